This is an optimization exercise on Yosys and OpenROAD, whose aim is small area, not a production implementation. Where RTL was checked, it was by simulation tests only, not by an equivalence proof against the original. Runs are listed by start time; runs that overlapped did not see each other's results, and the first one shown may already differ from the original design. The series may have gaps, and a smaller design here may also do less where the tests do not look. Function not checked in runs 2 to 6 and 15: the RTL went through the layout flow alone. The flow treats the clock pin as an ideal source, which a real chip does not have. Power is estimated from default activity; no workload was simulated.

===== design/flow/config.mk =====
export PLATFORM = sky130hd
export DESIGN_NAME = mem_ram
export DESIGN_NICKNAME = mem_ram
export VERILOG_FILES = /design/flow/design.v
export SDC_FILE = /design/flow/constraint.sdc
export NUM_CORES = 4
export LEC_CHECK = 0
export CAP_MARGIN = 20
export CORE_MARGIN = 2
export CORE_UTILIZATION = 40
export SLEW_MARGIN = 20

===== design/flow/constraint.sdc =====
create_clock -name core_clock -period 10.0 [get_ports {clk}]
set_input_delay 2.0000 -clock core_clock [delete_from_list [all_inputs] [get_ports {clk}]]
set_output_delay 2.0000 -clock core_clock [all_outputs]
set_load 0.01 [all_outputs]

===== design/flow/design.v =====
module mult(input [3:0] a, input [3:0] b, output reg [8:0] c
    );
always@(*)
c= a*b;
endmodule
module ad(input [8:0] a1, input [8:0] b1, output reg [9:0] c1
    );
always@(*)
c1= a1+b1;
endmodule
module ad2(input [8:0] a2, input [9:0] b2, output reg [10:0] c2
    );
always@(*)
c2= a2+b2;
endmodule
module ad3(input [8:0] a3, input [10:0] b3, output reg [11:0] c3
    );
always@(*)
c3= a3+b3;
endmodule
`timescale 1ns / 1ps
module mem_ram (input clk, wren, 
                input [3:0] d11,input [3:0] d12,input [3:0] d13,input [3:0] d14,input [3:0] d15,input [3:0] d16,input [3:0] d17,input [3:0]d18,
					 input [3:0] d21,input [3:0] d22,input [3:0] d23,input [3:0] d24,input [3:0] d25,input [3:0] d26,input [3:0] d27,input [3:0]d28,
					 input [3:0] d31,input [3:0] d32,input [3:0] d33,input [3:0] d34,input [3:0] d35,input [3:0] d36,input [3:0] d37,input [3:0]d38,
					 input [3:0] d41,input [3:0] d42,input [3:0] d43,input [3:0] d44,input [3:0] d45,input [3:0] d46,input [3:0] d47,input [3:0]d48,
					 input [3:0] r1,input [3:0] r2,
					 input [3:0] r3,input [3:0] r4,
					 output [11:0] w_sum11,
					 output [11:0] w_sum12,
					 output [11:0] w_sum13,
					 output [11:0] w_sum14,
					 output [11:0] w_sum15,
					 output [11:0] w_sum16,
					 output [11:0] w_sum17,
					 output [11:0] w_sum18
					 );
  reg [31:0] mem [3:0];  
  wire [8:0] p11, p21,p31,p41;
  wire [8:0] p12, p22,p32,p42;
  wire [8:0] p13, p23,p33,p43;
  wire [8:0] p14, p24,p34,p44;
  wire [8:0] p15, p25,p35,p45;
  wire [8:0] p16, p26,p36,p46;
  wire [8:0] p17, p27,p37,p47;
  wire [8:0] p18, p28,p38,p48;
wire [9:0] s11,s12,s13,s14,s15,s16,s17,s18;
wire [10:0] s21,s22,s23,s24,s25,s26,s27,s28;
wire [11:0] s31,s32,s33,s34,s35,s36,s37,s38;
  always @(posedge clk) 
      begin
            if (wren) begin
                mem[0][31-:4]<=d11;
					 mem[0][27-:4] <=d12;
					 mem[0][23-:4]<=d13;
					 mem[0][19-:4]<=d14;
					 mem[0][15-:4]<=d15;
					 mem[0][11-:4]<=d16;
					 mem[0][7-:4]<=d17;
					 mem[0][3-:4]<=d18;
					 mem[1][31-:4]<=d21;
					 mem[1][27-:4] <=d22;
					 mem[1][23-:4]<=d23;
					 mem[1][19-:4]<=d24;
					 mem[1][15-:4]<=d25;
					 mem[1][11-:4]<=d26;
					 mem[1][7-:4]<=d27;
					 mem[1][3-:4]<=d28;
					 mem[2][31-:4]<=d31;
					 mem[2][27-:4] <=d32;
					 mem[2][23-:4]<=d33;
					 mem[2][19-:4]<=d34;
					 mem[2][15-:4]<=d35;
					 mem[2][11-:4]<=d36;
					 mem[2][7-:4]<=d37;
					 mem[2][3-:4]<=d38;
					 mem[3][31-:4]<=d41;
					 mem[3][27-:4] <=d42;
					 mem[3][23-:4]<=d43;
					 mem[3][19-:4]<=d44;
					 mem[3][15-:4]<=d45;
					 mem[3][11-:4]<=d46;
					 mem[3][7-:4]<=d47;
					 mem[3][3-:4]<=d48;
            end
		end		 
generate
   mult m11(.a(r1),
				.b(mem[0][31-:4]),
				.c(p11) 
				);
	mult m21(
	         .a(r2),
				.b(mem[1][31-:4]),
				.c(p21)
	         );		
   mult m31(
	         .a(r3),
				.b(mem[2][31-:4]),
				.c(p31)
	         );		
   mult m41(
	         .a(r4),
				.b(mem[3][31-:4]), 
				.c(p41)
	         );	
  ad add11 ( 
            .a1(p11),
				.b1(p21),
				.c1(s11)
           );  
  ad2 add21 (
            .b2(s11),
				.a2(p31),
				.c2(s21)
          );
  ad3 add31 (
             .b3(s21),
				 .a3(p41),
				 .c3(s31)
				 );
    mult m12(.a(r1),
				.b(mem[0][27-:4]),
				.c(p12)
				);
	mult m22(
	         .a(r2),
				.b(mem[1][27-:4]),
				.c(p22)
	         );		
   mult m32(
	         .a(r3),
				.b(mem[2][27-:4]),
				.c(p32)
	         );		
   mult m42(
	         .a(r4),
				.b(mem[3][27-:4]), 
				.c(p42)
	         );	
  ad add12 ( 
            .a1(p12),
				.b1(p22),
				.c1(s12)
           );  
  ad2 add22 (
            .b2(s12),
				.a2(p32),
				.c2(s22)
          );
  ad3 add32 (
             .b3(s22),
				 .a3(p42),
				 .c3(s32)
				 );
   mult m13(.a(r1),
				.b(mem[0][23-:4]),
				.c(p13)
				);
	mult m23(
	         .a(r2),
				.b(mem[1][23-:4]),
				.c(p23)
	         );		
   mult m33(
	         .a(r3),
				.b(mem[2][23-:4]),
				.c(p33)
	         );		
   mult m43(
	         .a(r4),
				.b(mem[3][23-:4]), 
				.c(p43)
	         );	
  ad add13 ( 
            .a1(p13),
				.b1(p23),
				.c1(s13)
           );  
  ad2 add23 (
            .b2(s13),
				.a2(p33),
				.c2(s23)
          );
  ad3 add33 (
             .b3(s23),
				 .a3(p43),
				 .c3(s33)
				 );
  mult m14(.a(r1),
				.b(mem[0][19-:4]),
				.c(p14)
				);
	mult m24(
	         .a(r2),
				.b(mem[1][19-:4]),
				.c(p24)
	         );		
   mult m34(
	         .a(r3),
				.b(mem[2][19-:4]),
				.c(p34)
	         );		
   mult m44(
	         .a(r4),
				.b(mem[3][19-:4]), 
				.c(p44)
	         );	
  ad add14 ( 
            .a1(p14),
				.b1(p24),
				.c1(s14)
           );  
  ad2 add24 (
            .b2(s14),
				.a2(p34),
				.c2(s24)
          );
  ad3 add34 (
             .b3(s24),
				 .a3(p44),
				 .c3(s34)
				 );
  mult m15(.a(r1),
				.b(mem[0][15-:4]),
				.c(p15)
				);
	mult m25(
	         .a(r2),
				.b(mem[1][15-:4]),
				.c(p25)
	         );		
   mult m35(
	         .a(r3),
				.b(mem[2][15-:4]),
				.c(p35)
	         );		
   mult m45(
	         .a(r4),
				.b(mem[3][15-:4]), 
				.c(p45)
	         );	
  ad add15 ( 
            .a1(p15),
				.b1(p25),
				.c1(s15)
           );  
  ad2 add25 (
            .b2(s15),
				.a2(p35),
				.c2(s25)
          );
  ad3 add35 (
             .b3(s25),
				 .a3(p45),
				 .c3(s35)
				 );
   mult m16(.a(r1),
				.b(mem[0][11-:4]),
				.c(p16)
				);
	mult m26(
	         .a(r2),
				.b(mem[1][11-:4]),
				.c(p26)
	         );		
   mult m36(
	         .a(r3),
				.b(mem[2][11-:4]),
				.c(p36)
	         );		
   mult m46(
	         .a(r4),
				.b(mem[3][11-:4]), 
				.c(p46)
	         );	
  ad add16 ( 
            .a1(p16),
				.b1(p26),
				.c1(s16)
           );  
  ad2 add26 (
            .b2(s16),
				.a2(p36),
				.c2(s26)
          );
  ad3 add36 (
             .b3(s26),
				 .a3(p46),
				 .c3(s36)
				 );
   mult m17(.a(r1),
				.b(mem[0][7-:4]),
				.c(p17)
				);
	mult m27(
	         .a(r2),
				.b(mem[1][7-:4]),
				.c(p27)
	         );		
   mult m37(
	         .a(r3),
				.b(mem[2][7-:4]),
				.c(p37)
	         );		
   mult m47(
	         .a(r4),
				.b(mem[3][7-:4]), 
				.c(p47)
	         );	
  ad add17 ( 
            .a1(p17),
				.b1(p27),
				.c1(s17)
           );  
  ad2 add27 (
            .b2(s17),
				.a2(p37),
				.c2(s27)
          );
  ad3 add37 (
             .b3(s27),
				 .a3(p47),
				 .c3(s37)
				 );
  mult m18(.a(r1),
				.b(mem[0][3-:4]),
				.c(p18)
				);
	mult m28(
	         .a(r2),
				.b(mem[1][3-:4]),
				.c(p28)
	         );		
   mult m38(
	         .a(r3),
				.b(mem[2][3-:4]),
				.c(p38)
	         );		
   mult m48(
	         .a(r4),
				.b(mem[3][3-:4]), 
				.c(p48)
	         );	
  ad add18 ( 
            .a1(p18),
				.b1(p28),
				.c1(s18)
           );  
  ad2 add28 (
            .b2(s18),
				.a2(p38),
				.c2(s28)
          );
  ad3 add38 (
             .b3(s28),
				 .a3(p48),
				 .c3(s38)
				 );
assign w_sum11 =s31;
assign w_sum12 =s32;
assign w_sum13 =s33;
assign w_sum14 =s34;
assign w_sum15 =s35;
assign w_sum16 =s36;
assign w_sum17 =s37;
assign w_sum18 =s38;
endgenerate
endmodule

===== design/flow/run.sh =====
#!/bin/bash
# synth_recipe.tcl (not shown) runs the flow's synth.tcl, then flattens the netlist and writes it again
# the make line also repeats each setting of config.mk as NAME=value (left out here)
make -C /OpenROAD-flow-scripts/flow DESIGN_CONFIG=/design/flow/config.mk WORK_HOME=/design/flow/orfs CLKGATE_MAP_FILE= SYNTH_SCRIPT=/design/flow/synth_recipe.tcl finish

==> summary.txt, run 1 <==
worst hold-check path type in2reg; H-tree level count 4; via count around 15k; fin util 0.477; Worst setup EP type primary output; post-synthesis adder-cell area fraction 0.517; Global Route Usage Sum 0.197; post-CTS resize count 0; Synth top cells by count inv_1 (575), fa_1 (384), and2_1 (348); Slew Limit Fails 0; Synth-to-Final Area Change 17.8%; Critical Path Start Type primary input; CTS tree done; Synth area leaders fa_1 (35%), edfxtp_1 (18%), ha_1 (16%); Slew headroom 0.421; Critical Path AT between 7000 and 8000 ps; Final Cycle Share 0.965; most common cell in the synthesized netlist inv_1; RSZ-0062 raised after global routing no; syn avg cell area 10.0 um^2; total grt overflow 0; Yosys top cell area share 0.352; Synth Area in Simple Gates 0.143; worst slew pin tran 868 ps; Cell Area, Placed 25100 um^2; fmax 104 MHz; Top reg by flops mem; layout cells sized above 1 0.0299; number of synthesized flops with an enable pin 128; die area 56500 um^2; top-level I/O count 242; clock slew at reported path FFs 70 ps; final setup fails 0; nets@finish 3214; Max Cap Viol 0; DRT Pass-1 Iters 5; top flop regs mem: 128 flops; Post-Synthesis Cells 2174; Routed WL per cell roughly 17 um; max FFs per register between 100 and 150; post-CTS setup buffers 0; clock buffer count from CTS 17; global-route wire length before repair 85600 um; TNS Setup 0 ps; Post-synth ARST share 0; maximum number of pins on one net before global-route repair 78; PortBufs 233; Compound-Gate Fraction of Synth Area 0.0384; HPWL after DPL 40300 um; routability congestion estimate 0.804; post-synthesis register bit count approximately 130; count of cell types in the netlist 41; Final ANT Viol Nets 0; Root Buffer clkbuf_16; Fin. Hold Viols 0; hold-fix buffers at CTS 0; ys flop type edfxtp_1; initial DRC count 604; CTS sink cnt 128; Cell Area, Synth around 22000 um^2; # DRC 0; status no timing/DRC/antenna violations; Design Area, Final 25700 um^2; area leader, netlist fa_1; Starting Density 0.405; vias in the first global route 16.6k; Post-Synth XOR/XNOR Area 0.0136; Die Y-Extent 238 um; Core Rows 85; synth warn 7; main combinational cell family by area after synthesis adder cells; via/cell ratio 4.82; core footprint around 54000 um^2; critical path type in2out; worst hold slack 2050 ps; DIE WIDTH 238 um; Antenna Cells 0; mux share of post-synthesis cell area 0.00275; Seq/Total Area, Yosys 0.176; initial antenna violation count 3; CP required approximately 8000 ps; drt total wl 52000 um; crit-path max FO 32; deepest clock path buffer count 2; min Tclk post-route 9650 ps
## path summary, 6_finish.rpt
kind | start | to | slack, ps | cells past startpoint
hold / removal | d24[1] | mem[1][17] | 2050 | 1
setup / recovery | r3[3] | w_sum15[8] | 350 | 18
## cell usage in the layout, fill, tap and decap left out, types with 4 or more instances in the layout
| cell | instances |
|---|---|
| a211oi_1 | 7 |
| inv_1 | 575 |
| and2_1 | 348 |
| xor2_1 | 14 |
| buf_4 | 8 |
| clkdlybuf4s50_1 | 224 |
| a21oi_2 | 5 |
| o21a_1 | 12 |
| and4b_1 | 4 |
| a211oi_2 | 6 |
| nor3_1 | 7 |
| bufinv_16 | 6 |
| buf_12 | 11 |
| nor2b_1 | 7 |
| a21o_1 | 13 |
| o21ai_0 | 16 |
| buf_2 | 8 |
| mux2i_1 | 6 |
| o21ai_1 | 6 |
| nand2_1 | 183 |
| conb_1 | 8 |
| clkinv_4 | 4 |
| o21bai_1 | 6 |
| nor2_1 | 16 |
| edfxtp_1 | 128 |
| nand3_1 | 8 |
| ha_1 | 288 |
| a21oi_1 | 35 |
| clkbuf_16 | 17 |
| xnor2_1 | 20 |
| fa_1 | 384 |
## layer usage
layer  part of all wire  GRT usage
met2               0.49      0.334
met4              0.022     0.0646
met3              0.041     0.0305
met5            0.00038          0
met1               0.44      0.259
## final cells by class
| cell class | count | area [um^2] |
|---|---|---|
| timing repair buffer | 252 | 2570 |
| tap | 696 | 871 |
| clock inverter | 14 | 239 |
| multi-input combinational | 1422 | 15600 |
| inverter | 575 | 2160 |
| clock buffer | 17 | 425 |
| sequential | 128 | 3840 |
| fill | 5068 | 28200 |
## cells by family (layout without fill, tap and decap cells)
group / after synthesis / after routing
XOR/XNOR: 34 / 34
AND/OR/NAND/NOR: 578 / 578
multiplexers: 6 / 6
AO/OA/AOI/OAI: 124 / 124
buffers and inverters: 631 / 858
other: 1 / 8
flip-flops: 128 / 128
adder cells (fa/ha/maj): 672 / 672
## worst max-delay path, cell delays in order
cell and delay [ps]:
clkdlybuf4s50_1 450, buf_12 200, and2_1 180, fa_1 530, inv_1 50, fa_1 460, fa_1 510, inv_1 60
fa_1 530, inv_1 50, fa_1 380, fa_1 510, inv_1 40, ha_1 340, a211oi_1 340, o21ai_0 190
a22oi_1 220, clkdlybuf4s50_1 570
## metrics by stage
step	std cells	worst slack, ps
final	3104	352
after global routing	3104	91.1
after CTS	3104	361
after detailed placement	3073	380
after global placement	3073	433
after floorplan	2181	1530
Power of run 1 is not shown: the default activity estimate is doubtful for this run.
==> inputs of run 2 (changes only) <==
==> design/flow/design.v (replaced) <==
module mem_ram (input clk, wren,
  input [3:0] d11, d12, d13, d14, d15, d16, d17, d18,
  input [3:0] d21, d22, d23, d24, d25, d26, d27, d28,
  input [3:0] d31, d32, d33, d34, d35, d36, d37, d38,
  input [3:0] d41, d42, d43, d44, d45, d46, d47, d48,
  input [3:0] r1, r2, r3, r4,
  output [11:0] w_sum11, w_sum12, w_sum13, w_sum14,
  output [11:0] w_sum15, w_sum16, w_sum17, w_sum18);
  reg [31:0] mem [3:0];  
  always @(posedge clk)
    if (wren) begin
      mem[0] <= {d11, d12, d13, d14, d15, d16, d17, d18};
      mem[1] <= {d21, d22, d23, d24, d25, d26, d27, d28};
      mem[2] <= {d31, d32, d33, d34, d35, d36, d37, d38};
      mem[3] <= {d41, d42, d43, d44, d45, d46, d47, d48};
    end
  wire [3:0] e1_a = r1 & ~r2;
  wire [3:0] e2_a = ~r1 & r2;
  wire [3:0] e3_a = r1 & r2;
  wire [3:0] e1_b = r3 & ~r4;
  wire [3:0] e2_b = ~r3 & r4;
  wire [3:0] e3_b = r3 & r4;
  wire [11:0] y [0:7];
  genvar c;
  generate
    for (c = 0; c < 8; c = c + 1) begin : g_col
      mem_col u_col (.w1(mem[0][31-4*c -: 4]), .w2(mem[1][31-4*c -: 4]),
                     .w3(mem[2][31-4*c -: 4]), .w4(mem[3][31-4*c -: 4]),
                     .e1_a(e1_a), .e2_a(e2_a), .e3_a(e3_a),
                     .e1_b(e1_b), .e2_b(e2_b), .e3_b(e3_b), .y(y[c]));
    end
  endgenerate
  assign w_sum11 = y[0];
  assign w_sum12 = y[1];
  assign w_sum13 = y[2];
  assign w_sum14 = y[3];
  assign w_sum15 = y[4];
  assign w_sum16 = y[5];
  assign w_sum17 = y[6];
  assign w_sum18 = y[7];
endmodule
module mem_col (input [3:0] w1, w2, w3, w4,
                input [3:0] e1_a, e2_a, e3_a, e1_b, e2_b, e3_b,
                output [11:0] y);
  wire s1, c2;
  mem_ha u3 (.a(w1[0]), .b(w2[0]), .s(s1), .co(c2));
  wire s4, c5;
  mem_fa u6 (.a(w1[1]), .b(w2[1]), .c(c2), .s(s4), .co(c5));
  wire s7, c8;
  mem_fa u9 (.a(w1[2]), .b(w2[2]), .c(c5), .s(s7), .co(c8));
  wire s10, c11;
  mem_fa u12 (.a(w1[3]), .b(w2[3]), .c(c8), .s(s10), .co(c11));
  wire s13, c14;
  mem_ha u15 (.a(w3[0]), .b(w4[0]), .s(s13), .co(c14));
  wire s16, c17;
  mem_fa u18 (.a(w3[1]), .b(w4[1]), .c(c14), .s(s16), .co(c17));
  wire s19, c20;
  mem_fa u21 (.a(w3[2]), .b(w4[2]), .c(c17), .s(s19), .co(c20));
  wire s22, c23;
  mem_fa u24 (.a(w3[3]), .b(w4[3]), .c(c20), .s(s22), .co(c23));
  wire p25;
  mem_selinv u26 (.e1(e1_a[0]), .e2(e2_a[0]), .e3(e3_a[0]), .w1(w1[0]), .w2(w2[0]), .s(s1), .x(p25));
  wire p27;
  mem_selinv u28 (.e1(e1_a[0]), .e2(e2_a[0]), .e3(e3_a[0]), .w1(w1[1]), .w2(w2[1]), .s(s4), .x(p27));
  wire p29;
  mem_selinv u30 (.e1(e1_a[0]), .e2(e2_a[0]), .e3(e3_a[0]), .w1(w1[2]), .w2(w2[2]), .s(s7), .x(p29));
  wire p31;
  mem_selinv u32 (.e1(e1_a[0]), .e2(e2_a[0]), .e3(e3_a[0]), .w1(w1[3]), .w2(w2[3]), .s(s10), .x(p31));
  wire p33;
  assign p33 = ~(e3_a[0] & c11);
  wire p34;
  mem_selinv u35 (.e1(e1_b[0]), .e2(e2_b[0]), .e3(e3_b[0]), .w1(w3[0]), .w2(w4[0]), .s(s13), .x(p34));
  wire p36;
  mem_selinv u37 (.e1(e1_b[0]), .e2(e2_b[0]), .e3(e3_b[0]), .w1(w3[1]), .w2(w4[1]), .s(s16), .x(p36));
  wire p38;
  mem_selinv u39 (.e1(e1_b[0]), .e2(e2_b[0]), .e3(e3_b[0]), .w1(w3[2]), .w2(w4[2]), .s(s19), .x(p38));
  wire p40;
  mem_selinv u41 (.e1(e1_b[0]), .e2(e2_b[0]), .e3(e3_b[0]), .w1(w3[3]), .w2(w4[3]), .s(s22), .x(p40));
  wire p42;
  assign p42 = ~(e3_b[0] & c23);
  wire p43;
  mem_selinv u44 (.e1(e1_a[1]), .e2(e2_a[1]), .e3(e3_a[1]), .w1(w1[0]), .w2(w2[0]), .s(s1), .x(p43));
  wire p45;
  mem_selinv u46 (.e1(e1_a[1]), .e2(e2_a[1]), .e3(e3_a[1]), .w1(w1[1]), .w2(w2[1]), .s(s4), .x(p45));
  wire p47;
  mem_selinv u48 (.e1(e1_a[1]), .e2(e2_a[1]), .e3(e3_a[1]), .w1(w1[2]), .w2(w2[2]), .s(s7), .x(p47));
  wire p49;
  mem_selinv u50 (.e1(e1_a[1]), .e2(e2_a[1]), .e3(e3_a[1]), .w1(w1[3]), .w2(w2[3]), .s(s10), .x(p49));
  wire p51;
  assign p51 = ~(e3_a[1] & c11);
  wire p52;
  mem_selinv u53 (.e1(e1_b[1]), .e2(e2_b[1]), .e3(e3_b[1]), .w1(w3[0]), .w2(w4[0]), .s(s13), .x(p52));
  wire p54;
  mem_selinv u55 (.e1(e1_b[1]), .e2(e2_b[1]), .e3(e3_b[1]), .w1(w3[1]), .w2(w4[1]), .s(s16), .x(p54));
  wire p56;
  mem_selinv u57 (.e1(e1_b[1]), .e2(e2_b[1]), .e3(e3_b[1]), .w1(w3[2]), .w2(w4[2]), .s(s19), .x(p56));
  wire p58;
  mem_selinv u59 (.e1(e1_b[1]), .e2(e2_b[1]), .e3(e3_b[1]), .w1(w3[3]), .w2(w4[3]), .s(s22), .x(p58));
  wire p60;
  assign p60 = ~(e3_b[1] & c23);
  wire p61;
  mem_selinv u62 (.e1(e1_a[2]), .e2(e2_a[2]), .e3(e3_a[2]), .w1(w1[0]), .w2(w2[0]), .s(s1), .x(p61));
  wire p63;
  mem_selinv u64 (.e1(e1_a[2]), .e2(e2_a[2]), .e3(e3_a[2]), .w1(w1[1]), .w2(w2[1]), .s(s4), .x(p63));
  wire p65;
  mem_selinv u66 (.e1(e1_a[2]), .e2(e2_a[2]), .e3(e3_a[2]), .w1(w1[2]), .w2(w2[2]), .s(s7), .x(p65));
  wire p67;
  mem_selinv u68 (.e1(e1_a[2]), .e2(e2_a[2]), .e3(e3_a[2]), .w1(w1[3]), .w2(w2[3]), .s(s10), .x(p67));
  wire p69;
  assign p69 = ~(e3_a[2] & c11);
  wire p70;
  mem_selinv u71 (.e1(e1_b[2]), .e2(e2_b[2]), .e3(e3_b[2]), .w1(w3[0]), .w2(w4[0]), .s(s13), .x(p70));
  wire p72;
  mem_selinv u73 (.e1(e1_b[2]), .e2(e2_b[2]), .e3(e3_b[2]), .w1(w3[1]), .w2(w4[1]), .s(s16), .x(p72));
  wire p74;
  mem_selinv u75 (.e1(e1_b[2]), .e2(e2_b[2]), .e3(e3_b[2]), .w1(w3[2]), .w2(w4[2]), .s(s19), .x(p74));
  wire p76;
  mem_selinv u77 (.e1(e1_b[2]), .e2(e2_b[2]), .e3(e3_b[2]), .w1(w3[3]), .w2(w4[3]), .s(s22), .x(p76));
  wire p78;
  assign p78 = ~(e3_b[2] & c23);
  wire p79;
  mem_selinv u80 (.e1(e1_a[3]), .e2(e2_a[3]), .e3(e3_a[3]), .w1(w1[0]), .w2(w2[0]), .s(s1), .x(p79));
  wire p81;
  mem_selinv u82 (.e1(e1_a[3]), .e2(e2_a[3]), .e3(e3_a[3]), .w1(w1[1]), .w2(w2[1]), .s(s4), .x(p81));
  wire p83;
  mem_selinv u84 (.e1(e1_a[3]), .e2(e2_a[3]), .e3(e3_a[3]), .w1(w1[2]), .w2(w2[2]), .s(s7), .x(p83));
  wire p85;
  mem_selinv u86 (.e1(e1_a[3]), .e2(e2_a[3]), .e3(e3_a[3]), .w1(w1[3]), .w2(w2[3]), .s(s10), .x(p85));
  wire p87;
  assign p87 = ~(e3_a[3] & c11);
  wire p88;
  mem_selinv u89 (.e1(e1_b[3]), .e2(e2_b[3]), .e3(e3_b[3]), .w1(w3[0]), .w2(w4[0]), .s(s13), .x(p88));
  wire p90;
  mem_selinv u91 (.e1(e1_b[3]), .e2(e2_b[3]), .e3(e3_b[3]), .w1(w3[1]), .w2(w4[1]), .s(s16), .x(p90));
  wire p92;
  mem_selinv u93 (.e1(e1_b[3]), .e2(e2_b[3]), .e3(e3_b[3]), .w1(w3[2]), .w2(w4[2]), .s(s19), .x(p92));
  wire p94;
  mem_selinv u95 (.e1(e1_b[3]), .e2(e2_b[3]), .e3(e3_b[3]), .w1(w3[3]), .w2(w4[3]), .s(s22), .x(p94));
  wire p96;
  assign p96 = ~(e3_b[3] & c23);
  wire s97, c98;
  mem_fa u99 (.a(p25), .b(p34), .c(1'b1), .s(s97), .co(c98));
  wire s100, c101;
  mem_fa u102 (.a(p27), .b(p36), .c(p43), .s(s100), .co(c101));
  wire s103, c104;
  mem_fa u105 (.a(p52), .b(c98), .c(s100), .s(s103), .co(c104));
  wire s106, c107;
  mem_fa u108 (.a(p29), .b(p38), .c(1'b1), .s(s106), .co(c107));
  wire s109, c110;
  mem_fa u111 (.a(p45), .b(p54), .c(p61), .s(s109), .co(c110));
  wire s112, c113;
  mem_fa u114 (.a(p70), .b(c101), .c(s106), .s(s112), .co(c113));
  wire s115, c116;
  mem_fa u117 (.a(s109), .b(c104), .c(s112), .s(s115), .co(c116));
  wire s118, c119;
  mem_fa u120 (.a(p31), .b(p40), .c(1'b1), .s(s118), .co(c119));
  wire s121, c122;
  mem_fa u123 (.a(p47), .b(p56), .c(p63), .s(s121), .co(c122));
  wire s124, c125;
  mem_fa u126 (.a(p72), .b(p79), .c(p88), .s(s124), .co(c125));
  wire s127, c128;
  mem_fa u129 (.a(c107), .b(c110), .c(s118), .s(s127), .co(c128));
  wire s130, c131;
  mem_fa u132 (.a(s121), .b(s124), .c(c113), .s(s130), .co(c131));
  wire s133, c134;
  mem_fa u135 (.a(s127), .b(c116), .c(s130), .s(s133), .co(c134));
  wire s136, c137;
  mem_fa u138 (.a(p33), .b(p42), .c(1'b1), .s(s136), .co(c137));
  wire s139, c140;
  mem_fa u141 (.a(p49), .b(p58), .c(p65), .s(s139), .co(c140));
  wire s142, c143;
  mem_fa u144 (.a(p74), .b(p81), .c(p90), .s(s142), .co(c143));
  wire s145, c146;
  mem_fa u147 (.a(c119), .b(c122), .c(c125), .s(s145), .co(c146));
  wire s148, c149;
  mem_fa u150 (.a(s136), .b(s139), .c(s142), .s(s148), .co(c149));
  wire s151, c152;
  mem_fa u153 (.a(c128), .b(s145), .c(s148), .s(s151), .co(c152));
  wire s154, c155;
  mem_fa u156 (.a(c131), .b(s151), .c(c134), .s(s154), .co(c155));
  wire s157, c158;
  mem_fa u159 (.a(p51), .b(p60), .c(p67), .s(s157), .co(c158));
  wire s160, c161;
  mem_fa u162 (.a(p76), .b(p83), .c(p92), .s(s160), .co(c161));
  wire s163, c164;
  mem_fa u165 (.a(c137), .b(c140), .c(c143), .s(s163), .co(c164));
  wire s166, c167;
  mem_fa u168 (.a(s157), .b(s160), .c(c146), .s(s166), .co(c167));
  wire s169, c170;
  mem_fa u171 (.a(c149), .b(s163), .c(c152), .s(s169), .co(c170));
  wire s172, c173;
  mem_fa u174 (.a(s166), .b(s169), .c(c155), .s(s172), .co(c173));
  wire s175, c176;
  mem_fa u177 (.a(p69), .b(p78), .c(1'b1), .s(s175), .co(c176));
  wire s178, c179;
  mem_fa u180 (.a(p85), .b(p94), .c(c158), .s(s178), .co(c179));
  wire s181, c182;
  mem_fa u183 (.a(c161), .b(s175), .c(c164), .s(s181), .co(c182));
  wire s184, c185;
  mem_fa u186 (.a(s178), .b(c167), .c(s181), .s(s184), .co(c185));
  wire s187, c188;
  mem_fa u189 (.a(c170), .b(s184), .c(c173), .s(s187), .co(c188));
  wire s190, c191;
  mem_fa u192 (.a(p87), .b(p96), .c(c176), .s(s190), .co(c191));
  wire s193, c194;
  mem_fa u195 (.a(c179), .b(s190), .c(c182), .s(s193), .co(c194));
  wire s196, c197;
  mem_fa u198 (.a(c185), .b(s193), .c(c188), .s(s196), .co(c197));
  wire s199, c200;
  mem_fa u201 (.a(c191), .b(c194), .c(c197), .s(s199), .co(c200));
  assign y[0] = ~s97;
  assign y[1] = ~s103;
  assign y[2] = ~s115;
  assign y[3] = ~s133;
  assign y[4] = ~s154;
  assign y[5] = ~s172;
  assign y[6] = ~s187;
  assign y[7] = ~s196;
  assign y[8] = ~s199;
  assign y[9] = ~c200;
  assign y[11:10] = 2'b00;
endmodule
module mem_fa (input a, b, c, output s, co);
  assign s = a ^ b ^ c;
  assign co = (a & b) | (a & c) | (b & c);
endmodule
module mem_ha (input a, b, output s, co);
  assign s = a ^ b;
  assign co = a & b;
endmodule
module mem_fa1 (input a, b, output s, co);
  assign s = ~(a ^ b);
  assign co = a | b;
endmodule
module mem_selinv (input e1, e2, e3, w1, w2, s, output x);
  assign x = ~((e1 & w1) | (e2 & w2) | (e3 & s));
endmodule
module mem_seltrue (input e1, e2, e3, w1, w2, s, output x);
  assign x = (e1 & w1) | (e2 & w2) | (e3 & s);
endmodule
--- a/design/flow/config.mk
+++ b/design/flow/config.mk
@@ -9,3 +9,5 @@
 export CORE_MARGIN = 2
 export CORE_UTILIZATION = 40
 export SLEW_MARGIN = 20
+export SYNTH_HIERARCHICAL = 1
+export SYNTH_MINIMUM_KEEP_SIZE = 0
==> run 2 against run 1 <==
Compared with the run above:
- routed wire length shrank 11%
- via count shrank 25%
- core utilization grew 4.9 points
- synthesized area shrank 35%
- sequential share of layout area grew 6.1 points
- setup slack lost 180 ps
- synthesized cell count shrank 57%
- first-iteration DRC count grew to 4.9 times the previous value
- count of clock-buffer cells in the layout grew 1
- critical endpoint is now w_sum16[8]
==> summary.txt, run 2 <==
layout cells sized above 1 0.0849; number of synthesized flops with an enable pin 128; final std cells w/o fill 1719; global-route wire length before repair 68900 um; worst vdd ir ~0.49 mV; CTS tree done; maximum number of pins on one net before global-route repair 78; register share of total power 0.122; CTS sink cnt about 130; total grt overflow 0; HPWL after DPL 32900 um; deepest clock path buffer count 2; Core Rows 68; pwr dens about 320 nW/um^2; commonest non-fill, non-tap cells in the layout fa_1 (326), a222oi_1 (256), clkdlybuf4s50_1 (224), edfxtp_1 (128), inv_1 (80); H-tree level count 4; clock share of power 0.121; Seq/Total Area, Yosys 0.273; routability congestion estimate 0.890; core footprint 34600 um^2; worst hold slack about 2100 ps; crit-path max FO 20; Cell Area, Synth 14100 um^2; RSZ-0062 raised after global routing no; Final ANT Viol Nets 0; final setup fails 0; PortBufs roughly 230; DIE WIDTH around 190 um; vias in the first global route between 10k and 15k; post-synthesis register bit count 128; initial DRC count about 3k; fmax 102 MHz; sw frac 0.409; Worst setup EP type primary output; area leader, netlist fa_1; Final Cycle Share 0.983; Slew Limit Fails 0; ys flop type edfxtp_1; Slew headroom 0.463; Die Y-Extent between 150 and 200 um; Top reg by flops mem; Net Switching 2380 uW; via count 11.2k; Pint around 3500 uW; most common cell in the synthesized netlist fa_1; Fin. Hold Viols 0; clock slew at reported path FFs 60 ps; count of cell types in the netlist 10; critical path type in2out; top-level I/O count around 240; Root Buffer clkbuf_16; Global Route Usage Sum 0.256; Post-Synthesis Cells just over 900; Synth top cells by count fa_1 (328), a222oi_1 (256), edfxtp_1 (128); worst slew pin tran 806 ps; DP Cell Count 1683; Lkg Pwr 0.00627 uW; max FFs per register between 100 and 150; CP required 8000 ps; syn avg cell area 15.2 um^2; WP buf/inv 4; Max Cap Viol 0; Critical Path AT 7830 ps; Worst path slowest cell clkdlybuf4s50_1; synth warn 9; # DRC 0; CP delay by family, top adder cells; Yosys top cell area share 0.466; crit-path cells clkdlybuf4s50_1 > and2b_2 > buf_12 > a222oi_1 > fa_1 > fa_1 > fa_1 > fa_1 > fa_1 > fa_1 > fa_1 > fa_1 > fa_1 > inv_1 > clkdlybuf4s50_1; Synth-to-Final Area Change 29.4%; Routed WL per cell 26.8 um; DRT Pass-1 Iters 15; Post-synth ARST share 0; commonest non-fill, non-tap cell in the layout fa_1; Critical Path Start Type primary input; nets@finish ~1.7k; status no timing/DRC/antenna violations; via/cell ratio 6.53; initial antenna violation count 5; Gate power share 0.757; slowest cell delay on critical path approximately 530 ps; min Tclk post-route 9830 ps; CP dominant cell by count fa_1; Starting Density 0.407; drt total wl ~46000 um; die area 36800 um^2; worst hold-check path type in2reg; clock buffer count from CTS 17; TNS Setup 0 ps; Synth area leaders fa_1 (47%), edfxtp_1 (27%), a222oi_1 (18%); top flop regs mem: 128 flops; Power, Total approximately 5800 uW
## run 2: changes by cell type after synthesis, sizes merged, moves of 16 or more
cell,delta
ha,-272
o21ai,-23
fa,-56
a222oi,+256
nor2,-16
nand2,-120
and2b,+16
inv,-495
and2,-340
xnor2,-20
a21oi,-40
clkbuf,-48
## run 2: power groups by stage
stage	clock network, uW	registers (uW)	logic (uW)
floorplan	0	700	2250
global placement	0	719	4480
detailed placement	0	721	4490
CTS	721	711	4520
global route	736	721	4920
finish	704	713	4420
## run 2: cell families (layout without fill, tap and decap cells)
group                      count (synthesis)  in the layout  share of synthesized area
buffers and inverters                     96            388                     0.0298
AOI/OAI and AO/OA                        256            256                      0.182
DFF                                      128            128                      0.273
other                                     16             60                    0.00426
adders and majority gates                344            344                      0.480
and+or+nand+nor                           88             88                     0.0312
## run 2: repair_timing
action / in CTS / in global routing
gates resized for setup: 0 / 3
hold endpoints to repair: 0 / 0
setup buffers: 0 / 0
hold buffers: 0 / 0
setup endpoints to repair: 0 / 6
## run 2: area by class of cell
type,instances,area [um^2]
Multi-Input combinational cell,744,9990
Timing Repair Buffer,276,2890
Antenna cell,4,10.0
Inverter,80,300
Clock inverter,14,214
Tap cell,455,569
Fill cell,2916,16400
Sequential cell,128,3840
Clock buffer,18,429
## run 2: per-stage QoR
step	util	area (um^2)	setup slack [ps]
2_1_floorplan	-	14200	1430
3_3_place_gp	0.508	17600	135
3_5_place_dp	0.508	17600	125
4_1_cts	0.526	18200	104
5_1_grt	0.527	18200	1.62
6_report	0.527	18200	173
## run 2: final timing paths
check,end,depth (start not counted),slack (ps),from
hold / removal,mem[2][27],1,2100,wren
setup / recovery,w_sum16[8],15,170,r4[0]
## run 2: per-module statistics from Yosys, one instance, submodules excluded
module	copies in the design	area, um^2	flops+latches	cells
mem_fa	328	20.0	0	1
mem_col	8	90.1	0	22
mem_ha	16	12.5	0	1
mem_ram	1	4040	128	152
mem_selinv	256	10.0	0	1
## run 2: layer usage
metal  vias to the layer above  track usage  share of wire
met3                       144       0.0667           0.13
met1                      5640        0.313           0.33
met5                         -            0        0.00028
met2                       977        0.425           0.49
met4                         2        0.123          0.042
li1                       4463            -              -
==> inputs of run 3 (changes only) <==
==> design/flow/flow/run.sh (new file) <==
#!/bin/bash
# Standard ORFS layout; only the port buffers are the smallest buffer instead of ORFS's pick.
set -euo pipefail
bash standard.sh BUFFER_PORTS_ARGS="-buffer_cell sky130_fd_sc_hd__buf_1" finish > standard.log 2>&1
==> design/flow/standard.sh (new file) <==
#!/bin/bash
# synth_recipe.tcl (not shown) runs the flow's synth.tcl, then flattens the netlist and writes it again
# the make line also repeats each setting of config.mk as NAME=value (left out here)
make -C /OpenROAD-flow-scripts/flow DESIGN_CONFIG=/design/flow/config.mk WORK_HOME=/design/flow/orfs CLKGATE_MAP_FILE= SYNTH_SCRIPT=/design/flow/synth_recipe.tcl "${@:-finish}"
--- a/design/flow/config.mk
+++ b/design/flow/config.mk
@@ -8,6 +8,7 @@
 export CAP_MARGIN = 20
 export CORE_MARGIN = 2
 export CORE_UTILIZATION = 40
+export CTS_BUF_LIST = sky130_fd_sc_hd__clkbuf_4 sky130_fd_sc_hd__clkbuf_8
 export SLEW_MARGIN = 20
 export SYNTH_HIERARCHICAL = 1
 export SYNTH_MINIMUM_KEEP_SIZE = 0
removed: design/flow/run.sh
==> run 3 against run 2 <==
Compared with the run above:
- synthesized cell count unchanged
- fmax up 5.3%
- highest routed layer is now met4
- non-clock buffer count down 28
- synthesized area unchanged
- clock power down 39%
- global-route usage down 0.65 points
- flip-flop and latch count unchanged
- via count down 0.52%
==> summary.txt, run 3 <==
status no timing/DRC/antenna violations; worst vdd ir 0.486 mV; core footprint roughly 35000 um^2; clock buffer count from CTS 17; Hold EP mem[1][7]; Critical Path Start Type primary input; final std cells w/o fill 1688; via count 11.2k; Layout fillers 3169; Fin. Hold Viols 0; CTS sink cnt between 100 and 150; post-synthesis register bit count around 130; layout cells sized above 1 0.0649; Synth-to-Final Area Change 14.2%; PortBufs 225; syn avg cell area between 15 and 20 um^2; commonest non-fill, non-tap cells in the layout fa_1 (328), a222oi_1 (256), buf_1 (224), edfxtp_1 (128), inv_1 (80); synth warn 9; # DRC 0; DP Cell Count 1655; fmax 107 MHz; initial antenna violation count 1; Post-synth ARST share 0; top flop regs mem: 128 flops; ys flop type edfxtp_1; Root Buffer clkbuf_8; drt total wl 45100 um; die area 36800 um^2; TNS Setup 0 ps; nets@finish 1709; worst hold slack 1650 ps; Die Y-Extent between 150 and 200 um; CP required 8000 ps; global-route wire length before repair approximately 67000 um; top-level I/O count 242; post-CTS setup buffers 0; Top reg by flops mem; Final Cycle Share 0.933; Post-Synthesis Cells 928; Worst setup EP type primary output; CTS tree done; routability congestion estimate 0.884; most common cell in the synthesized netlist fa_1; final setup fails 0; post-CTS resize count 0; max FFs per register ~130; H-tree level count 4; hold-fix buffers at CTS 0; Final ANT Viol Nets 0; Global Route Usage Sum 0.250; via/cell ratio 6.62; pwr dens 284 nW/um^2; Slew Limit Fails 0; commonest non-fill, non-tap cell in the layout fa_1; number of synthesized flops with an enable pin 128; Core Rows 68; clock slew at reported path FFs 100 ps; Synth top cells by count fa_1 (328), a222oi_1 (256), edfxtp_1 (128); worst slew pin tran approximately 1100 ps; worst hold-check path type in2reg; Critical Path AT 7330 ps; Lkg Pwr between 0.005 and 0.006 uW; deepest clock path buffer count 2; worst hold path cell count 1; Synth area leaders fa_1 (47%), edfxtp_1 (27%), a222oi_1 (18%); HPWL after DPL 31400 um; crit-path max FO 22; RSZ-0062 raised after global routing no; maximum number of pins on one net before global-route repair 69; Seq/Total Area, Yosys 0.273; Yosys top cell area share 0.466; Starting Density 0.407; min Tclk post-route 9330 ps; area leader, netlist fa_1; Routed WL per cell 26.7 um; HP Start d27[3]; Max Cap Viol 0; count of cell types in the netlist 10; Slew headroom 0.290; Design Area, Final 16100 um^2; DIE WIDTH 192 um; critical path type in2out; initial DRC count 3028; vias in the first global route 11.6k; Cell Area, Placed 15700 um^2; DRT Pass-1 Iters 17; total grt overflow 0; Cell Area, Synth 14100 um^2
-- run 3: cell families (layout without fill, tap and decap cells) --
kind of cell             after synthesis  in the layout  synth area share
AO/OA/AOI/OAI                        256            256             0.182
buffers and inverters                 96            360            0.0298
other                                 16             57           0.00426
flip-flops                           128            128             0.273
adder cells (fa/ha/maj)              344            344             0.480
AND/OR/NAND/NOR                       88             88            0.0312
-- run 3: final cells by class --
cell class	instances	area, um^2	share of cell area
inverters	80	300	0.0187
clock buffers	18	241	0.0150
diodes	1	2.50	0.000156
repair buffers	248	1050	0.0650
flip-flops and latches	128	3840	0.239
multi-input cells	744	9980	0.620
well taps	455	569	0.0354
clock inverters	14	106	0.00661
-- run 3: per-layer routing --
layer  vias up  GRT usage  wire, um
met4         0      0.105      1670
met3       143     0.0709      6170
met2       992      0.415     22000
met1      5634      0.306     15300
met5         -          0         0
li1       4399          -         -
-- run 3: Yosys stat by module, one instance, submodules excluded --
| module | times used | area [um^2] |
|---|---|---|
| mem_col | 8 | 90.1 |
| mem_fa | 328 | 20.0 |
| mem_ha | 16 | 12.5 |
| mem_ram | 1 | 4040 |
| mem_selinv | 256 | 10.0 |
-- run 3: how the worst max path moves through the flow --
stage,start,endpoint,slack [ps]
2_1_floorplan,r4[0],w_sum11[8],1430
3_3_place_gp,r2[0],w_sum11[8],730
3_5_place_dp,r2[0],w_sum11[8],670
4_1_cts,r2[0],w_sum11[8],660
5_1_grt,r2[0],w_sum13[8],500
6_report,r2[0],w_sum11[8],670
-- run 3: through the flow --
stage | setup slack, ps | total power [uW] | util
5_1_grt | 496 | 5110 | 0.465
2_1_floorplan | 1430 | 2950 | -
4_1_cts | 658 | 4710 | 0.465
3_5_place_dp | 667 | 4250 | 0.455
3_3_place_gp | 732 | 4220 | 0.455
6_report | 666 | 4570 | 0.465
-- run 3: where the power goes --
part,internal (uW),switching (uW)
registers,641,73.6
logic,1390,2040
clock network,176,252
-- run 3: worst max-delay path, cell delays in order --
cell,delay (ps)
buf_1,90
and2b_2,420
buf_4,280
a222oi_1,530
fa_1,500
fa_1,460
fa_1,400
fa_1,410
fa_1,400
fa_1,390
fa_1,390
fa_1,390
fa_1,440
inv_1,60
buf_1,140
==> inputs of run 4 (changes only) <==
--- a/design/flow/config.mk
+++ b/design/flow/config.mk
@@ -9,6 +9,7 @@
 export CORE_MARGIN = 2
 export CORE_UTILIZATION = 40
 export CTS_BUF_LIST = sky130_fd_sc_hd__clkbuf_4 sky130_fd_sc_hd__clkbuf_8
+export GPL_TIMING_DRIVEN = 0
 export SLEW_MARGIN = 20
 export SYNTH_HIERARCHICAL = 1
 export SYNTH_MINIMUM_KEEP_SIZE = 0
==> run 4 against run 3 <==
Compared with the run above:
- hold slack lost 4.4 ps
- critical path type unchanged
- non-clock buffer count fell by 3
- highest routed layer unchanged
- final cell count shrank 0.24%
- still clean
- synthesized cell count unchanged
- cell area rose by 0.51%
- setup slack got worse by 220 ps
- die area unchanged
- global-route usage is 0.067 points lower
==> summary.txt, run 4 <==
worst slew pin tran 1210 ps; Worst path slowest cell and2_2; layout cells sized above 1 0.0618; RSZ-0062 raised after global routing no; pwr dens 285 nW/um^2; via/cell ratio 6.59; Yosys top cell area share 0.466; DIE WIDTH approximately 190 um; crit-path cells buf_1 > and2_2 > a222oi_1 > fa_1 > fa_1 > fa_1 > fa_1 > fa_1 > fa_1 > fa_1 > fa_1 > fa_1 > inv_1 > buf_1; setup slack after layout 451 ps; Die Y-Extent 192 um; main combinational cell family by area after synthesis adder cells; Starting Density 0.407; Routed WL per cell 26.5 um; Synth top cells by count fa_1 (328), a222oi_1 (256), edfxtp_1 (128); Lkg Pwr around 0.0054 uW; Max Cap Viol 0; post-synthesis register bit count 128; CTS tree done; initial DRC count 3267; Critical Path Start Type primary input; HPWL after DPL 29200 um; Root Buffer clkbuf_8; clock buffer count from CTS 17; Cell Area, Synth 14100 um^2; Synth-to-Final Area Change 14.7%; commonest non-fill, non-tap cell in the layout fa_1; Critical Path AT 7550 ps; synth warn 9; commonest non-fill, non-tap cells in the layout fa_1 (328), a222oi_1 (256), buf_1 (224), edfxtp_1 (128), inv_1 (80); core footprint 34600 um^2; global-route wire length before repair 66900 um; via count about 11k; count of cell types in the netlist 10; deepest clock path buffer count 2; Slew headroom 0.190; post-CTS setup buffers 0; clock slew at reported path FFs around 90 ps; fin util 0.467; PortBufs 225; pre-CTS WS 462 ps; drt total wl 44700 um; critical path type in2out; number of synthesized flops with an enable pin 128; area leader, netlist fa_1; post-synthesis adder-cell area fraction 0.480; # DRC 0; Synth area leaders fa_1 (47%), edfxtp_1 (27%), a222oi_1 (18%); CP required 8000 ps; total grt overflow 0; min Tclk post-route between 9000 and 10000 ps; Post-Synth XOR/XNOR Area 0; Global Route Usage Sum 0.249; Post-Synthesis Cells slightly above 900; worst vdd ir 0.340 mV; DRT Pass-1 Iters 15; nets@finish roughly 1.7k; final setup fails 0; TNS Setup 0 ps; routability congestion estimate about 0.86; Fin. Hold Viols 0; Layout fillers 3193; initial antenna violation count 0; Final ANT Viol Nets 0; Worst setup EP type primary output; Seq/Total Area, Yosys 0.273; mux share of post-synthesis cell area 0; Synth Area in Simple Gates 0.0313; Slew Limit Fails 0; slowest cell delay on critical path 960 ps; CP dominant cell by count fa_1; post-CTS resize count 0; max FFs per register 128; worst hold-check path type in2reg; Compound-Gate Fraction of Synth Area 0.182; top-level I/O count 242; CTS sink cnt 128; Top reg by flops mem; crit-path max FO 40; die area roughly 37000 um^2; Antenna Cells 0; syn avg cell area 15.2 um^2; top flop regs mem: 128 flops; maximum number of pins on one net before global-route repair 41; Post-synth ARST share 0; H-tree level count 4; hold-fix buffers at CTS 0; most common cell in the synthesized netlist fa_1; fmax 105 MHz; vias in the first global route 11.7k; Final Cycle Share 0.955; ys flop type edfxtp_1; Core Rows 68; status no timing/DRC/antenna violations
run 4: cell counts after synthesis:
Identical to the previous run, type by type.
run 4: kinds of logic after synthesis:
kind of cell,Yosys count
AOI/OAI and AO/OA,256
adders and majority gates,344
buffers and inverters,96
DFF,128
other,16
and+or+nand+nor,88
run 4: final timing paths:
path | slack (ps) | to | cells after the start | from
setup / recovery | 450 | w_sum13[8] | 14 | r4[0]
hold / removal | 1650 | mem[0][8] | 1 | d16[0]
run 4: worst max-delay path, delay by kind of cell:
kind | cells | cell delay (ps)
buf+inv | 3 | 320
compound gates | 1 | 280
fa+ha+maj | 9 | 3970
simple gates | 1 | 960
run 4: final cells by class:
type / instances / area, um^2 / area share
Buffer: 16 / 120 / 0.00743
Clock buffer: 18 / 241 / 0.0149
Clock inverter: 14 / 190 / 0.0118
Inverter: 80 / 300 / 0.0186
Multi-Input combinational cell: 744 / 9980 / 0.617
Sequential cell: 128 / 3840 / 0.238
Tap cell: 455 / 569 / 0.0352
Timing Repair Buffer: 229 / 926 / 0.0573
run 4: stage by stage:
step	cells	hold slack [ps]	area, um^2	total power (uW)
global route	1684	1620	16200	5130
floorplan	968	2100	14200	2950
global placement	1648	2170	15700	4150
finish	1684	1650	16200	4610
detailed placement	1652	2170	15700	4190
CTS	1684	1610	16200	4720
run 4: power breakdown:
group	internal [uW]	switching, uW
clock	273	241
sequential	641	69.1
combinational	1370	2020
total	2280	2330
run 4: Yosys stat by module, one instance, submodules excluded:
module	cells	area [um^2]	copies in the design
mem_col	22	90.1	8
mem_fa	1	20.0	328
mem_ha	1	12.5	16
mem_ram	152	4040	1
mem_selinv	1	10.0	256
run 4: layer usage:
metal,GRT usage,wire [um]
met4,0.119,1660
met2,0.406,21700
met5,0,0
met1,0.314,15200
met3,0.0601,6190
==> inputs of run 5 (changes only) <==
--- a/design/flow/design.v
+++ b/design/flow/design.v
@@ -139,85 +139,90 @@
   wire p96;
   assign p96 = ~(e3_b[3] & c23);
   wire s97, c98;
-  mem_fa u99 (.a(p25), .b(p34), .c(1'b1), .s(s97), .co(c98));
-  wire s100, c101;
-  mem_fa u102 (.a(p27), .b(p36), .c(p43), .s(s100), .co(c101));
-  wire s103, c104;
-  mem_fa u105 (.a(p52), .b(c98), .c(s100), .s(s103), .co(c104));
-  wire s106, c107;
-  mem_fa u108 (.a(p29), .b(p38), .c(1'b1), .s(s106), .co(c107));
-  wire s109, c110;
-  mem_fa u111 (.a(p45), .b(p54), .c(p61), .s(s109), .co(c110));
-  wire s112, c113;
-  mem_fa u114 (.a(p70), .b(c101), .c(s106), .s(s112), .co(c113));
-  wire s115, c116;
-  mem_fa u117 (.a(s109), .b(c104), .c(s112), .s(s115), .co(c116));
-  wire s118, c119;
-  mem_fa u120 (.a(p31), .b(p40), .c(1'b1), .s(s118), .co(c119));
-  wire s121, c122;
-  mem_fa u123 (.a(p47), .b(p56), .c(p63), .s(s121), .co(c122));
-  wire s124, c125;
-  mem_fa u126 (.a(p72), .b(p79), .c(p88), .s(s124), .co(c125));
-  wire s127, c128;
-  mem_fa u129 (.a(c107), .b(c110), .c(s118), .s(s127), .co(c128));
-  wire s130, c131;
-  mem_fa u132 (.a(s121), .b(s124), .c(c113), .s(s130), .co(c131));
-  wire s133, c134;
-  mem_fa u135 (.a(s127), .b(c116), .c(s130), .s(s133), .co(c134));
-  wire s136, c137;
-  mem_fa u138 (.a(p33), .b(p42), .c(1'b1), .s(s136), .co(c137));
+  mem_xor u99 (.a(p25), .b(p34), .y(s97));
+  mem_or u100 (.a(p25), .b(p34), .y(c98));
+  wire s101, c102;
+  mem_fa u103 (.a(p27), .b(p36), .c(p43), .s(s101), .co(c102));
+  wire s104, c105;
+  mem_fa u106 (.a(p52), .b(c98), .c(s101), .s(s104), .co(c105));
+  wire s107, c108;
+  mem_fa u109 (.a(p29), .b(p38), .c(p45), .s(s107), .co(c108));
+  wire s110, c111;
+  mem_fa u112 (.a(p54), .b(p61), .c(p70), .s(s110), .co(c111));
+  wire s113, c114;
+  mem_fa u115 (.a(c102), .b(s107), .c(s110), .s(s113), .co(c114));
+  wire s116, c117;
+  mem_xor u118 (.a(c105), .b(s113), .y(s116));
+  mem_or u119 (.a(c105), .b(s113), .y(c117));
+  wire s120, c121;
+  mem_fa u122 (.a(p31), .b(p40), .c(p47), .s(s120), .co(c121));
+  wire s123, c124;
+  mem_fa u125 (.a(p56), .b(p63), .c(p72), .s(s123), .co(c124));
+  wire s126, c127;
+  mem_fa u128 (.a(p79), .b(p88), .c(c108), .s(s126), .co(c127));
+  wire s129, c130;
+  mem_fa u131 (.a(c111), .b(s120), .c(s123), .s(s129), .co(c130));
+  wire s132, c133;
+  mem_fa u134 (.a(c114), .b(s126), .c(s129), .s(s132), .co(c133));
+  wire s135, c136;
+  mem_xor u137 (.a(c117), .b(s132), .y(s135));
+  mem_or u138 (.a(c117), .b(s132), .y(c136));
   wire s139, c140;
-  mem_fa u141 (.a(p49), .b(p58), .c(p65), .s(s139), .co(c140));
+  mem_fa u141 (.a(p33), .b(p42), .c(p49), .s(s139), .co(c140));
   wire s142, c143;
-  mem_fa u144 (.a(p74), .b(p81), .c(p90), .s(s142), .co(c143));
+  mem_fa u144 (.a(p58), .b(p65), .c(p74), .s(s142), .co(c143));
   wire s145, c146;
-  mem_fa u147 (.a(c119), .b(c122), .c(c125), .s(s145), .co(c146));
+  mem_fa u147 (.a(p81), .b(p90), .c(c121), .s(s145), .co(c146));
   wire s148, c149;
-  mem_fa u150 (.a(s136), .b(s139), .c(s142), .s(s148), .co(c149));
+  mem_fa u150 (.a(c124), .b(s139), .c(s142), .s(s148), .co(c149));
   wire s151, c152;
-  mem_fa u153 (.a(c128), .b(s145), .c(s148), .s(s151), .co(c152));
+  mem_fa u153 (.a(c127), .b(c130), .c(s145), .s(s151), .co(c152));
   wire s154, c155;
-  mem_fa u156 (.a(c131), .b(s151), .c(c134), .s(s154), .co(c155));
+  mem_fa u156 (.a(s148), .b(c133), .c(s151), .s(s154), .co(c155));
   wire s157, c158;
-  mem_fa u159 (.a(p51), .b(p60), .c(p67), .s(s157), .co(c158));
-  wire s160, c161;
-  mem_fa u162 (.a(p76), .b(p83), .c(p92), .s(s160), .co(c161));
-  wire s163, c164;
-  mem_fa u165 (.a(c137), .b(c140), .c(c143), .s(s163), .co(c164));
-  wire s166, c167;
-  mem_fa u168 (.a(s157), .b(s160), .c(c146), .s(s166), .co(c167));
-  wire s169, c170;
-  mem_fa u171 (.a(c149), .b(s163), .c(c152), .s(s169), .co(c170));
-  wire s172, c173;
-  mem_fa u174 (.a(s166), .b(s169), .c(c155), .s(s172), .co(c173));
-  wire s175, c176;
-  mem_fa u177 (.a(p69), .b(p78), .c(1'b1), .s(s175), .co(c176));
-  wire s178, c179;
-  mem_fa u180 (.a(p85), .b(p94), .c(c158), .s(s178), .co(c179));
-  wire s181, c182;
-  mem_fa u183 (.a(c161), .b(s175), .c(c164), .s(s181), .co(c182));
-  wire s184, c185;
-  mem_fa u186 (.a(s178), .b(c167), .c(s181), .s(s184), .co(c185));
-  wire s187, c188;
-  mem_fa u189 (.a(c170), .b(s184), .c(c173), .s(s187), .co(c188));
-  wire s190, c191;
-  mem_fa u192 (.a(p87), .b(p96), .c(c176), .s(s190), .co(c191));
-  wire s193, c194;
-  mem_fa u195 (.a(c179), .b(s190), .c(c182), .s(s193), .co(c194));
-  wire s196, c197;
-  mem_fa u198 (.a(c185), .b(s193), .c(c188), .s(s196), .co(c197));
-  wire s199, c200;
-  mem_fa u201 (.a(c191), .b(c194), .c(c197), .s(s199), .co(c200));
-  assign y[0] = ~s97;
-  assign y[1] = ~s103;
-  assign y[2] = ~s115;
-  assign y[3] = ~s133;
-  assign y[4] = ~s154;
-  assign y[5] = ~s172;
-  assign y[6] = ~s187;
-  assign y[7] = ~s196;
-  assign y[8] = ~s199;
-  assign y[9] = ~c200;
+  mem_xor u159 (.a(c136), .b(s154), .y(s157));
+  mem_or u160 (.a(c136), .b(s154), .y(c158));
+  wire s161, c162;
+  mem_fa u163 (.a(p51), .b(p60), .c(p67), .s(s161), .co(c162));
+  wire s164, c165;
+  mem_fa u166 (.a(p76), .b(p83), .c(p92), .s(s164), .co(c165));
+  wire s167, c168;
+  mem_fa u169 (.a(c140), .b(c143), .c(s161), .s(s167), .co(c168));
+  wire s170, c171;
+  mem_fa u172 (.a(s164), .b(c146), .c(c149), .s(s170), .co(c171));
+  wire s173, c174;
+  mem_fa u175 (.a(s167), .b(c152), .c(s170), .s(s173), .co(c174));
+  wire s176, c177;
+  mem_fa u178 (.a(c155), .b(s173), .c(c158), .s(s176), .co(c177));
+  wire s179, c180;
+  mem_fa u181 (.a(p69), .b(p78), .c(p85), .s(s179), .co(c180));
+  wire s182, c183;
+  mem_fa u184 (.a(p94), .b(c162), .c(c165), .s(s182), .co(c183));
+  wire s185, c186;
+  mem_fa u187 (.a(s179), .b(c168), .c(s182), .s(s185), .co(c186));
+  wire s188, c189;
+  mem_fa u190 (.a(c171), .b(s185), .c(c174), .s(s188), .co(c189));
+  wire s191, c192;
+  mem_xor u193 (.a(s188), .b(c177), .y(s191));
+  mem_or u194 (.a(s188), .b(c177), .y(c192));
+  wire s195, c196;
+  mem_fa u197 (.a(p87), .b(p96), .c(c180), .s(s195), .co(c196));
+  wire s198, c199;
+  mem_fa u200 (.a(c183), .b(s195), .c(c186), .s(s198), .co(c199));
+  wire s201, c202;
+  mem_fa u203 (.a(s198), .b(c189), .c(c192), .s(s201), .co(c202));
+  wire s204, c205;
+  mem_fa u206 (.a(c196), .b(c199), .c(c202), .s(s204), .co(c205));
+  assign y[0] = s97;
+  assign y[1] = ~s104;
+  assign y[2] = s116;
+  assign y[3] = s135;
+  assign y[4] = s157;
+  assign y[5] = ~s176;
+  assign y[6] = s191;
+  assign y[7] = ~s201;
+  assign y[8] = ~s204;
+  assign y[9] = ~c205;
   assign y[11:10] = 2'b00;
 endmodule
 module mem_fa (input a, b, c, output s, co);
@@ -228,9 +233,14 @@
   assign s = a ^ b;
   assign co = a & b;
 endmodule
-module mem_fa1 (input a, b, output s, co);
-  assign s = ~(a ^ b);
-  assign co = a | b;
+module mem_xnor (input a, b, output y);
+  assign y = ~(a ^ b);
+endmodule
+module mem_xor (input a, b, output y);
+  assign y = a ^ b;
+endmodule
+module mem_or (input a, b, output y);
+  assign y = a | b;
 endmodule
 module mem_selinv (input e1, e2, e3, w1, w2, s, output x);
   assign x = ~((e1 & w1) | (e2 & w2) | (e3 & s));
==> design/flow/config.mk (replaced) <==
export PLATFORM = sky130hd
export DESIGN_NAME = mem_ram
export DESIGN_NICKNAME = mem_ram
export VERILOG_FILES = /design/flow/design.v
export SDC_FILE = /design/flow/constraint.sdc
export NUM_CORES = 4
export LEC_CHECK = 0
export CAP_MARGIN = 0
export CORE_MARGIN = 2
export CORE_UTILIZATION = 40
export CTS_BUF_LIST = sky130_fd_sc_hd__clkbuf_4 sky130_fd_sc_hd__clkbuf_8
export CTS_CLUSTER_DIAMETER = 100
export CTS_CLUSTER_SIZE = 30
export GPL_TIMING_DRIVEN = 0
export SLEW_MARGIN = 0
export SYNTH_HIERARCHICAL = 1
export SYNTH_MINIMUM_KEEP_SIZE = 0
==> run 5 against run 4 <==
Compared with the run above:
- clock power fell by 19%
- final cell count barely moved
- core utilization fell by 0.80 points
- critical endpoint is now w_sum15[8]
- largest power group unchanged
- hold slack improved by 15 ps
- sequential power barely moved
- critical path type unchanged
- non-clock buffer count rose by 39
- highest routed layer unchanged
- fmax rose by 1.2%
- sequential share of layout area rose by 0.47 points
==> summary.txt, run 5 <==
ys flop type edfxtp_1; via count 11.0k; Slew Limit Fails 0; HPWL after DPL roughly 28000 um; worst vdd ir 0.279 mV; Synth-to-Final Area Change 13.1%; die area 36500 um^2; syn avg cell area 14.6 um^2; hold-fix buffers at CTS 0; nets@finish 1665; clock buffer count from CTS 17; Cell Area, Synth 14000 um^2; Routed WL per cell 26.4 um; Core Rows 68; deepest clock path buffer count 2; max FFs per register between 100 and 150; post-CTS setup buffers 0; top flop regs mem: 128 flops; CTS sink cnt 128; CP dominant cell by count fa_1; fmax 106 MHz; Die Y-Extent 191 um; DRT Pass-1 Iters 14; crit-path cells buf_1 > and2_2 > a222oi_1 > fa_1 > fa_1 > fa_1 > fa_1 > or2_1 > fa_1 > or2_1 > fa_1 > fa_1 > inv_1 > buf_1; Final ANT Viol Nets 0; CTS tree done; layout cells sized above 1 0.0936; CP delay by family, top adder cells; Critical Path AT between 7000 and 8000 ps; Seq/Total Area, Yosys 0.274; Synth top cells by count fa_1 (288), a222oi_1 (256), edfxtp_1 (128); total grt overflow 0; worst hold-check path type in2reg; Antenna Cells 0; Global Route Usage Sum 0.246; commonest non-fill, non-tap cells in the layout fa_1 (288), a222oi_1 (256), buf_1 (224), edfxtp_1 (128), nand2_1 (64); Top reg by flops mem; top-level I/O count 242; TNS Setup 0 ps; most common cell in the synthesized netlist fa_1; CP required 8000 ps; RSZ-0062 raised after global routing no; worst slew pin tran 1230 ps; drt total wl 44400 um; Worst path slowest cell and2_2; via/cell ratio 6.53; Layout fillers 3188; Post-Synthesis Cells 960; Yosys top cell area share 0.411; status no timing/DRC/antenna violations; Worst setup EP type primary output; core footprint 34500 um^2; Root Buffer clkbuf_8; Final Cycle Share 0.944; vias in the first global route 11.6k; Critical Path Start Type primary input; # DRC 0; Fin. Hold Viols 0; DIE WIDTH 191 um; number of synthesized flops with an enable pin around 130; post-CTS resize count 0; register area 3840 um^2; min Tclk post-route 9440 ps; crit-path max FO 40; commonest non-fill, non-tap cell in the layout fa_1; final setup fails 0; pwr dens just over 300 nW/um^2; initial antenna violation count 0; initial DRC count 3112; maximum number of pins on one net before global-route repair 41; synth warn 9; Max Cap Viol 0; Synth area leaders fa_1 (41%), edfxtp_1 (27%), a222oi_1 (18%); Post-synth ARST share 0; count of cell types in the netlist 12; Slew headroom 0.182; slowest cell delay on critical path 1000 ps; WP buf/inv 3; area leader, netlist fa_1; combined area of the multi-input logic cells 9630 um^2; H-tree level count 4; post-synthesis register bit count ~130; Starting Density 0.406; routability congestion estimate 0.816; Lkg Pwr ~0.005 uW; worst hold slack about 1700 ps; critical path type in2out; global-route wire length before repair 66200 um; clock slew at reported path FFs 90 ps; PortBufs 225
run 5: changes by cell type after synthesis:
| cell | previous run | this run |
|---|---|---|
| conb_1 | 16 | 8 |
| fa_1 | 328 | 288 |
| buf_4 | 16 | 56 |
| or2_1 | 0 | 40 |
| xor2_1 | 0 | 40 |
| inv_1 | 80 | 40 |
run 5: cell families (layout without fill, tap and decap cells):
| group | after synthesis | in the layout | synth area share |
|---|---|---|---|
| xor gates and xnor gates | 40 | 40 | 0.0250 |
| other | 8 | 16 | 0.00214 |
| and+or+nand+nor | 128 | 128 | 0.0493 |
| adders and majority gates | 304 | 304 | 0.426 |
| DFF | 128 | 128 | 0.274 |
| buffers and inverters | 96 | 356 | 0.0407 |
| AOI/OAI and AO/OA | 256 | 256 | 0.183 |
run 5: final timing paths:
| kind | from | to | slack [ps] | depth (start not counted) |
|---|---|---|---|---|
| hold / removal | d18[1] | mem[0][1] | 1660 | 1 |
| setup / recovery | r4[0] | w_sum15[8] | 560 | 14 |
run 5: final cells by class:
cell class | count | area share
multi-input cells | 744 | 0.607
clock inverters | 14 | 0.00600
repair buffers | 228 | 0.0571
well taps | 455 | 0.0359
inverters | 40 | 0.00947
plain buffers | 56 | 0.0265
flip-flops and latches | 128 | 0.242
clock buffers | 18 | 0.0152
run 5: through the flow:
stage	instances	util	instance area (um^2)	worst slack, ps	power, uW
floorplan	968	-	14000	1570	3440
CTS	1683	0.459	15900	614	5000
detailed placement	1651	0.449	15500	627	4560
global placement	1648	0.447	15500	683	4520
global route	1683	0.459	15900	434	5440
finish	1683	0.459	15900	560	4930
run 5: Yosys stat by module, one instance, submodules excluded:
module      cell area, um^2  copies in the design
mem_col                 105                     8
mem_or                 6.26                    40
mem_ha                 12.5                    16
mem_fa                 20.0                   288
mem_xor                8.76                    40
mem_ram                4040                     1
mem_selinv             10.0                   256
run 5: layer usage:
layer  up-vias  global-route usage  part of all wire
li1       4467                   -                 -
met1      5466               0.312              0.35
met2       955               0.401              0.49
met3       107              0.0562              0.13
met4         0               0.113             0.032
met5         -                   0                 0
run 5: report_power, final:
part / leakage (uW) / total, uW / switching (uW) / internal [uW]
Combinational: 0.00361 / 3800 / 2020 / 1780
Clock: 0.000169 / 415 / 243 / 172
Sequential: 0.00125 / 710 / 68.9 / 641
==> inputs of run 6 (changes only) <==
==> design/flow/config.mk (replaced) <==
export PLATFORM = sky130hd
export DESIGN_NAME = mem_ram
export DESIGN_NICKNAME = mem_ram
export VERILOG_FILES = /design/flow/design.v
export SDC_FILE = /design/flow/constraint.sdc
export NUM_CORES = 4
export LEC_CHECK = 0
export CAP_MARGIN = 20
export CORE_MARGIN = 2
export CORE_UTILIZATION = 40
export CTS_BUF_LIST = sky130_fd_sc_hd__clkbuf_4 sky130_fd_sc_hd__clkbuf_8
export CTS_CLUSTER_DIAMETER = 100
export CTS_CLUSTER_SIZE = 30
export GPL_TIMING_DRIVEN = 0
export SLEW_MARGIN = 20
export SYNTH_HIERARCHICAL = 1
export SYNTH_MINIMUM_KEEP_SIZE = 0
==> run 6 against run 5 <==
Compared with the run above:
- still clean on timing, DRC and antenna
- non-clock buffer count increased by 1
- fmax increased by 0.66%
- largest power group unchanged
- first-iteration DRC count decreased by 1.3%
- total power increased by 0.87%
- synthesized area unchanged
- setup slack improved by 62 ps
==> summary.txt, run 6 <==
min Tclk post-route 9380 ps; ys flop type edfxtp_1; H-tree level count 4; Post-Synthesis Cells 960; hold-fix buffers at CTS 0; Yosys top cell area share 0.411; Core Rows 68; top-level I/O count 242; Synth-to-Final Area Change 13.6%; commonest non-fill, non-tap cells in the layout fa_1 (288), a222oi_1 (256), buf_1 (224), edfxtp_1 (128), nand2_1 (64); maximum number of pins on one net before global-route repair 41; number of synthesized flops with an enable pin between 100 and 150; syn avg cell area roughly 15 um^2; final std cells w/o fill between 1.5k and 2k; fin util 0.461; Starting Density 0.406; CP required 8000 ps; drt total wl 44400 um; Final Cycle Share 0.938; Fin. Hold Viols 0; setup slack after layout a little over 600 ps; Worst setup EP type primary output; clock buffer count from CTS 17; DIE WIDTH 191 um; HPWL after DPL between 20000 and 30000 um; vias in the first global route ~12k; Global Route Usage Sum 0.245; CTS sink cnt 128; layout cells sized above 1 0.0944; # DRC 0; Post-synth ARST share 0; Synth top cells by count fa_1 (288), a222oi_1 (256), edfxtp_1 (128); Critical Path Start Type primary input; Seq/Total Area, Yosys 0.274; worst slew pin tran 1190 ps; worst hold-check path type in2reg; post-CTS setup buffers 0; pwr dens about 310 nW/um^2; PortBufs 225; Synth Area in Simple Gates 0.0493; commonest non-fill, non-tap cell in the layout fa_1; count of cell types in the netlist 12; Slew Limit Fails 0; clock slew at reported path FFs approximately 90 ps; deepest clock path buffer count 2; DP Cell Count 1652; Root Buffer clkbuf_8; initial DRC count 3070; area leader, netlist fa_1; final setup fails 0; Lkg Pwr 0.00506 uW; Cell Area, Synth roughly 14000 um^2; Post-Synth XOR/XNOR Area 0.0250; Synth area leaders fa_1 (41%), edfxtp_1 (27%), a222oi_1 (18%); Top reg by flops mem; total grt overflow 0; Compound-Gate Fraction of Synth Area 0.183; core footprint 34500 um^2; initial antenna violation count 0; critical path type in2out; die area 36500 um^2; via/cell ratio 6.58; Antenna Cells 0; status no timing/DRC/antenna violations; top flop regs mem: 128 flops; post-synthesis adder-cell area fraction 0.426; synth warn 9; post-CTS resize count 0; crit-path max FO 40; global-route wire length before repair 66000 um; DRT Pass-1 Iters 15; most common cell in the synthesized netlist fa_1; nets@finish 1666; Die Y-Extent approximately 190 um; via count roughly 11k; worst vdd ir 0.367 mV; post-synthesis register bit count 128; Layout fillers 3173; Slew headroom 0.204; CTS tree done; main combinational cell family by area after synthesis adder cells; mux share of post-synthesis cell area 0; fmax 107 MHz; Design Area, Final about 16000 um^2; max FFs per register 128; Critical Path AT 7380 ps; pre-CTS WS 644 ps; RSZ-0062 raised after global routing no; Final ANT Viol Nets 0; TNS Setup 0 ps; routability congestion estimate roughly 0.8; Cell Area, Placed 15500 um^2; Max Cap Viol 0; Routed WL per cell between 20 and 30 um
==> run 6: cell counts after synthesis <==
Identical to the previous run, type by type.
==> run 6: critical path, cell delays in order <==
cell	delay, ps
buf_1	130
and2_2	970
a222oi_1	280
fa_1	580
fa_1	450
fa_1	540
fa_1	460
or2_1	260
fa_1	390
or2_1	250
fa_1	390
fa_1	450
inv_1	70
buf_1	140
==> run 6: kinds of logic after synthesis <==
kind of cell	after synthesis
adder cells (fa/ha/maj)	304
AND/OR/NAND/NOR	128
XOR/XNOR	40
AO/OA/AOI/OAI	256
buffers and inverters	96
flip-flops	128
other	8
==> run 6: through the flow <==
step	power [uW]	hold WS, ps
global placement	4520	2170
CTS	5040	1620
finish	4970	1660
floorplan	3440	2100
detailed placement	4550	2170
global route	5480	1620
==> run 6: modules after synthesis (local to each module, per instance) <==
| module | cell area [um^2] | times used |
|---|---|---|
| mem_fa | 20.0 | 288 |
| mem_col | 105 | 8 |
| mem_selinv | 10.0 | 256 |
| mem_or | 6.26 | 40 |
| mem_xor | 8.76 | 40 |
| mem_ram | 4040 | 1 |
| mem_ha | 12.5 | 16 |
==> run 6: layout make-up <==
cell class / count / area, um^2 / area share
Multi-Input combinational cell: 744 / 9630 / 0.605
Sequential cell: 128 / 3840 / 0.241
Timing Repair Buffer: 229 / 926 / 0.0582
Tap cell: 455 / 569 / 0.0358
Buffer: 56 / 420 / 0.0264
Clock buffer: 17 / 234 / 0.0147
Inverter: 40 / 150 / 0.00943
Clock inverter: 15 / 145 / 0.00912
==> run 6: report_power, final <==
part	switching (uW)	internal [uW]	leakage (uW)
Clock	243	218	0.000185
Combinational	2020	1780	0.00362
Sequential	69.6	641	0.00125
Total	2330	2640	0.00506
==> run 6: routing by layer <==
layer	global-route usage	wire length, um
met1	0.312	16300
met3	0.0499	5250
met2	0.407	21400
met5	0	0
met4	0.107	1420
==> run 6: path summary, 6_finish.rpt <==
path	slack (ps)	start	end	depth (start not counted)
hold / removal	1660	d21[0]	mem[1][28]	1
setup / recovery	620	r4[0]	w_sum12[8]	14
==> inputs of run 7 (changes only) <==
--- a/design/flow/design.v
+++ b/design/flow/design.v
@@ -20,7 +20,7 @@
   wire [3:0] e1_b = r3 & ~r4;
   wire [3:0] e2_b = ~r3 & r4;
   wire [3:0] e3_b = r3 & r4;
-  wire [11:0] y [0:7];
+  wire [9:0] y [0:7];
   genvar c;
   generate
     for (c = 0; c < 8; c = c + 1) begin : g_col
@@ -30,18 +30,18 @@
                      .e1_b(e1_b), .e2_b(e2_b), .e3_b(e3_b), .y(y[c]));
     end
   endgenerate
-  assign w_sum11 = y[0];
-  assign w_sum12 = y[1];
-  assign w_sum13 = y[2];
-  assign w_sum14 = y[3];
-  assign w_sum15 = y[4];
-  assign w_sum16 = y[5];
-  assign w_sum17 = y[6];
-  assign w_sum18 = y[7];
+  assign w_sum11 = {2'b00, y[0]};
+  assign w_sum12 = {2'b00, y[1]};
+  assign w_sum13 = {2'b00, y[2]};
+  assign w_sum14 = {2'b00, y[3]};
+  assign w_sum15 = {2'b00, y[4]};
+  assign w_sum16 = {2'b00, y[5]};
+  assign w_sum17 = {2'b00, y[6]};
+  assign w_sum18 = {2'b00, y[7]};
 endmodule
 module mem_col (input [3:0] w1, w2, w3, w4,
                 input [3:0] e1_a, e2_a, e3_a, e1_b, e2_b, e3_b,
-                output [11:0] y);
+                output [9:0] y);
   wire s1, c2;
   mem_ha u3 (.a(w1[0]), .b(w2[0]), .s(s1), .co(c2));
   wire s4, c5;
@@ -139,91 +139,90 @@
   wire p96;
   assign p96 = ~(e3_b[3] & c23);
   wire s97, c98;
-  mem_xor u99 (.a(p25), .b(p34), .y(s97));
-  mem_or u100 (.a(p25), .b(p34), .y(c98));
-  wire s101, c102;
-  mem_fa u103 (.a(p27), .b(p36), .c(p43), .s(s101), .co(c102));
-  wire s104, c105;
-  mem_fa u106 (.a(p52), .b(c98), .c(s101), .s(s104), .co(c105));
-  wire s107, c108;
-  mem_fa u109 (.a(p29), .b(p38), .c(p45), .s(s107), .co(c108));
-  wire s110, c111;
-  mem_fa u112 (.a(p54), .b(p61), .c(p70), .s(s110), .co(c111));
-  wire s113, c114;
-  mem_fa u115 (.a(c102), .b(s107), .c(s110), .s(s113), .co(c114));
-  wire s116, c117;
-  mem_xor u118 (.a(c105), .b(s113), .y(s116));
-  mem_or u119 (.a(c105), .b(s113), .y(c117));
-  wire s120, c121;
-  mem_fa u122 (.a(p31), .b(p40), .c(p47), .s(s120), .co(c121));
-  wire s123, c124;
-  mem_fa u125 (.a(p56), .b(p63), .c(p72), .s(s123), .co(c124));
-  wire s126, c127;
-  mem_fa u128 (.a(p79), .b(p88), .c(c108), .s(s126), .co(c127));
-  wire s129, c130;
-  mem_fa u131 (.a(c111), .b(s120), .c(s123), .s(s129), .co(c130));
-  wire s132, c133;
-  mem_fa u134 (.a(c114), .b(s126), .c(s129), .s(s132), .co(c133));
-  wire s135, c136;
-  mem_xor u137 (.a(c117), .b(s132), .y(s135));
-  mem_or u138 (.a(c117), .b(s132), .y(c136));
+  assign s97 = p25 ^ p34;
+  mem_or u99 (.a(p25), .b(p34), .y(c98));
+  wire s100, c101;
+  mem_fa u102 (.a(p27), .b(p36), .c(p43), .s(s100), .co(c101));
+  wire s103, c104;
+  mem_fa u105 (.a(p52), .b(c98), .c(s100), .s(s103), .co(c104));
+  wire s106, c107;
+  mem_fa u108 (.a(p29), .b(p38), .c(p45), .s(s106), .co(c107));
+  wire s109, c110;
+  mem_fa u111 (.a(p54), .b(p61), .c(p70), .s(s109), .co(c110));
+  wire s112, c113;
+  mem_fa u114 (.a(c101), .b(s106), .c(s109), .s(s112), .co(c113));
+  wire s115, c116;
+  assign s115 = c104 ^ s112;
+  mem_or u117 (.a(c104), .b(s112), .y(c116));
+  wire s118, c119;
+  mem_fa u120 (.a(p31), .b(p40), .c(p47), .s(s118), .co(c119));
+  wire s121, c122;
+  mem_fa u123 (.a(p56), .b(p63), .c(p72), .s(s121), .co(c122));
+  wire s124, c125;
+  mem_fa u126 (.a(p79), .b(p88), .c(c107), .s(s124), .co(c125));
+  wire s127, c128;
+  mem_fa u129 (.a(c110), .b(s118), .c(s121), .s(s127), .co(c128));
+  wire s130, c131;
+  mem_fa u132 (.a(c113), .b(s124), .c(s127), .s(s130), .co(c131));
+  wire s133, c134;
+  assign s133 = c116 ^ s130;
+  mem_or u135 (.a(c116), .b(s130), .y(c134));
+  wire s136, c137;
+  mem_fa u138 (.a(p33), .b(p42), .c(p49), .s(s136), .co(c137));
   wire s139, c140;
-  mem_fa u141 (.a(p33), .b(p42), .c(p49), .s(s139), .co(c140));
+  mem_fa u141 (.a(p58), .b(p65), .c(p74), .s(s139), .co(c140));
   wire s142, c143;
-  mem_fa u144 (.a(p58), .b(p65), .c(p74), .s(s142), .co(c143));
+  mem_fa u144 (.a(p81), .b(p90), .c(c119), .s(s142), .co(c143));
   wire s145, c146;
-  mem_fa u147 (.a(p81), .b(p90), .c(c121), .s(s145), .co(c146));
+  mem_fa u147 (.a(c122), .b(s136), .c(s139), .s(s145), .co(c146));
   wire s148, c149;
-  mem_fa u150 (.a(c124), .b(s139), .c(s142), .s(s148), .co(c149));
+  mem_fa u150 (.a(c125), .b(c128), .c(s142), .s(s148), .co(c149));
   wire s151, c152;
-  mem_fa u153 (.a(c127), .b(c130), .c(s145), .s(s151), .co(c152));
+  mem_fa u153 (.a(s145), .b(c131), .c(s148), .s(s151), .co(c152));
   wire s154, c155;
-  mem_fa u156 (.a(s148), .b(c133), .c(s151), .s(s154), .co(c155));
+  assign s154 = c134 ^ s151;
+  mem_or u156 (.a(c134), .b(s151), .y(c155));
   wire s157, c158;
-  mem_xor u159 (.a(c136), .b(s154), .y(s157));
-  mem_or u160 (.a(c136), .b(s154), .y(c158));
-  wire s161, c162;
-  mem_fa u163 (.a(p51), .b(p60), .c(p67), .s(s161), .co(c162));
-  wire s164, c165;
-  mem_fa u166 (.a(p76), .b(p83), .c(p92), .s(s164), .co(c165));
-  wire s167, c168;
-  mem_fa u169 (.a(c140), .b(c143), .c(s161), .s(s167), .co(c168));
-  wire s170, c171;
-  mem_fa u172 (.a(s164), .b(c146), .c(c149), .s(s170), .co(c171));
-  wire s173, c174;
-  mem_fa u175 (.a(s167), .b(c152), .c(s170), .s(s173), .co(c174));
-  wire s176, c177;
-  mem_fa u178 (.a(c155), .b(s173), .c(c158), .s(s176), .co(c177));
-  wire s179, c180;
-  mem_fa u181 (.a(p69), .b(p78), .c(p85), .s(s179), .co(c180));
-  wire s182, c183;
-  mem_fa u184 (.a(p94), .b(c162), .c(c165), .s(s182), .co(c183));
-  wire s185, c186;
-  mem_fa u187 (.a(s179), .b(c168), .c(s182), .s(s185), .co(c186));
-  wire s188, c189;
-  mem_fa u190 (.a(c171), .b(s185), .c(c174), .s(s188), .co(c189));
-  wire s191, c192;
-  mem_xor u193 (.a(s188), .b(c177), .y(s191));
-  mem_or u194 (.a(s188), .b(c177), .y(c192));
-  wire s195, c196;
-  mem_fa u197 (.a(p87), .b(p96), .c(c180), .s(s195), .co(c196));
-  wire s198, c199;
-  mem_fa u200 (.a(c183), .b(s195), .c(c186), .s(s198), .co(c199));
-  wire s201, c202;
-  mem_fa u203 (.a(s198), .b(c189), .c(c192), .s(s201), .co(c202));
-  wire s204, c205;
-  mem_fa u206 (.a(c196), .b(c199), .c(c202), .s(s204), .co(c205));
+  mem_fa u159 (.a(p51), .b(p60), .c(p67), .s(s157), .co(c158));
+  wire s160, c161;
+  mem_fa u162 (.a(p76), .b(p83), .c(p92), .s(s160), .co(c161));
+  wire s163, c164;
+  mem_fa u165 (.a(c137), .b(c140), .c(s157), .s(s163), .co(c164));
+  wire s166, c167;
+  mem_fa u168 (.a(s160), .b(c143), .c(c146), .s(s166), .co(c167));
+  wire s169, c170;
+  mem_fa u171 (.a(s163), .b(c149), .c(s166), .s(s169), .co(c170));
+  wire s172, c173;
+  mem_fa u174 (.a(c152), .b(s169), .c(c155), .s(s172), .co(c173));
+  wire s175, c176;
+  mem_fa u177 (.a(p69), .b(p78), .c(p85), .s(s175), .co(c176));
+  wire s178, c179;
+  mem_fa u180 (.a(p94), .b(c158), .c(c161), .s(s178), .co(c179));
+  wire s181, c182;
+  mem_fa u183 (.a(s175), .b(c164), .c(s178), .s(s181), .co(c182));
+  wire s184, c185;
+  mem_fa u186 (.a(c167), .b(s181), .c(c170), .s(s184), .co(c185));
+  wire s187, c188;
+  assign s187 = s184 ^ c173;
+  mem_or u189 (.a(s184), .b(c173), .y(c188));
+  wire s190, c191;
+  mem_fa u192 (.a(p87), .b(p96), .c(c176), .s(s190), .co(c191));
+  wire s193, c194;
+  mem_fa u195 (.a(c179), .b(s190), .c(c182), .s(s193), .co(c194));
+  wire s196, c197;
+  mem_fa u198 (.a(s193), .b(c185), .c(c188), .s(s196), .co(c197));
+  wire s199, c200;
+  mem_fa u201 (.a(c191), .b(c194), .c(c197), .s(s199), .co(c200));
   assign y[0] = s97;
-  assign y[1] = ~s104;
-  assign y[2] = s116;
-  assign y[3] = s135;
-  assign y[4] = s157;
-  assign y[5] = ~s176;
-  assign y[6] = s191;
-  assign y[7] = ~s201;
-  assign y[8] = ~s204;
-  assign y[9] = ~c205;
-  assign y[11:10] = 2'b00;
+  assign y[1] = ~s103;
+  assign y[2] = s115;
+  assign y[3] = s133;
+  assign y[4] = s154;
+  assign y[5] = ~s172;
+  assign y[6] = s187;
+  assign y[7] = ~s196;
+  assign y[8] = ~s199;
+  assign y[9] = ~c200;
 endmodule
 module mem_fa (input a, b, c, output s, co);
   assign s = a ^ b ^ c;
==> design/flow/flow/run.sh (replaced) <==
#!/bin/bash
# Standard ORFS layout (standard.sh) with these changes: the port buffers are the
# smallest buffer, the buffers that synthesis left are removed at floorplan, and CTS adds
# no dummy load cells.
set -euo pipefail
bash standard.sh BUFFER_PORTS_ARGS="-buffer_cell sky130_fd_sc_hd__buf_1" REMOVE_ABC_BUFFERS=1 \
  CTS_ARGS="-sink_clustering_enable -repair_clock_nets -dont_use_dummy_load -buf_list sky130_fd_sc_hd__clkbuf_8" \
  finish > standard.log 2>&1
==> design/flow/config.mk (replaced) <==
export PLATFORM = sky130hd
export DESIGN_NAME = mem_ram
export DESIGN_NICKNAME = mem_ram
export VERILOG_FILES = /design/flow/design.v
export SDC_FILE = /design/flow/constraint.sdc
export NUM_CORES = 4
export LEC_CHECK = 0
export CAP_MARGIN = 0
export CORE_MARGIN = 2
export CORE_UTILIZATION = 40
export GPL_TIMING_DRIVEN = 0
export SLEW_MARGIN = 0
export SYNTH_HIERARCHICAL = 1
export SYNTH_MINIMUM_KEEP_SIZE = 0
==> run 7 against run 6 <==
Compared with the run above:
- highest routed layer unchanged
- final cell count fell by 4.3%
- non-clock buffer count shrank 57
- die area down 0.18%
- still clean on timing, DRC and antenna
- largest power group unchanged
- critical path type unchanged
- synthesized cell count fell by 0.73%
==> summary.txt, run 7 <==
status no timing/DRC/antenna violations; Starting Density 0.406; worst vdd ir 0.333 mV; crit-path max FO 40; combined area of the multi-input logic cells between 9000 and 10000 um^2; final std cells w/o fill 1612; slowest cell delay on critical path 1000 ps; PortBufs 225; Global Route Usage Sum 0.248; fmax 106 MHz; number of synthesized flops with an enable pin 128; pre-CTS WS between 600 and 700 ps; Fin. Hold Viols 0; maximum number of pins on one net before global-route repair 41; Top reg by flops mem; initial DRC count 2729; syn avg cell area about 15 um^2; Slew Limit Fails 0; top flop regs mem: 128 flops; commonest non-fill, non-tap cells in the layout fa_1 (288), a222oi_1 (256), buf_1 (224), edfxtp_1 (128), nand2_1 (64); worst hold-check path type in2reg; Final ANT Viol Nets 0; Worst setup EP type primary output; Power, Total 4340 uW; Critical Path AT 7430 ps; min Tclk post-route 9430 ps; # DRC 0; CP delay by family, top adder cells; worst hold path cell count 1; final setup fails 0; main combinational cell family by area after synthesis adder cells; setup slack after layout ~570 ps; RSZ-0062 raised after global routing no; area leader, netlist fa_1; crit path launch r4[0]; deepest clock path buffer count 2; hold-fix buffers at CTS 0; max FFs per register 128; Seq/Total Area, Yosys 0.275; Synth Area in Simple Gates 0.0494; clock slew at reported path FFs 90 ps; Final Cycle Share 0.943; Hold EP mem[2][19]; Lkg Pwr roughly 0.0047 uW; core footprint roughly 34000 um^2; register area 3840 um^2; via/cell ratio 6.72; H-tree level count 4; most common cell in the synthesized netlist fa_1; post-CTS setup buffers 0; Slew headroom 0.155; Worst path slowest cell and2_2; post-synthesis adder-cell area fraction 0.427; Layout fillers 3195; HPWL after DPL 28100 um; critical path type in2out; DIE WIDTH 191 um; Core Rows 68; Post-Synthesis Cells 953; Synth top cells by count fa_1 (288), a222oi_1 (256), edfxtp_1 (128); Die Y-Extent 191 um; count of cell types in the netlist 12; Post-synth ARST share 0; DRT Pass-1 Iters 14; TNS Setup 0 ps; CTS tree done; Antenna Cells 0; Synth-to-Final Area Change 9.62%; WP buf/inv 3; post-CTS resize count 0; top-level I/O count 242; post-synthesis register bit count 128; CP required 8000 ps; Synth area leaders fa_1 (41%), edfxtp_1 (27%), a222oi_1 (18%); Post-Synth XOR/XNOR Area 0.0250; Root Buffer clkbuf_8; ys flop type edfxtp_1; drt total wl 44700 um; nets@finish 1609; layout cells sized above 1 0.0389; CTS sink cnt around 130; HP Start d34[3]; CP dominant cell by count fa_1; DP Cell Count about 1.6k; clock buffer count from CTS 17; crit-path cells buf_1 > and2_2 > a222oi_1 > fa_1 > fa_1 > fa_1 > fa_1 > or2_1 > fa_1 > or2_1 > fa_1 > fa_1 > inv_1 > buf_1; Yosys top cell area share 0.412; routability congestion estimate 0.839; worst slew pin tran between 1000 and 1500 ps; initial antenna violation count 0; Routed WL per cell between 20 and 30 um; mux share of post-synthesis cell area 0; Critical Path Start Type primary input; synth warn 9; pwr dens about 280 nW/um^2; via count approximately 11k; Compound-Gate Fraction of Synth Area 0.183; total grt overflow 0; die area 36500 um^2; Max Cap Viol 0; fin util 0.445; vias in the first global route between 10k and 15k; global-route wire length before repair between 60000 and 70000 um; commonest non-fill, non-tap cell in the layout fa_1; Cell Area, Synth 14000 um^2
-- run 7: worst max path at each step --
stage	slack, ps	to	cells past startpoint
after floorplan	1570	w_sum11[8]	12
after global placement	620	w_sum12[8]	14
after detailed placement	620	w_sum12[8]	14
after CTS	610	w_sum12[8]	14
final	570	w_sum12[8]	14
after global routing	440	w_sum12[8]	14
-- run 7: per-layer routing --
metal  routed length, um  up-vias  GRT usage
li1                    -     4340          -
met1               15600     5445      0.312
met2               21600      922      0.411
met3                5870      120     0.0628
met4                1560        0     0.0963
met5                   0        -          0
-- run 7: report_power, final --
part / leakage (uW) / total (uW) / switching [uW] / internal [uW]
clock network: 0.000122 / 351 / 201 / 149
logic: 0.00333 / 3280 / 1920 / 1360
registers: 0.00125 / 709 / 67.5 / 641
total: 0.00471 / 4340 / 2190 / 2150
-- run 7: cell type report --
| type | count | area share |
|---|---|---|
| clock buffers | 17 | 0.0153 |
| inverters | 40 | 0.00979 |
| multi-input cells | 744 | 0.628 |
| flip-flops and latches | 128 | 0.251 |
| well taps | 455 | 0.0371 |
| repair buffers | 228 | 0.0591 |
-- run 7: kinds of logic (layout without fill, tap and decap cells) --
family / after synthesis / after routing
fa+ha+maj: 304 / 304
compound gates: 256 / 256
flops: 128 / 128
simple gates: 128 / 128
buf+inv: 96 / 285
xor+xnor: 40 / 40
other cells: 1 / 16
-- run 7: Yosys stat by module (local to each module, per instance) --
module,cells,area [um^2],flip-flops and latches
mem_ram,169,4170,128
mem_col,23,130,0
mem_fa,1,20.0,0
mem_ha,1,12.5,0
mem_selinv,1,10.0,0
mem_or,1,6.26,0
-- run 7: stage by stage --
stage | hold slack [ps] | cell area (um^2)
finish | 1680 | 15300
global route | 1640 | 15300
CTS | 1630 | 15300
detailed placement | 2170 | 15100
global placement | 2170 | 15000
floorplan | 2100 | 13600
==> inputs of run 8 (changes only) <==
==> design/flow/flow/run.sh (replaced) <==
#!/bin/bash
# Standard ORFS layout (standard.sh) with these changes: the port buffers are the
# smallest buffer; the buffers that synthesis left are removed at floorplan; one tie cell
# drives all constant outputs; CTS adds no dummy load cells.
set -euo pipefail
bash standard.sh BUFFER_PORTS_ARGS="-buffer_cell sky130_fd_sc_hd__buf_1" REMOVE_ABC_BUFFERS=1 \
  SKIP_REPAIR_TIE_FANOUT=1 \
  CTS_ARGS="-sink_clustering_enable -repair_clock_nets -dont_use_dummy_load -buf_list sky130_fd_sc_hd__clkbuf_8" \
  finish > standard.log 2>&1
==> run 8 against run 7 <==
Compared with the run above:
- still clean
- flip-flop and latch count unchanged
- clock power about the same
- die area unchanged
- synthesized cell count unchanged
- synthesized area unchanged
- core utilization down 0.16 points
- combinational power about the same
- count of clock-buffer cells in the layout unchanged
- fmax up 0.74%
- global-route usage down 0.49 points
- cell area down 0.37%
- critical endpoint is now w_sum14[8]
- largest power group unchanged
==> summary.txt, run 8 <==
status no timing/DRC/antenna violations; Final ANT Viol Nets 0; max FFs per register 128; number of synthesized flops with an enable pin approximately 130; via count 10.9k; Die Y-Extent approximately 190 um; Post-Synthesis Cells approximately 950; Worst path slowest cell and2_2; Seq/Total Area, Yosys 0.275; drt total wl 43600 um; Design Area, Final 15300 um^2; clock slew at reported path FFs approximately 80 ps; worst hold-check path type in2reg; HPWL after DPL 28000 um; Critical Path AT 7360 ps; vias in the first global route 11.5k; Worst setup EP type primary output; Cell Area, Placed between 15000 and 20000 um^2; Synth area leaders fa_1 (41%), edfxtp_1 (27%), a222oi_1 (18%); most common cell in the synthesized netlist fa_1; register share of total power 0.164; Top reg by flops mem; worst vdd ir approximately 0.35 mV; Critical Path Start Type primary input; Gate power share 0.755; ys flop type edfxtp_1; initial antenna violation count 0; crit-path cells buf_1 > and2_2 > a222oi_1 > fa_1 > fa_1 > fa_1 > fa_1 > or2_1 > fa_1 > or2_1 > fa_1 > fa_1 > inv_1 > buf_1; combined area of the multi-input logic cells 9570 um^2; initial DRC count 3456; Antenna Cells 0; Global Route Usage Sum 0.243; Routed WL per cell around 27 um; Net Switching 2190 uW; RSZ-0062 raised after global routing no; Starting Density 0.406; Layout fillers 3183; PortBufs 225; routability congestion estimate 0.828; Pint 2140 uW; via/cell ratio 6.82; maximum number of pins on one net before global-route repair 42; hold-fix buffers at CTS 0; TNS Setup 0 ps; Cell Area, Synth 14000 um^2; DIE WIDTH around 190 um; Core Rows 68; Synth-to-Final Area Change 9.21%; min Tclk post-route 9360 ps; Slew headroom 0.166; final setup fails 0; syn avg cell area 14.7 um^2; fmax around 110 MHz; Post-synth ARST share 0; total grt overflow 0; CP required ~8000 ps; top flop regs mem: 128 flops; worst hold slack around 1700 ps; clock share of power 0.081; top-level I/O count around 240; core footprint roughly 34000 um^2; Fin. Hold Viols 0; critical path type in2out; die area between 30000 and 40000 um^2; CP dominant cell by count fa_1; sw frac 0.505; Final Cycle Share 0.936; Max Cap Viol 0; commonest non-fill, non-tap cell in the layout fa_1; worst slew pin tran 1250 ps; synth warn 9; H-tree level count 4; deepest clock path buffer count 2; commonest non-fill, non-tap cells in the layout fa_1 (288), a222oi_1 (256), buf_1 (224), edfxtp_1 (128), nand2_1 (64); Yosys top cell area share 0.412; pwr dens 284 nW/um^2; Synth top cells by count fa_1 (288), a222oi_1 (256), edfxtp_1 (128); slowest cell delay on critical path 970 ps; # DRC 0; Slew Limit Fails 0; DRT Pass-1 Iters 17; area leader, netlist fa_1; crit-path max FO 40; Root Buffer clkbuf_8; CTS sink cnt between 100 and 150; clock buffer count from CTS 17; post-CTS setup buffers 0; post-CTS resize count 0; count of cell types in the netlist 12; layout cells sized above 1 0.0394; post-synthesis register bit count ~130; register area 3840 um^2; nets@finish about 1.6k; CTS tree done; Lkg Pwr 0.00466 uW; global-route wire length before repair roughly 66000 um
run 8: worst paths after layout:
kind | from | endpoint | slack, ps | cells past startpoint
max | r4[1] | w_sum14[8] | 640 | 14
min | d21[1] | mem[1][29] | 1680 | 1
run 8: cells by family (layout without fill, tap and decap cells):
| logic type | count (synthesis) | count (layout) | share of synthesized area |
|---|---|---|---|
| other | 1 | 1 | 0.000268 |
| adders and majority gates | 304 | 304 | 0.427 |
| xor gates and xnor gates | 40 | 40 | 0.0250 |
| buffers and inverters | 96 | 285 | 0.0408 |
| AOI/OAI and AO/OA | 256 | 256 | 0.183 |
| DFF | 128 | 128 | 0.275 |
| and+or+nand+nor | 128 | 128 | 0.0494 |
run 8: final cells by class:
type                    instances  share of cell area
multi-input cells             729               0.627
flip-flops and latches        128               0.252
repair buffers                228              0.0593
well taps                     455              0.0373
clock buffers                  17              0.0153
inverters                      40             0.00983
run 8: metrics by stage:
step | instances | setup WS [ps] | total power [uW] | util
floorplan | 897 | 1570 | 2950 | -
global placement | 1577 | 702 | 4010 | 0.435
detailed placement | 1580 | 679 | 4040 | 0.437
CTS | 1597 | 669 | 4420 | 0.443
global route | 1597 | 484 | 4820 | 0.443
finish | 1597 | 642 | 4330 | 0.443
run 8: power by group through the flow:
stage	logic (uW)	clock network, uW	registers [uW]
floorplan	2250	0	700
global placement	3290	0	721
detailed placement	3320	0	718
CTS	3340	367	707
global route	3720	384	717
finish	3270	350	710
run 8: critical path, delay by kind of cell:
| family | cells | cell delay [ps] |
|---|---|---|
| adders and majority gates | 7 | 3160 |
| and+or+nand+nor | 3 | 1490 |
| buffers and inverters | 3 | 390 |
| AOI/OAI and AO/OA | 1 | 280 |
run 8: routing by layer:
| layer | wire length, um | GRT usage | up-vias |
|---|---|---|---|
| met5 | 0 | 0 | - |
| met4 | 1440 | 0.0951 | 0 |
| li1 | - | - | 4325 |
| met2 | 20800 | 0.395 | 928 |
| met3 | 5660 | 0.0547 | 113 |
| met1 | 15800 | 0.317 | 5529 |
run 8: Yosys stat by module, one instance, submodules excluded:
module	cells	copies in the design	flops+latches	area (um^2)
mem_ram	169	1	128	4170
mem_selinv	1	256	0	10.0
mem_fa	1	288	0	20.0
mem_ha	1	16	0	12.5
mem_col	23	8	0	130
mem_or	1	40	0	6.26
==> inputs of run 9 (changes only) <==
==> design/flow/flow/run.sh (replaced) <==
#!/bin/bash
# Standard ORFS layout (standard.sh) with these changes: the port buffers are the
# smallest buffer; the buffers that synthesis left are removed at floorplan; one tie cell
# drives all constant outputs; CTS adds no dummy load cells and uses clkbuf_4 leaves, of
# which those that drive 9 or more registers are made clkbuf_8 (flow/post_cts.tcl).
set -euo pipefail
here=$(pwd)
bash standard.sh BUFFER_PORTS_ARGS="-buffer_cell sky130_fd_sc_hd__buf_1" REMOVE_ABC_BUFFERS=1 \
  SKIP_REPAIR_TIE_FANOUT=1 \
  CTS_ARGS="-sink_clustering_enable -repair_clock_nets -dont_use_dummy_load -buf_list sky130_fd_sc_hd__clkbuf_4 -root_buf sky130_fd_sc_hd__clkbuf_8" \
  POST_CTS_TCL="$here/flow/post_cts.tcl" \
  finish > standard.log 2>&1
==> design/flow/flow/post_cts.tcl (new file) <==
# After CTS: a leaf clock buffer (clkbuf_4) that drives 9 or more registers becomes a clkbuf_8,
# to keep the slew at the register clock pins low; then the placement is legalized again.
set db [ord::get_db]
set block [ord::get_db_block]
set m8 [$db findMaster sky130_fd_sc_hd__clkbuf_8]
set count 0
foreach inst [$block getInsts] {
  if { [[$inst getMaster] getName] ne "sky130_fd_sc_hd__clkbuf_4" } { continue }
  set net [[$inst findITerm X] getNet]
  if { $net eq "NULL" || [$net getSigType] ne "CLOCK" } { continue }
  set n [expr { [llength [$net getITerms]] - 1 }]
  if { $n >= 9 } {
    $inst swapMaster $m8
    incr count
  }
}
puts "post_cts: $count leaf clock buffers resized to clkbuf_8"
detailed_placement
check_placement -verbose
estimate_parasitics -placement
==> run 9 against run 8 <==
Compared with the run above:
- critical path depth unchanged
- routed wire length decreased by 0.16%
- first-iteration DRC count decreased by 3.0%
- largest power group unchanged
- sequential power about the same
- die area unchanged
- synthesized area unchanged
==> summary.txt, run 9 <==
PortBufs 225; Synth-to-Final Area Change 8.74%; nets@finish 1594; crit-path max FO 40; max FFs per register between 100 and 150; Seq/Total Area, Yosys 0.275; crit path launch r3[1]; layout cells sized above 1 0.0394; commonest non-fill, non-tap cells in the layout fa_1 (288), a222oi_1 (256), buf_1 (224), edfxtp_1 (128), nand2_1 (64); CP delay by family, top adder cells; final setup fails 0; core footprint 34500 um^2; synth warn 9; HP Start d38[1]; CTS sink cnt approximately 130; area leader, netlist fa_1; fmax 107 MHz; Synth top cells by count fa_1 (288), a222oi_1 (256), edfxtp_1 (128); Fin. Hold Viols 0; global-route wire length before repair 65800 um; pwr dens 281 nW/um^2; Layout fillers 3195; DIE WIDTH 191 um; total grt overflow 0; via/cell ratio 6.80; Final Cycle Share 0.937; critical path type in2out; CP required around 8000 ps; worst vdd ir 0.351 mV; count of cell types in the netlist 12; Max Cap Viol 0; Global Route Usage Sum 0.243; initial DRC count 3353; status no timing/DRC/antenna violations; Critical Path AT ~7400 ps; Slew headroom 0.160; TNS Setup 0 ps; Yosys top cell area share 0.412; worst hold slack ~1700 ps; Worst path slowest cell and2_2; via count roughly 11k; vias in the first global route 11.5k; Lkg Pwr approximately 0.0046 uW; number of synthesized flops with an enable pin 128; die area approximately 36000 um^2; Slew Limit Fails 0; min Tclk post-route 9370 ps; Worst setup EP type primary output; Post-Synthesis Cells 953; # DRC 0; Synth area leaders fa_1 (41%), edfxtp_1 (27%), a222oi_1 (18%); crit-path cells buf_1 > and2_2 > a222oi_1 > fa_1 > fa_1 > fa_1 > fa_1 > or2_1 > fa_1 > or2_1 > fa_1 > fa_1 > inv_1 > buf_1; drt total wl 43600 um; Top reg by flops mem; worst hold-check path type in2reg; top flop regs mem: 128 flops; Post-synth ARST share 0; final std cells w/o fill 1598; CP dominant cell by count fa_1; WP buf/inv 3; top-level I/O count around 240; ys flop type edfxtp_1; Die Y-Extent 191 um; Routed WL per cell 27.3 um; DP Cell Count 1580; Core Rows between 60 and 70; Starting Density 0.406; Final ANT Viol Nets 0; initial antenna violation count 1; syn avg cell area 14.7 um^2; routability congestion estimate 0.828; worst slew pin tran roughly 1300 ps; HPWL after DPL approximately 28000 um; slowest cell delay on critical path about 990 ps; most common cell in the synthesized netlist fa_1; RSZ-0062 raised after global routing no; Critical Path Start Type primary input; Cell Area, Synth 14000 um^2; DRT Pass-1 Iters 17; commonest non-fill, non-tap cell in the layout fa_1; clock slew at reported path FFs 120 ps; CTS tree done; post-synthesis register bit count approximately 130; maximum number of pins on one net before global-route repair 42
==> run 9: cell counts after synthesis <==
No cell type changed its count.
==> run 9: cell families after synthesis <==
group,Yosys count,share of synthesized area
flip-flops,128,0.275
AO/OA/AOI/OAI,256,0.183
AND/OR/NAND/NOR,128,0.0494
other,1,0.000268
buffers and inverters,96,0.0408
XOR/XNOR,40,0.0250
adder cells (fa/ha/maj),304,0.427
==> run 9: cell type report <==
| cell class | count | area, um^2 | share of cell area |
|---|---|---|---|
| Multi-Input combinational cell | 729 | 9570 | 0.629 |
| Sequential cell | 128 | 3840 | 0.253 |
| Timing Repair Buffer | 228 | 906 | 0.0596 |
| Tap cell | 455 | 569 | 0.0374 |
| Clock buffer | 17 | 165 | 0.0109 |
| Inverter | 40 | 150 | 0.00987 |
| Antenna cell | 1 | 2.50 | 0.000165 |
==> run 9: path summary, 6_finish.rpt <==
check | to | cells after the start
max | w_sum14[8] | 14
min | mem[2][1] | 1
==> run 9: report_power, final <==
group	switching (uW)	leakage (uW)	total, uW	internal [uW]
clock	194	0.0000938	298	104
sequential	67.9	0.00125	709	641
combinational	1920	0.00329	3270	1350
==> run 9: metal layers <==
metal	up-vias	wire length, um	track usage
met2	926	20700	0.394
met3	115	5840	0.0560
met1	5504	15600	0.315
met4	0	1410	0.0969
li1	4328	-	-
met5	-	0	0
==> run 9: metrics by stage <==
| stage | setup slack (ps) | util | total power (uW) | area, um^2 |
|---|---|---|---|---|
| 2_1_floorplan | 1570 | - | 2950 | 13600 |
| 3_3_place_gp | 702 | 0.435 | 4010 | 15000 |
| 3_5_place_dp | 679 | 0.437 | 4040 | 15000 |
| 5_1_grt | 483 | 0.441 | 4770 | 15200 |
| 6_report | 631 | 0.441 | 4280 | 15200 |
==> run 9: Yosys stat by module (local to each module, per instance) <==
module | cells inside | area [um^2] | flip-flops and latches
mem_col | 23 | 130 | 0
mem_fa | 1 | 20.0 | 0
mem_ha | 1 | 12.5 | 0
mem_or | 1 | 6.26 | 0
mem_ram | 169 | 4170 | 128
mem_selinv | 1 | 10.0 | 0
==> inputs of run 10 (changes only) <==
==> design/flow/flow/run.sh (replaced) <==
#!/bin/bash
# Standard ORFS layout (standard.sh) with these changes: the port buffers are the
# smallest buffer; the buffers that synthesis left are removed at floorplan; one tie cell
# drives all constant outputs; CTS adds no dummy load cells and uses a clkbuf_16 root and clkbuf_4 leaves, of
# which those whose estimated slew at the registers is over 105 ps are made clkbuf_8 (flow/post_cts.tcl).
set -euo pipefail
here=$(pwd)
bash standard.sh BUFFER_PORTS_ARGS="-buffer_cell sky130_fd_sc_hd__buf_1" REMOVE_ABC_BUFFERS=1 \
  SKIP_REPAIR_TIE_FANOUT=1 \
  CTS_ARGS="-sink_clustering_enable -repair_clock_nets -dont_use_dummy_load -buf_list sky130_fd_sc_hd__clkbuf_4 -root_buf sky130_fd_sc_hd__clkbuf_16" \
  POST_CTS_TCL="$here/flow/post_cts.tcl" \
  finish > standard.log 2>&1
==> design/flow/flow/post_cts.tcl (replaced) <==
# After CTS: every leaf clock buffer (clkbuf_4) whose estimated worst slew at the register
# clock pins it drives is over 105 ps becomes a clkbuf_8; then the placement is legalized again.
set db [ord::get_db]
set block [ord::get_db_block]
set m8 [$db findMaster sky130_fd_sc_hd__clkbuf_8]
estimate_parasitics -placement
set count 0
foreach inst [$block getInsts] {
  if { [[$inst getMaster] getName] ne "sky130_fd_sc_hd__clkbuf_4" } { continue }
  set net [[$inst findITerm X] getNet]
  if { $net eq "NULL" || [$net getSigType] ne "CLOCK" } { continue }
  set worst 0
  foreach it [$net getITerms] {
    if { [$it isOutputSignal] } { continue }
    set s [get_property [get_pins "[[$it getInst] getName]/[[$it getMTerm] getName]"] slew_max]
    if { $s > $worst } { set worst $s }
  }
  if { $worst > 0.105 } {
    $inst swapMaster $m8
    incr count
  }
}
puts "post_cts: $count leaf clock buffers resized to clkbuf_8"
detailed_placement
check_placement -verbose
estimate_parasitics -placement
==> run 10 against run 9 <==
Compared with the run above:
- non-clock buffer count unchanged
- setup slack better by 7.9 ps
- cell area up 0.18%
- fmax about the same
- die area unchanged
- synthesized area unchanged
- via count up 0.37%
- highest routed layer unchanged
- core utilization up 0.080 points
- critical endpoint unchanged
- sequential power about the same
- global-route usage about the same
- hold slack better by 82 ps
- total power up 0.67%
==> summary.txt, run 10 <==
status no timing/DRC/antenna violations; RSZ-0062 raised after global routing no; Slew Limit Fails 0; pwr dens 283 nW/um^2; worst hold-check path type in2reg; synth warn 9; CTS tree done; Fin. Hold Viols 0; crit-path cells buf_1 > and2_2 > a222oi_1 > fa_1 > fa_1 > fa_1 > fa_1 > or2_1 > fa_1 > or2_1 > fa_1 > fa_1 > inv_1 > buf_1; top-level I/O count between 200 and 250; HPWL after DPL 28000 um; layout cells sized above 1 0.0394; last element of the critical path w_sum14[8]; Synth-to-Final Area Change 8.94%; clock slew at reported path FFs 100 ps; CTS sink cnt 128; crit path launch r3[1]; Synth area leaders fa_1 (41%), edfxtp_1 (27%), a222oi_1 (18%); Post-Synthesis Cells 953; via count 10.9k; top flop regs mem: 128 flops; crit-path max FO 40; initial DRC count 3293; syn avg cell area between 10 and 15 um^2; critical path type in2out; number of synthesized flops with an enable pin ~130; maximum number of pins on one net before global-route repair 42; Core Rows 68; Slew headroom 0.171; Design Area, Final 15200 um^2; worst hold path cell count 1; global-route wire length before repair 65800 um; Seq/Total Area, Yosys 0.275; Critical Path Start Type primary input; Max Cap Viol 0; Top reg by flops mem; post-synthesis register bit count about 130; slowest cell delay on critical path between 900 and 1000 ps; Starting Density 0.406; final setup fails 0; ys flop type edfxtp_1; DIE WIDTH roughly 190 um; Cell Area, Synth 14000 um^2; HP Start d37[3]; nets@finish 1594; commonest non-fill, non-tap cell in the layout fa_1; area leader, netlist fa_1; Final Cycle Share 0.936; Global Route Usage Sum 0.243; worst vdd ir 0.351 mV; commonest non-fill, non-tap cells in the layout fa_1 (288), a222oi_1 (256), buf_1 (224), edfxtp_1 (128), nand2_1 (64); worst slew pin tran approximately 1200 ps; most common cell in the synthesized netlist fa_1; Synth top cells by count fa_1 (288), a222oi_1 (256), edfxtp_1 (128); CP dominant cell by count fa_1; CP required 8000 ps; Worst setup EP type primary output; Post-synth ARST share 0; PortBufs 225; initial antenna violation count 0; DP Cell Count 1580; Antenna Cells 0; via/cell ratio roughly 6.8; Critical Path AT 7360 ps; final std cells w/o fill 1597; total grt overflow 0; fmax roughly 110 MHz; Routed WL per cell 27.3 um; Cell Area, Placed between 15000 and 20000 um^2; Die Y-Extent 191 um; TNS Setup 0 ps; Lkg Pwr 0.00464 uW; routability congestion estimate about 0.83; Final ANT Viol Nets 0; max FFs per register approximately 130; count of cell types in the netlist 12; die area around 36000 um^2; Worst path slowest cell and2_2; DRT Pass-1 Iters 14; Yosys top cell area share 0.412; drt total wl 43700 um; vias in the first global route 11.5k; # DRC 0; min Tclk post-route 9360 ps; core footprint 34500 um^2
## run 10: cells by family (layout without fill, tap and decap cells)
| kind of cell | after synthesis | count (layout) | share of synthesized area |
|---|---|---|---|
| fa+ha+maj | 304 | 304 | 0.427 |
| compound gates | 256 | 256 | 0.183 |
| flops | 128 | 128 | 0.275 |
| simple gates | 128 | 128 | 0.0494 |
| buf+inv | 96 | 285 | 0.0408 |
| xor+xnor | 40 | 40 | 0.0250 |
| other cells | 1 | 1 | 0.000268 |
## run 10: report_power, final
group	internal, uW	leakage, uW	switching (uW)	total, uW
clock network	127	0.000107	196	323
logic	1350	0.00329	1920	3270
registers	641	0.00125	68.3	709
## run 10: area by class of cell
class	count	area (um^2)
Inverter	40	150
Multi-Input combinational cell	729	9570
Sequential cell	128	3840
Timing Repair Buffer	228	906
Clock buffer	17	195
Tap cell	455	569
Fill cell	3193	19200
## run 10: metrics by stage
stage	hold WS (ps)	utilization	worst slack, ps	power, uW
finish	1750	0.442	638	4310
global placement	2170	0.435	702	4010
floorplan	2100	-	1570	2950
global route	1730	0.442	483	4800
detailed placement	2170	0.437	679	4040
## run 10: how the worst min path moves through the flow
stage / endpoint / slack, ps
detailed placement: mem[0][11] / 2170
global route: mem[0][7] / 1730
global placement: mem[3][11] / 2170
finish: mem[2][7] / 1750
floorplan: mem[0][0] / 2100
## run 10: per-module statistics from Yosys (local to each module, per instance)
module | area (um^2) | flip-flops and latches | cells | times used
mem_fa | 20.0 | 0 | 1 | 288
mem_selinv | 10.0 | 0 | 1 | 256
mem_ram | 4170 | 128 | 169 | 1
mem_or | 6.26 | 0 | 1 | 40
mem_ha | 12.5 | 0 | 1 | 16
mem_col | 130 | 0 | 23 | 8
## run 10: routing by layer
| metal | routed length [um] | vias to the layer above | global-route usage |
|---|---|---|---|
| met5 | 0 | - | 0 |
| met4 | 1360 | 0 | 0.0969 |
| met3 | 5780 | 106 | 0.0560 |
| met2 | 21000 | 958 | 0.394 |
| met1 | 15500 | 5527 | 0.315 |
| li1 | - | 4322 | - |
## run 10: critical path, delay by kind of cell
family / cells / cell delay, ps
AO/OA/AOI/OAI: 1 / 280
AND/OR/NAND/NOR: 3 / 1500
buffers and inverters: 3 / 390
adder cells (fa/ha/maj): 7 / 3160
==> inputs of run 11 (changes only) <==
==> design/flow/flow/run.sh (replaced) <==
#!/bin/bash
# Standard ORFS layout (standard.sh) with these changes: the port buffers are the
# smallest buffer; the buffers that synthesis left are removed at floorplan; one tie cell
# drives all constant outputs; CTS adds no dummy load cells and uses clkbuf_4 leaves, of
# which those whose estimated slew at the registers is over 105 ps are made clkbuf_8 (flow/post_cts.tcl).
set -euo pipefail
here=$(pwd)
bash standard.sh BUFFER_PORTS_ARGS="-buffer_cell sky130_fd_sc_hd__buf_1" REMOVE_ABC_BUFFERS=1 \
  SKIP_REPAIR_TIE_FANOUT=1 \
  CTS_ARGS="-sink_clustering_enable -repair_clock_nets -dont_use_dummy_load -buf_list sky130_fd_sc_hd__clkbuf_4 -root_buf sky130_fd_sc_hd__clkbuf_8" \
  POST_CTS_TCL="$here/flow/post_cts.tcl" \
  finish > standard.log 2>&1
==> run 11 against run 10 <==
Compared with the run above:
- critical path type unchanged
- via count fell by 0.39%
- sequential share of layout area about the same
- still clean
- fmax rose by 0.13%
- largest cell class unchanged
- clock power is 3% lower
- combinational power is essentially flat
- final cell count unchanged
- largest power group unchanged
- global-route usage hardly changed
==> summary.txt, run 11 <==
status no timing/DRC/antenna violations; Lkg Pwr 0.00464 uW; Slew headroom 0.162; Top reg by flops mem; Synth area leaders fa_1 (41%), edfxtp_1 (27%), a222oi_1 (18%); Core Rows 68; Critical Path Stages 14; maximum number of pins on one net before global-route repair 42; via/cell ratio 6.81; Critical Path Start Type primary input; top-level I/O count roughly 240; combined area of the multi-input logic cells 9570 um^2; WP buf/inv 3; Synth top cells by count fa_1 (288), a222oi_1 (256), edfxtp_1 (128); ys flop type edfxtp_1; last element of the critical path w_sum14[8]; Die Y-Extent 191 um; CP dominant cell by count fa_1; CTS tree done; PortBufs 225; area leader, netlist fa_1; CP required 8000 ps; Critical Path AT 7350 ps; Slew Limit Fails 0; Seq/Total Area, Yosys 0.275; register area 3840 um^2; DRT Pass-1 Iters 13; Gate power share 0.762; routability congestion estimate around 0.83; DIE WIDTH roughly 190 um; commonest non-fill, non-tap cell in the layout fa_1; CTS sink cnt 128; core footprint 34500 um^2; CP delay by family, top adder cells; TNS Setup 0 ps; clock slew at reported path FFs 100 ps; max FFs per register 128; syn avg cell area between 10 and 15 um^2; HPWL after DPL 28000 um; Yosys top cell area share 0.412; min Tclk post-route 9350 ps; fmax between 100 and 150 MHz; clock share of power 0.073; fin util 0.442; layout cells sized above 1 0.0394; crit-path cells buf_1 > and2_2 > a222oi_1 > fa_1 > fa_1 > fa_1 > fa_1 > or2_1 > fa_1 > or2_1 > fa_1 > fa_1 > inv_1 > buf_1; Post-Synthesis Cells 953; final setup fails 0; Layout fillers 3192; Global Route Usage Sum 0.243; Final ANT Viol Nets 0; Starting Density 0.406; Post-synth ARST share 0; die area 36500 um^2; count of cell types in the netlist 12; Final Cycle Share 0.935; via count 10.9k; Net Switching 2180 uW; commonest non-fill, non-tap cells in the layout fa_1 (288), a222oi_1 (256), buf_1 (224), edfxtp_1 (128), nand2_1 (64); Worst path slowest cell and2_2; nets@finish 1594; register share of total power 0.165; Worst setup EP type primary output; RSZ-0062 raised after global routing no; Max Cap Viol 0; synth warn 9; critical path type in2out; slowest cell delay on critical path between 900 and 1000 ps; worst slew pin tran 1260 ps; Routed WL per cell 27.3 um; drt total wl 43700 um; top flop regs mem: 128 flops; initial DRC count 3347; Cell Area, Synth about 14000 um^2; worst hold-check path type in2reg; total grt overflow 0; number of synthesized flops with an enable pin 128; Fin. Hold Viols 0; # DRC 0; pwr dens 282 nW/um^2; Antenna Cells 0; sw frac 0.508; most common cell in the synthesized netlist fa_1; crit-path max FO 40; Pint about 2100 uW; global-route wire length before repair 65800 um; post-synthesis register bit count 128; Power, Total 4290 uW; Synth-to-Final Area Change 8.86%; vias in the first global route 11.5k; worst vdd ir 0.351 mV; crit path launch r3[1]; initial antenna violation count 0
[run 11: changes by cell type in the layout (fill, tap and decap cells not counted)]
cell       delta
clkbuf_16     -1
clkbuf_8      +1
[run 11: how the worst min path moves through the flow]
stage                      start          to  depth (start not counted)
after detailed placement  d16[3]  mem[0][11]                          1
after floorplan           d18[0]   mem[0][0]                          0
final                     d37[3]   mem[2][7]                          1
after global placement    d46[3]  mem[3][11]                          1
after global routing      d17[3]   mem[0][7]                          1
[run 11: layout make-up]
type                       instances  share of cell area
multi-input combinational        729               0.629
sequential                       128               0.252
timing repair buffer             228              0.0595
tap                              455              0.0374
clock buffer                      17              0.0121
inverter                          40             0.00986
[run 11: Yosys stat by module, one instance, submodules excluded]
module	cells	times used	flops+latches	area [um^2]
mem_ram	169	1	128	4170
mem_col	23	8	0	130
mem_fa	1	288	0	20.0
mem_ha	1	16	0	12.5
mem_selinv	1	256	0	10.0
mem_or	1	40	0	6.26
[run 11: power by group through the flow]
stage | registers, uW | logic, uW | clock network [uW]
3_5_place_dp | 718 | 3320 | 0
6_report | 709 | 3270 | 313
5_1_grt | 717 | 3720 | 345
2_1_floorplan | 700 | 2250 | 0
3_3_place_gp | 721 | 3290 | 0
[run 11: stage by stage]
step / setup WS [ps] / hold WS [ps] / instance area (um^2) / cells
after global routing: 483 / 1640 / 15200 / 1597
after floorplan: 1570 / 2100 / 13600 / 897
after detailed placement: 679 / 2170 / 15000 / 1580
final: 651 / 1680 / 15200 / 1597
after global placement: 702 / 2170 / 15000 / 1577
[run 11: metal layers]
layer	routed length, um	GRT usage	share of wire	vias up
met1	15500	0.315	0.35	5523
met5	0	0	0	-
met2	20900	0.394	0.48	925
met4	1330	0.0969	0.030	0
li1	-	-	-	4322
met3	5920	0.0560	0.14	100
[run 11: kinds of logic (layout without fill, tap and decap cells)]
logic type      count (synthesis)  in the layout  share of synthesized area
compound gates                256            256                      0.183
other cells                     1              1                   0.000268
flops                         128            128                      0.275
xor+xnor                       40             40                     0.0250
simple gates                  128            128                     0.0494
fa+ha+maj                     304            304                      0.427
buf+inv                        96            285                     0.0408
==> inputs of run 12 (changes only) <==
==> design/flow/flow/run.sh (replaced) <==
#!/bin/bash
# Standard ORFS layout (standard.sh) with these changes: the port buffers are the
# smallest buffer; the buffers that synthesis left are removed at floorplan; one tie cell
# drives all constant outputs; CTS adds no dummy load cells and uses clkbuf_4 leaves, of
# which those whose estimated slew at the registers is over 105 ps are made clkbuf_8 (flow/post_cts.tcl); after global routing, gates off the critical paths are downsized (RECOVER_POWER).
set -euo pipefail
here=$(pwd)
bash standard.sh BUFFER_PORTS_ARGS="-buffer_cell sky130_fd_sc_hd__buf_1" REMOVE_ABC_BUFFERS=1 \
  SKIP_REPAIR_TIE_FANOUT=1 RECOVER_POWER=100 \
  CTS_ARGS="-sink_clustering_enable -repair_clock_nets -dont_use_dummy_load -buf_list sky130_fd_sc_hd__clkbuf_4 -root_buf sky130_fd_sc_hd__clkbuf_8" \
  POST_CTS_TCL="$here/flow/post_cts.tcl" \
  finish > standard.log 2>&1
==> run 12 against run 11 <==
Compared with the run above:
- now fails the layout checks on capacitance limit, slew limit
- cell area is 0.30% lower
- critical endpoint unchanged
- total power hardly changed
- die area stayed put
- largest power group unchanged
- critical path depth stayed put
- largest cell class unchanged
- critical path type unchanged
- routed wire length is 0.26% lower
==> summary.txt, run 12 <==
status failed layout checks; layout check faults capacitance limit, slew limit; Post-synth ARST share 0; worst hold-check path type in2reg; crit-path max FO 40; CP dominant cell by count fa_1; pre-CTS WS 679 ps; via/cell ratio around 6.8; Net Switching 2180 uW; Starting Density 0.406; RSZ-0062 raised after global routing no; Top reg by flops mem; mux share of post-synthesis cell area 0; Post-Synthesis Cells roughly 950; initial antenna violation count 0; Worst path slowest cell and2_2; worst hold path cell count 1; Lkg Pwr ~0.0046 uW; pwr dens 282 nW/um^2; TNS Setup 0 ps; routability congestion estimate 0.828; Routed WL per cell 27.2 um; fmax 107 MHz; PortBufs ~230; final setup fails 0; WP buf/inv 3; # DRC 0; drt total wl 43600 um; Yosys top cell area share 0.412; global-route wire length before repair around 66000 um; Worst setup EP type primary output; Pint 2110 uW; CTS tree done; Global Route Usage Sum 0.243; Critical Path Start Type primary input; CP delay by family, top adder cells; Synth Area in Simple Gates 0.0494; count of cell types in the netlist 12; Synth top cells by count fa_1 (288), a222oi_1 (256), edfxtp_1 (128); die area around 36000 um^2; number of synthesized flops with an enable pin roughly 130; register share of total power 0.166; slowest cell delay on critical path 980 ps; clock slew at reported path FFs 90 ps; critical path type in2out; total grt overflow 0; Final Cycle Share 0.936; area leader, netlist fa_1; main combinational cell family by area after synthesis adder cells; Core Rows 68; ys flop type edfxtp_1; via count 10.8k; sw frac 0.509; Synth area leaders fa_1 (41%), edfxtp_1 (27%), a222oi_1 (18%); HPWL after DPL ~28000 um; worst vdd ir about 0.35 mV; max FFs per register ~130; maximum number of pins on one net before global-route repair 42; Critical Path Stages 14; Synth-to-Final Area Change 8.53%; syn avg cell area 14.7 um^2; Cell Area, Synth 14000 um^2; Fin. Hold Viols 0; CTS sink cnt roughly 130; setup slack after layout roughly 640 ps; HP Start d36[3]; Seq/Total Area, Yosys 0.275; Slew Limit Fails 83; synth warn 9; clock share of power 0.073; min Tclk post-route 9360 ps; Compound-Gate Fraction of Synth Area 0.183; Gate power share 0.761; layout cells sized above 1 0.0359; post-synthesis register bit count 128; Final ANT Viol Nets 0; most common cell in the synthesized netlist fa_1; vias in the first global route 11.5k; Max Cap Viol 2; worst slew pin tran 2260 ps; DRT Pass-1 Iters 15; initial DRC count 3395; commonest non-fill, non-tap cells in the layout fa_1 (288), a222oi_1 (256), buf_1 (224), edfxtp_1 (128), nand2_1 (64); core footprint 34500 um^2; top-level I/O count around 240; Die Y-Extent 191 um; Hold EP mem[2][11]; Slew headroom -0.504; DIE WIDTH 191 um; post-synthesis adder-cell area fraction 0.427; nets@finish 1594; Post-Synth XOR/XNOR Area 0.0250; crit-path cells buf_1 > and2_2 > a222oi_1 > fa_1 > fa_1 > fa_1 > fa_1 > or2_0 > fa_1 > or2_0 > fa_1 > fa_1 > inv_1 > buf_1; top flop regs mem: 128 flops; commonest non-fill, non-tap cell in the layout fa_1; Critical Path AT 7360 ps; CP required around 8000 ps
## run 12: cell count changes in the layout (fill, tap and decap cells not counted)
cell | before | now
or2_0 | 0 | 15
or2_1 | 40 | 25
clkbuf_1 | 0 | 4
buf_12 | 3 | 0
diode_2 | 0 | 2
buf_2 | 1 | 0
## run 12: how the worst max path moves through the flow
stage,from,to
6_report,r3[1],w_sum14[8]
5_1_grt,r4[0],w_sum13[8]
3_5_place_dp,r2[0],w_sum14[8]
3_3_place_gp,r3[1],w_sum14[8]
2_1_floorplan,r4[0],w_sum11[8]
## run 12: kinds of logic (layout without fill, tap and decap cells)
| logic type | Yosys count | in the layout |
|---|---|---|
| fa+ha+maj | 304 | 304 |
| compound gates | 256 | 256 |
| flops | 128 | 128 |
| simple gates | 128 | 128 |
| buf+inv | 96 | 285 |
| xor+xnor | 40 | 40 |
| other cells | 1 | 3 |
## run 12: per-module statistics from Yosys, one instance, submodules excluded
module / cells / area, um^2 / copies in the design / flops+latches
mem_ram: 169 / 4170 / 1 / 128
mem_col: 23 / 130 / 8 / 0
mem_fa: 1 / 20.0 / 288 / 0
mem_ha: 1 / 12.5 / 16 / 0
mem_selinv: 1 / 10.0 / 256 / 0
mem_or: 1 / 6.26 / 40 / 0
## run 12: layer usage
metal | GRT usage | vias up | share of wire
li1 | - | 4329 | -
met1 | 0.315 | 5467 | 0.36
met2 | 0.394 | 912 | 0.48
met3 | 0.0560 | 109 | 0.13
met4 | 0.0969 | 0 | 0.032
met5 | 0 | - | 0
## run 12: area by class of cell
type | instances | area, um^2
Fill cell | 3203 | 19300
Multi-Input combinational cell | 729 | 9570
Sequential cell | 128 | 3840
Timing Repair Buffer | 228 | 856
Tap cell | 455 | 569
Clock buffer | 17 | 184
Inverter | 40 | 150
Antenna cell | 2 | 5.00
## run 12: power groups by stage
stage / combinational, uW / clock, uW / sequential [uW]
finish: 3260 / 313 / 710
detailed placement: 3320 / 0 / 718
global placement: 3290 / 0 / 721
floorplan: 2250 / 0 / 700
global route: 3720 / 345 / 719
## run 12: metrics by stage
stage | instances | hold WS (ps) | util | power [uW] | cell area [um^2]
3_3_place_gp | 1577 | 2170 | 0.435 | 4010 | 15000
6_report | 1599 | 1680 | 0.441 | 4290 | 15200
2_1_floorplan | 897 | 2100 | - | 2950 | 13600
3_5_place_dp | 1580 | 2170 | 0.437 | 4040 | 15000
5_1_grt | 1597 | 1640 | 0.440 | 4780 | 15200
==> inputs of run 13 (changes only) <==
--- a/design/flow/config.mk
+++ b/design/flow/config.mk
@@ -5,10 +5,10 @@
 export SDC_FILE = /design/flow/constraint.sdc
 export NUM_CORES = 4
 export LEC_CHECK = 0
-export CAP_MARGIN = 0
+export CAP_MARGIN = 20
 export CORE_MARGIN = 2
 export CORE_UTILIZATION = 40
 export GPL_TIMING_DRIVEN = 0
-export SLEW_MARGIN = 0
+export SLEW_MARGIN = 20
 export SYNTH_HIERARCHICAL = 1
 export SYNTH_MINIMUM_KEEP_SIZE = 0
==> run 13 against run 12 <==
Compared with the run above:
- still fails the layout checks on capacitance limit, slew limit
- highest routed layer unchanged
- synthesized cell count is the same
- flip-flop and latch count stayed put
- combinational power about the same
- core utilization hardly changed
- final cell count about the same
- non-clock buffer count increased by 1
- first-iteration DRC count fell by 2.9%
- setup slack improved by 44 ps
- global-route usage shrank 0.12 points
- total power about the same
- cell area is essentially flat
==> summary.txt, run 13 <==
Yosys top cell area share 0.412; Critical Path AT 7320 ps; critical path type in2out; via/cell ratio 6.80; Post-Synthesis Cells between 900 and 1k; top-level I/O count 242; worst hold-check path type in2reg; top flop regs mem: 128 flops; Synth-to-Final Area Change 8.53%; via count 10.9k; Lkg Pwr 0.00461 uW; number of synthesized flops with an enable pin 128; min Tclk post-route 9320 ps; layout cells sized above 1 0.0359; Slew Limit Fails 67; clock share of power 0.073; max FFs per register 128; DIE WIDTH roughly 190 um; # DRC 0; Die Y-Extent around 190 um; Synth area leaders fa_1 (41%), edfxtp_1 (27%), a222oi_1 (18%); Slew headroom -0.242; commonest non-fill, non-tap cells in the layout fa_1 (288), a222oi_1 (256), buf_1 (224), edfxtp_1 (128), nand2_1 (64); fin util 0.441; Routed WL per cell 27.3 um; initial DRC count between 3k and 4k; Synth top cells by count fa_1 (288), a222oi_1 (256), edfxtp_1 (128); vias in the first global route 11.5k; maximum number of pins on one net before global-route repair 41; syn avg cell area roughly 15 um^2; Gate power share 0.761; drt total wl 43600 um; Core Rows 68; Starting Density 0.406; Critical Path Start Type primary input; pwr dens 283 nW/um^2; nets@finish 1595; worst vdd ir between 0.3 and 0.4 mV; Cell Area, Synth 14000 um^2; commonest non-fill, non-tap cell in the layout fa_1; layout check faults capacitance limit, slew limit; Pint 2110 uW; Layout fillers around 3.2k; synth warn 9; Post-synth ARST share 0; Antenna Cells 0; Max Cap Viol 2; PortBufs 225; global-route wire length before repair 65900 um; Net Switching 2180 uW; Final ANT Viol Nets 0; ys flop type edfxtp_1; total grt overflow 0; clock slew at reported path FFs 110 ps; Fin. Hold Viols 0; register share of total power 0.166; Final Cycle Share 0.932; worst slew pin tran between 1500 and 2000 ps; CTS tree done; initial antenna violation count 0; worst hold slack 1670 ps; CP required roughly 8000 ps; Power, Total 4290 uW; fmax 107 MHz; die area between 30000 and 40000 um^2; Worst setup EP type primary output; core footprint 34500 um^2; TNS Setup 0 ps; DRT Pass-1 Iters 14; post-synthesis register bit count about 130; final setup fails 0; crit-path max FO 40; Top reg by flops mem; Global Route Usage Sum 0.241; routability congestion estimate between 0.8 and 0.9; HPWL after DPL 28100 um; sw frac 0.509; most common cell in the synthesized netlist fa_1; CTS sink cnt 128; count of cell types in the netlist 12; area leader, netlist fa_1; RSZ-0062 raised after global routing no; status failed layout checks; Seq/Total Area, Yosys 0.275
[run 13: cell counts after synthesis]
No cell type changed its count.
[run 13: path summary, 6_finish.rpt]
path                    from    endpoint  slack, ps  cells after the start
worst min-delay path  d31[1]  mem[2][29]       1670                      1
worst max-delay path   r3[1]  w_sum14[8]        680                     14
[run 13: per-stage QoR]
stage / cells / area, um^2 / setup WS [ps]
finish: 1598 / 15200 / 684
global route: 1598 / 15200 / 469
detailed placement: 1581 / 15100 / 691
global placement: 1577 / 15000 / 702
floorplan: 897 / 13600 / 1570
[run 13: final cells by class]
type / instances / area, um^2 / share of cell area
sequential: 128 / 3840 / 0.253
timing repair buffer: 229 / 860 / 0.0566
tap: 455 / 569 / 0.0375
clock buffer: 17 / 184 / 0.0121
inverter: 40 / 150 / 0.00989
multi-input combinational: 729 / 9570 / 0.631
[run 13: kinds of logic after synthesis]
group                    count (synthesis)  synth area share
adder cells (fa/ha/maj)                304             0.427
AO/OA/AOI/OAI                          256             0.183
AND/OR/NAND/NOR                        128            0.0494
flip-flops                             128             0.275
buffers and inverters                   96            0.0408
XOR/XNOR                                40            0.0250
other                                    1          0.000268
[run 13: power by group through the flow]
stage | Combinational, uW | Clock (uW) | Sequential [uW]
after floorplan | 2250 | 0 | 700
after global placement | 3290 | 0 | 721
after detailed placement | 3320 | 0 | 719
after global routing | 3710 | 345 | 719
final | 3270 | 314 | 711
[run 13: critical path: stages]
cell      delay, ps
buf_1           110
and2_2          960
a222oi_1        280
fa_1            520
fa_1            460
fa_1            530
fa_1            440
or2_0           250
fa_1            410
or2_0           250
fa_1            390
fa_1            450
inv_1            60
buf_1           190
[run 13: layer usage]
layer	vias to the layer above	global-route usage	part of all wire
met5	-	0	0
met4	0	0.0936	0.029
met3	105	0.0534	0.13
met2	895	0.390	0.48
met1	5542	0.318	0.36
li1	4326	-	-
[run 13: modules after synthesis, one instance, submodules excluded]
module,times used,area (um^2),cells inside
mem_col,8,130,23
mem_fa,288,20.0,1
mem_ha,16,12.5,1
mem_or,40,6.26,1
mem_ram,1,4170,169
mem_selinv,256,10.0,1
==> inputs of run 14 (changes only) <==
--- a/design/flow/design.v
+++ b/design/flow/design.v
@@ -7,13 +7,18 @@
   output [11:0] w_sum11, w_sum12, w_sum13, w_sum14,
   output [11:0] w_sum15, w_sum16, w_sum17, w_sum18);
   reg [31:0] mem [3:0];  
-  always @(posedge clk)
-    if (wren) begin
-      mem[0] <= {d11, d12, d13, d14, d15, d16, d17, d18};
-      mem[1] <= {d21, d22, d23, d24, d25, d26, d27, d28};
-      mem[2] <= {d31, d32, d33, d34, d35, d36, d37, d38};
-      mem[3] <= {d41, d42, d43, d44, d45, d46, d47, d48};
-    end
+  wire wren_n = ~wren;
+  wire [31:0] nxt [3:0];
+  mem_hold u_h0 (.en(wren), .en_n(wren_n), .d({d11, d12, d13, d14, d15, d16, d17, d18}), .q(mem[0]), .y(nxt[0]));
+  mem_hold u_h1 (.en(wren), .en_n(wren_n), .d({d21, d22, d23, d24, d25, d26, d27, d28}), .q(mem[1]), .y(nxt[1]));
+  mem_hold u_h2 (.en(wren), .en_n(wren_n), .d({d31, d32, d33, d34, d35, d36, d37, d38}), .q(mem[2]), .y(nxt[2]));
+  mem_hold u_h3 (.en(wren), .en_n(wren_n), .d({d41, d42, d43, d44, d45, d46, d47, d48}), .q(mem[3]), .y(nxt[3]));
+  always @(posedge clk) begin
+    mem[0] <= nxt[0];
+    mem[1] <= nxt[1];
+    mem[2] <= nxt[2];
+    mem[3] <= nxt[3];
+  end
   wire [3:0] e1_a = r1 & ~r2;
   wire [3:0] e2_a = ~r1 & r2;
   wire [3:0] e3_a = r1 & r2;
@@ -224,6 +229,9 @@
   assign y[8] = ~s199;
   assign y[9] = ~c200;
 endmodule
+module mem_hold (input en, en_n, input [31:0] d, q, output [31:0] y);
+  assign y = ({32{en}} & d) | ({32{en_n}} & q);
+endmodule
 module mem_fa (input a, b, c, output s, co);
   assign s = a ^ b ^ c;
   assign co = (a & b) | (a & c) | (b & c);
==> design/flow/flow/run.sh (replaced) <==
#!/bin/bash
# Standard ORFS layout (standard.sh) with these changes: the port buffers are the
# smallest buffer; the buffers that synthesis left are removed at floorplan; one tie cell
# drives all constant outputs; CTS adds no dummy load cells and uses clkbuf_4 leaves, of
# which those whose estimated slew at the registers is over 105 ps are made clkbuf_8 (flow/post_cts.tcl).
set -euo pipefail
here=$(pwd)
bash standard.sh BUFFER_PORTS_ARGS="-buffer_cell sky130_fd_sc_hd__buf_1" REMOVE_ABC_BUFFERS=1 \
  SKIP_REPAIR_TIE_FANOUT=1 \
  CTS_ARGS="-sink_clustering_enable -repair_clock_nets -dont_use_dummy_load -buf_list sky130_fd_sc_hd__clkbuf_4 -root_buf sky130_fd_sc_hd__clkbuf_8" \
  POST_CTS_TCL="$here/flow/post_cts.tcl" \
  finish > standard.log 2>&1
--- a/design/flow/config.mk
+++ b/design/flow/config.mk
@@ -5,10 +5,10 @@
 export SDC_FILE = /design/flow/constraint.sdc
 export NUM_CORES = 4
 export LEC_CHECK = 0
-export CAP_MARGIN = 20
+export CAP_MARGIN = 0
 export CORE_MARGIN = 2
 export CORE_UTILIZATION = 40
 export GPL_TIMING_DRIVEN = 0
-export SLEW_MARGIN = 20
+export SLEW_MARGIN = 0
 export SYNTH_HIERARCHICAL = 1
 export SYNTH_MINIMUM_KEEP_SIZE = 0
==> run 14 against run 13 <==
Compared with the run above:
- now clean on timing, DRC and antenna
- die area increased by 0.87%
- routed wire length increased by 4.2%
- synthesized cell count increased by 16%
- setup slack got worse by 110 ps
- count of clock-buffer cells in the layout unchanged
- global-route usage increased by 0.92 points
- hold slack got worse by 1100 ps
- core utilization decreased by 0.45 points
- cell area decreased by 0.54%
==> summary.txt, run 14 <==
PortBufs roughly 230; clock share of power 0.078; Post-synth ARST share 0; CTS tree done; Final Cycle Share 0.943; count of cell types in the netlist 15; global-route wire length before repair between 60000 and 70000 um; register area 2560 um^2; Routed WL per cell roughly 26 um; DIE WIDTH 192 um; worst hold-check path type reg2reg; RSZ-0062 raised after global routing no; Max Cap Viol 0; number of synthesized flops with an enable pin 0; worst vdd ir 0.345 mV; Slew headroom 0.179; Cell Area, Synth approximately 14000 um^2; top-level I/O count 242; Power, Total 4150 uW; fmax 106 MHz; Layout fillers roughly 3.3k; CP required approximately 8000 ps; Seq/Total Area, Yosys 0.182; nets@finish 1723; Worst setup EP type primary output; commonest non-fill, non-tap cells in the layout fa_1 (288), a222oi_1 (256), buf_1 (224), dfxtp_1 (128), a22o_1 (120); Final ANT Viol Nets 0; Synth area leaders fa_1 (41%), a222oi_1 (18%), dfxtp_1 (18%); core footprint around 35000 um^2; Slew Limit Fails 0; die area 36800 um^2; via/cell ratio 6.76; min Tclk post-route around 9400 ps; Lkg Pwr around 0.0049 uW; initial antenna violation count 1; Critical Path AT 7430 ps; CTS sink cnt between 100 and 150; DRT Pass-1 Iters 15; Critical Path Start Type primary input; syn avg cell area 12.8 um^2; via count 11.7k; most common cell in the synthesized netlist fa_1; clock skew 0 ps; crit-path max FO 40; Fin. Hold Viols 0; Net Switching 2140 uW; Synth-to-Final Area Change 7.00%; maximum number of pins on one net before global-route repair 74; Global Route Usage Sum 0.251; post-synthesis register bit count approximately 130; critical path type in2out; combined area of the multi-input logic cells about 11000 um^2; worst hold slack 594 ps; DP Cell Count 1709; vias in the first global route 12.1k; max FFs per register 128; routability congestion estimate between 0.8 and 0.9; initial DRC count 2964; Top reg by flops mem; Pint 2010 uW; Post-Synthesis Cells roughly 1.1k; commonest non-fill, non-tap cell in the layout fa_1; sw frac 0.515; # DRC 0; clock latency on the worst-skew pair 470 ps; top flop regs mem: 128 flops; register share of total power 0.157; worst slew pin tran about 1200 ps; synth warn 9; Starting Density 0.408; final std cells w/o fill between 1.5k and 2k; final setup fails 0; Yosys top cell area share 0.409; total grt overflow 0; pwr dens 275 nW/um^2; layout cells sized above 1 0.0425; Core Rows 68; clock slew at reported path FFs 80 ps; area leader, netlist fa_1; Synth top cells by count fa_1 (288), a222oi_1 (256), dfxtp_1 (128); ys flop type dfxtp_1; Gate power share 0.765; Die Y-Extent 192 um; status no timing/DRC/antenna violations; HPWL after DPL 29600 um; drt total wl 45500 um
-- run 14: cell count changes after synthesis --
| cell | before | now |
|---|---|---|
| buf_6 | 0 | 24 |
| a22o_1 | 0 | 120 |
| a22o_2 | 0 | 8 |
| dfxtp_1 | 0 | 128 |
| edfxtp_1 | 128 | 0 |
| inv_1 | 40 | 41 |
-- run 14: metrics by stage --
step,TNS [ps],setup slack [ps],utilization,area (um^2)
3_3_place_gp,-391980,-3120,0.428,14800
2_1_floorplan,0,1570,-,13400
6_report,0,570,0.436,15100
5_1_grt,0,378,0.436,15100
3_5_place_dp,0,623,0.430,14900
-- run 14: worst paths after layout --
| kind | from | end | slack (ps) | depth (start not counted) |
|---|---|---|---|---|
| setup reg to reg | mem[0][30] | mem[0][30] | 9250 | 1 |
| hold reg to reg | mem[2][0] | mem[2][0] | 590 | 1 |
| hold / removal | mem[2][0] | mem[2][0] | 590 | 1 |
| setup / recovery | r3[0] | w_sum12[8] | 570 | 14 |
-- run 14: logic make-up after synthesis --
| group | after synthesis | share of synthesized area |
|---|---|---|
| other | 1 | 0.000266 |
| adder cells (fa/ha/maj) | 304 | 0.423 |
| buffers and inverters | 121 | 0.0599 |
| XOR/XNOR | 40 | 0.0248 |
| AND/OR/NAND/NOR | 128 | 0.0489 |
| flip-flops | 128 | 0.182 |
| AO/OA/AOI/OAI | 384 | 0.262 |
-- run 14: layer usage --
metal / track usage / up-vias / wire length, um
met4: 0.0820 / 0 / 1150
met2: 0.396 / 882 / 21200
met3: 0.0596 / 82 / 5470
li1: - / 4853 / -
met5: 0 / - / 0
met1: 0.339 / 5862 / 17700
-- run 14: critical path: stages --
cell and delay, ps:
buf_1 140, and2_2 970, a222oi_1 300, fa_1 560, fa_1 430, fa_1 530, fa_1 440, or2_1 270
fa_1 400, or2_1 280, fa_1 390, fa_1 430, inv_1 110, buf_1 160
-- run 14: cell type report --
class | instances | area share
multi-input cells | 857 | 0.709
flip-flops and latches | 128 | 0.170
repair buffers | 228 | 0.0605
well taps | 455 | 0.0377
clock buffers | 17 | 0.0126
inverters | 41 | 0.0104
diodes | 1 | 0.000166
-- run 14: Yosys stat by module (local to each module, per instance) --
module,flops+latches,times used,area (um^2),cells
mem_col,0,8,130,23
mem_ha,0,16,12.5,1
mem_or,0,40,6.26,1
mem_selinv,0,256,10.0,1
mem_fa,0,288,20.0,1
mem_hold,0,4,350,38
mem_ram,128,1,2890,170
-- run 14: power by group through the flow --
| stage | logic (uW) | registers, uW | clock network (uW) |
|---|---|---|---|
| detailed placement | 3210 | 660 | 0 |
| global route | 3590 | 661 | 352 |
| floorplan | 2180 | 634 | 0 |
| global placement | 3190 | 655 | 0 |
| finish | 3170 | 650 | 324 |
==> inputs of run 15 (changes only) <==
--- a/design/flow/design.v
+++ b/design/flow/design.v
@@ -9,22 +9,33 @@
   reg [31:0] mem [3:0];  
   wire wren_n = ~wren;
   wire [31:0] nxt [3:0];
-  mem_hold u_h0 (.en(wren), .en_n(wren_n), .d({d11, d12, d13, d14, d15, d16, d17, d18}), .q(mem[0]), .y(nxt[0]));
-  mem_hold u_h1 (.en(wren), .en_n(wren_n), .d({d21, d22, d23, d24, d25, d26, d27, d28}), .q(mem[1]), .y(nxt[1]));
-  mem_hold u_h2 (.en(wren), .en_n(wren_n), .d({d31, d32, d33, d34, d35, d36, d37, d38}), .q(mem[2]), .y(nxt[2]));
-  mem_hold u_h3 (.en(wren), .en_n(wren_n), .d({d41, d42, d43, d44, d45, d46, d47, d48}), .q(mem[3]), .y(nxt[3]));
+  wire [31:0] din [3:0];
+  assign din[0] = {d11, d12, d13, d14, d15, d16, d17, d18};
+  assign din[1] = {d21, d22, d23, d24, d25, d26, d27, d28};
+  assign din[2] = {d31, d32, d33, d34, d35, d36, d37, d38};
+  assign din[3] = {d41, d42, d43, d44, d45, d46, d47, d48};
+  genvar hr, hb;
+  generate
+    for (hr = 0; hr < 4; hr = hr + 1) begin : g_hrow
+      for (hb = 0; hb < 32; hb = hb + 1) begin : g_hbit
+        mem_hold u_h (.en(wren), .en_n(wren_n), .d(din[hr][hb]), .q(mem[hr][hb]), .y(nxt[hr][hb]));
+      end
+    end
+  endgenerate
   always @(posedge clk) begin
     mem[0] <= nxt[0];
     mem[1] <= nxt[1];
     mem[2] <= nxt[2];
     mem[3] <= nxt[3];
   end
-  wire [3:0] e1_a = r1 & ~r2;
-  wire [3:0] e2_a = ~r1 & r2;
-  wire [3:0] e3_a = r1 & r2;
-  wire [3:0] e1_b = r3 & ~r4;
-  wire [3:0] e2_b = ~r3 & r4;
-  wire [3:0] e3_b = r3 & r4;
+  wire [3:0] e1_a, e2_a, e3_a, e1_b, e2_b, e3_b;
+  genvar dj;
+  generate
+    for (dj = 0; dj < 4; dj = dj + 1) begin : g_dec
+      mem_dec u_da (.a(r1[dj]), .b(r2[dj]), .e1(e1_a[dj]), .e2(e2_a[dj]), .e3(e3_a[dj]));
+      mem_dec u_db (.a(r3[dj]), .b(r4[dj]), .e1(e1_b[dj]), .e2(e2_b[dj]), .e3(e3_b[dj]));
+    end
+  endgenerate
   wire [9:0] y [0:7];
   genvar c;
   generate
@@ -229,8 +240,13 @@
   assign y[8] = ~s199;
   assign y[9] = ~c200;
 endmodule
-module mem_hold (input en, en_n, input [31:0] d, q, output [31:0] y);
-  assign y = ({32{en}} & d) | ({32{en_n}} & q);
+module mem_hold (input en, en_n, d, q, output y);
+  assign y = (en & d) | (en_n & q);
+endmodule
+module mem_dec (input a, b, output e1, e2, e3);
+  assign e1 = a & ~b;
+  assign e2 = ~a & b;
+  assign e3 = a & b;
 endmodule
 module mem_fa (input a, b, c, output s, co);
   assign s = a ^ b ^ c;
==> run 15 against run 14 <==
Compared with the run above:
- cell area rose by 0.82%
- clock power is 3% lower
- critical endpoint is now w_sum16[8]
- count of clock-buffer cells in the layout is the same
- critical path type unchanged
- synthesized area shrank 2.1%
- global-route usage rose by 0.15 points
==> summary.txt, run 15 <==
Slew headroom 0.181; Slew Limit Fails 0; WP buf/inv 3; crit-path max FO 40; count of cell types in the netlist 14; Lkg Pwr 0.00492 uW; fin util 0.444; Layout fillers around 3.3k; initial DRC count 2914; Synth area leaders fa_1 (42%), a222oi_1 (19%), dfxtp_1 (19%); Antenna Cells 0; Cell Area, Synth 13800 um^2; Starting Density 0.403; crit-path cells buf_1 > and2_2 > a222oi_1 > fa_1 > fa_1 > fa_1 > fa_1 > or2_1 > fa_1 > or2_1 > fa_1 > fa_1 > inv_1 > buf_1; routability congestion estimate 0.846; CP dominant cell by count fa_1; CP delay by family, top adder cells; fmax 106 MHz; DIE WIDTH 190 um; Worst R2R Setup Slack 9260 ps; Routed WL per cell about 26 um; global-route wire length before repair 69300 um; Fin. Hold Viols 0; worst vdd ir 0.319 mV; min Tclk post-route 9460 ps; final setup fails 0; HPWL after DPL 30000 um; Critical Path Start Type primary input; max FFs per register 128; Global Route Usage Sum 0.252; R2R cell count 1; syn avg cell area ~13 um^2; DRT Pass-1 Iters 15; Final ANT Viol Nets 0; critical path type in2out; top-level I/O count ~240; Worst setup EP type primary output; Cell Area, Placed 15000 um^2; Hold EP mem[2][28]; worst slew pin tran 1230 ps; worst flop-to-flop path startpoint mem[2][13]; slowest cell delay on critical path roughly 1000 ps; post-synthesis register bit count 128; Core Rows 68; top flop regs mem: 128 flops; commonest non-fill, non-tap cells in the layout fa_1 (288), a222oi_1 (256), buf_1 (224), a22o_1 (128), dfxtp_1 (128); worst hold path cell count 1; most common cell in the synthesized netlist fa_1; drt total wl 44900 um; number of synthesized flops with an enable pin 0; ys flop type dfxtp_1; PortBufs 225; maximum number of pins on one net before global-route repair 88; Yosys top cell area share 0.417; clock latency on the worst-skew pair 450 ps; RR Endpoint mem[2][13]; Post-Synthesis Cells 1082; area leader, netlist fa_1; vias in the first global route 12.1k; Synth-to-Final Area Change 10.2%; total grt overflow 0; via count 11.8k; CP required 8000 ps; CTS tree done; clock slew at reported path FFs approximately 80 ps; RSZ-0062 raised after global routing no; Seq/Total Area, Yosys 0.186; TNS Setup 0 ps; CTS sink cnt 128; # DRC 0; HP Start mem[2][28]; Worst path slowest cell and2_2; commonest non-fill, non-tap cell in the layout fa_1; pwr dens 273 nW/um^2; Post-synth ARST share 0; Die Y-Extent between 150 and 200 um; Max Cap Viol 0; clock skew 0 ps; initial antenna violation count 2; synth warn 9; layout cells sized above 1 0.0392; die area 36000 um^2; status no timing/DRC/antenna violations; Top reg by flops mem; Final Cycle Share 0.946; worst hold-check path type reg2reg; nets@finish between 1.5k and 2k; core footprint between 30000 and 40000 um^2; via/cell ratio 6.80; Power, Total between 4000 and 5000 uW; Critical Path Stages 14; Synth top cells by count fa_1 (288), a222oi_1 (256), a22o_1 (128), dfxtp_1 (128), nand2_1 (64); Critical Path AT about 7500 ps; Design Area, Final 15200 um^2
run 15: final cells by class:
class / instances / area [um^2] / share of cell area
well taps: 455 / 569 / 0.0374
multi-input cells: 857 / 10700 / 0.705
inverters: 41 / 156 / 0.0103
flip-flops and latches: 128 / 2560 / 0.168
clock buffers: 17 / 184 / 0.0121
repair buffers: 232 / 1020 / 0.0667
run 15: how the worst max path moves through the flow:
stage	startpoint	endpoint	slack, ps
2_1_floorplan	r1[0]	w_sum11[8]	910
3_3_place_gp	wren	mem[1][22]	-3140
3_5_place_dp	r4[0]	w_sum16[8]	590
5_1_grt	r4[0]	w_sum16[8]	370
6_report	r4[0]	w_sum16[8]	540
run 15: per-layer routing:
metal,up-vias,track usage,part of all wire
li1,4861,-,-
met3,85,0.0504,0.14
met2,955,0.405,0.47
met5,-,0,0.00022
met1,5866,0.346,0.37
met4,2,0.0766,0.021
run 15: report_power, final:
group          internal [uW]  leakage [uW]  switching [uW]
registers                558       0.00108            93.9
logic                   1340       0.00374            1850
clock network            117      0.000102             199
run 15: cell families (layout without fill, tap and decap cells):
logic type / count (synthesis) / in the layout / synth area share
AO/OA/AOI/OAI: 384 / 384 / 0.267
AND/OR/NAND/NOR: 128 / 128 / 0.0486
adder cells (fa/ha/maj): 304 / 304 / 0.432
other: 1 / 1 / 0.000272
buffers and inverters: 97 / 290 / 0.0416
XOR/XNOR: 40 / 40 / 0.0254
flip-flops: 128 / 128 / 0.186
run 15: metrics by stage:
stage	cells	setup WS, ps	hold slack [ps]
6_report	1730	538	598
2_1_floorplan	1026	908	529
3_3_place_gp	1706	-3140	554
3_5_place_dp	1713	591	571
5_1_grt	1730	367	607
run 15: per-module statistics from Yosys (local to each module, per instance):
module      cells inside  flip-flops and latches  area (um^2)
mem_ram              146                     128         2690
mem_hold               1                       0         8.76
mem_or                 1                       0         6.26
mem_fa                 1                       0         20.0
mem_ha                 1                       0         12.5
mem_selinv             1                       0         10.0
mem_dec                3                       0         22.5
mem_col               23                       0          130

==> what the ideal ports hide <==
The results above use ideal ports. As a check the final layouts listed here were re-extracted and re-timed, cells and wires unchanged. Step 1, drivers: a clkbuf_16 drives clk and a buf_2 each remaining input, both assumed. Step 2 times the ports against the registers' clock, not the clock port: input delays grow and output delays shrink by t, the midpoint of the rising clock arrivals with the driver on. Three values: ideal ports, drivers, drivers and shift; two values: the first two.
run	t, ns	setup WS [ns]	worst setup path at the end
run 1	0.543	0.352 / 0.330 / 0.330	input to output
run 2	0.490	0.173 / 0.126 / 0.126	input to output
run 3	0.543	0.666 / 0.612 / 0.612	input to output
run 4	0.555	0.451 / 0.415 / 0.415	input to output
run 5	0.538	0.560 / 0.526 / 0.526	input to output
run 6	0.546	0.622 / 0.588 / 0.588	input to output
run 7	0.521	0.572 / 0.548 / 0.548	input to output
run 8	0.520	0.642 / 0.608 / 0.608	input to output
run 9	0.515	0.631 / 0.596 / 0.596	input to output
run 10	0.441	0.638 / 0.605 / 0.605	input to output
run 11	0.514	0.651 / 0.617 / 0.617	input to output
run 12	0.521	0.640 / 0.607 / 0.607	input to output
run 13	0.518	0.684 / 0.653 / 0.653	input to output
run 14	0.516	0.570 / 0.546 / 0.546	input to output
run 15	0.495	0.538 / 0.457 / 0.457	input to output
The setup slack of run 15, which loses most, moves by -0.081 ns with the drivers and by -0.081 ns with both steps.
